Source: an optimization exercise on an open RTL-to-GDS flow (aim: a short achievable clock period and few clock cycles). Production flows keep margins and buffers that such runs may drop.
RTL that was checked went through simulation tests only; none was proved equivalent to the original.
Order is by start time. A run may have started before the one above it ended, and the first run may already hold edits.
Not every run is shown, and edits may drop behaviour that the tests do not exercise.
Function not checked in runs 2 to 4: the RTL went through the layout flow alone.
Power figures rest on the tool's default switching activity, not on a simulated workload.

`config.mk`:
```
export PLATFORM = sky130hd
export DESIGN_NAME = minirv_top
export DESIGN_NICKNAME = minirv_top
export VERILOG_FILES = /design/flow/design.v
export SDC_FILE = /design/flow/constraint.sdc
export NUM_CORES = 4
export LEC_CHECK = 0
export CAP_MARGIN = 20
export CORE_MARGIN = 2
export CORE_UTILIZATION = 30
export PLACE_DENSITY = 0.5
export SETUP_SLACK_MARGIN = 0.6
export SLEW_MARGIN = 20
```
`design.v`:
```
module pc
(
    input  wire [31:0]  D,
    input  wire         enable,
    input  wire         clk,
    input  wire         rst,
    output wire [31:0]  pc_out
);
    reg [31:0] reg_pc_out;
    always @(posedge clk or posedge rst)
    begin
        if (rst) 
        begin
            reg_pc_out <= 32'h80000000;
        end else if (enable) 
        begin
            reg_pc_out <= D;
        end
    end
    assign pc_out = reg_pc_out;
endmodule
module my_decoder 
(
    input   wire [31:0] instruction,
    output  wire [6:0]  opcode,
    output  wire [4:0]  rd,
    output  wire [2:0]  funct3,
    output  wire [4:0]  rs1,
    output  wire [4:0]  rs2,
    output  wire [6:0]  funct7,
    output  wire        ebreak
);
    assign opcode   = instruction[6:0];
    assign rd       = instruction[11:7];
    assign funct3   = instruction[14:12];
    assign rs1      = instruction[19:15];
    assign rs2      = instruction[24:20];
    assign funct7   = instruction[31:25];
    assign ebreak   = (instruction == 32'h0010_0073) ? 1'b1 : 1'b0;
endmodule
module which_type (
    input  wire [6:0]   opcode,
    output wire         r_type,
    output wire         i_type,
    output wire         s_type,
    output wire         u_type
);
    assign r_type = (opcode == 7'b0110011);  
    assign i_type =
        (opcode == 7'b0010011) ||  
        (opcode == 7'b0000011) ||  
        (opcode == 7'b1100111);    
    assign s_type = (opcode == 7'b0100011);  
    assign u_type = (opcode == 7'b0110111);  
endmodule
module which_instruction
(
    input   wire [6:0]  opcode,
    input   wire [2:0]  funct3,
    input   wire [6:0]  funct7,
    input   wire        ebreak,
    output  wire        add,
    output  wire        addi,
    output  wire        lui,
    output  wire        lw,
    output  wire        lbu,
    output  wire        sw,
    output  wire        sb,
    output  wire        jalr,
    output  wire        illegal
);
    localparam [6:0] OPCODE_RTYPE  = 7'b0110011;  
    localparam [6:0] OPCODE_ITYPE  = 7'b0010011;  
    localparam [6:0] OPCODE_LOAD   = 7'b0000011;  
    localparam [6:0] OPCODE_STORE  = 7'b0100011;  
    localparam [6:0] OPCODE_LUI    = 7'b0110111;  
    localparam [6:0] OPCODE_JALR   = 7'b1100111;  
    assign add  = (opcode == OPCODE_RTYPE) && (funct3 == 3'b000) && (funct7 == 7'b0000000) && ~ebreak;
    assign addi = (opcode == OPCODE_ITYPE) && (funct3 == 3'b000) && ~ebreak;
    assign lui  = (opcode == OPCODE_LUI) && ~ebreak;
    assign lw   = (opcode == OPCODE_LOAD)  && (funct3 == 3'b010) && ~ebreak;
    assign lbu  = (opcode == OPCODE_LOAD)  && (funct3 == 3'b100) && ~ebreak;
    assign sw   = (opcode == OPCODE_STORE) && (funct3 == 3'b010) && ~ebreak;
    assign sb   = (opcode == OPCODE_STORE) && (funct3 == 3'b000) && ~ebreak;
    assign jalr = (opcode == OPCODE_JALR)  && (funct3 == 3'b000) && ~ebreak;
    assign illegal = ~(add | addi | lui | lw | lbu | sw | sb | jalr) && ~ebreak;
endmodule
module immediate_generator (
    input   wire [31:0] instruction,
    input   wire        illegal,
    input   wire        r_type,
    input   wire        i_type,
    input   wire        s_type,
    input   wire        u_type,
    output  wire [31:0] imm
);
    reg     [31:0] reg_imm;
    wire    [11:0] imm_i = instruction[31:20];
    wire    [11:0] imm_s = {instruction[31:25], instruction[11:7]};
    wire    [19:0] imm_u = instruction[31:12];
    always @(*) 
    begin
        if (i_type) 
        begin
            reg_imm = {{20{imm_i[11]}}, imm_i};
        end
        else if (s_type) 
        begin
            reg_imm = {{20{imm_s[11]}}, imm_s};
        end
        else if (u_type) 
        begin
            reg_imm = {imm_u, 12'b0};
        end
        else 
        begin
            reg_imm = 32'b0;
        end
    end
    assign imm = reg_imm;
endmodule
module reg_write_enabler
(
    input   wire add,
    input   wire addi,
    input   wire lui,
    input   wire lw,
    input   wire lbu,
    input   wire jalr,
    input   wire illegal,
    input   wire ebreak,
    output  wire reg_write
);
    assign reg_write = ((add || addi || lui || lw || lbu || jalr) && ~illegal && ~ebreak);
endmodule
module register_32bits 
(
    input   wire [31:0]     D,
    input   wire            enable,
    input   wire            clk,
    input   wire            rst,
    output  wire [31:0]     reg_out
);
    reg [31:0] reg_reg_out;
    always @(posedge clk or posedge rst)
    begin
        if (rst) 
        begin
            reg_reg_out <= 32'b0;
        end
        else 
        begin
            if (enable) 
            begin
                reg_reg_out <= D;
            end
        end
    end
    assign reg_out = reg_reg_out;
endmodule
module mux_32to1_32bits 
(   
    input   wire    [31:0]  in0,
    input   wire    [31:0]  in1,
    input   wire    [31:0]  in2,
    input   wire    [31:0]  in3,
    input   wire    [31:0]  in4,
    input   wire    [31:0]  in5,
    input   wire    [31:0]  in6,
    input   wire    [31:0]  in7,
    input   wire    [31:0]  in8,
    input   wire    [31:0]  in9,
    input   wire    [31:0]  in10,
    input   wire    [31:0]  in11,
    input   wire    [31:0]  in12,
    input   wire    [31:0]  in13,
    input   wire    [31:0]  in14,
    input   wire    [31:0]  in15,
    input   wire    [31:0]  in16,
    input   wire    [31:0]  in17,
    input   wire    [31:0]  in18,
    input   wire    [31:0]  in19,
    input   wire    [31:0]  in20,
    input   wire    [31:0]  in21,
    input   wire    [31:0]  in22,
    input   wire    [31:0]  in23,
    input   wire    [31:0]  in24,
    input   wire    [31:0]  in25,
    input   wire    [31:0]  in26,
    input   wire    [31:0]  in27,
    input   wire    [31:0]  in28,
    input   wire    [31:0]  in29,
    input   wire    [31:0]  in30,
    input   wire    [31:0]  in31,
    input   wire    [4:0]   sel, 
    output  wire    [31:0]  mux_out
);
    reg [31:0] reg_mux_out;
    always @(*) 
    begin
        case (sel)
            5'b00000: reg_mux_out = in0;
            5'b00001: reg_mux_out = in1;
            5'b00010: reg_mux_out = in2;
            5'b00011: reg_mux_out = in3;
            5'b00100: reg_mux_out = in4;
            5'b00101: reg_mux_out = in5;
            5'b00110: reg_mux_out = in6;
            5'b00111: reg_mux_out = in7;
            5'b01000: reg_mux_out = in8;
            5'b01001: reg_mux_out = in9;
            5'b01010: reg_mux_out = in10;
            5'b01011: reg_mux_out = in11;
            5'b01100: reg_mux_out = in12;
            5'b01101: reg_mux_out = in13;
            5'b01110: reg_mux_out = in14;
            5'b01111: reg_mux_out = in15;
            5'b10000: reg_mux_out = in16;
            5'b10001: reg_mux_out = in17;
            5'b10010: reg_mux_out = in18;
            5'b10011: reg_mux_out = in19;
            5'b10100: reg_mux_out = in20;
            5'b10101: reg_mux_out = in21;
            5'b10110: reg_mux_out = in22;
            5'b10111: reg_mux_out = in23;
            5'b11000: reg_mux_out = in24;
            5'b11001: reg_mux_out = in25;
            5'b11010: reg_mux_out = in26;
            5'b11011: reg_mux_out = in27;
            5'b11100: reg_mux_out = in28;
            5'b11101: reg_mux_out = in29;
            5'b11110: reg_mux_out = in30;
            5'b11111: reg_mux_out = in31;
            default: reg_mux_out = 32'd0;
        endcase
    end
    assign mux_out = reg_mux_out;
endmodule
module register_file
(
    input   wire [4:0]  rs1_addr,
    input   wire [4:0]  rs2_addr,
    input   wire [4:0]  rd_addr,
    input   wire        reg_write,
    input   wire [31:0] rd_data,
    input   wire        clk,
    input   wire        rst,
    output  wire [31:0] rs1_val,
    output  wire [31:0] rs2_val,
    output wire [31:0] register_32bits_0_value,
    output wire [31:0] register_32bits_1_value,
    output wire [31:0] register_32bits_2_value,
    output wire [31:0] register_32bits_3_value,
    output wire [31:0] register_32bits_4_value,
    output wire [31:0] register_32bits_5_value,
    output wire [31:0] register_32bits_6_value,
    output wire [31:0] register_32bits_7_value,
    output wire [31:0] register_32bits_8_value,
    output wire [31:0] register_32bits_9_value,
    output wire [31:0] register_32bits_10_value,
    output wire [31:0] register_32bits_11_value,
    output wire [31:0] register_32bits_12_value,
    output wire [31:0] register_32bits_13_value,
    output wire [31:0] register_32bits_14_value,
    output wire [31:0] register_32bits_15_value,
    output wire [31:0] register_32bits_16_value,
    output wire [31:0] register_32bits_17_value,
    output wire [31:0] register_32bits_18_value,
    output wire [31:0] register_32bits_19_value,
    output wire [31:0] register_32bits_20_value,
    output wire [31:0] register_32bits_21_value,
    output wire [31:0] register_32bits_22_value,
    output wire [31:0] register_32bits_23_value,
    output wire [31:0] register_32bits_24_value,
    output wire [31:0] register_32bits_25_value,
    output wire [31:0] register_32bits_26_value,
    output wire [31:0] register_32bits_27_value,
    output wire [31:0] register_32bits_28_value,
    output wire [31:0] register_32bits_29_value,
    output wire [31:0] register_32bits_30_value,
    output wire [31:0] register_32bits_31_value
);
    wire [31:0] wire_register_32bits_0_reg_out;
    wire [31:0] wire_register_32bits_1_reg_out;
    wire [31:0] wire_register_32bits_2_reg_out;
    wire [31:0] wire_register_32bits_3_reg_out;
    wire [31:0] wire_register_32bits_4_reg_out;
    wire [31:0] wire_register_32bits_5_reg_out;
    wire [31:0] wire_register_32bits_6_reg_out;
    wire [31:0] wire_register_32bits_7_reg_out;
    wire [31:0] wire_register_32bits_8_reg_out;
    wire [31:0] wire_register_32bits_9_reg_out;
    wire [31:0] wire_register_32bits_10_reg_out;
    wire [31:0] wire_register_32bits_11_reg_out;
    wire [31:0] wire_register_32bits_12_reg_out;
    wire [31:0] wire_register_32bits_13_reg_out;
    wire [31:0] wire_register_32bits_14_reg_out;
    wire [31:0] wire_register_32bits_15_reg_out;
    wire [31:0] wire_register_32bits_16_reg_out;
    wire [31:0] wire_register_32bits_17_reg_out;
    wire [31:0] wire_register_32bits_18_reg_out;
    wire [31:0] wire_register_32bits_19_reg_out;
    wire [31:0] wire_register_32bits_20_reg_out;
    wire [31:0] wire_register_32bits_21_reg_out;
    wire [31:0] wire_register_32bits_22_reg_out;
    wire [31:0] wire_register_32bits_23_reg_out;
    wire [31:0] wire_register_32bits_24_reg_out;
    wire [31:0] wire_register_32bits_25_reg_out;
    wire [31:0] wire_register_32bits_26_reg_out;
    wire [31:0] wire_register_32bits_27_reg_out;
    wire [31:0] wire_register_32bits_28_reg_out;
    wire [31:0] wire_register_32bits_29_reg_out;
    wire [31:0] wire_register_32bits_30_reg_out;
    wire [31:0] wire_register_32bits_31_reg_out;
    assign register_32bits_0_value  = wire_register_32bits_0_reg_out;
    assign register_32bits_1_value  = wire_register_32bits_1_reg_out;
    assign register_32bits_2_value  = wire_register_32bits_2_reg_out;
    assign register_32bits_3_value  = wire_register_32bits_3_reg_out;
    assign register_32bits_4_value  = wire_register_32bits_4_reg_out;
    assign register_32bits_5_value  = wire_register_32bits_5_reg_out;
    assign register_32bits_6_value  = wire_register_32bits_6_reg_out;
    assign register_32bits_7_value  = wire_register_32bits_7_reg_out;
    assign register_32bits_8_value  = wire_register_32bits_8_reg_out;
    assign register_32bits_9_value  = wire_register_32bits_9_reg_out;
    assign register_32bits_10_value = wire_register_32bits_10_reg_out;
    assign register_32bits_11_value = wire_register_32bits_11_reg_out;
    assign register_32bits_12_value = wire_register_32bits_12_reg_out;
    assign register_32bits_13_value = wire_register_32bits_13_reg_out;
    assign register_32bits_14_value = wire_register_32bits_14_reg_out;
    assign register_32bits_15_value = wire_register_32bits_15_reg_out;
    assign register_32bits_16_value = wire_register_32bits_16_reg_out;
    assign register_32bits_17_value = wire_register_32bits_17_reg_out;
    assign register_32bits_18_value = wire_register_32bits_18_reg_out;
    assign register_32bits_19_value = wire_register_32bits_19_reg_out;
    assign register_32bits_20_value = wire_register_32bits_20_reg_out;
    assign register_32bits_21_value = wire_register_32bits_21_reg_out;
    assign register_32bits_22_value = wire_register_32bits_22_reg_out;
    assign register_32bits_23_value = wire_register_32bits_23_reg_out;
    assign register_32bits_24_value = wire_register_32bits_24_reg_out;
    assign register_32bits_25_value = wire_register_32bits_25_reg_out;
    assign register_32bits_26_value = wire_register_32bits_26_reg_out;
    assign register_32bits_27_value = wire_register_32bits_27_reg_out;
    assign register_32bits_28_value = wire_register_32bits_28_reg_out;
    assign register_32bits_29_value = wire_register_32bits_29_reg_out;
    assign register_32bits_30_value = wire_register_32bits_30_reg_out;
    assign register_32bits_31_value = wire_register_32bits_31_reg_out;
    register_32bits register_32bits_0 
    (
        .D(32'd0),
        .enable(1'b0),
        .clk(clk),
        .rst(rst),
        .reg_out(wire_register_32bits_0_reg_out)
    );
    register_32bits register_32bits_1 
    (
        .D(rd_data),
        .enable((rd_addr == 5'd1) && reg_write),
        .clk(clk),
        .rst(rst),
        .reg_out(wire_register_32bits_1_reg_out)
    );
    register_32bits register_32bits_2
    (
        .D(rd_data),
        .enable((rd_addr == 5'd2) && reg_write),
        .clk(clk),
        .rst(rst),
        .reg_out(wire_register_32bits_2_reg_out)
    );
    register_32bits register_32bits_3
    (
        .D(rd_data),
        .enable((rd_addr == 5'd3) && reg_write),
        .clk(clk),
        .rst(rst),
        .reg_out(wire_register_32bits_3_reg_out)
    );
    register_32bits register_32bits_4 
    (
        .D(rd_data),
        .enable((rd_addr == 5'd4) && reg_write),
        .clk(clk),
        .rst(rst),
        .reg_out(wire_register_32bits_4_reg_out)
    );
    register_32bits register_32bits_5
    (
        .D(rd_data),
        .enable((rd_addr == 5'd5) && reg_write),
        .clk(clk),
        .rst(rst),
        .reg_out(wire_register_32bits_5_reg_out)
    );
    register_32bits register_32bits_6 
    (
        .D(rd_data),
        .enable((rd_addr == 5'd6) && reg_write),
        .clk(clk),
        .rst(rst),
        .reg_out(wire_register_32bits_6_reg_out)
    );
    register_32bits register_32bits_7 
    (
        .D(rd_data),
        .enable((rd_addr == 5'd7) && reg_write),
        .clk(clk),
        .rst(rst),
        .reg_out(wire_register_32bits_7_reg_out)
    );
    register_32bits register_32bits_8 
    (
        .D(rd_data),
        .enable((rd_addr == 5'd8) && reg_write),
        .clk(clk),
        .rst(rst),
        .reg_out(wire_register_32bits_8_reg_out)
    );
    register_32bits register_32bits_9 
    (
        .D(rd_data),
        .enable((rd_addr == 5'd9) && reg_write),
        .clk(clk),
        .rst(rst),
        .reg_out(wire_register_32bits_9_reg_out)
    );
    register_32bits register_32bits_10 
    (
        .D(rd_data),
        .enable((rd_addr == 5'd10) && reg_write),
        .clk(clk),
        .rst(rst),
        .reg_out(wire_register_32bits_10_reg_out)
    );
    register_32bits register_32bits_11 
    (
        .D(rd_data),
        .enable((rd_addr == 5'd11) && reg_write),
        .clk(clk),
        .rst(rst),
        .reg_out(wire_register_32bits_11_reg_out)
    );
    register_32bits register_32bits_12 
    (
        .D(rd_data),
        .enable((rd_addr == 5'd12) && reg_write),
        .clk(clk),
        .rst(rst),
        .reg_out(wire_register_32bits_12_reg_out)
    );
    register_32bits register_32bits_13 
    (
        .D(rd_data),
        .enable((rd_addr == 5'd13) && reg_write),
        .clk(clk),
        .rst(rst),
        .reg_out(wire_register_32bits_13_reg_out)
    );
    register_32bits register_32bits_14 
    (
        .D(rd_data),
        .enable((rd_addr == 5'd14) && reg_write),
        .clk(clk),
        .rst(rst),
        .reg_out(wire_register_32bits_14_reg_out)
    );
    register_32bits register_32bits_15 
    (
        .D(rd_data),
        .enable((rd_addr == 5'd15) && reg_write),
        .clk(clk),
        .rst(rst),
        .reg_out(wire_register_32bits_15_reg_out)
    );
    register_32bits register_32bits_16
    (
        .D(rd_data),
        .enable((rd_addr == 5'd16) && reg_write),
        .clk(clk),
        .rst(rst),
        .reg_out(wire_register_32bits_16_reg_out)
    );
    register_32bits register_32bits_17
    (
        .D(rd_data),
        .enable((rd_addr == 5'd17) && reg_write),
        .clk(clk),
        .rst(rst),
        .reg_out(wire_register_32bits_17_reg_out)
    );
    register_32bits register_32bits_18
    (
        .D(rd_data),
        .enable((rd_addr == 5'd18) && reg_write),
        .clk(clk),
        .rst(rst),
        .reg_out(wire_register_32bits_18_reg_out)
    );
    register_32bits register_32bits_19
    (
        .D(rd_data),
        .enable((rd_addr == 5'd19) && reg_write),
        .clk(clk),
        .rst(rst),
        .reg_out(wire_register_32bits_19_reg_out)
    );
    register_32bits register_32bits_20
    (
        .D(rd_data),
        .enable((rd_addr == 5'd20) && reg_write),
        .clk(clk),
        .rst(rst),
        .reg_out(wire_register_32bits_20_reg_out)
    );
    register_32bits register_32bits_21
    (
        .D(rd_data),
        .enable((rd_addr == 5'd21) && reg_write),
        .clk(clk),
        .rst(rst),
        .reg_out(wire_register_32bits_21_reg_out)
    );
    register_32bits register_32bits_22
    (
        .D(rd_data),
        .enable((rd_addr == 5'd22) && reg_write),
        .clk(clk),
        .rst(rst),
        .reg_out(wire_register_32bits_22_reg_out)
    );
    register_32bits register_32bits_23
    (
        .D(rd_data),
        .enable((rd_addr == 5'd23) && reg_write),
        .clk(clk),
        .rst(rst),
        .reg_out(wire_register_32bits_23_reg_out)
    );
    register_32bits register_32bits_24
    (
        .D(rd_data),
        .enable((rd_addr == 5'd24) && reg_write),
        .clk(clk),
        .rst(rst),
        .reg_out(wire_register_32bits_24_reg_out)
    );
    register_32bits register_32bits_25
    (
        .D(rd_data),
        .enable((rd_addr == 5'd25) && reg_write),
        .clk(clk),
        .rst(rst),
        .reg_out(wire_register_32bits_25_reg_out)
    );
    register_32bits register_32bits_26
    (
        .D(rd_data),
        .enable((rd_addr == 5'd26) && reg_write),
        .clk(clk),
        .rst(rst),
        .reg_out(wire_register_32bits_26_reg_out)
    );
    register_32bits register_32bits_27
    (
        .D(rd_data),
        .enable((rd_addr == 5'd27) && reg_write),
        .clk(clk),
        .rst(rst),
        .reg_out(wire_register_32bits_27_reg_out)
    );
    register_32bits register_32bits_28
    (
        .D(rd_data),
        .enable((rd_addr == 5'd28) && reg_write),
        .clk(clk),
        .rst(rst),
        .reg_out(wire_register_32bits_28_reg_out)
    );
    register_32bits register_32bits_29
    (
        .D(rd_data),
        .enable((rd_addr == 5'd29) && reg_write),
        .clk(clk),
        .rst(rst),
        .reg_out(wire_register_32bits_29_reg_out)
    );
    register_32bits register_32bits_30
    (
        .D(rd_data),
        .enable((rd_addr == 5'd30) && reg_write),
        .clk(clk),
        .rst(rst),
        .reg_out(wire_register_32bits_30_reg_out)
    );
    register_32bits register_32bits_31
    (
        .D(rd_data),
        .enable((rd_addr == 5'd31) && reg_write),
        .clk(clk),
        .rst(rst),
        .reg_out(wire_register_32bits_31_reg_out)
    );
    mux_32to1_32bits mux_32to1_32bits_0 
    (
        .in0(wire_register_32bits_0_reg_out),
        .in1(wire_register_32bits_1_reg_out),
        .in2(wire_register_32bits_2_reg_out),
        .in3(wire_register_32bits_3_reg_out),
        .in4(wire_register_32bits_4_reg_out),
        .in5(wire_register_32bits_5_reg_out),
        .in6(wire_register_32bits_6_reg_out),
        .in7(wire_register_32bits_7_reg_out),
        .in8(wire_register_32bits_8_reg_out),
        .in9(wire_register_32bits_9_reg_out),
        .in10(wire_register_32bits_10_reg_out),
        .in11(wire_register_32bits_11_reg_out),
        .in12(wire_register_32bits_12_reg_out),
        .in13(wire_register_32bits_13_reg_out),
        .in14(wire_register_32bits_14_reg_out),
        .in15(wire_register_32bits_15_reg_out),
        .in16(wire_register_32bits_16_reg_out),
        .in17(wire_register_32bits_17_reg_out),
        .in18(wire_register_32bits_18_reg_out),
        .in19(wire_register_32bits_19_reg_out),
        .in20(wire_register_32bits_20_reg_out),
        .in21(wire_register_32bits_21_reg_out),
        .in22(wire_register_32bits_22_reg_out),
        .in23(wire_register_32bits_23_reg_out),
        .in24(wire_register_32bits_24_reg_out),
        .in25(wire_register_32bits_25_reg_out),
        .in26(wire_register_32bits_26_reg_out),
        .in27(wire_register_32bits_27_reg_out),
        .in28(wire_register_32bits_28_reg_out),
        .in29(wire_register_32bits_29_reg_out),
        .in30(wire_register_32bits_30_reg_out),
        .in31(wire_register_32bits_31_reg_out),
        .sel(rs1_addr),
        .mux_out(rs1_val)
    );
    mux_32to1_32bits mux_32to1_32bits_1
    (
        .in0(wire_register_32bits_0_reg_out),
        .in1(wire_register_32bits_1_reg_out),
        .in2(wire_register_32bits_2_reg_out),
        .in3(wire_register_32bits_3_reg_out),
        .in4(wire_register_32bits_4_reg_out),
        .in5(wire_register_32bits_5_reg_out),
        .in6(wire_register_32bits_6_reg_out),
        .in7(wire_register_32bits_7_reg_out),
        .in8(wire_register_32bits_8_reg_out),
        .in9(wire_register_32bits_9_reg_out),
        .in10(wire_register_32bits_10_reg_out),
        .in11(wire_register_32bits_11_reg_out),
        .in12(wire_register_32bits_12_reg_out),
        .in13(wire_register_32bits_13_reg_out),
        .in14(wire_register_32bits_14_reg_out),
        .in15(wire_register_32bits_15_reg_out),
        .in16(wire_register_32bits_16_reg_out),
        .in17(wire_register_32bits_17_reg_out),
        .in18(wire_register_32bits_18_reg_out),
        .in19(wire_register_32bits_19_reg_out),
        .in20(wire_register_32bits_20_reg_out),
        .in21(wire_register_32bits_21_reg_out),
        .in22(wire_register_32bits_22_reg_out),
        .in23(wire_register_32bits_23_reg_out),
        .in24(wire_register_32bits_24_reg_out),
        .in25(wire_register_32bits_25_reg_out),
        .in26(wire_register_32bits_26_reg_out),
        .in27(wire_register_32bits_27_reg_out),
        .in28(wire_register_32bits_28_reg_out),
        .in29(wire_register_32bits_29_reg_out),
        .in30(wire_register_32bits_30_reg_out),
        .in31(wire_register_32bits_31_reg_out),
        .sel(rs2_addr),
        .mux_out(rs2_val)
    );
endmodule
module b_mux 
(
    input   wire [31:0] rs2_val,
    input   wire [31:0] imm,
    input   wire        addi,
    input   wire        lw,
    input   wire        lbu,
    input   wire        sw,
    input   wire        sb,
    input   wire        jalr,
    output  wire [31:0] b
);
    assign b = (addi || lw || lbu || sw || sb || jalr) ? imm : rs2_val;
endmodule
module alu
(
    input   wire [31:0] a,
    input   wire [31:0] b,
    output  wire [31:0] y
);
    assign y = a + b;
endmodule
module pc_plus_4
(
    input   wire [31:0] pc,
    output  wire [31:0] pc_plus_4_out
);
    assign pc_plus_4_out = pc + 4;
endmodule
module writeback_mux
(
    input   wire [31:0] y,
    input   wire [31:0] imm,
    input   wire [31:0] read_data,
    input   wire [31:0] pc_plus_4,
    input   wire        lw,
    input   wire        lbu,
    input   wire        lui,
    input   wire        jalr,
    output  wire [31:0] rd_data
);
    assign rd_data =
        (lw  || lbu) ? read_data :
        (lui)        ? imm       :
        (jalr)       ? pc_plus_4  :
                       y;
endmodule
module next_pc 
(
    input   wire [31:0] pc_plus_4,
    input   wire [31:0] y,
    input   wire        jalr,
    output  wire [31:0] pc_next
);
    assign pc_next = jalr ? {y[31:1], 1'b0} : pc_plus_4;
endmodule
module memory_control
(
    input  wire [31:0] y,          
    input  wire [31:0] rs2_val,     
    input  wire        lw,
    input  wire        lbu,
    input  wire        sw,
    input  wire        sb,
    input  wire        ebreak,      
    input  wire [31:0] d_rdata_word,   
    output wire [31:0] d_addr,         
    output wire [31:0] d_wdata,        
    output wire [3:0]  d_wstrb,        
    output wire        d_we,           
    output wire [31:0] load_data       
);
    wire [31:0] addr_aligned = {y[31:2], 2'b00};
    assign d_addr = addr_aligned;
    assign d_we = (sw | sb) & ~ebreak;
    assign d_wstrb =
        sw ? 4'b1111 :
        sb ? (4'b0001 << y[1:0]) :
             4'b0000;
    assign d_wdata =
        sw ? rs2_val :
        sb ? {4{rs2_val[7:0]}} :
             32'b0;
    wire [7:0] sel_byte =
        (y[1:0] == 2'b00) ? d_rdata_word[7:0]   :
        (y[1:0] == 2'b01) ? d_rdata_word[15:8]  :
        (y[1:0] == 2'b10) ? d_rdata_word[23:16] :
                            d_rdata_word[31:24];
    assign load_data =
        lw  ? d_rdata_word :
        lbu ? {24'b0, sel_byte} :
              32'b0;
endmodule
module minirv_top
(
    input   wire        clk,
    input   wire        rst,
    output  wire [31:0] i_addr,
    input   wire [31:0] i_rdata,
    output  wire [31:0] d_addr,
    output  wire [31:0] d_wdata,
    output  wire [3:0]  d_wstrb,
    output  wire        d_we,
    input   wire [31:0] d_rdata,
    output  wire        halt,
    output  wire [31:0] reg0_val,
    output  wire [31:0] reg1_val,
    output  wire [31:0] reg2_val,
    output  wire [31:0] reg3_val,
    output  wire [31:0] reg4_val,
    output  wire [31:0] reg5_val,
    output  wire [31:0] reg6_val,
    output  wire [31:0] reg7_val,
    output  wire [31:0] reg8_val,
    output  wire [31:0] reg9_val,
    output  wire [31:0] reg10_val,
    output  wire [31:0] reg11_val,
    output  wire [31:0] reg12_val,
    output  wire [31:0] reg13_val,
    output  wire [31:0] reg14_val,
    output  wire [31:0] reg15_val,
    output  wire [31:0] reg16_val,
    output  wire [31:0] reg17_val,
    output  wire [31:0] reg18_val,
    output  wire [31:0] reg19_val,
    output  wire [31:0] reg20_val,
    output  wire [31:0] reg21_val,
    output  wire [31:0] reg22_val,
    output  wire [31:0] reg23_val,
    output  wire [31:0] reg24_val,
    output  wire [31:0] reg25_val,
    output  wire [31:0] reg26_val,
    output  wire [31:0] reg27_val,
    output  wire [31:0] reg28_val,
    output  wire [31:0] reg29_val,
    output  wire [31:0] reg30_val,
    output  wire [31:0] reg31_val
);
    wire [31:0] wire_pc_pc_out;
    wire [6:0] wire_my_decoder_opcode;
    wire [4:0] wire_my_decoder_rd;
    wire [2:0] wire_my_decoder_funct3;
    wire [4:0] wire_my_decoder_rs1;
    wire [4:0] wire_my_decoder_rs2;
    wire [6:0] wire_my_decoder_funct7;
    wire       wire_my_decoder_ebreak;
    wire wire_which_type_r_type;
    wire wire_which_type_i_type;
    wire wire_which_type_s_type;
    wire wire_which_type_u_type;
    wire [31:0] wire_register_file_rs1_val;
    wire [31:0] wire_register_file_rs2_val;
    wire [31:0] wire_register_file_reg0_val;
    wire [31:0] wire_register_file_reg1_val;
    wire [31:0] wire_register_file_reg2_val;
    wire [31:0] wire_register_file_reg3_val;
    wire [31:0] wire_register_file_reg4_val;
    wire [31:0] wire_register_file_reg5_val;
    wire [31:0] wire_register_file_reg6_val;
    wire [31:0] wire_register_file_reg7_val;
    wire [31:0] wire_register_file_reg8_val;
    wire [31:0] wire_register_file_reg9_val;
    wire [31:0] wire_register_file_reg10_val;
    wire [31:0] wire_register_file_reg11_val;
    wire [31:0] wire_register_file_reg12_val;
    wire [31:0] wire_register_file_reg13_val;
    wire [31:0] wire_register_file_reg14_val;
    wire [31:0] wire_register_file_reg15_val;
    wire [31:0] wire_register_file_reg16_val;
    wire [31:0] wire_register_file_reg17_val;
    wire [31:0] wire_register_file_reg18_val;
    wire [31:0] wire_register_file_reg19_val;
    wire [31:0] wire_register_file_reg20_val;
    wire [31:0] wire_register_file_reg21_val;
    wire [31:0] wire_register_file_reg22_val;
    wire [31:0] wire_register_file_reg23_val;
    wire [31:0] wire_register_file_reg24_val;
    wire [31:0] wire_register_file_reg25_val;
    wire [31:0] wire_register_file_reg26_val;
    wire [31:0] wire_register_file_reg27_val;
    wire [31:0] wire_register_file_reg28_val;
    wire [31:0] wire_register_file_reg29_val;
    wire [31:0] wire_register_file_reg30_val;
    wire [31:0] wire_register_file_reg31_val;
    wire [31:0] wire_immediate_generator_imm;
    wire wire_which_instruction_add;
    wire wire_which_instruction_addi;
    wire wire_which_instruction_lui;
    wire wire_which_instruction_lw;
    wire wire_which_instruction_lbu;
    wire wire_which_instruction_sw;
    wire wire_which_instruction_sb;
    wire wire_which_instruction_jalr;
    wire wire_which_instruction_illegal;
    wire [31:0] wire_b_mux_b;
    wire [31:0] wire_alu_y;
    wire [31:0] wire_writeback_mux_rd_data;
    wire [31:0] wire_pc_plus_4_pc_plus_4_out;
    wire [31:0] wire_next_pc_pc_next;
    wire wire_reg_write_enabler_reg_write;
    wire [31:0] wire_unified_memory_i_rdata;
    wire [31:0] wire_unified_memory_d_rdata;
    wire [31:0] wire_memory_control_d_addr;
    wire [31:0] wire_memory_control_d_wdata;
    wire [3:0]  wire_memory_control_d_wstrb;
    wire        wire_memory_control_d_we;
    wire [31:0] wire_memory_control_load_data;
    pc pc_0 
    (
        .D      (wire_next_pc_pc_next),
        .enable (~wire_my_decoder_ebreak),
        .clk    (clk),
        .rst    (rst),
        .pc_out (wire_pc_pc_out)
    );
    assign wire_unified_memory_i_rdata = i_rdata;
    assign wire_unified_memory_d_rdata = d_rdata;
    assign i_addr  = wire_pc_pc_out;
    assign d_addr  = wire_memory_control_d_addr;
    assign d_wdata = wire_memory_control_d_wdata;
    assign d_wstrb = wire_memory_control_d_wstrb;
    assign d_we    = wire_memory_control_d_we;
    memory_control memory_control_0
    (
        .y                  (wire_alu_y),
        .rs2_val            (wire_register_file_rs2_val),
        .lw                 (wire_which_instruction_lw),
        .lbu                (wire_which_instruction_lbu),
        .sw                 (wire_which_instruction_sw),
        .sb                 (wire_which_instruction_sb),
        .ebreak             (wire_my_decoder_ebreak),
        .d_rdata_word       (wire_unified_memory_d_rdata),
        .d_addr             (wire_memory_control_d_addr),
        .d_wdata            (wire_memory_control_d_wdata),
        .d_wstrb            (wire_memory_control_d_wstrb),
        .d_we               (wire_memory_control_d_we),
        .load_data          (wire_memory_control_load_data)
    );
    my_decoder my_decoder_0 
    (
        .instruction (wire_unified_memory_i_rdata),
        .opcode      (wire_my_decoder_opcode),
        .rd          (wire_my_decoder_rd),
        .funct3      (wire_my_decoder_funct3),
        .rs1         (wire_my_decoder_rs1),
        .rs2         (wire_my_decoder_rs2),
        .funct7      (wire_my_decoder_funct7),
        .ebreak      (wire_my_decoder_ebreak)
    );
    which_type which_type_0
    (
        .opcode (wire_my_decoder_opcode),
        .r_type (wire_which_type_r_type),
        .i_type (wire_which_type_i_type),
        .s_type (wire_which_type_s_type),
        .u_type (wire_which_type_u_type)
    );
    which_instruction which_instruction_0
    (
        .opcode  (wire_my_decoder_opcode),
        .funct3  (wire_my_decoder_funct3),
        .funct7  (wire_my_decoder_funct7),
        .ebreak  (wire_my_decoder_ebreak),
        .add     (wire_which_instruction_add),
        .addi    (wire_which_instruction_addi),
        .lui     (wire_which_instruction_lui),
        .lw      (wire_which_instruction_lw),
        .lbu     (wire_which_instruction_lbu),
        .sw      (wire_which_instruction_sw),
        .sb      (wire_which_instruction_sb),
        .jalr    (wire_which_instruction_jalr),
        .illegal (wire_which_instruction_illegal)
    );
    immediate_generator immediate_generator_0
    (
        .instruction (wire_unified_memory_i_rdata),
        .illegal     (wire_which_instruction_illegal),
        .r_type      (wire_which_type_r_type),
        .i_type      (wire_which_type_i_type),
        .s_type      (wire_which_type_s_type),
        .u_type      (wire_which_type_u_type),
        .imm         (wire_immediate_generator_imm)
    );
    reg_write_enabler reg_write_enabler_0
    (
        .add      (wire_which_instruction_add),
        .addi     (wire_which_instruction_addi),
        .lui      (wire_which_instruction_lui),
        .lw       (wire_which_instruction_lw),
        .lbu      (wire_which_instruction_lbu),
        .jalr     (wire_which_instruction_jalr),
        .illegal  (wire_which_instruction_illegal),
        .ebreak   (wire_my_decoder_ebreak),
        .reg_write(wire_reg_write_enabler_reg_write)
    );
    register_file register_file_0
    (
        .rs1_addr                   (wire_my_decoder_rs1),
        .rs2_addr                   (wire_my_decoder_rs2),
        .rd_addr                    (wire_my_decoder_rd),
        .reg_write                  (wire_reg_write_enabler_reg_write),
        .rd_data                    (wire_writeback_mux_rd_data),
        .clk                        (clk),
        .rst                        (rst),
        .rs1_val                    (wire_register_file_rs1_val),
        .rs2_val                    (wire_register_file_rs2_val),
        .register_32bits_0_value    (wire_register_file_reg0_val),
        .register_32bits_1_value    (wire_register_file_reg1_val),
        .register_32bits_2_value    (wire_register_file_reg2_val),
        .register_32bits_3_value    (wire_register_file_reg3_val),
        .register_32bits_4_value    (wire_register_file_reg4_val),
        .register_32bits_5_value    (wire_register_file_reg5_val),
        .register_32bits_6_value    (wire_register_file_reg6_val),
        .register_32bits_7_value    (wire_register_file_reg7_val),
        .register_32bits_8_value    (wire_register_file_reg8_val),
        .register_32bits_9_value    (wire_register_file_reg9_val),
        .register_32bits_10_value   (wire_register_file_reg10_val),
        .register_32bits_11_value   (wire_register_file_reg11_val),
        .register_32bits_12_value   (wire_register_file_reg12_val),
        .register_32bits_13_value   (wire_register_file_reg13_val),
        .register_32bits_14_value   (wire_register_file_reg14_val),
        .register_32bits_15_value   (wire_register_file_reg15_val),
        .register_32bits_16_value   (wire_register_file_reg16_val),
        .register_32bits_17_value   (wire_register_file_reg17_val),
        .register_32bits_18_value   (wire_register_file_reg18_val),
        .register_32bits_19_value   (wire_register_file_reg19_val),
        .register_32bits_20_value   (wire_register_file_reg20_val),
        .register_32bits_21_value   (wire_register_file_reg21_val),
        .register_32bits_22_value   (wire_register_file_reg22_val),
        .register_32bits_23_value   (wire_register_file_reg23_val),
        .register_32bits_24_value   (wire_register_file_reg24_val),
        .register_32bits_25_value   (wire_register_file_reg25_val),
        .register_32bits_26_value   (wire_register_file_reg26_val),
        .register_32bits_27_value   (wire_register_file_reg27_val),
        .register_32bits_28_value   (wire_register_file_reg28_val),
        .register_32bits_29_value   (wire_register_file_reg29_val),
        .register_32bits_30_value   (wire_register_file_reg30_val),
        .register_32bits_31_value   (wire_register_file_reg31_val)
    );
    b_mux b_mux_0
    (
        .rs2_val (wire_register_file_rs2_val),
        .imm     (wire_immediate_generator_imm),
        .addi    (wire_which_instruction_addi),
        .lw      (wire_which_instruction_lw),
        .lbu     (wire_which_instruction_lbu),
        .sw      (wire_which_instruction_sw),
        .sb      (wire_which_instruction_sb),
        .jalr    (wire_which_instruction_jalr),
        .b       (wire_b_mux_b)
    );
    alu alu_0
    (
        .a (wire_register_file_rs1_val),
        .b (wire_b_mux_b),
        .y (wire_alu_y)
    );
    pc_plus_4 pc_plus_4_0
    (
        .pc          (wire_pc_pc_out),
        .pc_plus_4_out(wire_pc_plus_4_pc_plus_4_out)
    );
    writeback_mux writeback_mux_0
    (
        .y         (wire_alu_y),
        .imm       (wire_immediate_generator_imm),
        .read_data (wire_memory_control_load_data),
        .pc_plus_4 (wire_pc_plus_4_pc_plus_4_out),
        .lw        (wire_which_instruction_lw),
        .lbu       (wire_which_instruction_lbu),
        .lui       (wire_which_instruction_lui),
        .jalr      (wire_which_instruction_jalr),
        .rd_data   (wire_writeback_mux_rd_data)
    );
    next_pc next_pc_0
    (
        .pc_plus_4 (wire_pc_plus_4_pc_plus_4_out),
        .y         (wire_alu_y),
        .jalr      (wire_which_instruction_jalr),
        .pc_next   (wire_next_pc_pc_next)
    );
    assign halt        = wire_my_decoder_ebreak;
    assign reg0_val  = wire_register_file_reg0_val;
    assign reg1_val  = wire_register_file_reg1_val;
    assign reg2_val  = wire_register_file_reg2_val;
    assign reg3_val  = wire_register_file_reg3_val;
    assign reg4_val  = wire_register_file_reg4_val;
    assign reg5_val  = wire_register_file_reg5_val;
    assign reg6_val  = wire_register_file_reg6_val;
    assign reg7_val  = wire_register_file_reg7_val;
    assign reg8_val  = wire_register_file_reg8_val;
    assign reg9_val  = wire_register_file_reg9_val;
    assign reg10_val = wire_register_file_reg10_val;
    assign reg11_val = wire_register_file_reg11_val;
    assign reg12_val = wire_register_file_reg12_val;
    assign reg13_val = wire_register_file_reg13_val;
    assign reg14_val = wire_register_file_reg14_val;
    assign reg15_val = wire_register_file_reg15_val;
    assign reg16_val  = wire_register_file_reg16_val;
    assign reg17_val  = wire_register_file_reg17_val;
    assign reg18_val  = wire_register_file_reg18_val;
    assign reg19_val  = wire_register_file_reg19_val;
    assign reg20_val  = wire_register_file_reg20_val;
    assign reg21_val  = wire_register_file_reg21_val;
    assign reg22_val  = wire_register_file_reg22_val;
    assign reg23_val  = wire_register_file_reg23_val;
    assign reg24_val  = wire_register_file_reg24_val;
    assign reg25_val  = wire_register_file_reg25_val;
    assign reg26_val = wire_register_file_reg26_val;
    assign reg27_val = wire_register_file_reg27_val;
    assign reg28_val = wire_register_file_reg28_val;
    assign reg29_val = wire_register_file_reg29_val;
    assign reg30_val = wire_register_file_reg30_val;
    assign reg31_val = wire_register_file_reg31_val;
endmodule
```
`run.sh`:
```
#!/bin/bash
# synth_recipe.tcl (not shown) runs the flow's synth.tcl, then flattens the netlist and writes it again
# the make line also repeats each setting of config.mk as NAME=value (left out here)
make -C /OpenROAD-flow-scripts/flow DESIGN_CONFIG=/design/flow/config.mk WORK_HOME=/design/flow/orfs CLKGATE_MAP_FILE= SYNTH_SCRIPT=/design/flow/synth_recipe.tcl finish
```
`constraint.sdc`:
```
create_clock -name core_clock -period 9.5 [get_ports {clk}]
set_input_delay 1.9000 -clock core_clock [delete_from_list [all_inputs] [get_ports {clk}]]
set_output_delay 1.9000 -clock core_clock [all_outputs]
set_load 0.01 [all_outputs]
```
==> out/results.ini, run 1 <==
[setup_path]
max_stage_delay_ps = 510
worst_ep_required_time_ps = 7600
cp-end-kind = output pin
critPathKind = primary input to output pin
startpoint_type = primary input
cpMostUsedCell = buf_4
critPathSlowestCell = clkdlybuf4s50_1
cp.arrival_ps = 7080
crit_path_cell_trace = clkdlybuf4s50_1 > buf_12 > nand2b_2 > buf_12 > nor2_4 > buf_4 > buf_4 > a222oi_1 > nand4_1 > or3_1 > ha_1 > nand2_1 > nor2_1 > a221oi_2 > buf_4 > a2111oi_4 > buf_4 > a21oi_4 > a311o_1 > nor2_2 > inv_1 > dlygate4sd2_1
cp_max_fo = 20

[cts]
cts_sinks = 1023
cts_hold_buf = 0
h-tree-depth = 3
cts_root_buffer = clkbuf_16
cts_max_path_buffers = 3
insertion_delay_ps = 840
cts_tree = yes
cts_buffers = 112
clk_pin_slew_ps = 60

[floorplan]
core-area_um2 = 174000
fp.dieH_um = 422
die-area_um2 = 178000
ios = 1192
die_w_um = 422
start_util_pct = 30.2
rows = 153

[final_layout]
area_growth_syn_to_layout_pct = 43.9
nFillCells = 17055
seq_area_um2 = 25600
stdcell_count = 9533
fin_nets = 7202
multi_input_area_um2 = 25900
layout-drive-gt1-share_pct = 15.2

[timing]
rsz0062_at_grt = yes
fmax_ghz = 0.111
post-route-period-util_pct = 94.5
hold_viol = 0
period_minus_slack_ps = 8980
setup_viol = 0
drv_slew = 0
slew_headroom_pct = 20.9
finalClockSkew_ps = 92.0
hold_slack_ps = 549
worst_slack_ps = 521
worstMarginPinSlew_ps = 1180

[logic_synthesis]
syn_area_um2 = 52500
yosysMostFrequentCell = dfrtp_1
synth_edf_count = 0
yosys-top-cells-count = dfrtp_1, nor2_1, a21oi_1, nand2_1, a22oi_1
ys_seq_area_share_pct = 48.8
synth_top_area_cell = dfrtp_1
ys_types = 88
ys_ff_latch = 1023
yosysTopAreaCellShare_pct = 48.7
ys_warn_count = 4
yosys-top-cells-area = dfrtp_1, a22oi_1, a21oi_1
synth-main-ff-cell = dfrtp_1
syn_avg_cell_area_um2 = 9.01
syn_inst = 5825
ys_async_sr_fraction_pct = 100

[place]
gp_congestion = 1.07
hpwl_um = 339000
dpl.cell_count = 9206
port_buffers = 1156
pre_cts_ws_ps = -392

[pwr]
power_w = 0.0103
leakage_nw = 31.9
power_density_nw_per_um2 = 136
ir_drop_mv = 0.142

[drt]
drtAntennaViolNets = 0
drtIter0Drc = 11089
topRoutingLayerUsed = met5
dr.pass1.iters = 10
dr_wl_met2_um = 188000
drcViolationCount = 0
vias = 64538
avgRoutedWirePerCell_um = 48.5
met3WireLength_um = 58200
wirelength_um = 462000
routed_via_density = 6.77
drt-met1-wl_um = 175000

[global_route]
grt_max_degree = 169
antenna_found_initial = 39
grtUsageTotal_pct = 49.8
grt_pass1_vias = 59519
grt_pass1_wl_um = 597000
grt.overflow.total = 0

[flow_run]
drv_cap = 0

[hold_path]
min_path_type = flop to flop

[outcome]
status = complete, no violations

[critical path: cells and delay by family]
| kind | cells | cell delay, ps |
|---|---|---|
| buf+inv | 9 | 2130 |
| compound gates | 5 | 1350 |
| simple gates | 7 | 1250 |
| fa+ha+maj | 1 | 390 |
[per-stage QoR]
step	instance area (µm²)	TNS (ps)	util, %
4_1_cts	74900	0	43.1
2_1_floorplan	52600	-6644570	-
6_report	75500	0	43.4
5_1_grt	75500	0	43.4
3_5_place_dp	70000	-2670	40.3
3_3_place_gp	70000	-3100	40.2
[area by class of cell]
cell class / count / area share, %
antenna: 19 / 0.0630
multi-input combinational: 4198 / 34.4
clock buffer: 155 / 4.22
tap: 2325 / 3.85
inverter: 32 / 0.167
timing repair buffer: 1736 / 22.7
clock inverter: 45 / 0.723
sequential: 1023 / 33.9
[power breakdown]
group | switching (W) | total (W) | internal [W]
registers | 0.000241 | 0.00468 | 0.00444
logic | 0.000659 | 0.00104 | 0.000377
clock network | 0.00201 | 0.00457 | 0.00256
total | 0.00291 | 0.0103 | 0.00738
[final timing paths]
check	to	slack, ps	depth (start not counted)	startpoint
min	pc_0.reg_pc_out[1]	550	2	pc_0.reg_pc_out[1]
max	d_addr[29]	520	22	i_rdata[15]
max reg2reg	flop	3400	20	flop
min reg2reg	pc_0.reg_pc_out[1]	550	2	pc_0.reg_pc_out[1]
max in group asynchronous	asynchronous set/reset pin	5990	4	rst
min in group asynchronous	pc_0.reg_pc_out[7]	1480	2	rst
[routing by layer]
layer / vias to the layer above / global-route usage (%)
met2: 5992 / 70.5
met3: 1822 / 18.8
met1: 32569 / 62.6
met5: - / 0
li1: 24123 / -
met4: 32 / 33.9
[kinds of logic (layout without fill, tap and decap cells)]
logic type	count (synthesis)	count (layout)	share of synthesized area [%]
flops	1023	1023	48.8
simple gates	1813	1813	15.4
xor+xnor	57	57	0.966
other cells	1	54	0.00715
compound gates	2208	2208	27.9
fa+ha+maj	33	33	0.801
mux	52	52	1.09
buf+inv	638	1968	5.05
[layout by cell type (no fill, tap or decap), types with 21 or more instances in the layout]
cell type,instances
clkdlybuf4s50_1,1134
dfrtp_1,1022
nor2_1,679
a21oi_1,607
nand2_1,531
a22oi_1,478
buf_4,471
o21ai_0,351
a22o_1,207
a221oi_1,189
nand3_1,133
nand4_1,117
clkbuf_16,115
o21ai_1,100
buf_12,83
a222oi_1,65
nor2_4,61
a21oi_2,51
mux2_2,40
conb_1,35
and3_1,34
or3_1,33
nor3_1,32
xnor2_1,29
a21o_1,28
ha_1,28
inv_1,27
clkbuf_1,22
a221oi_2,21
xor2_1,21
[repair_timing]
item	4_1_cts	5_1_grt
endpoints found under the hold margin	0	0
cloned	1	2
endpoints found under the setup margin	25	21
pin swaps	43	36
gates resized for setup	121	70
setup buffers	81	21
Testbench counts, summed over its fixed seeds: cycles 30,642.
==> run 2, diff against run 1 <==
--- a/design.v
+++ b/design.v
@@ -815,278 +815,363 @@
 );
-    wire [31:0] wire_pc_pc_out;
-    wire [6:0] wire_my_decoder_opcode;
-    wire [4:0] wire_my_decoder_rd;
-    wire [2:0] wire_my_decoder_funct3;
-    wire [4:0] wire_my_decoder_rs1;
-    wire [4:0] wire_my_decoder_rs2;
-    wire [6:0] wire_my_decoder_funct7;
-    wire       wire_my_decoder_ebreak;
-    wire wire_which_type_r_type;
-    wire wire_which_type_i_type;
-    wire wire_which_type_s_type;
-    wire wire_which_type_u_type;
-    wire [31:0] wire_register_file_rs1_val;
-    wire [31:0] wire_register_file_rs2_val;
-    wire [31:0] wire_register_file_reg0_val;
-    wire [31:0] wire_register_file_reg1_val;
-    wire [31:0] wire_register_file_reg2_val;
-    wire [31:0] wire_register_file_reg3_val;
-    wire [31:0] wire_register_file_reg4_val;
-    wire [31:0] wire_register_file_reg5_val;
-    wire [31:0] wire_register_file_reg6_val;
-    wire [31:0] wire_register_file_reg7_val;
-    wire [31:0] wire_register_file_reg8_val;
-    wire [31:0] wire_register_file_reg9_val;
-    wire [31:0] wire_register_file_reg10_val;
-    wire [31:0] wire_register_file_reg11_val;
-    wire [31:0] wire_register_file_reg12_val;
-    wire [31:0] wire_register_file_reg13_val;
-    wire [31:0] wire_register_file_reg14_val;
-    wire [31:0] wire_register_file_reg15_val;
-    wire [31:0] wire_register_file_reg16_val;
-    wire [31:0] wire_register_file_reg17_val;
-    wire [31:0] wire_register_file_reg18_val;
-    wire [31:0] wire_register_file_reg19_val;
-    wire [31:0] wire_register_file_reg20_val;
-    wire [31:0] wire_register_file_reg21_val;
-    wire [31:0] wire_register_file_reg22_val;
-    wire [31:0] wire_register_file_reg23_val;
-    wire [31:0] wire_register_file_reg24_val;
-    wire [31:0] wire_register_file_reg25_val;
-    wire [31:0] wire_register_file_reg26_val;
-    wire [31:0] wire_register_file_reg27_val;
-    wire [31:0] wire_register_file_reg28_val;
-    wire [31:0] wire_register_file_reg29_val;
-    wire [31:0] wire_register_file_reg30_val;
-    wire [31:0] wire_register_file_reg31_val;
-    wire [31:0] wire_immediate_generator_imm;
-    wire wire_which_instruction_add;
-    wire wire_which_instruction_addi;
-    wire wire_which_instruction_lui;
-    wire wire_which_instruction_lw;
-    wire wire_which_instruction_lbu;
-    wire wire_which_instruction_sw;
-    wire wire_which_instruction_sb;
-    wire wire_which_instruction_jalr;
-    wire wire_which_instruction_illegal;
-    wire [31:0] wire_b_mux_b;
-    wire [31:0] wire_alu_y;
-    wire [31:0] wire_writeback_mux_rd_data;
-    wire [31:0] wire_pc_plus_4_pc_plus_4_out;
-    wire [31:0] wire_next_pc_pc_next;
-    wire wire_reg_write_enabler_reg_write;
-    wire [31:0] wire_unified_memory_i_rdata;
-    wire [31:0] wire_unified_memory_d_rdata;
-    wire [31:0] wire_memory_control_d_addr;
-    wire [31:0] wire_memory_control_d_wdata;
-    wire [3:0]  wire_memory_control_d_wstrb;
-    wire        wire_memory_control_d_we;
-    wire [31:0] wire_memory_control_load_data;
-    pc pc_0 
-    (
-        .D      (wire_next_pc_pc_next),
-        .enable (~wire_my_decoder_ebreak),
-        .clk    (clk),
-        .rst    (rst),
-        .pc_out (wire_pc_pc_out)
-    );
-    assign wire_unified_memory_i_rdata = i_rdata;
-    assign wire_unified_memory_d_rdata = d_rdata;
-    assign i_addr  = wire_pc_pc_out;
-    assign d_addr  = wire_memory_control_d_addr;
-    assign d_wdata = wire_memory_control_d_wdata;
-    assign d_wstrb = wire_memory_control_d_wstrb;
-    assign d_we    = wire_memory_control_d_we;
-    memory_control memory_control_0
-    (
-        .y                  (wire_alu_y),
-        .rs2_val            (wire_register_file_rs2_val),
-        .lw                 (wire_which_instruction_lw),
-        .lbu                (wire_which_instruction_lbu),
-        .sw                 (wire_which_instruction_sw),
-        .sb                 (wire_which_instruction_sb),
-        .ebreak             (wire_my_decoder_ebreak),
-        .d_rdata_word       (wire_unified_memory_d_rdata),
-        .d_addr             (wire_memory_control_d_addr),
-        .d_wdata            (wire_memory_control_d_wdata),
-        .d_wstrb            (wire_memory_control_d_wstrb),
-        .d_we               (wire_memory_control_d_we),
-        .load_data          (wire_memory_control_load_data)
-    );
-    my_decoder my_decoder_0 
-    (
-        .instruction (wire_unified_memory_i_rdata),
-        .opcode      (wire_my_decoder_opcode),
-        .rd          (wire_my_decoder_rd),
-        .funct3      (wire_my_decoder_funct3),
-        .rs1         (wire_my_decoder_rs1),
-        .rs2         (wire_my_decoder_rs2),
-        .funct7      (wire_my_decoder_funct7),
-        .ebreak      (wire_my_decoder_ebreak)
-    );
-    which_type which_type_0
-    (
-        .opcode (wire_my_decoder_opcode),
-        .r_type (wire_which_type_r_type),
-        .i_type (wire_which_type_i_type),
-        .s_type (wire_which_type_s_type),
-        .u_type (wire_which_type_u_type)
-    );
-    which_instruction which_instruction_0
-    (
-        .opcode  (wire_my_decoder_opcode),
-        .funct3  (wire_my_decoder_funct3),
-        .funct7  (wire_my_decoder_funct7),
-        .ebreak  (wire_my_decoder_ebreak),
-        .add     (wire_which_instruction_add),
-        .addi    (wire_which_instruction_addi),
-        .lui     (wire_which_instruction_lui),
-        .lw      (wire_which_instruction_lw),
-        .lbu     (wire_which_instruction_lbu),
-        .sw      (wire_which_instruction_sw),
-        .sb      (wire_which_instruction_sb),
-        .jalr    (wire_which_instruction_jalr),
-        .illegal (wire_which_instruction_illegal)
-    );
-    immediate_generator immediate_generator_0
-    (
-        .instruction (wire_unified_memory_i_rdata),
-        .illegal     (wire_which_instruction_illegal),
-        .r_type      (wire_which_type_r_type),
-        .i_type      (wire_which_type_i_type),
-        .s_type      (wire_which_type_s_type),
-        .u_type      (wire_which_type_u_type),
-        .imm         (wire_immediate_generator_imm)
-    );
-    reg_write_enabler reg_write_enabler_0
-    (
-        .add      (wire_which_instruction_add),
-        .addi     (wire_which_instruction_addi),
-        .lui      (wire_which_instruction_lui),
-        .lw       (wire_which_instruction_lw),
-        .lbu      (wire_which_instruction_lbu),
-        .jalr     (wire_which_instruction_jalr),
-        .illegal  (wire_which_instruction_illegal),
-        .ebreak   (wire_my_decoder_ebreak),
-        .reg_write(wire_reg_write_enabler_reg_write)
-    );
-    register_file register_file_0
-    (
-        .rs1_addr                   (wire_my_decoder_rs1),
-        .rs2_addr                   (wire_my_decoder_rs2),
-        .rd_addr                    (wire_my_decoder_rd),
-        .reg_write                  (wire_reg_write_enabler_reg_write),
-        .rd_data                    (wire_writeback_mux_rd_data),
-        .clk                        (clk),
-        .rst                        (rst),
-        .rs1_val                    (wire_register_file_rs1_val),
-        .rs2_val                    (wire_register_file_rs2_val),
-        .register_32bits_0_value    (wire_register_file_reg0_val),
-        .register_32bits_1_value    (wire_register_file_reg1_val),
-        .register_32bits_2_value    (wire_register_file_reg2_val),
-        .register_32bits_3_value    (wire_register_file_reg3_val),
-        .register_32bits_4_value    (wire_register_file_reg4_val),
-        .register_32bits_5_value    (wire_register_file_reg5_val),
-        .register_32bits_6_value    (wire_register_file_reg6_val),
-        .register_32bits_7_value    (wire_register_file_reg7_val),
-        .register_32bits_8_value    (wire_register_file_reg8_val),
-        .register_32bits_9_value    (wire_register_file_reg9_val),
-        .register_32bits_10_value   (wire_register_file_reg10_val),
-        .register_32bits_11_value   (wire_register_file_reg11_val),
-        .register_32bits_12_value   (wire_register_file_reg12_val),
-        .register_32bits_13_value   (wire_register_file_reg13_val),
-        .register_32bits_14_value   (wire_register_file_reg14_val),
-        .register_32bits_15_value   (wire_register_file_reg15_val),
-        .register_32bits_16_value   (wire_register_file_reg16_val),
-        .register_32bits_17_value   (wire_register_file_reg17_val),
-        .register_32bits_18_value   (wire_register_file_reg18_val),
-        .register_32bits_19_value   (wire_register_file_reg19_val),
-        .register_32bits_20_value   (wire_register_file_reg20_val),
-        .register_32bits_21_value   (wire_register_file_reg21_val),
-        .register_32bits_22_value   (wire_register_file_reg22_val),
-        .register_32bits_23_value   (wire_register_file_reg23_val),
-        .register_32bits_24_value   (wire_register_file_reg24_val),
-        .register_32bits_25_value   (wire_register_file_reg25_val),
-        .register_32bits_26_value   (wire_register_file_reg26_val),
-        .register_32bits_27_value   (wire_register_file_reg27_val),
-        .register_32bits_28_value   (wire_register_file_reg28_val),
-        .register_32bits_29_value   (wire_register_file_reg29_val),
-        .register_32bits_30_value   (wire_register_file_reg30_val),
-        .register_32bits_31_value   (wire_register_file_reg31_val)
-    );
-    b_mux b_mux_0
-    (
-        .rs2_val (wire_register_file_rs2_val),
-        .imm     (wire_immediate_generator_imm),
-        .addi    (wire_which_instruction_addi),
-        .lw      (wire_which_instruction_lw),
-        .lbu     (wire_which_instruction_lbu),
-        .sw      (wire_which_instruction_sw),
-        .sb      (wire_which_instruction_sb),
-        .jalr    (wire_which_instruction_jalr),
-        .b       (wire_b_mux_b)
-    );
-    alu alu_0
-    (
-        .a (wire_register_file_rs1_val),
-        .b (wire_b_mux_b),
-        .y (wire_alu_y)
-    );
-    pc_plus_4 pc_plus_4_0
-    (
-        .pc          (wire_pc_pc_out),
-        .pc_plus_4_out(wire_pc_plus_4_pc_plus_4_out)
-    );
-    writeback_mux writeback_mux_0
-    (
-        .y         (wire_alu_y),
-        .imm       (wire_immediate_generator_imm),
-        .read_data (wire_memory_control_load_data),
-        .pc_plus_4 (wire_pc_plus_4_pc_plus_4_out),
-        .lw        (wire_which_instruction_lw),
-        .lbu       (wire_which_instruction_lbu),
-        .lui       (wire_which_instruction_lui),
-        .jalr      (wire_which_instruction_jalr),
-        .rd_data   (wire_writeback_mux_rd_data)
-    );
-    next_pc next_pc_0
-    (
-        .pc_plus_4 (wire_pc_plus_4_pc_plus_4_out),
-        .y         (wire_alu_y),
-        .jalr      (wire_which_instruction_jalr),
-        .pc_next   (wire_next_pc_pc_next)
-    );
-    assign halt        = wire_my_decoder_ebreak;
-    assign reg0_val  = wire_register_file_reg0_val;
-    assign reg1_val  = wire_register_file_reg1_val;
-    assign reg2_val  = wire_register_file_reg2_val;
-    assign reg3_val  = wire_register_file_reg3_val;
-    assign reg4_val  = wire_register_file_reg4_val;
-    assign reg5_val  = wire_register_file_reg5_val;
-    assign reg6_val  = wire_register_file_reg6_val;
-    assign reg7_val  = wire_register_file_reg7_val;
-    assign reg8_val  = wire_register_file_reg8_val;
-    assign reg9_val  = wire_register_file_reg9_val;
-    assign reg10_val = wire_register_file_reg10_val;
-    assign reg11_val = wire_register_file_reg11_val;
-    assign reg12_val = wire_register_file_reg12_val;
-    assign reg13_val = wire_register_file_reg13_val;
-    assign reg14_val = wire_register_file_reg14_val;
-    assign reg15_val = wire_register_file_reg15_val;
-    assign reg16_val  = wire_register_file_reg16_val;
-    assign reg17_val  = wire_register_file_reg17_val;
-    assign reg18_val  = wire_register_file_reg18_val;
-    assign reg19_val  = wire_register_file_reg19_val;
-    assign reg20_val  = wire_register_file_reg20_val;
-    assign reg21_val  = wire_register_file_reg21_val;
-    assign reg22_val  = wire_register_file_reg22_val;
-    assign reg23_val  = wire_register_file_reg23_val;
-    assign reg24_val  = wire_register_file_reg24_val;
-    assign reg25_val  = wire_register_file_reg25_val;
-    assign reg26_val = wire_register_file_reg26_val;
-    assign reg27_val = wire_register_file_reg27_val;
-    assign reg28_val = wire_register_file_reg28_val;
-    assign reg29_val = wire_register_file_reg29_val;
-    assign reg30_val = wire_register_file_reg30_val;
-    assign reg31_val = wire_register_file_reg31_val;
+    localparam [31:0] RESET_PC = 32'h8000_0000;
+    reg  [4:0]  rd_w0, rd_w1;
+    reg  [31:0] res_w0, res_w1;
+    reg clr;
+    always @(posedge clk or posedge rst) begin
+        if (rst)
+            clr <= 1'b1;
+        else
+            clr <= 1'b0;
+    end
+    reg  [4:0]  rd_x0, rd_x1;
+    reg  [31:0] res_x0, res_x1;
+    wire [31:0] rfv [0:31];
+    wire [31:0] rov [0:31];
+    assign rfv[0] = 32'd0;
+    assign rov[0] = 32'd0;
+    genvar gi;
+    generate
+        for (gi = 1; gi < 32; gi = gi + 1) begin : g_rf
+            reg [31:0] r;
+            reg [31:0] o;
+            always @(posedge clk) begin
+                if (clr)
+                    r <= 32'd0;
+                else if (rd_w1 == gi)
+                    r <= res_w1;
+                else if (rd_w0 == gi)
+                    r <= res_w0;
+            end
+            always @(posedge clk) begin
+                if (clr)
+                    o <= 32'd0;
+                else if (rd_x1 == gi)
+                    o <= res_x1;
+                else if (rd_x0 == gi)
+                    o <= res_x0;
+            end
+            assign rfv[gi] = r;
+            assign rov[gi] = o;
+        end
+    endgenerate
+    reg  [31:0] pc_f;
+    reg         f2ok;        
+    reg  [31:0] q0, q1, q2, q3, pc0;
+    reg  [2:0]  qn;
+    wire        v0 = (qn != 3'd0);
+    wire        v1 = (qn[2] | qn[1]);
+    wire [31:0] ir0 = q0;
+    wire [31:0] ir1 = q1;
+    reg         stopped;
+    reg  [31:0] a0_v, b0_v, s0_v, p1_v, q1_v, r1_v, s1_v;
+    reg  [4:0]  a0_s, b0_s, s0_s, p1_s, q1_s, r1_s, s1_s;    
+    reg         s1_c;                                        
+    reg  [31:0] link_e0, link_e1;
+    reg  [4:0]  rd_e0, rd_e1;
+    reg         ld_e0, ld_e1, lw_e0, lw_e1, st_e0, st_e1, sw_e0, sw_e1, jalr_e0, jalr_e1;
+    reg         h_e;
+    reg  [31:0] sum_m0, sum_m1, link_m0, link_m1;
+    reg  [31:0] daddr_r, wdata_m;
+    reg  [3:0]  wstrb_m;
+    reg         we_m;
+    reg  [4:0]  rd_m0, rd_m1;
+    reg         lw_m0, lw_m1, lbu_m0, lbu_m1, jalr_m0, jalr_m1;
+    reg         h_m, h_w;
+    reg         halt_r;
+    wire [6:0] op0 = ir0[6:0];
+    wire [2:0] f3_0 = ir0[14:12];
+    wire add0  = (op0 == 7'h33) && (f3_0 == 3'd0) && (ir0[31:25] == 7'd0);
+    wire addi0 = (op0 == 7'h13) && (f3_0 == 3'd0);
+    wire lui0  = (op0 == 7'h37);
+    wire lw0   = (op0 == 7'h03) && (f3_0 == 3'd2);
+    wire lbu0  = (op0 == 7'h03) && (f3_0 == 3'd4);
+    wire sw0   = (op0 == 7'h23) && (f3_0 == 3'd2);
+    wire sb0   = (op0 == 7'h23) && (f3_0 == 3'd0);
+    wire jalr0 = (op0 == 7'h67) && (f3_0 == 3'd0);
+    wire ebrk0 = (ir0 == 32'h0010_0073);
+    wire wr0   = (add0 | addi0 | lui0 | lw0 | lbu0 | jalr0) && (ir0[11:7] != 5'd0);
+    wire ld0   = (lw0 | lbu0) && wr0;      
+    wire st0   = sw0 | sb0;
+    wire mem0  = ld0 | st0;
+    wire alu0  = add0 | addi0 | lui0;
+    wire [4:0] rd0  = wr0 ? ir0[11:7] : 5'd0;
+    wire [4:0] fa0  = (add0 | addi0 | ld0 | st0 | jalr0) ? ir0[19:15] : 5'd0;
+    wire [4:0] fb0  = (add0 | st0) ? ir0[24:20] : 5'd0;
+    wire [31:0] imm0 = lui0 ? {ir0[31:12], 12'd0} :
+                        st0  ? {{20{ir0[31]}}, ir0[31:25], ir0[11:7]} :
+                                 {{20{ir0[31]}}, ir0[31:20]};
+    wire [6:0] op1 = ir1[6:0];
+    wire [2:0] f3_1 = ir1[14:12];
+    wire add1  = (op1 == 7'h33) && (f3_1 == 3'd0) && (ir1[31:25] == 7'd0);
+    wire addi1 = (op1 == 7'h13) && (f3_1 == 3'd0);
+    wire lui1  = (op1 == 7'h37);
+    wire lw1   = (op1 == 7'h03) && (f3_1 == 3'd2);
+    wire lbu1  = (op1 == 7'h03) && (f3_1 == 3'd4);
+    wire sw1   = (op1 == 7'h23) && (f3_1 == 3'd2);
+    wire sb1   = (op1 == 7'h23) && (f3_1 == 3'd0);
+    wire jalr1 = (op1 == 7'h67) && (f3_1 == 3'd0);
+    wire ebrk1 = (ir1 == 32'h0010_0073);
+    wire wr1   = (add1 | addi1 | lui1 | lw1 | lbu1 | jalr1) && (ir1[11:7] != 5'd0);
+    wire ld1   = (lw1 | lbu1) && wr1;      
+    wire st1   = sw1 | sb1;
+    wire mem1  = ld1 | st1;
+    wire alu1  = add1 | addi1 | lui1;
+    wire [4:0] rd1  = wr1 ? ir1[11:7] : 5'd0;
+    wire [4:0] fa1  = (add1 | addi1 | ld1 | st1 | jalr1) ? ir1[19:15] : 5'd0;
+    wire [4:0] fb1  = (add1 | st1) ? ir1[24:20] : 5'd0;
+    wire [31:0] imm1 = lui1 ? {ir1[31:12], 12'd0} :
+                        st1  ? {{20{ir1[31]}}, ir1[31:25], ir1[11:7]} :
+                                 {{20{ir1[31]}}, ir1[31:20]};
+    wire [31:0] fa0_rv = (fa0 == rd_w1 && rd_w1 != 5'd0) ? res_w1 :
+                        (fa0 == rd_w0 && rd_w0 != 5'd0) ? res_w0 : rfv[fa0];
+    wire fa0_me1 = (fa0 != 5'd0) && (fa0 == rd_e1);
+    wire fa0_me0 = (fa0 != 5'd0) && (fa0 == rd_e0);
+    wire fa0_mm1 = (fa0 != 5'd0) && (fa0 == rd_m1);
+    wire fa0_mm0 = (fa0 != 5'd0) && (fa0 == rd_m0);
+    wire [4:0] fa0_sel = fa0_me1 ? 5'b00100 : fa0_me0 ? 5'b00010 :
+                        fa0_mm1 ? 5'b10000 : fa0_mm0 ? 5'b01000 : 5'b00001;
+    wire fa0_haz = (fa0_me1 && ld_e1) || (!fa0_me1 && fa0_me0 && ld_e0);
+    wire [31:0] fb0_rv = (fb0 == rd_w1 && rd_w1 != 5'd0) ? res_w1 :
+                        (fb0 == rd_w0 && rd_w0 != 5'd0) ? res_w0 : rfv[fb0];
+    wire fb0_me1 = (fb0 != 5'd0) && (fb0 == rd_e1);
+    wire fb0_me0 = (fb0 != 5'd0) && (fb0 == rd_e0);
+    wire fb0_mm1 = (fb0 != 5'd0) && (fb0 == rd_m1);
+    wire fb0_mm0 = (fb0 != 5'd0) && (fb0 == rd_m0);
+    wire [4:0] fb0_sel = fb0_me1 ? 5'b00100 : fb0_me0 ? 5'b00010 :
+                        fb0_mm1 ? 5'b10000 : fb0_mm0 ? 5'b01000 : 5'b00001;
+    wire fb0_haz = (fb0_me1 && ld_e1) || (!fb0_me1 && fb0_me0 && ld_e0);
+    wire [31:0] fa1_rv = (fa1 == rd_w1 && rd_w1 != 5'd0) ? res_w1 :
+                        (fa1 == rd_w0 && rd_w0 != 5'd0) ? res_w0 : rfv[fa1];
+    wire fa1_me1 = (fa1 != 5'd0) && (fa1 == rd_e1);
+    wire fa1_me0 = (fa1 != 5'd0) && (fa1 == rd_e0);
+    wire fa1_mm1 = (fa1 != 5'd0) && (fa1 == rd_m1);
+    wire fa1_mm0 = (fa1 != 5'd0) && (fa1 == rd_m0);
+    wire [4:0] fa1_sel = fa1_me1 ? 5'b00100 : fa1_me0 ? 5'b00010 :
+                        fa1_mm1 ? 5'b10000 : fa1_mm0 ? 5'b01000 : 5'b00001;
+    wire fa1_haz = (fa1_me1 && ld_e1) || (!fa1_me1 && fa1_me0 && ld_e0);
+    wire [31:0] fb1_rv = (fb1 == rd_w1 && rd_w1 != 5'd0) ? res_w1 :
+                        (fb1 == rd_w0 && rd_w0 != 5'd0) ? res_w0 : rfv[fb1];
+    wire fb1_me1 = (fb1 != 5'd0) && (fb1 == rd_e1);
+    wire fb1_me0 = (fb1 != 5'd0) && (fb1 == rd_e0);
+    wire fb1_mm1 = (fb1 != 5'd0) && (fb1 == rd_m1);
+    wire fb1_mm0 = (fb1 != 5'd0) && (fb1 == rd_m0);
+    wire [4:0] fb1_sel = fb1_me1 ? 5'b00100 : fb1_me0 ? 5'b00010 :
+                        fb1_mm1 ? 5'b10000 : fb1_mm0 ? 5'b01000 : 5'b00001;
+    wire fb1_haz = (fb1_me1 && ld_e1) || (!fb1_me1 && fb1_me0 && ld_e0);
+    wire cascA = (fa1 != 5'd0) && (fa1 == rd0);
+    wire cascB = add1 && (fb1 != 5'd0) && (fb1 == rd0);
+    wire cascS = st1 && (fb1 != 5'd0) && (fb1 == rd0);
+    wire casc  = cascA | cascB | cascS;
+    wire haz0  = fa0_haz | fb0_haz;
+    wire haz1  = (fa1_haz && !cascA) || (fb1_haz && !(cascB || cascS));
+    wire pair_ok = v1 && !jalr0 && !(mem0 && mem1) && !haz1 && !ebrk1 &&
+                   (!casc || alu0) && !(cascA && cascB);
+    wire redirect = jalr_e0 | jalr_e1;
+    wire ebrk_go  = v0 && ebrk0 && !redirect;
+    wire issue0   = v0 && !ebrk0 && !haz0 && !redirect;
+    wire issue1   = issue0 && pair_ok;
+    wire [1:0] k    = issue1 ? 2'd2 : issue0 ? 2'd1 : 2'd0;
+    wire [2:0] rem  = qn - {1'b0, k};
+    wire [1:0] acc  = (rem == 3'd4) ? 2'd0 : (rem == 3'd3 || !f2ok) ? 2'd1 : 2'd2;
+    wire [31:0] sum_e0, sum_e1;
+    wire [31:0] a0_x = ({32{a0_s[0]}} & a0_v) | ({32{a0_s[1]}} & sum_m0) | ({32{a0_s[2]}} & sum_m1) |
+                       ({32{a0_s[3]}} & res_w0) | ({32{a0_s[4]}} & res_w1);
+    wire [31:0] b0_x = ({32{b0_s[0]}} & b0_v) | ({32{b0_s[1]}} & sum_m0) | ({32{b0_s[2]}} & sum_m1) |
+                       ({32{b0_s[3]}} & res_w0) | ({32{b0_s[4]}} & res_w1);
+    wire [31:0] s0_x = ({32{s0_s[0]}} & s0_v) | ({32{s0_s[1]}} & sum_m0) | ({32{s0_s[2]}} & sum_m1) |
+                       ({32{s0_s[3]}} & res_w0) | ({32{s0_s[4]}} & res_w1);
+    wire [31:0] p1_x = ({32{p1_s[0]}} & p1_v) | ({32{p1_s[1]}} & sum_m0) | ({32{p1_s[2]}} & sum_m1) |
+                       ({32{p1_s[3]}} & res_w0) | ({32{p1_s[4]}} & res_w1);
+    wire [31:0] q1_x = ({32{q1_s[0]}} & q1_v) | ({32{q1_s[1]}} & sum_m0) | ({32{q1_s[2]}} & sum_m1) |
+                       ({32{q1_s[3]}} & res_w0) | ({32{q1_s[4]}} & res_w1);
+    wire [31:0] r1_x = ({32{r1_s[0]}} & r1_v) | ({32{r1_s[1]}} & sum_m0) | ({32{r1_s[2]}} & sum_m1) |
+                       ({32{r1_s[3]}} & res_w0) | ({32{r1_s[4]}} & res_w1);
+    wire [31:0] s1_x = ({32{s1_s[0]}} & s1_v) | ({32{s1_s[1]}} & sum_m0) | ({32{s1_s[2]}} & sum_m1) |
+                       ({32{s1_s[3]}} & res_w0) | ({32{s1_s[4]}} & res_w1) | ({32{s1_c}} & sum_e0);
+    assign sum_e0 = a0_x + b0_x;
+    wire [31:0] csa_s = p1_x ^ q1_x ^ r1_x;
+    wire [31:0] csa_c = (p1_x & q1_x) | (p1_x & r1_x) | (q1_x & r1_x);
+    assign sum_e1 = csa_s + {csa_c[30:0], 1'b0};
+    wire [31:0] target = jalr_e0 ? sum_e0 : sum_e1;
+    wire        mem_e0 = ld_e0 | st_e0;
+    wire        mem_e1 = ld_e1 | st_e1;
+    wire [31:0] st_x   = st_e0 ? s0_x : s1_x;
+    wire        st_sw  = st_e0 ? sw_e0 : sw_e1;
+    reg [7:0] lbyte;
+    always @(*) begin
+        case (daddr_r[1:0])
+            2'd0: lbyte = d_rdata[7:0];
+            2'd1: lbyte = d_rdata[15:8];
+            2'd2: lbyte = d_rdata[23:16];
+            default: lbyte = d_rdata[31:24];
+        endcase
+    end
+    wire [31:0] res_m0 = lw_m0 ? d_rdata : lbu_m0 ? {24'd0, lbyte} : jalr_m0 ? link_m0 : sum_m0;
+    wire [31:0] res_m1 = lw_m1 ? d_rdata : lbu_m1 ? {24'd0, lbyte} : jalr_m1 ? link_m1 : sum_m1;
+    wire [31:0] pc_f4  = pc_f + 32'd4;
+    wire [31:0] pc_f8  = pc_f + 32'd8;
+    wire [31:0] pc_f12 = pc_f + 32'd12;
+    wire [31:0] pc0_4  = pc0 + 32'd4;
+    wire [31:0] pc0_8  = pc0 + 32'd8;
+    reg  [31:0] qx0, qx1, qx2, qx3;
+    always @(*) begin
+        case (k)
+            2'd0: begin qx0 = q0; qx1 = q1; qx2 = q2; qx3 = q3; end
+            2'd1: begin qx0 = q1; qx1 = q2; qx2 = q3; qx3 = q3; end
+            default: begin qx0 = q2; qx1 = q3; qx2 = q3; qx3 = q3; end
+        endcase
+        case (rem)
+            3'd0: begin qx0 = i_rdata; qx1 = d_rdata; end
+            3'd1: begin qx1 = i_rdata; qx2 = d_rdata; end
+            3'd2: begin qx2 = i_rdata; qx3 = d_rdata; end
+            3'd3: begin qx3 = i_rdata; end
+            default: ;
+        endcase
+    end
+    always @(posedge clk or posedge rst) begin
+        if (rst) begin
+            pc_f    <= RESET_PC;
+            daddr_r <= RESET_PC + 32'd4;
+            f2ok    <= 1'b1;
+            qn      <= 3'd0;
+            pc0     <= RESET_PC;
+            stopped <= 1'b0;
+            rd_e0 <= 5'd0; rd_e1 <= 5'd0;
+            ld_e0 <= 1'b0; ld_e1 <= 1'b0; st_e0 <= 1'b0; st_e1 <= 1'b0;
+            jalr_e0 <= 1'b0; jalr_e1 <= 1'b0;
+            h_e <= 1'b0; h_m <= 1'b0; h_w <= 1'b0; halt_r <= 1'b0;
+            rd_x0 <= 5'd0; rd_x1 <= 5'd0;
+            we_m <= 1'b0;
+            rd_m0 <= 5'd0; rd_m1 <= 5'd0;
+            lw_m0 <= 1'b0; lw_m1 <= 1'b0; lbu_m0 <= 1'b0; lbu_m1 <= 1'b0;
+            jalr_m0 <= 1'b0; jalr_m1 <= 1'b0;
+            rd_w0 <= 5'd0; rd_w1 <= 5'd0;
+        end else begin
+            if (redirect) begin
+                pc_f <= {target[31:1], 1'b0};
+                qn   <= 3'd0;
+            end else if (stopped || ebrk_go) begin
+                qn   <= 3'd0;
+            end else begin
+                pc_f <= (acc == 2'd2) ? pc_f8 : (acc == 2'd1) ? pc_f4 : pc_f;
+                qn   <= rem + {1'b0, acc};
+            end
+            if (ebrk_go) stopped <= 1'b1;
+            pc0 <= redirect ? {target[31:1], 1'b0} : (k == 2'd2) ? pc0_8 : (k == 2'd1) ? pc0_4 : pc0;
+            if (mem_e0)
+                daddr_r <= sum_e0;
+            else if (mem_e1)
+                daddr_r <= sum_e1;
+            else
+                daddr_r <= (acc == 2'd2) ? pc_f12 : (acc == 2'd1) ? pc_f8 : pc_f4;
+            f2ok <= !mem_e0 && !mem_e1 && !redirect;
+            rd_e0   <= issue0 ? rd0 : 5'd0;
+            ld_e0   <= issue0 && ld0;
+            st_e0   <= issue0 && st0;
+            jalr_e0 <= issue0 && jalr0;
+            rd_e1   <= issue1 ? rd1 : 5'd0;
+            ld_e1   <= issue1 && ld1;
+            st_e1   <= issue1 && st1;
+            jalr_e1 <= issue1 && jalr1;
+            h_e     <= ebrk_go;
+            we_m    <= st_e0 | st_e1;
+            rd_m0   <= rd_e0;
+            rd_m1   <= rd_e1;
+            lw_m0   <= ld_e0 && lw_e0;
+            lbu_m0  <= ld_e0 && !lw_e0;
+            lw_m1   <= ld_e1 && lw_e1;
+            lbu_m1  <= ld_e1 && !lw_e1;
+            jalr_m0 <= jalr_e0;
+            jalr_m1 <= jalr_e1;
+            h_m     <= h_e;
+            h_w     <= h_m;
+            halt_r  <= halt_r | h_w;
+            rd_w0   <= rd_m0;
+            rd_w1   <= rd_m1;
+            rd_x0   <= rd_w0;
+            rd_x1   <= rd_w1;
+        end
+    end
+    always @(posedge clk) begin
+        q0 <= qx0;
+        q1 <= qx1;
+        q2 <= qx2;
+        q3 <= qx3;
+        a0_v <= lui0 ? 32'd0 : fa0_rv;
+        a0_s <= fa0_sel;
+        b0_v <= add0 ? fb0_rv : imm0;
+        b0_s <= add0 ? fb0_sel : 5'b00001;
+        s0_v <= fb0_rv;
+        s0_s <= fb0_sel;
+        link_e0 <= pc0_4;
+        lw_e0 <= lw0;
+        sw_e0 <= sw0;
+        if (cascA) begin
+            p1_v <= lui0 ? 32'd0 : fa0_rv;  p1_s <= fa0_sel;
+            q1_v <= add0 ? fb0_rv : imm0;   q1_s <= add0 ? fb0_sel : 5'b00001;
+            r1_v <= add1 ? fb1_rv : imm1;   r1_s <= add1 ? fb1_sel : 5'b00001;
+        end else if (cascB) begin
+            p1_v <= lui0 ? 32'd0 : fa0_rv;  p1_s <= fa0_sel;
+            q1_v <= add0 ? fb0_rv : imm0;   q1_s <= add0 ? fb0_sel : 5'b00001;
+            r1_v <= fa1_rv;                 r1_s <= fa1_sel;
+        end else begin
+            p1_v <= lui1 ? 32'd0 : fa1_rv;  p1_s <= fa1_sel;
+            q1_v <= add1 ? fb1_rv : imm1;   q1_s <= add1 ? fb1_sel : 5'b00001;
+            r1_v <= 32'd0;                  r1_s <= 5'b00001;
+        end
+        s1_v <= fb1_rv;
+        s1_s <= cascS ? 5'b00000 : fb1_sel;
+        s1_c <= cascS;
+        link_e1 <= pc0_8;
+        lw_e1 <= lw1;
+        sw_e1 <= sw1;
+        sum_m0  <= sum_e0;
+        sum_m1  <= sum_e1;
+        link_m0 <= link_e0;
+        link_m1 <= link_e1;
+        wdata_m <= st_sw ? st_x : {4{st_x[7:0]}};
+        wstrb_m <= st_sw ? 4'b1111 : (4'b0001 << (st_e0 ? sum_e0[1:0] : sum_e1[1:0]));
+        res_w0 <= res_m0;
+        res_w1 <= res_m1;
+        res_x0 <= res_w0;
+        res_x1 <= res_w1;
+    end
+    assign i_addr  = pc_f;
+    assign d_addr  = daddr_r;
+    assign d_wdata = wdata_m;
+    assign d_wstrb = wstrb_m;
+    assign d_we    = we_m;
+    assign halt    = halt_r;
+    assign reg0_val = rov[0];
+    assign reg1_val = rov[1];
+    assign reg2_val = rov[2];
+    assign reg3_val = rov[3];
+    assign reg4_val = rov[4];
+    assign reg5_val = rov[5];
+    assign reg6_val = rov[6];
+    assign reg7_val = rov[7];
+    assign reg8_val = rov[8];
+    assign reg9_val = rov[9];
+    assign reg10_val = rov[10];
+    assign reg11_val = rov[11];
+    assign reg12_val = rov[12];
+    assign reg13_val = rov[13];
+    assign reg14_val = rov[14];
+    assign reg15_val = rov[15];
+    assign reg16_val = rov[16];
+    assign reg17_val = rov[17];
+    assign reg18_val = rov[18];
+    assign reg19_val = rov[19];
+    assign reg20_val = rov[20];
+    assign reg21_val = rov[21];
+    assign reg22_val = rov[22];
+    assign reg23_val = rov[23];
+    assign reg24_val = rov[24];
+    assign reg25_val = rov[25];
+    assign reg26_val = rov[26];
+    assign reg27_val = rov[27];
+    assign reg28_val = rov[28];
+    assign reg29_val = rov[29];
+    assign reg30_val = rov[30];
+    assign reg31_val = rov[31];
 endmodule
==> flow/run.sh (new file) <==
#!/bin/bash
set -euo pipefail
MARGIN=$(cat flow/margin.txt 2>/dev/null || echo 6.5)
bash standard.sh SETUP_SLACK_MARGIN=$MARGIN finish > make_finish.log 2>&1
==> flow/margin.txt (new file) <==
6.5
==> standard.sh (new file) <==
#!/bin/bash
# synth_recipe.tcl (not shown) runs the flow's synth.tcl, then flattens the netlist and writes it again
# the make line also repeats each setting of config.mk as NAME=value (left out here)
make -C /OpenROAD-flow-scripts/flow DESIGN_CONFIG=/design/flow/config.mk WORK_HOME=/design/flow/orfs CLKGATE_MAP_FILE= SYNTH_SCRIPT=/design/flow/synth_recipe.tcl "${@:-finish}"
--- a/config.mk
+++ b/config.mk
@@ -7,7 +7,8 @@
 export LEC_CHECK = 0
+export ABC_CLOCK_PERIOD_IN_PS = 2500
 export CAP_MARGIN = 20
 export CORE_MARGIN = 2
-export CORE_UTILIZATION = 30
-export PLACE_DENSITY = 0.5
-export SETUP_SLACK_MARGIN = 0.6
+export CORE_UTILIZATION = 45
+export PLACE_DENSITY = 0.6
+export SETUP_SLACK_MARGIN = 5
 export SLEW_MARGIN = 20
removed: run.sh
==> run 2 against run 1 <==
Compared with the run above: the flow now stops in global routing; synthesized cell count increased to 3.2 times the previous value; synthesized area increased to 3.1 times the previous value.
==> out/results.ini, run 2 <==
[logic_synthesis]
yosys.area_share.simple_pct = 12.3
yosys-top-cells-count = dfxtp_1, nor2_1, mux2i_1, a211oi_1, clkbuf_1
synth-main-ff-cell = dfxtp_1
syn_inst = 18385
ys_types = 120
muxShareOfSynthArea_pct = 14.8
ys_async_sr_fraction_pct = 5.41
yosys.area_share.adder_pct = 0.971
syn_avg_cell_area_um2 = 8.76
synth_compound_area_share_pct = 27.9
syn_area_um2 = 161000
yosysTopAreaCellShare_pct = 32.3
synth_edf_count = 128
synth_top_family_by_area = compound AO/OA/AOI/OAI gates
ys_ff_latch = 2882
synth-xor-area-share_pct = 1.25
ys_seq_area_share_pct = 37.1
synth_top_area_cell = dfxtp_1
ys_warn_count = 1
yosys-top-cells-area = dfxtp_1, mux2i_1, a211oi_1
yosysMostFrequentCell = dfxtp_1

[floorplan]
die_w_um = 602
ios = 1192
fp.dieH_um = 602
rows = 219
start_util_pct = 45.2

[place]
gp_congestion = 1.22
hpwl_um = 910000
port_buffers = 1158

[cts]
h-tree-depth = 5
cts_buffers = 324
cts_hold_buf = 0
cts_sinks = 2882
cts_max_path_buffers = 4
cts_root_buffer = clkbuf_16

[global_route]
grt_pass1_vias = 215201
grt.overflow.total = 10
grt_pass1_wl_um = 2120000
grt_max_degree = 216
grtUsageTotal_pct = 85.6

[outcome]
error = [ERROR GRT-0116] Global routing finished with congestion. Check the congestion regions in the DRC Viewer.
status = aborted with a tool error
failed_stage = global routing

==> run 2: cell types whose count changed after synthesis, moves of 173 or more <==
cell      previous run  this run
a211oi_1             5      2064
a21oi_1            631       458
a222oi_1            65       326
a22oi_1            479      1241
clkbuf_1           435      1745
dfrtp_1           1022       150
dfxtp_1              0      2598
mux2i_1             11      2225
nand2_1            533      1023
nor2_1             748      2487
==> run 2: timing repair <==
action	in CTS
cloned	98
setup endpoints to repair	2480
pin swaps	688
gates resized for setup	9403
buffers inserted	1345
==> run 2: worst min path at each step <==
stage,endpoint,from,slack (ps)
floorplan,link_m0[10],link_e0[10],310
global placement,link_m1[27],link_e1[27],310
detailed placement,link_m0[27],link_e0[27],310
CTS,link_m1[25],link_e1[25],320
==> run 2: routing by layer <==
metal	GRT usage (%)	GRT overflow
met5	62.0	0
met1	87.9	0
met2	93.3	3
met3	78.1	1
met4	80.4	6
==> run 2: through the flow <==
step | util, % | cells | setup slack, ps | hold WS [ps] | cell area (µm²)
CTS | 62.0 | 25041 | 4070 | 325 | 221000
detailed placement | 51.0 | 23014 | 2460 | 312 | 181000
global placement | 50.9 | 23010 | 2300 | 310 | 181000
floorplan | - | 18418 | 4060 | 310 | 164000
==> run 2: logic make-up after synthesis <==
| group | after synthesis |
|---|---|
| AO/OA/AOI/OAI | 5921 |
| AND/OR/NAND/NOR | 4602 |
| flip-flops | 2882 |
| multiplexers | 2348 |
| buffers and inverters | 2298 |
| XOR/XNOR | 229 |
| adder cells (fa/ha/maj) | 104 |
| other | 1 |
==> run 2: power groups by stage <==
stage,Combinational (W),Sequential [W],Clock [W]
3_3_place_gp,0.0213,0.0169,0
3_5_place_dp,0.0214,0.0169,0
4_1_cts,0.0286,0.0165,0.0136
2_1_floorplan,0.0110,0.0153,0
==> run 3, diff against run 2 <==
--- a/design.v
+++ b/design.v
@@ -858,3 +858,4 @@
     reg         f2ok;        
-    reg  [31:0] q0, q1, q2, q3, pc0;
+    reg  [60:0] q0, q1, q2, q3;
+    reg  [31:0] pc0;
     reg  [2:0]  qn;
@@ -862,7 +863,7 @@
     wire        v1 = (qn[2] | qn[1]);
-    wire [31:0] ir0 = q0;
-    wire [31:0] ir1 = q1;
+    wire [31:0] ir0 = q0[31:0];
+    wire [31:0] ir1 = q1[31:0];
     reg         stopped;
-    reg  [31:0] a0_v, b0_v, s0_v, p1_v, q1_v, r1_v, s1_v;
-    reg  [4:0]  a0_s, b0_s, s0_s, p1_s, q1_s, r1_s, s1_s;    
+    reg  [31:0] a0_v, b0_v, s0_v, p1_v, q1_v, s1_v;
+    reg  [4:0]  a0_s, b0_s, s0_s, p1_s, q1_s, s1_s;    
     reg         s1_c;                                        
@@ -880,21 +881,63 @@
     reg         halt_r;
-    wire [6:0] op0 = ir0[6:0];
-    wire [2:0] f3_0 = ir0[14:12];
-    wire add0  = (op0 == 7'h33) && (f3_0 == 3'd0) && (ir0[31:25] == 7'd0);
-    wire addi0 = (op0 == 7'h13) && (f3_0 == 3'd0);
-    wire lui0  = (op0 == 7'h37);
-    wire lw0   = (op0 == 7'h03) && (f3_0 == 3'd2);
-    wire lbu0  = (op0 == 7'h03) && (f3_0 == 3'd4);
-    wire sw0   = (op0 == 7'h23) && (f3_0 == 3'd2);
-    wire sb0   = (op0 == 7'h23) && (f3_0 == 3'd0);
-    wire jalr0 = (op0 == 7'h67) && (f3_0 == 3'd0);
-    wire ebrk0 = (ir0 == 32'h0010_0073);
-    wire wr0   = (add0 | addi0 | lui0 | lw0 | lbu0 | jalr0) && (ir0[11:7] != 5'd0);
-    wire ld0   = (lw0 | lbu0) && wr0;      
-    wire st0   = sw0 | sb0;
-    wire mem0  = ld0 | st0;
-    wire alu0  = add0 | addi0 | lui0;
-    wire [4:0] rd0  = wr0 ? ir0[11:7] : 5'd0;
-    wire [4:0] fa0  = (add0 | addi0 | ld0 | st0 | jalr0) ? ir0[19:15] : 5'd0;
-    wire [4:0] fb0  = (add0 | st0) ? ir0[24:20] : 5'd0;
+    wire [6:0] pw0_op = i_rdata[6:0];
+    wire [2:0] pw0_f3 = i_rdata[14:12];
+    wire pw0_add  = (pw0_op == 7'h33) && (pw0_f3 == 3'd0) && (i_rdata[31:25] == 7'd0);
+    wire pw0_addi = (pw0_op == 7'h13) && (pw0_f3 == 3'd0);
+    wire pw0_lui  = (pw0_op == 7'h37);
+    wire pw0_lw   = (pw0_op == 7'h03) && (pw0_f3 == 3'd2);
+    wire pw0_lbu  = (pw0_op == 7'h03) && (pw0_f3 == 3'd4);
+    wire pw0_sw   = (pw0_op == 7'h23) && (pw0_f3 == 3'd2);
+    wire pw0_sb   = (pw0_op == 7'h23) && (pw0_f3 == 3'd0);
+    wire pw0_jalr = (pw0_op == 7'h67) && (pw0_f3 == 3'd0);
+    wire pw0_ebrk = (i_rdata == 32'h0010_0073);
+    wire pw0_wr   = (pw0_add | pw0_addi | pw0_lui | pw0_lw | pw0_lbu | pw0_jalr) && (i_rdata[11:7] != 5'd0);
+    wire pw0_ld   = (pw0_lw | pw0_lbu) && pw0_wr;      
+    wire pw0_st   = pw0_sw | pw0_sb;
+    wire pw0_mem  = pw0_ld | pw0_st;
+    wire pw0_alu  = pw0_add | pw0_addi | pw0_lui;
+    wire [4:0] pw0_rd = pw0_wr ? i_rdata[11:7] : 5'd0;
+    wire [4:0] pw0_fa = (pw0_add | pw0_addi | pw0_ld | pw0_st | pw0_jalr) ? i_rdata[19:15] : 5'd0;
+    wire [4:0] pw0_fb = (pw0_add | pw0_st) ? i_rdata[24:20] : 5'd0;
+    wire [60:0] pw0 = {pw0_fb, pw0_fa, pw0_rd, pw0_alu, pw0_mem, pw0_st, pw0_ld, pw0_wr,
+                        pw0_ebrk, pw0_jalr, pw0_sb, pw0_sw, pw0_lbu, pw0_lw, pw0_lui, pw0_addi,
+                        pw0_add, i_rdata};
+    wire [6:0] pw1_op = d_rdata[6:0];
+    wire [2:0] pw1_f3 = d_rdata[14:12];
+    wire pw1_add  = (pw1_op == 7'h33) && (pw1_f3 == 3'd0) && (d_rdata[31:25] == 7'd0);
+    wire pw1_addi = (pw1_op == 7'h13) && (pw1_f3 == 3'd0);
+    wire pw1_lui  = (pw1_op == 7'h37);
+    wire pw1_lw   = (pw1_op == 7'h03) && (pw1_f3 == 3'd2);
+    wire pw1_lbu  = (pw1_op == 7'h03) && (pw1_f3 == 3'd4);
+    wire pw1_sw   = (pw1_op == 7'h23) && (pw1_f3 == 3'd2);
+    wire pw1_sb   = (pw1_op == 7'h23) && (pw1_f3 == 3'd0);
+    wire pw1_jalr = (pw1_op == 7'h67) && (pw1_f3 == 3'd0);
+    wire pw1_ebrk = (d_rdata == 32'h0010_0073);
+    wire pw1_wr   = (pw1_add | pw1_addi | pw1_lui | pw1_lw | pw1_lbu | pw1_jalr) && (d_rdata[11:7] != 5'd0);
+    wire pw1_ld   = (pw1_lw | pw1_lbu) && pw1_wr;      
+    wire pw1_st   = pw1_sw | pw1_sb;
+    wire pw1_mem  = pw1_ld | pw1_st;
+    wire pw1_alu  = pw1_add | pw1_addi | pw1_lui;
+    wire [4:0] pw1_rd = pw1_wr ? d_rdata[11:7] : 5'd0;
+    wire [4:0] pw1_fa = (pw1_add | pw1_addi | pw1_ld | pw1_st | pw1_jalr) ? d_rdata[19:15] : 5'd0;
+    wire [4:0] pw1_fb = (pw1_add | pw1_st) ? d_rdata[24:20] : 5'd0;
+    wire [60:0] pw1 = {pw1_fb, pw1_fa, pw1_rd, pw1_alu, pw1_mem, pw1_st, pw1_ld, pw1_wr,
+                        pw1_ebrk, pw1_jalr, pw1_sb, pw1_sw, pw1_lbu, pw1_lw, pw1_lui, pw1_addi,
+                        pw1_add, d_rdata};
+    wire add0  = q0[32];
+    wire addi0 = q0[33];
+    wire lui0  = q0[34];
+    wire lw0   = q0[35];
+    wire lbu0  = q0[36];
+    wire sw0   = q0[37];
+    wire sb0   = q0[38];
+    wire jalr0 = q0[39];
+    wire ebrk0 = q0[40];
+    wire wr0   = q0[41];
+    wire ld0   = q0[42];
+    wire st0   = q0[43];
+    wire mem0  = q0[44];
+    wire alu0  = q0[45];
+    wire [4:0] rd0 = q0[50:46];
+    wire [4:0] fa0 = q0[55:51];
+    wire [4:0] fb0 = q0[60:56];
     wire [31:0] imm0 = lui0 ? {ir0[31:12], 12'd0} :
@@ -902,21 +945,19 @@
                                  {{20{ir0[31]}}, ir0[31:20]};
-    wire [6:0] op1 = ir1[6:0];
-    wire [2:0] f3_1 = ir1[14:12];
-    wire add1  = (op1 == 7'h33) && (f3_1 == 3'd0) && (ir1[31:25] == 7'd0);
-    wire addi1 = (op1 == 7'h13) && (f3_1 == 3'd0);
-    wire lui1  = (op1 == 7'h37);
-    wire lw1   = (op1 == 7'h03) && (f3_1 == 3'd2);
-    wire lbu1  = (op1 == 7'h03) && (f3_1 == 3'd4);
-    wire sw1   = (op1 == 7'h23) && (f3_1 == 3'd2);
-    wire sb1   = (op1 == 7'h23) && (f3_1 == 3'd0);
-    wire jalr1 = (op1 == 7'h67) && (f3_1 == 3'd0);
-    wire ebrk1 = (ir1 == 32'h0010_0073);
-    wire wr1   = (add1 | addi1 | lui1 | lw1 | lbu1 | jalr1) && (ir1[11:7] != 5'd0);
-    wire ld1   = (lw1 | lbu1) && wr1;      
-    wire st1   = sw1 | sb1;
-    wire mem1  = ld1 | st1;
-    wire alu1  = add1 | addi1 | lui1;
-    wire [4:0] rd1  = wr1 ? ir1[11:7] : 5'd0;
-    wire [4:0] fa1  = (add1 | addi1 | ld1 | st1 | jalr1) ? ir1[19:15] : 5'd0;
-    wire [4:0] fb1  = (add1 | st1) ? ir1[24:20] : 5'd0;
+    wire add1  = q1[32];
+    wire addi1 = q1[33];
+    wire lui1  = q1[34];
+    wire lw1   = q1[35];
+    wire lbu1  = q1[36];
+    wire sw1   = q1[37];
+    wire sb1   = q1[38];
+    wire jalr1 = q1[39];
+    wire ebrk1 = q1[40];
+    wire wr1   = q1[41];
+    wire ld1   = q1[42];
+    wire st1   = q1[43];
+    wire mem1  = q1[44];
+    wire alu1  = q1[45];
+    wire [4:0] rd1 = q1[50:46];
+    wire [4:0] fa1 = q1[55:51];
+    wire [4:0] fb1 = q1[60:56];
     wire [31:0] imm1 = lui1 ? {ir1[31:12], 12'd0} :
@@ -924,4 +965,5 @@
                                  {{20{ir1[31]}}, ir1[31:20]};
-    wire [31:0] fa0_rv = (fa0 == rd_w1 && rd_w1 != 5'd0) ? res_w1 :
-                        (fa0 == rd_w0 && rd_w0 != 5'd0) ? res_w0 : rfv[fa0];
+    wire [4:0]  fa0_r  = ir0[19:15];
+    wire [31:0] fa0_rv = (fa0_r == rd_w1 && rd_w1 != 5'd0) ? res_w1 :
+                        (fa0_r == rd_w0 && rd_w0 != 5'd0) ? res_w0 : rfv[fa0_r];
     wire fa0_me1 = (fa0 != 5'd0) && (fa0 == rd_e1);
@@ -933,4 +975,5 @@
     wire fa0_haz = (fa0_me1 && ld_e1) || (!fa0_me1 && fa0_me0 && ld_e0);
-    wire [31:0] fb0_rv = (fb0 == rd_w1 && rd_w1 != 5'd0) ? res_w1 :
-                        (fb0 == rd_w0 && rd_w0 != 5'd0) ? res_w0 : rfv[fb0];
+    wire [4:0]  fb0_r  = ir0[24:20];
+    wire [31:0] fb0_rv = (fb0_r == rd_w1 && rd_w1 != 5'd0) ? res_w1 :
+                        (fb0_r == rd_w0 && rd_w0 != 5'd0) ? res_w0 : rfv[fb0_r];
     wire fb0_me1 = (fb0 != 5'd0) && (fb0 == rd_e1);
@@ -942,4 +985,5 @@
     wire fb0_haz = (fb0_me1 && ld_e1) || (!fb0_me1 && fb0_me0 && ld_e0);
-    wire [31:0] fa1_rv = (fa1 == rd_w1 && rd_w1 != 5'd0) ? res_w1 :
-                        (fa1 == rd_w0 && rd_w0 != 5'd0) ? res_w0 : rfv[fa1];
+    wire [4:0]  fa1_r  = ir1[19:15];
+    wire [31:0] fa1_rv = (fa1_r == rd_w1 && rd_w1 != 5'd0) ? res_w1 :
+                        (fa1_r == rd_w0 && rd_w0 != 5'd0) ? res_w0 : rfv[fa1_r];
     wire fa1_me1 = (fa1 != 5'd0) && (fa1 == rd_e1);
@@ -951,4 +995,5 @@
     wire fa1_haz = (fa1_me1 && ld_e1) || (!fa1_me1 && fa1_me0 && ld_e0);
-    wire [31:0] fb1_rv = (fb1 == rd_w1 && rd_w1 != 5'd0) ? res_w1 :
-                        (fb1 == rd_w0 && rd_w0 != 5'd0) ? res_w0 : rfv[fb1];
+    wire [4:0]  fb1_r  = ir1[24:20];
+    wire [31:0] fb1_rv = (fb1_r == rd_w1 && rd_w1 != 5'd0) ? res_w1 :
+                        (fb1_r == rd_w0 && rd_w0 != 5'd0) ? res_w0 : rfv[fb1_r];
     wire fb1_me1 = (fb1 != 5'd0) && (fb1 == rd_e1);
@@ -960,2 +1005,3 @@
     wire fb1_haz = (fb1_me1 && ld_e1) || (!fb1_me1 && fb1_me0 && ld_e0);
+    wire [31:0] kc = imm0 + imm1;
     wire cascA = (fa1 != 5'd0) && (fa1 == rd0);
@@ -967,3 +1013,4 @@
     wire pair_ok = v1 && !jalr0 && !(mem0 && mem1) && !haz1 && !ebrk1 &&
-                   (!casc || alu0) && !(cascA && cascB);
+                   (!casc || alu0) && !(cascA && cascB) &&
+                   (!cascA || lui0 || (addi0 && !add1)) && (!cascB || lui0);
     wire redirect = jalr_e0 | jalr_e1;
@@ -973,4 +1020,32 @@
     wire [1:0] k    = issue1 ? 2'd2 : issue0 ? 2'd1 : 2'd0;
-    wire [2:0] rem  = qn - {1'b0, k};
-    wire [1:0] acc  = (rem == 3'd4) ? 2'd0 : (rem == 3'd3 || !f2ok) ? 2'd1 : 2'd2;
+    reg  [2:0] rem_0, rem_1, rem_2;      
+    reg  [2:0] qn_0, qn_1, qn_2;         
+    reg  [1:0] acc_0, acc_1, acc_2;      
+    always @(*) begin
+        case (qn)
+            3'd0: begin rem_0 = 3'd0; rem_1 = 3'd0; rem_2 = 3'd0; end
+            3'd1: begin rem_0 = 3'd1; rem_1 = 3'd0; rem_2 = 3'd0; end
+            3'd2: begin rem_0 = 3'd2; rem_1 = 3'd1; rem_2 = 3'd0; end
+            3'd3: begin rem_0 = 3'd3; rem_1 = 3'd2; rem_2 = 3'd1; end
+            default: begin rem_0 = 3'd4; rem_1 = 3'd3; rem_2 = 3'd2; end
+        endcase
+        case (rem_0)
+            3'd4: begin acc_0 = 2'd0; qn_0 = 3'd4; end
+            3'd3: begin acc_0 = 2'd1; qn_0 = 3'd4; end
+            3'd2: begin acc_0 = f2ok ? 2'd2 : 2'd1; qn_0 = f2ok ? 3'd4 : 3'd3; end
+            3'd1: begin acc_0 = f2ok ? 2'd2 : 2'd1; qn_0 = f2ok ? 3'd3 : 3'd2; end
+            default: begin acc_0 = f2ok ? 2'd2 : 2'd1; qn_0 = f2ok ? 3'd2 : 3'd1; end
+        endcase
+        case (rem_1)
+            3'd3: begin acc_1 = 2'd1; qn_1 = 3'd4; end
+            3'd2: begin acc_1 = f2ok ? 2'd2 : 2'd1; qn_1 = f2ok ? 3'd4 : 3'd3; end
+            3'd1: begin acc_1 = f2ok ? 2'd2 : 2'd1; qn_1 = f2ok ? 3'd3 : 3'd2; end
+            default: begin acc_1 = f2ok ? 2'd2 : 2'd1; qn_1 = f2ok ? 3'd2 : 3'd1; end
+        endcase
+        case (rem_2)
+            3'd2: begin acc_2 = f2ok ? 2'd2 : 2'd1; qn_2 = f2ok ? 3'd4 : 3'd3; end
+            3'd1: begin acc_2 = f2ok ? 2'd2 : 2'd1; qn_2 = f2ok ? 3'd3 : 3'd2; end
+            default: begin acc_2 = f2ok ? 2'd2 : 2'd1; qn_2 = f2ok ? 3'd2 : 3'd1; end
+        endcase
+    end
     wire [31:0] sum_e0, sum_e1;
@@ -986,4 +1061,2 @@
                        ({32{q1_s[3]}} & res_w0) | ({32{q1_s[4]}} & res_w1);
-    wire [31:0] r1_x = ({32{r1_s[0]}} & r1_v) | ({32{r1_s[1]}} & sum_m0) | ({32{r1_s[2]}} & sum_m1) |
-                       ({32{r1_s[3]}} & res_w0) | ({32{r1_s[4]}} & res_w1);
     wire [31:0] s1_x = ({32{s1_s[0]}} & s1_v) | ({32{s1_s[1]}} & sum_m0) | ({32{s1_s[2]}} & sum_m1) |
@@ -991,5 +1064,3 @@
     assign sum_e0 = a0_x + b0_x;
-    wire [31:0] csa_s = p1_x ^ q1_x ^ r1_x;
-    wire [31:0] csa_c = (p1_x & q1_x) | (p1_x & r1_x) | (q1_x & r1_x);
-    assign sum_e1 = csa_s + {csa_c[30:0], 1'b0};
+    assign sum_e1 = p1_x + q1_x;
     wire [31:0] target = jalr_e0 ? sum_e0 : sum_e1;
@@ -1015,17 +1086,32 @@
     wire [31:0] pc0_8  = pc0 + 32'd8;
-    reg  [31:0] qx0, qx1, qx2, qx3;
-    always @(*) begin
-        case (k)
-            2'd0: begin qx0 = q0; qx1 = q1; qx2 = q2; qx3 = q3; end
-            2'd1: begin qx0 = q1; qx1 = q2; qx2 = q3; qx3 = q3; end
-            default: begin qx0 = q2; qx1 = q3; qx2 = q3; qx3 = q3; end
-        endcase
-        case (rem)
-            3'd0: begin qx0 = i_rdata; qx1 = d_rdata; end
-            3'd1: begin qx1 = i_rdata; qx2 = d_rdata; end
-            3'd2: begin qx2 = i_rdata; qx3 = d_rdata; end
-            3'd3: begin qx3 = i_rdata; end
-            default: ;
-        endcase
-    end
+    wire [60:0] qa [0:3];
+    assign qa[0] = q0; assign qa[1] = q1; assign qa[2] = q2; assign qa[3] = q3;
+    wire [60:0] qk0 [0:3];
+    wire [60:0] qk1 [0:3];
+    wire [60:0] qk2 [0:3];
+    generate
+        for (gi = 0; gi < 4; gi = gi + 1) begin : g_qx
+            assign qk0[gi] = (gi < rem_0) ? qa[gi] : (gi == rem_0) ? pw0 : pw1;
+            if (gi < 3) begin : g1
+                assign qk1[gi] = (gi < rem_1) ? qa[gi + 1] : (gi == rem_1) ? pw0 : pw1;
+            end else begin : g1n
+                assign qk1[gi] = (gi == rem_1) ? pw0 : pw1;
+            end
+            if (gi < 2) begin : g2
+                assign qk2[gi] = (gi < rem_2) ? qa[gi + 2] : (gi == rem_2) ? pw0 : pw1;
+            end else begin : g2n
+                assign qk2[gi] = (gi == rem_2) ? pw0 : pw1;
+            end
+        end
+    endgenerate
+    wire [60:0] qx0 = issue1 ? qk2[0] : issue0 ? qk1[0] : qk0[0];
+    wire [60:0] qx1 = issue1 ? qk2[1] : issue0 ? qk1[1] : qk0[1];
+    wire [60:0] qx2 = issue1 ? qk2[2] : issue0 ? qk1[2] : qk0[2];
+    wire [60:0] qx3 = issue1 ? qk2[3] : issue0 ? qk1[3] : qk0[3];
+    wire [31:0] pcn_0 = (acc_0 == 2'd2) ? pc_f8 : (acc_0 == 2'd1) ? pc_f4 : pc_f;
+    wire [31:0] pcn_1 = (acc_1 == 2'd2) ? pc_f8 : pc_f4;
+    wire [31:0] pcn_2 = (acc_2 == 2'd2) ? pc_f8 : pc_f4;
+    wire [31:0] dan_0 = (acc_0 == 2'd2) ? pc_f12 : (acc_0 == 2'd1) ? pc_f8 : pc_f4;
+    wire [31:0] dan_1 = (acc_1 == 2'd2) ? pc_f12 : pc_f8;
+    wire [31:0] dan_2 = (acc_2 == 2'd2) ? pc_f12 : pc_f8;
     always @(posedge clk or posedge rst) begin
@@ -1055,4 +1141,4 @@
             end else begin
-                pc_f <= (acc == 2'd2) ? pc_f8 : (acc == 2'd1) ? pc_f4 : pc_f;
-                qn   <= rem + {1'b0, acc};
+                pc_f <= issue1 ? pcn_2 : issue0 ? pcn_1 : pcn_0;
+                qn   <= issue1 ? qn_2 : issue0 ? qn_1 : qn_0;
             end
@@ -1065,3 +1151,3 @@
             else
-                daddr_r <= (acc == 2'd2) ? pc_f12 : (acc == 2'd1) ? pc_f8 : pc_f4;
+                daddr_r <= issue1 ? dan_2 : issue0 ? dan_1 : dan_0;
             f2ok <= !mem_e0 && !mem_e1 && !redirect;
@@ -1108,10 +1194,14 @@
         sw_e0 <= sw0;
-        if (cascA) begin
-            p1_v <= lui0 ? 32'd0 : fa0_rv;  p1_s <= fa0_sel;
-            q1_v <= add0 ? fb0_rv : imm0;   q1_s <= add0 ? fb0_sel : 5'b00001;
-            r1_v <= add1 ? fb1_rv : imm1;   r1_s <= add1 ? fb1_sel : 5'b00001;
+        if (cascA && lui0 && add1) begin
+            p1_v <= imm0;                   p1_s <= 5'b00001;
+            q1_v <= fb1_rv;                 q1_s <= fb1_sel;
+        end else if (cascA && lui0) begin
+            p1_v <= kc;                     p1_s <= 5'b00001;
+            q1_v <= 32'd0;                  q1_s <= 5'b00001;
+        end else if (cascA) begin
+            p1_v <= fa0_rv;                 p1_s <= fa0_sel;
+            q1_v <= kc;                     q1_s <= 5'b00001;
         end else if (cascB) begin
-            p1_v <= lui0 ? 32'd0 : fa0_rv;  p1_s <= fa0_sel;
-            q1_v <= add0 ? fb0_rv : imm0;   q1_s <= add0 ? fb0_sel : 5'b00001;
-            r1_v <= fa1_rv;                 r1_s <= fa1_sel;
+            p1_v <= fa1_rv;                 p1_s <= fa1_sel;
+            q1_v <= imm0;                   q1_s <= 5'b00001;
         end else begin
@@ -1119,3 +1209,2 @@
             q1_v <= add1 ? fb1_rv : imm1;   q1_s <= add1 ? fb1_sel : 5'b00001;
-            r1_v <= 32'd0;                  r1_s <= 5'b00001;
         end
--- a/config.mk
+++ b/config.mk
@@ -7,3 +7,3 @@
 export LEC_CHECK = 0
-export ABC_CLOCK_PERIOD_IN_PS = 2500
+export ABC_CLOCK_PERIOD_IN_PS = 1500
 export CAP_MARGIN = 20
==> run 3 against run 2 <==
Compared with the run above: the flow again stops in global routing; synthesized cell count rose by 6.8%; synthesized area rose by 2.7%.
==> out/results.ini, run 3 <==
[global_route]
grt.overflow.total = 4
grtUsageTotal_pct = 70.7
grt_max_degree = 187

[logic_synthesis]
ys_ff_latch = 2922
yosys-top-cells-count = nor2_1, dfxtp_1, mux2i_1, a211oi_1, clkbuf_1
yosysTopAreaCellShare_pct = 31.0
syn_inst = 19640
ys_async_sr_fraction_pct = 5.37
yosysMostFrequentCell = nor2_1
ys_types = 115
synth-main-ff-cell = dfxtp_1
ys_seq_area_share_pct = 37.1
syn_avg_cell_area_um2 = 8.42
ys_warn_count = 1
synth_edf_count = 204
synth_top_area_cell = dfxtp_1
yosys-top-cells-area = dfxtp_1, mux2i_1, a211oi_1
syn_area_um2 = 165000

[cts]
cts_max_path_buffers = 4
cts_root_buffer = clkbuf_16
h-tree-depth = 5
cts_buffers = 339
cts_sinks = 2922

[place]
dpl_cell_area_um2 = 182000
port_buffers = 1158
hpwl_um = 752000
pre_cts_ws_ps = 3600
gp_congestion = 1.13

[floorplan]
rows = 222
ios = 1192
fp.dieH_um = 610
start_util_pct = 45.2
die_w_um = 610

[outcome]
error = [ERROR GRT-0232] Routing congestion too high. Check the congestion heatmap in the GUI.
failed_stage = global routing
status = aborted with a tool error

==> run 3: cell types whose count changed after synthesis, moves of 82 or more <==
cell and delta:
a21oi_1 +120, a221oi_1 -209, a222oi_1 -82, a22o_1 -147, a22oi_1 +691, buf_2 -122
clkbuf_1 +205, mux2_2 -88, mux2i_1 -84, nand2_1 +563, nand3_1 +142, nor2_1 +124
o21ai_0 +84
==> run 3: power by group through the flow <==
stage	clock, W	combinational [W]	sequential, W
3_5_place_dp	0	0.0249	0.0176
3_3_place_gp	0	0.0250	0.0177
4_1_cts	0.0137	0.0357	0.0172
2_1_floorplan	0	0.0136	0.0155
==> run 3: per-layer routing <==
metal	track usage, %	overflow
met5	34.5	0
met4	61.1	0
met3	55.4	4
met2	83.7	0
met1	76.2	0
==> run 3: cell families after synthesis <==
| family | share of synthesized area, % |
|---|---|
| fa+ha+maj | 0.800 |
| mux | 13.2 |
| buf+inv | 5.60 |
| simple gates | 14.3 |
| other cells | 0.00227 |
| compound gates | 27.4 |
| flops | 37.1 |
| xor+xnor | 1.60 |
==> run 3: what timing repair did <==
action	4_1_cts
pin swaps	819
gates cloned	174
hold buffers	0
hold endpoints to repair	0
resized for setup	10013
buffers inserted	1304
setup endpoints to repair	2721
==> run 3: worst min path at each step <==
| stage | cells after the start | to | from | slack [ps] |
|---|---|---|---|---|
| 3_5_place_dp | 0 | link_m0[16] | link_e0[16] | 310 |
| 2_1_floorplan | 0 | link_m0[10] | link_e0[10] | 310 |
| 4_1_cts | 0 | link_m0[12] | link_e0[12] | 320 |
| 3_3_place_gp | 0 | link_m0[13] | link_e0[13] | 310 |
==> run 3: stage by stage <==
stage / cells / hold slack, ps / util, % / total power, W
after global placement: 23979 / 311 / 49.8 / 0.0426
after detailed placement: 23981 / 312 / 49.8 / 0.0426
after CTS: 26072 / 321 / 61.3 / 0.0666
after floorplan: 19673 / 310 / - / 0.0291
==> run 4, diff against run 3 <==
--- a/design.v
+++ b/design.v
@@ -816,2 +816,3 @@
     localparam [31:0] RESET_PC = 32'h8000_0000;
+    wire [31:0] res_m0, res_m1;      
     reg  [4:0]  rd_w0, rd_w1;
@@ -867,5 +868,6 @@
     reg  [31:0] a0_v, b0_v, s0_v, p1_v, q1_v, s1_v;
-    reg  [4:0]  a0_s, b0_s, s0_s, p1_s, q1_s, s1_s;    
+    reg  [2:0]  a0_s, b0_s, s0_s, p1_s, q1_s, s1_s;    
     reg         s1_c;                                        
     reg  [31:0] link_e0, link_e1;
+    reg  [31:0] jb0_v, jq1_v;        
     reg  [4:0]  rd_e0, rd_e1;
@@ -972,4 +974,4 @@
     wire fa0_mm0 = (fa0 != 5'd0) && (fa0 == rd_m0);
-    wire [4:0] fa0_sel = fa0_me1 ? 5'b00100 : fa0_me0 ? 5'b00010 :
-                        fa0_mm1 ? 5'b10000 : fa0_mm0 ? 5'b01000 : 5'b00001;
+    wire [2:0] fa0_sel = fa0_me1 ? 3'b100 : fa0_me0 ? 3'b010 : 3'b001;
+    wire [31:0] fa0_vv = fa0_mm1 ? res_m1 : fa0_mm0 ? res_m0 : fa0_rv;
     wire fa0_haz = (fa0_me1 && ld_e1) || (!fa0_me1 && fa0_me0 && ld_e0);
@@ -982,4 +984,4 @@
     wire fb0_mm0 = (fb0 != 5'd0) && (fb0 == rd_m0);
-    wire [4:0] fb0_sel = fb0_me1 ? 5'b00100 : fb0_me0 ? 5'b00010 :
-                        fb0_mm1 ? 5'b10000 : fb0_mm0 ? 5'b01000 : 5'b00001;
+    wire [2:0] fb0_sel = fb0_me1 ? 3'b100 : fb0_me0 ? 3'b010 : 3'b001;
+    wire [31:0] fb0_vv = fb0_mm1 ? res_m1 : fb0_mm0 ? res_m0 : fb0_rv;
     wire fb0_haz = (fb0_me1 && ld_e1) || (!fb0_me1 && fb0_me0 && ld_e0);
@@ -992,4 +994,4 @@
     wire fa1_mm0 = (fa1 != 5'd0) && (fa1 == rd_m0);
-    wire [4:0] fa1_sel = fa1_me1 ? 5'b00100 : fa1_me0 ? 5'b00010 :
-                        fa1_mm1 ? 5'b10000 : fa1_mm0 ? 5'b01000 : 5'b00001;
+    wire [2:0] fa1_sel = fa1_me1 ? 3'b100 : fa1_me0 ? 3'b010 : 3'b001;
+    wire [31:0] fa1_vv = fa1_mm1 ? res_m1 : fa1_mm0 ? res_m0 : fa1_rv;
     wire fa1_haz = (fa1_me1 && ld_e1) || (!fa1_me1 && fa1_me0 && ld_e0);
@@ -1002,6 +1004,15 @@
     wire fb1_mm0 = (fb1 != 5'd0) && (fb1 == rd_m0);
-    wire [4:0] fb1_sel = fb1_me1 ? 5'b00100 : fb1_me0 ? 5'b00010 :
-                        fb1_mm1 ? 5'b10000 : fb1_mm0 ? 5'b01000 : 5'b00001;
+    wire [2:0] fb1_sel = fb1_me1 ? 3'b100 : fb1_me0 ? 3'b010 : 3'b001;
+    wire [31:0] fb1_vv = fb1_mm1 ? res_m1 : fb1_mm0 ? res_m0 : fb1_rv;
     wire fb1_haz = (fb1_me1 && ld_e1) || (!fb1_me1 && fb1_me0 && ld_e0);
-    wire [31:0] kc = imm0 + imm1;
+    wire [12:0] i0_13  = {ir0[31], ir0[31:20]};           
+    wire [12:0] i1_13  = {imm1[11], imm1[11:0]};           
+    wire [12:0] kc13   = i0_13 + i1_13;
+    wire [12:0] i0p4   = i0_13 + 13'd4;
+    wire [12:0] i1p4   = i1_13 + 13'd4;
+    wire [12:0] kcp413 = i0_13 + i1p4;
+    wire [31:0] kc     = {{19{kc13[12]}}, kc13};
+    wire [31:0] imm0p4 = {{19{i0p4[12]}}, i0p4};
+    wire [31:0] imm1p4 = {{19{i1p4[12]}}, i1p4};
+    wire [31:0] kcp4   = {{19{kcp413[12]}}, kcp413};
     wire cascA = (fa1 != 5'd0) && (fa1 == rd0);
@@ -1051,14 +1062,9 @@
     wire [31:0] sum_e0, sum_e1;
-    wire [31:0] a0_x = ({32{a0_s[0]}} & a0_v) | ({32{a0_s[1]}} & sum_m0) | ({32{a0_s[2]}} & sum_m1) |
-                       ({32{a0_s[3]}} & res_w0) | ({32{a0_s[4]}} & res_w1);
-    wire [31:0] b0_x = ({32{b0_s[0]}} & b0_v) | ({32{b0_s[1]}} & sum_m0) | ({32{b0_s[2]}} & sum_m1) |
-                       ({32{b0_s[3]}} & res_w0) | ({32{b0_s[4]}} & res_w1);
-    wire [31:0] s0_x = ({32{s0_s[0]}} & s0_v) | ({32{s0_s[1]}} & sum_m0) | ({32{s0_s[2]}} & sum_m1) |
-                       ({32{s0_s[3]}} & res_w0) | ({32{s0_s[4]}} & res_w1);
-    wire [31:0] p1_x = ({32{p1_s[0]}} & p1_v) | ({32{p1_s[1]}} & sum_m0) | ({32{p1_s[2]}} & sum_m1) |
-                       ({32{p1_s[3]}} & res_w0) | ({32{p1_s[4]}} & res_w1);
-    wire [31:0] q1_x = ({32{q1_s[0]}} & q1_v) | ({32{q1_s[1]}} & sum_m0) | ({32{q1_s[2]}} & sum_m1) |
-                       ({32{q1_s[3]}} & res_w0) | ({32{q1_s[4]}} & res_w1);
+    wire [31:0] a0_x = ({32{a0_s[0]}} & a0_v) | ({32{a0_s[1]}} & sum_m0) | ({32{a0_s[2]}} & sum_m1);
+    wire [31:0] b0_x = ({32{b0_s[0]}} & b0_v) | ({32{b0_s[1]}} & sum_m0) | ({32{b0_s[2]}} & sum_m1);
+    wire [31:0] s0_x = ({32{s0_s[0]}} & s0_v) | ({32{s0_s[1]}} & sum_m0) | ({32{s0_s[2]}} & sum_m1);
+    wire [31:0] p1_x = ({32{p1_s[0]}} & p1_v) | ({32{p1_s[1]}} & sum_m0) | ({32{p1_s[2]}} & sum_m1);
+    wire [31:0] q1_x = ({32{q1_s[0]}} & q1_v) | ({32{q1_s[1]}} & sum_m0) | ({32{q1_s[2]}} & sum_m1);
     wire [31:0] s1_x = ({32{s1_s[0]}} & s1_v) | ({32{s1_s[1]}} & sum_m0) | ({32{s1_s[2]}} & sum_m1) |
-                       ({32{s1_s[3]}} & res_w0) | ({32{s1_s[4]}} & res_w1) | ({32{s1_c}} & sum_e0);
+                       ({32{s1_c}} & sum_e0);
     assign sum_e0 = a0_x + b0_x;
@@ -1066,2 +1072,5 @@
     wire [31:0] target = jalr_e0 ? sum_e0 : sum_e1;
+    wire [31:0] t4_e0 = a0_x + jb0_v;
+    wire [31:0] t4_e1 = p1_x + jq1_v;
+    wire [31:0] tgt4  = jalr_e0 ? t4_e0 : t4_e1;
     wire        mem_e0 = ld_e0 | st_e0;
@@ -1079,4 +1088,4 @@
     end
-    wire [31:0] res_m0 = lw_m0 ? d_rdata : lbu_m0 ? {24'd0, lbyte} : jalr_m0 ? link_m0 : sum_m0;
-    wire [31:0] res_m1 = lw_m1 ? d_rdata : lbu_m1 ? {24'd0, lbyte} : jalr_m1 ? link_m1 : sum_m1;
+    assign res_m0 = lw_m0 ? d_rdata : lbu_m0 ? {24'd0, lbyte} : jalr_m0 ? link_m0 : sum_m0;
+    assign res_m1 = lw_m1 ? d_rdata : lbu_m1 ? {24'd0, lbyte} : jalr_m1 ? link_m1 : sum_m1;
     wire [31:0] pc_f4  = pc_f + 32'd4;
@@ -1150,5 +1159,7 @@
                 daddr_r <= sum_e1;
+            else if (redirect)
+                daddr_r <= {tgt4[31:1], 1'b0};
             else
                 daddr_r <= issue1 ? dan_2 : issue0 ? dan_1 : dan_0;
-            f2ok <= !mem_e0 && !mem_e1 && !redirect;
+            f2ok <= !mem_e0 && !mem_e1;
             rd_e0   <= issue0 ? rd0 : 5'd0;
@@ -1185,9 +1196,10 @@
         q3 <= qx3;
-        a0_v <= lui0 ? 32'd0 : fa0_rv;
+        a0_v <= lui0 ? 32'd0 : fa0_vv;
         a0_s <= fa0_sel;
-        b0_v <= add0 ? fb0_rv : imm0;
-        b0_s <= add0 ? fb0_sel : 5'b00001;
-        s0_v <= fb0_rv;
+        b0_v <= add0 ? fb0_vv : imm0;
+        b0_s <= add0 ? fb0_sel : 3'b001;
+        s0_v <= fb0_vv;
         s0_s <= fb0_sel;
         link_e0 <= pc0_4;
+        jb0_v   <= imm0p4;
         lw_e0 <= lw0;
@@ -1195,21 +1207,22 @@
         if (cascA && lui0 && add1) begin
-            p1_v <= imm0;                   p1_s <= 5'b00001;
-            q1_v <= fb1_rv;                 q1_s <= fb1_sel;
+            p1_v <= imm0;                   p1_s <= 3'b001;
+            q1_v <= fb1_vv;                 q1_s <= fb1_sel;
         end else if (cascA && lui0) begin
-            p1_v <= kc;                     p1_s <= 5'b00001;
-            q1_v <= 32'd0;                  q1_s <= 5'b00001;
+            p1_v <= imm0;                   p1_s <= 3'b001;
+            q1_v <= imm1;                   q1_s <= 3'b001;
         end else if (cascA) begin
-            p1_v <= fa0_rv;                 p1_s <= fa0_sel;
-            q1_v <= kc;                     q1_s <= 5'b00001;
+            p1_v <= fa0_vv;                 p1_s <= fa0_sel;
+            q1_v <= kc;                     q1_s <= 3'b001;
         end else if (cascB) begin
-            p1_v <= fa1_rv;                 p1_s <= fa1_sel;
-            q1_v <= imm0;                   q1_s <= 5'b00001;
+            p1_v <= fa1_vv;                 p1_s <= fa1_sel;
+            q1_v <= imm0;                   q1_s <= 3'b001;
         end else begin
-            p1_v <= lui1 ? 32'd0 : fa1_rv;  p1_s <= fa1_sel;
-            q1_v <= add1 ? fb1_rv : imm1;   q1_s <= add1 ? fb1_sel : 5'b00001;
+            p1_v <= lui1 ? 32'd0 : fa1_vv;  p1_s <= fa1_sel;
+            q1_v <= add1 ? fb1_vv : imm1;   q1_s <= add1 ? fb1_sel : 3'b001;
         end
-        s1_v <= fb1_rv;
-        s1_s <= cascS ? 5'b00000 : fb1_sel;
+        s1_v <= fb1_vv;
+        s1_s <= cascS ? 3'b000 : fb1_sel;
         s1_c <= cascS;
         link_e1 <= pc0_8;
+        jq1_v   <= (cascA && !lui0) ? kcp4 : imm1p4;
         lw_e1 <= lw1;
==> flow/run.sh (replaced) <==
#!/bin/bash
# Standard ORFS layout (standard synthesis unchanged) with more timing repair:
#  - cell resizing after CTS may change footprints;
set -euo pipefail
MARGIN=$(cat flow/margin.txt 2>/dev/null || echo 6.5)
bash standard.sh SETUP_SLACK_MARGIN=$MARGIN MATCH_CELL_FOOTPRINT=0 \
    POST_RESIZE_TCL=$PWD/flow/post_resize.tcl finish > make_finish.log 2>&1
==> flow/post_resize.tcl (new file) <==
# extra timing repair after placement resizing (detailed placement follows)
estimate_parasitics -placement
repair_timing -setup -setup_margin $::env(SETUP_SLACK_MARGIN) -repair_tns 100 -verbose
--- a/config.mk
+++ b/config.mk
@@ -7,7 +7,7 @@
 export LEC_CHECK = 0
-export ABC_CLOCK_PERIOD_IN_PS = 1500
+export ABC_CLOCK_PERIOD_IN_PS = 1000
 export CAP_MARGIN = 20
 export CORE_MARGIN = 2
-export CORE_UTILIZATION = 45
-export PLACE_DENSITY = 0.6
+export CORE_UTILIZATION = 35
+export PLACE_DENSITY = 0.5
 export SETUP_SLACK_MARGIN = 5
==> run 4 against run 3 <==
Compared with the run above: the flow stops in placement repair; synthesized cell count increased by 2.4%; synthesized area increased by 2.8%.
==> out/results.ini, run 4 <==
[outcome]
status = aborted with a tool error
failed_stage = placement repair
error = Error: resize.tcl, 39 can't read "::env(SETUP_SLACK_MARGIN)": no such variable

[logic_synthesis]
synth_top_area_cell = dfxtp_1
ys_types = 97
yosysTopAreaCellShare_pct = 30.3
synth_edf_count = 204
ys_ff_latch = 2936
ys_warn_count = 1
syn_inst = 20107
ys_async_sr_fraction_pct = 5.35
yosys-top-cells-area = dfxtp_1, mux2i_1, a211oi_1
syn_avg_cell_area_um2 = 8.46
synth-main-ff-cell = dfxtp_1
yosysMostFrequentCell = nor2_1
yosys-top-cells-count = nor2_1, dfxtp_1, mux2i_1, a211oi_1, clkbuf_1
syn_area_um2 = 170000
ys_seq_area_share_pct = 36.2

[floorplan]
start_util_pct = 35.2
ios = 1192
fp.dieH_um = 701
die_w_um = 701
rows = 255

[place]
gp_congestion = 1.10
port_buffers = 1158

[run 4: cells by family after synthesis]
logic type,synth area share (%)
AO/OA/AOI/OAI,27.4
AND/OR/NAND/NOR,14.0
flip-flops,36.2
buffers and inverters,5.88
multiplexers,13.4
XOR/XNOR,1.91
adder cells (fa/ha/maj),1.21
other,0.00221
[run 4: power groups by stage]
stage	clock (W)	combinational [W]	sequential, W
2_1_floorplan	0	0.0152	0.0157
3_3_place_gp	0	0.0303	0.0178
[run 4: worst max-delay path by stage]
stage | endpoint | start | slack [ps] | cells past startpoint
after floorplan | q2[55] | i_rdata[12] | 5430 | 11
after global placement | p1_v[14] | q0[17] | 3350 | 13
[run 4: stage by stage]
step              cells  hold slack (ps)
floorplan         20140              310
global placement  26103              312
==> run 5, diff against run 4 <==
--- a/design.v
+++ b/design.v
@@ -816,18 +816,6 @@
     localparam [31:0] RESET_PC = 32'h8000_0000;
-    wire [31:0] res_m0, res_m1;      
-    reg  [4:0]  rd_w0, rd_w1;
-    reg  [31:0] res_w0, res_w1;
-    reg clr;
-    always @(posedge clk or posedge rst) begin
-        if (rst)
-            clr <= 1'b1;
-        else
-            clr <= 1'b0;
-    end
-    reg  [4:0]  rd_x0, rd_x1;
-    reg  [31:0] res_x0, res_x1;
     wire [31:0] rfv [0:31];
-    wire [31:0] rov [0:31];
     assign rfv[0] = 32'd0;
-    assign rov[0] = 32'd0;
+    reg  [4:0]  rd_w;
+    reg  [31:0] res_w;
     genvar gi;
@@ -836,21 +824,9 @@
             reg [31:0] r;
-            reg [31:0] o;
-            always @(posedge clk) begin
-                if (clr)
+            always @(posedge clk or posedge rst) begin
+                if (rst)
                     r <= 32'd0;
-                else if (rd_w1 == gi)
-                    r <= res_w1;
-                else if (rd_w0 == gi)
-                    r <= res_w0;
-            end
-            always @(posedge clk) begin
-                if (clr)
-                    o <= 32'd0;
-                else if (rd_x1 == gi)
-                    o <= res_x1;
-                else if (rd_x0 == gi)
-                    o <= res_x0;
+                else if (rd_w == gi)
+                    r <= res_w;
             end
             assign rfv[gi] = r;
-            assign rov[gi] = o;
         end
@@ -858,226 +834,62 @@
     reg  [31:0] pc_f;
-    reg         f2ok;        
-    reg  [60:0] q0, q1, q2, q3;
-    reg  [31:0] pc0;
-    reg  [2:0]  qn;
-    wire        v0 = (qn != 3'd0);
-    wire        v1 = (qn[2] | qn[1]);
-    wire [31:0] ir0 = q0[31:0];
-    wire [31:0] ir1 = q1[31:0];
+    reg  [31:0] ir_d, pc_d;
+    reg         v_d;
     reg         stopped;
-    reg  [31:0] a0_v, b0_v, s0_v, p1_v, q1_v, s1_v;
-    reg  [2:0]  a0_s, b0_s, s0_s, p1_s, q1_s, s1_s;    
-    reg         s1_c;                                        
-    reg  [31:0] link_e0, link_e1;
-    reg  [31:0] jb0_v, jq1_v;        
-    reg  [4:0]  rd_e0, rd_e1;
-    reg         ld_e0, ld_e1, lw_e0, lw_e1, st_e0, st_e1, sw_e0, sw_e1, jalr_e0, jalr_e1;
+    reg  [31:0] a_e, b_e, sd_e, link_e;
+    reg         fa_m, fa_l, fa_w, fa_0;
+    reg         fb_m, fb_l, fb_w, fb_0;
+    reg         fs_m, fs_l, fs_w, fs_0;
+    reg  [4:0]  rd_e;
+    reg         ld_e, lw_e, st_e, sw_e, jalr_e;
     reg         h_e;
-    reg  [31:0] sum_m0, sum_m1, link_m0, link_m1;
-    reg  [31:0] daddr_r, wdata_m;
+    reg  [31:0] sum_m, link_m, wdata_m;
     reg  [3:0]  wstrb_m;
     reg         we_m;
-    reg  [4:0]  rd_m0, rd_m1;
-    reg         lw_m0, lw_m1, lbu_m0, lbu_m1, jalr_m0, jalr_m1;
-    reg         h_m, h_w;
+    reg  [4:0]  rd_m;
+    reg         lw_m, lbu_m, jalr_m;
+    reg         h_m;
     reg         halt_r;
-    wire [6:0] pw0_op = i_rdata[6:0];
-    wire [2:0] pw0_f3 = i_rdata[14:12];
-    wire pw0_add  = (pw0_op == 7'h33) && (pw0_f3 == 3'd0) && (i_rdata[31:25] == 7'd0);
-    wire pw0_addi = (pw0_op == 7'h13) && (pw0_f3 == 3'd0);
-    wire pw0_lui  = (pw0_op == 7'h37);
-    wire pw0_lw   = (pw0_op == 7'h03) && (pw0_f3 == 3'd2);
-    wire pw0_lbu  = (pw0_op == 7'h03) && (pw0_f3 == 3'd4);
-    wire pw0_sw   = (pw0_op == 7'h23) && (pw0_f3 == 3'd2);
-    wire pw0_sb   = (pw0_op == 7'h23) && (pw0_f3 == 3'd0);
-    wire pw0_jalr = (pw0_op == 7'h67) && (pw0_f3 == 3'd0);
-    wire pw0_ebrk = (i_rdata == 32'h0010_0073);
-    wire pw0_wr   = (pw0_add | pw0_addi | pw0_lui | pw0_lw | pw0_lbu | pw0_jalr) && (i_rdata[11:7] != 5'd0);
-    wire pw0_ld   = (pw0_lw | pw0_lbu) && pw0_wr;      
-    wire pw0_st   = pw0_sw | pw0_sb;
-    wire pw0_mem  = pw0_ld | pw0_st;
-    wire pw0_alu  = pw0_add | pw0_addi | pw0_lui;
-    wire [4:0] pw0_rd = pw0_wr ? i_rdata[11:7] : 5'd0;
-    wire [4:0] pw0_fa = (pw0_add | pw0_addi | pw0_ld | pw0_st | pw0_jalr) ? i_rdata[19:15] : 5'd0;
-    wire [4:0] pw0_fb = (pw0_add | pw0_st) ? i_rdata[24:20] : 5'd0;
-    wire [60:0] pw0 = {pw0_fb, pw0_fa, pw0_rd, pw0_alu, pw0_mem, pw0_st, pw0_ld, pw0_wr,
-                        pw0_ebrk, pw0_jalr, pw0_sb, pw0_sw, pw0_lbu, pw0_lw, pw0_lui, pw0_addi,
-                        pw0_add, i_rdata};
-    wire [6:0] pw1_op = d_rdata[6:0];
-    wire [2:0] pw1_f3 = d_rdata[14:12];
-    wire pw1_add  = (pw1_op == 7'h33) && (pw1_f3 == 3'd0) && (d_rdata[31:25] == 7'd0);
-    wire pw1_addi = (pw1_op == 7'h13) && (pw1_f3 == 3'd0);
-    wire pw1_lui  = (pw1_op == 7'h37);
-    wire pw1_lw   = (pw1_op == 7'h03) && (pw1_f3 == 3'd2);
-    wire pw1_lbu  = (pw1_op == 7'h03) && (pw1_f3 == 3'd4);
-    wire pw1_sw   = (pw1_op == 7'h23) && (pw1_f3 == 3'd2);
-    wire pw1_sb   = (pw1_op == 7'h23) && (pw1_f3 == 3'd0);
-    wire pw1_jalr = (pw1_op == 7'h67) && (pw1_f3 == 3'd0);
-    wire pw1_ebrk = (d_rdata == 32'h0010_0073);
-    wire pw1_wr   = (pw1_add | pw1_addi | pw1_lui | pw1_lw | pw1_lbu | pw1_jalr) && (d_rdata[11:7] != 5'd0);
-    wire pw1_ld   = (pw1_lw | pw1_lbu) && pw1_wr;      
-    wire pw1_st   = pw1_sw | pw1_sb;
-    wire pw1_mem  = pw1_ld | pw1_st;
-    wire pw1_alu  = pw1_add | pw1_addi | pw1_lui;
-    wire [4:0] pw1_rd = pw1_wr ? d_rdata[11:7] : 5'd0;
-    wire [4:0] pw1_fa = (pw1_add | pw1_addi | pw1_ld | pw1_st | pw1_jalr) ? d_rdata[19:15] : 5'd0;
-    wire [4:0] pw1_fb = (pw1_add | pw1_st) ? d_rdata[24:20] : 5'd0;
-    wire [60:0] pw1 = {pw1_fb, pw1_fa, pw1_rd, pw1_alu, pw1_mem, pw1_st, pw1_ld, pw1_wr,
-                        pw1_ebrk, pw1_jalr, pw1_sb, pw1_sw, pw1_lbu, pw1_lw, pw1_lui, pw1_addi,
-                        pw1_add, d_rdata};
-    wire add0  = q0[32];
-    wire addi0 = q0[33];
-    wire lui0  = q0[34];
-    wire lw0   = q0[35];
-    wire lbu0  = q0[36];
-    wire sw0   = q0[37];
-    wire sb0   = q0[38];
-    wire jalr0 = q0[39];
-    wire ebrk0 = q0[40];
-    wire wr0   = q0[41];
-    wire ld0   = q0[42];
-    wire st0   = q0[43];
-    wire mem0  = q0[44];
-    wire alu0  = q0[45];
-    wire [4:0] rd0 = q0[50:46];
-    wire [4:0] fa0 = q0[55:51];
-    wire [4:0] fb0 = q0[60:56];
-    wire [31:0] imm0 = lui0 ? {ir0[31:12], 12'd0} :
-                        st0  ? {{20{ir0[31]}}, ir0[31:25], ir0[11:7]} :
-                                 {{20{ir0[31]}}, ir0[31:20]};
-    wire add1  = q1[32];
-    wire addi1 = q1[33];
-    wire lui1  = q1[34];
-    wire lw1   = q1[35];
-    wire lbu1  = q1[36];
-    wire sw1   = q1[37];
-    wire sb1   = q1[38];
-    wire jalr1 = q1[39];
-    wire ebrk1 = q1[40];
-    wire wr1   = q1[41];
-    wire ld1   = q1[42];
-    wire st1   = q1[43];
-    wire mem1  = q1[44];
-    wire alu1  = q1[45];
-    wire [4:0] rd1 = q1[50:46];
-    wire [4:0] fa1 = q1[55:51];
-    wire [4:0] fb1 = q1[60:56];
-    wire [31:0] imm1 = lui1 ? {ir1[31:12], 12'd0} :
-                        st1  ? {{20{ir1[31]}}, ir1[31:25], ir1[11:7]} :
-                                 {{20{ir1[31]}}, ir1[31:20]};
-    wire [4:0]  fa0_r  = ir0[19:15];
-    wire [31:0] fa0_rv = (fa0_r == rd_w1 && rd_w1 != 5'd0) ? res_w1 :
-                        (fa0_r == rd_w0 && rd_w0 != 5'd0) ? res_w0 : rfv[fa0_r];
-    wire fa0_me1 = (fa0 != 5'd0) && (fa0 == rd_e1);
-    wire fa0_me0 = (fa0 != 5'd0) && (fa0 == rd_e0);
-    wire fa0_mm1 = (fa0 != 5'd0) && (fa0 == rd_m1);
-    wire fa0_mm0 = (fa0 != 5'd0) && (fa0 == rd_m0);
-    wire [2:0] fa0_sel = fa0_me1 ? 3'b100 : fa0_me0 ? 3'b010 : 3'b001;
-    wire [31:0] fa0_vv = fa0_mm1 ? res_m1 : fa0_mm0 ? res_m0 : fa0_rv;
-    wire fa0_haz = (fa0_me1 && ld_e1) || (!fa0_me1 && fa0_me0 && ld_e0);
-    wire [4:0]  fb0_r  = ir0[24:20];
-    wire [31:0] fb0_rv = (fb0_r == rd_w1 && rd_w1 != 5'd0) ? res_w1 :
-                        (fb0_r == rd_w0 && rd_w0 != 5'd0) ? res_w0 : rfv[fb0_r];
-    wire fb0_me1 = (fb0 != 5'd0) && (fb0 == rd_e1);
-    wire fb0_me0 = (fb0 != 5'd0) && (fb0 == rd_e0);
-    wire fb0_mm1 = (fb0 != 5'd0) && (fb0 == rd_m1);
-    wire fb0_mm0 = (fb0 != 5'd0) && (fb0 == rd_m0);
-    wire [2:0] fb0_sel = fb0_me1 ? 3'b100 : fb0_me0 ? 3'b010 : 3'b001;
-    wire [31:0] fb0_vv = fb0_mm1 ? res_m1 : fb0_mm0 ? res_m0 : fb0_rv;
-    wire fb0_haz = (fb0_me1 && ld_e1) || (!fb0_me1 && fb0_me0 && ld_e0);
-    wire [4:0]  fa1_r  = ir1[19:15];
-    wire [31:0] fa1_rv = (fa1_r == rd_w1 && rd_w1 != 5'd0) ? res_w1 :
-                        (fa1_r == rd_w0 && rd_w0 != 5'd0) ? res_w0 : rfv[fa1_r];
-    wire fa1_me1 = (fa1 != 5'd0) && (fa1 == rd_e1);
-    wire fa1_me0 = (fa1 != 5'd0) && (fa1 == rd_e0);
-    wire fa1_mm1 = (fa1 != 5'd0) && (fa1 == rd_m1);
-    wire fa1_mm0 = (fa1 != 5'd0) && (fa1 == rd_m0);
-    wire [2:0] fa1_sel = fa1_me1 ? 3'b100 : fa1_me0 ? 3'b010 : 3'b001;
-    wire [31:0] fa1_vv = fa1_mm1 ? res_m1 : fa1_mm0 ? res_m0 : fa1_rv;
-    wire fa1_haz = (fa1_me1 && ld_e1) || (!fa1_me1 && fa1_me0 && ld_e0);
-    wire [4:0]  fb1_r  = ir1[24:20];
-    wire [31:0] fb1_rv = (fb1_r == rd_w1 && rd_w1 != 5'd0) ? res_w1 :
-                        (fb1_r == rd_w0 && rd_w0 != 5'd0) ? res_w0 : rfv[fb1_r];
-    wire fb1_me1 = (fb1 != 5'd0) && (fb1 == rd_e1);
-    wire fb1_me0 = (fb1 != 5'd0) && (fb1 == rd_e0);
-    wire fb1_mm1 = (fb1 != 5'd0) && (fb1 == rd_m1);
-    wire fb1_mm0 = (fb1 != 5'd0) && (fb1 == rd_m0);
-    wire [2:0] fb1_sel = fb1_me1 ? 3'b100 : fb1_me0 ? 3'b010 : 3'b001;
-    wire [31:0] fb1_vv = fb1_mm1 ? res_m1 : fb1_mm0 ? res_m0 : fb1_rv;
-    wire fb1_haz = (fb1_me1 && ld_e1) || (!fb1_me1 && fb1_me0 && ld_e0);
-    wire [12:0] i0_13  = {ir0[31], ir0[31:20]};           
-    wire [12:0] i1_13  = {imm1[11], imm1[11:0]};           
-    wire [12:0] kc13   = i0_13 + i1_13;
-    wire [12:0] i0p4   = i0_13 + 13'd4;
-    wire [12:0] i1p4   = i1_13 + 13'd4;
-    wire [12:0] kcp413 = i0_13 + i1p4;
-    wire [31:0] kc     = {{19{kc13[12]}}, kc13};
-    wire [31:0] imm0p4 = {{19{i0p4[12]}}, i0p4};
-    wire [31:0] imm1p4 = {{19{i1p4[12]}}, i1p4};
-    wire [31:0] kcp4   = {{19{kcp413[12]}}, kcp413};
-    wire cascA = (fa1 != 5'd0) && (fa1 == rd0);
-    wire cascB = add1 && (fb1 != 5'd0) && (fb1 == rd0);
-    wire cascS = st1 && (fb1 != 5'd0) && (fb1 == rd0);
-    wire casc  = cascA | cascB | cascS;
-    wire haz0  = fa0_haz | fb0_haz;
-    wire haz1  = (fa1_haz && !cascA) || (fb1_haz && !(cascB || cascS));
-    wire pair_ok = v1 && !jalr0 && !(mem0 && mem1) && !haz1 && !ebrk1 &&
-                   (!casc || alu0) && !(cascA && cascB) &&
-                   (!cascA || lui0 || (addi0 && !add1)) && (!cascB || lui0);
-    wire redirect = jalr_e0 | jalr_e1;
-    wire ebrk_go  = v0 && ebrk0 && !redirect;
-    wire issue0   = v0 && !ebrk0 && !haz0 && !redirect;
-    wire issue1   = issue0 && pair_ok;
-    wire [1:0] k    = issue1 ? 2'd2 : issue0 ? 2'd1 : 2'd0;
-    reg  [2:0] rem_0, rem_1, rem_2;      
-    reg  [2:0] qn_0, qn_1, qn_2;         
-    reg  [1:0] acc_0, acc_1, acc_2;      
-    always @(*) begin
-        case (qn)
-            3'd0: begin rem_0 = 3'd0; rem_1 = 3'd0; rem_2 = 3'd0; end
-            3'd1: begin rem_0 = 3'd1; rem_1 = 3'd0; rem_2 = 3'd0; end
-            3'd2: begin rem_0 = 3'd2; rem_1 = 3'd1; rem_2 = 3'd0; end
-            3'd3: begin rem_0 = 3'd3; rem_1 = 3'd2; rem_2 = 3'd1; end
-            default: begin rem_0 = 3'd4; rem_1 = 3'd3; rem_2 = 3'd2; end
-        endcase
-        case (rem_0)
-            3'd4: begin acc_0 = 2'd0; qn_0 = 3'd4; end
-            3'd3: begin acc_0 = 2'd1; qn_0 = 3'd4; end
-            3'd2: begin acc_0 = f2ok ? 2'd2 : 2'd1; qn_0 = f2ok ? 3'd4 : 3'd3; end
-            3'd1: begin acc_0 = f2ok ? 2'd2 : 2'd1; qn_0 = f2ok ? 3'd3 : 3'd2; end
-            default: begin acc_0 = f2ok ? 2'd2 : 2'd1; qn_0 = f2ok ? 3'd2 : 3'd1; end
-        endcase
-        case (rem_1)
-            3'd3: begin acc_1 = 2'd1; qn_1 = 3'd4; end
-            3'd2: begin acc_1 = f2ok ? 2'd2 : 2'd1; qn_1 = f2ok ? 3'd4 : 3'd3; end
-            3'd1: begin acc_1 = f2ok ? 2'd2 : 2'd1; qn_1 = f2ok ? 3'd3 : 3'd2; end
-            default: begin acc_1 = f2ok ? 2'd2 : 2'd1; qn_1 = f2ok ? 3'd2 : 3'd1; end
-        endcase
-        case (rem_2)
-            3'd2: begin acc_2 = f2ok ? 2'd2 : 2'd1; qn_2 = f2ok ? 3'd4 : 3'd3; end
-            3'd1: begin acc_2 = f2ok ? 2'd2 : 2'd1; qn_2 = f2ok ? 3'd3 : 3'd2; end
-            default: begin acc_2 = f2ok ? 2'd2 : 2'd1; qn_2 = f2ok ? 3'd2 : 3'd1; end
-        endcase
-    end
-    wire [31:0] sum_e0, sum_e1;
-    wire [31:0] a0_x = ({32{a0_s[0]}} & a0_v) | ({32{a0_s[1]}} & sum_m0) | ({32{a0_s[2]}} & sum_m1);
-    wire [31:0] b0_x = ({32{b0_s[0]}} & b0_v) | ({32{b0_s[1]}} & sum_m0) | ({32{b0_s[2]}} & sum_m1);
-    wire [31:0] s0_x = ({32{s0_s[0]}} & s0_v) | ({32{s0_s[1]}} & sum_m0) | ({32{s0_s[2]}} & sum_m1);
-    wire [31:0] p1_x = ({32{p1_s[0]}} & p1_v) | ({32{p1_s[1]}} & sum_m0) | ({32{p1_s[2]}} & sum_m1);
-    wire [31:0] q1_x = ({32{q1_s[0]}} & q1_v) | ({32{q1_s[1]}} & sum_m0) | ({32{q1_s[2]}} & sum_m1);
-    wire [31:0] s1_x = ({32{s1_s[0]}} & s1_v) | ({32{s1_s[1]}} & sum_m0) | ({32{s1_s[2]}} & sum_m1) |
-                       ({32{s1_c}} & sum_e0);
-    assign sum_e0 = a0_x + b0_x;
-    assign sum_e1 = p1_x + q1_x;
-    wire [31:0] target = jalr_e0 ? sum_e0 : sum_e1;
-    wire [31:0] t4_e0 = a0_x + jb0_v;
-    wire [31:0] t4_e1 = p1_x + jq1_v;
-    wire [31:0] tgt4  = jalr_e0 ? t4_e0 : t4_e1;
-    wire        mem_e0 = ld_e0 | st_e0;
-    wire        mem_e1 = ld_e1 | st_e1;
-    wire [31:0] st_x   = st_e0 ? s0_x : s1_x;
-    wire        st_sw  = st_e0 ? sw_e0 : sw_e1;
+    wire [6:0] op  = ir_d[6:0];
+    wire [2:0] f3  = ir_d[14:12];
+    wire [6:0] f7  = ir_d[31:25];
+    wire [4:0] rd  = ir_d[11:7];
+    wire [4:0] rs1 = ir_d[19:15];
+    wire [4:0] rs2 = ir_d[24:20];
+    wire d_add   = (op == 7'h33) && (f3 == 3'd0) && (f7 == 7'd0);
+    wire d_addi  = (op == 7'h13) && (f3 == 3'd0);
+    wire d_lui   = (op == 7'h37);
+    wire d_lw    = (op == 7'h03) && (f3 == 3'd2);
+    wire d_lbu   = (op == 7'h03) && (f3 == 3'd4);
+    wire d_sw    = (op == 7'h23) && (f3 == 3'd2);
+    wire d_sb    = (op == 7'h23) && (f3 == 3'd0);
+    wire d_jalr  = (op == 7'h67) && (f3 == 3'd0);
+    wire d_ebrk  = (ir_d == 32'h0010_0073);
+    wire d_wr    = (d_add | d_addi | d_lui | d_lw | d_lbu | d_jalr) && (rd != 5'd0);
+    wire d_use1  = d_add | d_addi | d_lw | d_lbu | d_sw | d_sb | d_jalr;
+    wire d_use2  = d_add | d_sw | d_sb;
+    wire d_st    = d_sw | d_sb;
+    wire d_live  = d_wr | d_st | d_jalr;
+    wire [31:0] imm_i = {{20{ir_d[31]}}, ir_d[31:20]};
+    wire [31:0] imm_s = {{20{ir_d[31]}}, ir_d[31:25], ir_d[11:7]};
+    wire [31:0] imm_u = {ir_d[31:12], 12'd0};
+    wire [31:0] r1 = (rd_w == rs1 && rs1 != 5'd0) ? res_w : rfv[rs1];
+    wire [31:0] r2 = (rd_w == rs2 && rs2 != 5'd0) ? res_w : rfv[rs2];
+    wire m1e = (rs1 != 5'd0) && (rs1 == rd_e);
+    wire m1m = (rs1 != 5'd0) && (rs1 == rd_m);
+    wire m2e = (rs2 != 5'd0) && (rs2 == rd_e);
+    wire m2m = (rs2 != 5'd0) && (rs2 == rd_m);
+    wire        redirect = jalr_e;
+    wire        stall    = v_d && ld_e && ((d_use1 && m1e) || (d_use2 && m2e));
+    wire        ebrk_go  = v_d && d_ebrk && !redirect;
+    wire        issue    = v_d && d_live && !redirect && !stall;
+    wire [31:0] a_x = ({32{fa_m}} & sum_m) | ({32{fa_l}} & link_m) |
+                      ({32{fa_w}} & res_w) | ({32{fa_0}} & a_e);
+    wire [31:0] b_x = ({32{fb_m}} & sum_m) | ({32{fb_l}} & link_m) |
+                      ({32{fb_w}} & res_w) | ({32{fb_0}} & b_e);
+    wire [31:0] s_x = ({32{fs_m}} & sum_m) | ({32{fs_l}} & link_m) |
+                      ({32{fs_w}} & res_w) | ({32{fs_0}} & sd_e);
+    wire [31:0] sum = a_x + b_x;
     reg [7:0] lbyte;
     always @(*) begin
-        case (daddr_r[1:0])
+        case (sum_m[1:0])
             2'd0: lbyte = d_rdata[7:0];
@@ -1088,39 +900,5 @@
     end
-    assign res_m0 = lw_m0 ? d_rdata : lbu_m0 ? {24'd0, lbyte} : jalr_m0 ? link_m0 : sum_m0;
-    assign res_m1 = lw_m1 ? d_rdata : lbu_m1 ? {24'd0, lbyte} : jalr_m1 ? link_m1 : sum_m1;
-    wire [31:0] pc_f4  = pc_f + 32'd4;
-    wire [31:0] pc_f8  = pc_f + 32'd8;
-    wire [31:0] pc_f12 = pc_f + 32'd12;
-    wire [31:0] pc0_4  = pc0 + 32'd4;
-    wire [31:0] pc0_8  = pc0 + 32'd8;
-    wire [60:0] qa [0:3];
-    assign qa[0] = q0; assign qa[1] = q1; assign qa[2] = q2; assign qa[3] = q3;
-    wire [60:0] qk0 [0:3];
-    wire [60:0] qk1 [0:3];
-    wire [60:0] qk2 [0:3];
-    generate
-        for (gi = 0; gi < 4; gi = gi + 1) begin : g_qx
-            assign qk0[gi] = (gi < rem_0) ? qa[gi] : (gi == rem_0) ? pw0 : pw1;
-            if (gi < 3) begin : g1
-                assign qk1[gi] = (gi < rem_1) ? qa[gi + 1] : (gi == rem_1) ? pw0 : pw1;
-            end else begin : g1n
-                assign qk1[gi] = (gi == rem_1) ? pw0 : pw1;
-            end
-            if (gi < 2) begin : g2
-                assign qk2[gi] = (gi < rem_2) ? qa[gi + 2] : (gi == rem_2) ? pw0 : pw1;
-            end else begin : g2n
-                assign qk2[gi] = (gi == rem_2) ? pw0 : pw1;
-            end
-        end
-    endgenerate
-    wire [60:0] qx0 = issue1 ? qk2[0] : issue0 ? qk1[0] : qk0[0];
-    wire [60:0] qx1 = issue1 ? qk2[1] : issue0 ? qk1[1] : qk0[1];
-    wire [60:0] qx2 = issue1 ? qk2[2] : issue0 ? qk1[2] : qk0[2];
-    wire [60:0] qx3 = issue1 ? qk2[3] : issue0 ? qk1[3] : qk0[3];
-    wire [31:0] pcn_0 = (acc_0 == 2'd2) ? pc_f8 : (acc_0 == 2'd1) ? pc_f4 : pc_f;
-    wire [31:0] pcn_1 = (acc_1 == 2'd2) ? pc_f8 : pc_f4;
-    wire [31:0] pcn_2 = (acc_2 == 2'd2) ? pc_f8 : pc_f4;
-    wire [31:0] dan_0 = (acc_0 == 2'd2) ? pc_f12 : (acc_0 == 2'd1) ? pc_f8 : pc_f4;
-    wire [31:0] dan_1 = (acc_1 == 2'd2) ? pc_f12 : pc_f8;
-    wire [31:0] dan_2 = (acc_2 == 2'd2) ? pc_f12 : pc_f8;
+    wire [31:0] res_mx = lw_m   ? d_rdata :
+                         lbu_m  ? {24'd0, lbyte} :
+                         jalr_m ? link_m : sum_m;
     always @(posedge clk or posedge rst) begin
@@ -1128,63 +906,46 @@
             pc_f    <= RESET_PC;
-            daddr_r <= RESET_PC + 32'd4;
-            f2ok    <= 1'b1;
-            qn      <= 3'd0;
-            pc0     <= RESET_PC;
+            v_d     <= 1'b0;
             stopped <= 1'b0;
-            rd_e0 <= 5'd0; rd_e1 <= 5'd0;
-            ld_e0 <= 1'b0; ld_e1 <= 1'b0; st_e0 <= 1'b0; st_e1 <= 1'b0;
-            jalr_e0 <= 1'b0; jalr_e1 <= 1'b0;
-            h_e <= 1'b0; h_m <= 1'b0; h_w <= 1'b0; halt_r <= 1'b0;
-            rd_x0 <= 5'd0; rd_x1 <= 5'd0;
-            we_m <= 1'b0;
-            rd_m0 <= 5'd0; rd_m1 <= 5'd0;
-            lw_m0 <= 1'b0; lw_m1 <= 1'b0; lbu_m0 <= 1'b0; lbu_m1 <= 1'b0;
-            jalr_m0 <= 1'b0; jalr_m1 <= 1'b0;
-            rd_w0 <= 5'd0; rd_w1 <= 5'd0;
+            rd_e    <= 5'd0;
+            ld_e    <= 1'b0;
+            lw_e    <= 1'b0;
+            st_e    <= 1'b0;
+            sw_e    <= 1'b0;
+            jalr_e  <= 1'b0;
+            h_e     <= 1'b0;
+            we_m    <= 1'b0;
+            rd_m    <= 5'd0;
+            lw_m    <= 1'b0;
+            lbu_m   <= 1'b0;
+            jalr_m  <= 1'b0;
+            h_m     <= 1'b0;
+            halt_r  <= 1'b0;
+            rd_w    <= 5'd0;
         end else begin
             if (redirect) begin
-                pc_f <= {target[31:1], 1'b0};
-                qn   <= 3'd0;
+                pc_f <= {sum[31:1], 1'b0};
+                v_d  <= 1'b0;
+            end else if (stall) begin
             end else if (stopped || ebrk_go) begin
-                qn   <= 3'd0;
+                v_d  <= 1'b0;
             end else begin
-                pc_f <= issue1 ? pcn_2 : issue0 ? pcn_1 : pcn_0;
-                qn   <= issue1 ? qn_2 : issue0 ? qn_1 : qn_0;
+                pc_f <= pc_f + 32'd4;
+                v_d  <= 1'b1;
             end
             if (ebrk_go) stopped <= 1'b1;
-            pc0 <= redirect ? {target[31:1], 1'b0} : (k == 2'd2) ? pc0_8 : (k == 2'd1) ? pc0_4 : pc0;
-            if (mem_e0)
-                daddr_r <= sum_e0;
-            else if (mem_e1)
-                daddr_r <= sum_e1;
-            else if (redirect)
-                daddr_r <= {tgt4[31:1], 1'b0};
-            else
-                daddr_r <= issue1 ? dan_2 : issue0 ? dan_1 : dan_0;
-            f2ok <= !mem_e0 && !mem_e1;
-            rd_e0   <= issue0 ? rd0 : 5'd0;
-            ld_e0   <= issue0 && ld0;
-            st_e0   <= issue0 && st0;
-            jalr_e0 <= issue0 && jalr0;
-            rd_e1   <= issue1 ? rd1 : 5'd0;
-            ld_e1   <= issue1 && ld1;
-            st_e1   <= issue1 && st1;
-            jalr_e1 <= issue1 && jalr1;
-            h_e     <= ebrk_go;
-            we_m    <= st_e0 | st_e1;
-            rd_m0   <= rd_e0;
-            rd_m1   <= rd_e1;
-            lw_m0   <= ld_e0 && lw_e0;
-            lbu_m0  <= ld_e0 && !lw_e0;
-            lw_m1   <= ld_e1 && lw_e1;
-            lbu_m1  <= ld_e1 && !lw_e1;
-            jalr_m0 <= jalr_e0;
-            jalr_m1 <= jalr_e1;
-            h_m     <= h_e;
-            h_w     <= h_m;
-            halt_r  <= halt_r | h_w;
-            rd_w0   <= rd_m0;
-            rd_w1   <= rd_m1;
-            rd_x0   <= rd_w0;
-            rd_x1   <= rd_w1;
+            rd_e   <= (issue && d_wr) ? rd : 5'd0;
+            ld_e   <= issue && (d_lw | d_lbu) && d_wr;
+            lw_e   <= d_lw;
+            st_e   <= issue && d_st;
+            sw_e   <= d_sw;
+            jalr_e <= issue && d_jalr;
+            h_e    <= ebrk_go;
+            we_m   <= st_e;
+            rd_m   <= rd_e;
+            lw_m   <= ld_e && lw_e;
+            lbu_m  <= ld_e && !lw_e;
+            jalr_m <= jalr_e;
+            h_m    <= h_e;
+            halt_r <= halt_r | h_m;
+            rd_w   <= rd_m;
         end
@@ -1192,52 +953,30 @@
     always @(posedge clk) begin
-        q0 <= qx0;
-        q1 <= qx1;
-        q2 <= qx2;
-        q3 <= qx3;
-        a0_v <= lui0 ? 32'd0 : fa0_vv;
-        a0_s <= fa0_sel;
-        b0_v <= add0 ? fb0_vv : imm0;
-        b0_s <= add0 ? fb0_sel : 3'b001;
-        s0_v <= fb0_vv;
-        s0_s <= fb0_sel;
-        link_e0 <= pc0_4;
-        jb0_v   <= imm0p4;
-        lw_e0 <= lw0;
-        sw_e0 <= sw0;
-        if (cascA && lui0 && add1) begin
-            p1_v <= imm0;                   p1_s <= 3'b001;
-            q1_v <= fb1_vv;                 q1_s <= fb1_sel;
-        end else if (cascA && lui0) begin
-            p1_v <= imm0;                   p1_s <= 3'b001;
-            q1_v <= imm1;                   q1_s <= 3'b001;
-        end else if (cascA) begin
-            p1_v <= fa0_vv;                 p1_s <= fa0_sel;
-            q1_v <= kc;                     q1_s <= 3'b001;
-        end else if (cascB) begin
-            p1_v <= fa1_vv;                 p1_s <= fa1_sel;
-            q1_v <= imm0;                   q1_s <= 3'b001;
-        end else begin
-            p1_v <= lui1 ? 32'd0 : fa1_vv;  p1_s <= fa1_sel;
-            q1_v <= add1 ? fb1_vv : imm1;   q1_s <= add1 ? fb1_sel : 3'b001;
+        if (!stall && !redirect) begin
+            ir_d <= i_rdata;
+            pc_d <= pc_f;
         end
-        s1_v <= fb1_vv;
-        s1_s <= cascS ? 3'b000 : fb1_sel;
-        s1_c <= cascS;
-        link_e1 <= pc0_8;
-        jq1_v   <= (cascA && !lui0) ? kcp4 : imm1p4;
-        lw_e1 <= lw1;
-        sw_e1 <= sw1;
-        sum_m0  <= sum_e0;
-        sum_m1  <= sum_e1;
-        link_m0 <= link_e0;
-        link_m1 <= link_e1;
-        wdata_m <= st_sw ? st_x : {4{st_x[7:0]}};
-        wstrb_m <= st_sw ? 4'b1111 : (4'b0001 << (st_e0 ? sum_e0[1:0] : sum_e1[1:0]));
-        res_w0 <= res_m0;
-        res_w1 <= res_m1;
-        res_x0 <= res_w0;
-        res_x1 <= res_w1;
+        a_e    <= d_lui ? 32'd0 : r1;
+        b_e    <= d_add ? r2 : (d_lui ? imm_u : (d_st ? imm_s : imm_i));
+        sd_e   <= r2;
+        link_e <= pc_d + 32'd4;
+        fa_m   <= d_use1 && m1e && !jalr_e;
+        fa_l   <= d_use1 && m1e && jalr_e;
+        fa_w   <= d_use1 && !m1e && m1m;
+        fa_0   <= !(d_use1 && (m1e || m1m));
+        fb_m   <= d_add && m2e && !jalr_e;
+        fb_l   <= d_add && m2e && jalr_e;
+        fb_w   <= d_add && !m2e && m2m;
+        fb_0   <= !(d_add && (m2e || m2m));
+        fs_m   <= m2e && !jalr_e;
+        fs_l   <= m2e && jalr_e;
+        fs_w   <= !m2e && m2m;
+        fs_0   <= !(m2e || m2m);
+        sum_m   <= sum;
+        link_m  <= link_e;
+        wdata_m <= sw_e ? s_x : {4{s_x[7:0]}};
+        wstrb_m <= sw_e ? 4'b1111 : (4'b0001 << sum[1:0]);
+        res_w  <= res_mx;
     end
     assign i_addr  = pc_f;
-    assign d_addr  = daddr_r;
+    assign d_addr  = sum_m;
     assign d_wdata = wdata_m;
@@ -1246,34 +985,34 @@
     assign halt    = halt_r;
-    assign reg0_val = rov[0];
-    assign reg1_val = rov[1];
-    assign reg2_val = rov[2];
-    assign reg3_val = rov[3];
-    assign reg4_val = rov[4];
-    assign reg5_val = rov[5];
-    assign reg6_val = rov[6];
-    assign reg7_val = rov[7];
-    assign reg8_val = rov[8];
-    assign reg9_val = rov[9];
-    assign reg10_val = rov[10];
-    assign reg11_val = rov[11];
-    assign reg12_val = rov[12];
-    assign reg13_val = rov[13];
-    assign reg14_val = rov[14];
-    assign reg15_val = rov[15];
-    assign reg16_val = rov[16];
-    assign reg17_val = rov[17];
-    assign reg18_val = rov[18];
-    assign reg19_val = rov[19];
-    assign reg20_val = rov[20];
-    assign reg21_val = rov[21];
-    assign reg22_val = rov[22];
-    assign reg23_val = rov[23];
-    assign reg24_val = rov[24];
-    assign reg25_val = rov[25];
-    assign reg26_val = rov[26];
-    assign reg27_val = rov[27];
-    assign reg28_val = rov[28];
-    assign reg29_val = rov[29];
-    assign reg30_val = rov[30];
-    assign reg31_val = rov[31];
+    assign reg0_val = rfv[0];
+    assign reg1_val = rfv[1];
+    assign reg2_val = rfv[2];
+    assign reg3_val = rfv[3];
+    assign reg4_val = rfv[4];
+    assign reg5_val = rfv[5];
+    assign reg6_val = rfv[6];
+    assign reg7_val = rfv[7];
+    assign reg8_val = rfv[8];
+    assign reg9_val = rfv[9];
+    assign reg10_val = rfv[10];
+    assign reg11_val = rfv[11];
+    assign reg12_val = rfv[12];
+    assign reg13_val = rfv[13];
+    assign reg14_val = rfv[14];
+    assign reg15_val = rfv[15];
+    assign reg16_val = rfv[16];
+    assign reg17_val = rfv[17];
+    assign reg18_val = rfv[18];
+    assign reg19_val = rfv[19];
+    assign reg20_val = rfv[20];
+    assign reg21_val = rfv[21];
+    assign reg22_val = rfv[22];
+    assign reg23_val = rfv[23];
+    assign reg24_val = rfv[24];
+    assign reg25_val = rfv[25];
+    assign reg26_val = rfv[26];
+    assign reg27_val = rfv[27];
+    assign reg28_val = rfv[28];
+    assign reg29_val = rfv[29];
+    assign reg30_val = rfv[30];
+    assign reg31_val = rfv[31];
 endmodule
==> flow/post_resize.tcl (replaced) <==
# extra timing repair after placement resizing (detailed placement follows);
# aims past the loose clock, like the setup margin given to the later steps
estimate_parasitics -placement
repair_timing -setup -setup_margin 6.5 -repair_tns 100 -verbose
--- a/config.mk
+++ b/config.mk
@@ -10,3 +10,3 @@
 export CORE_MARGIN = 2
-export CORE_UTILIZATION = 35
+export CORE_UTILIZATION = 30
 export PLACE_DENSITY = 0.5
removed: flow/margin.txt
==> run 5 against run 4 <==
Compared with the run above: now clean on timing, DRC and antenna; synthesized area decreased by 62%; synthesized cell count shrank 71%.
==> out/results.ini, run 5 <==
[setup_path]
cp_top_family = flip-flops
worst_ep_required_time_ps = 7600
cp-startpoint = g_rf[13].r[30]
startpoint_type = flop
crit_path_cell_trace = buf_6
cp_max_fo = 2
cp.arrival_ps = 1650
path_buf_inv = 1
timing.rr.start = fa_w
critPathKind = flop to output pin
max_stage_delay_ps = 620
critPathSlowestCell = dfrtp_4
cp-end-kind = output pin

[drt]
drtAntennaViolNets = 0
routed_via_density = 6.46
wirelength_um = 511000
vias = 71276
avgRoutedWirePerCell_um = 46.3
drcViolationCount = 0
dr.pass1.iters = 17
drtIter0Drc = 13279

[global_route]
grt_max_degree = 65
antenna_found_initial = 27
grt_pass1_wl_um = 662000
grt_pass1_vias = 68647
grtUsageTotal_pct = 44.5
grt.overflow.total = 0

[place]
hpwl_um = 357000
gp_congestion = 1.02
pre_cts_ws_ps = 6100
port_buffers = 1158

[pwr]
power_density_nw_per_um2 = 148
leakage_nw = 46.9
ir_drop_mv = 0.202

[logic_synthesis]
yosys.area_share.adder_pct = 0.665
syn_avg_cell_area_um2 = 11.3
muxShareOfSynthArea_pct = 18.1
ys_warn_count = 1
syn_inst = 5757
synth-main-ff-cell = dfrtp_1
yosysTopAreaCellShare_pct = 40.4
synth-xor-area-share_pct = 1.53
synth_top_area_cell = dfrtp_1
ys_types = 71
ys_seq_area_share_pct = 51.7
yosys-top-cells-area = dfrtp_1, mux2_2, a22oi_1
yosysMostFrequentCell = dfrtp_1
synth_compound_area_share_pct = 16.1
ys_async_sr_fraction_pct = 76.0
synth_top_family_by_area = multiplexers
ys_ff_latch = 1385
syn_area_um2 = 65100
yosys.area_share.simple_pct = 8.22
yosys-top-cells-count = dfrtp_1, a22oi_1, mux2_2, clkbuf_1, nand2_1
synth_edf_count = 63

[floorplan]
die_w_um = 470
die-area_um2 = 221000
fp.dieH_um = 470
core-area_um2 = 215000
ios = 1192
rows = 170
start_util_pct = 30.3

[timing]
worst_slack_ps = 5950
hold_viol = 0
setup_viol = 0
hold_slack_ps = 316
slew_headroom_pct = 15.8
worstMarginPinSlew_ps = 1260
post-route-period-util_pct = 37.4
finalClockSkew_ps = 39.4
rsz0062_at_grt = yes
period_minus_slack_ps = 3550
fmax_ghz = 0.281
drv_slew = 0

[cts]
cts_root_buffer = clkbuf_16
cts_hold_buf = 0
cts_buffers = 160
cts_sinks = 1385
cts_max_path_buffers = 3
insertion_delay_ps = 860
h-tree-depth = 4
clk_pin_slew_ps = 70
cts_tree = yes

[final_layout]
final_common_cell = buf_4
layout-drive-gt1-share_pct = 62.1
area_growth_syn_to_layout_pct = 54.8
largest_reg_flops = 992
final_cell_mix = buf_4, buf_6, a22oi_1, mux2_2, dfrtp_2
fin_nets = 8150
regMostFlops = g_rf.r
nFillCells = 19920

[flow_run]
drv_cap = 0

[outcome]
status = complete, no violations

[hold_path]
min_path_type = flop to flop
hold_start = link_e[15]

## run 5: changes by cell type after synthesis, moves of 657 or more
cell and change:
dfxtp_1 -2305, nor2_1 -2403, dfrtp_1 +900, mux2_2 +923, a211oi_1 -2100, clkbuf_1 -1552, nand2_1 -657, a21oi_1 -676
mux2i_1 -2136
## run 5: worst paths after layout
kind	to	slack (ps)	cells after the start
setup / recovery	reg13_val[30]	5950	1
min in group asynchronous	g_rf[2].r[16]	1670	4
setup reg to reg	pc_f[31]	6240	13
hold reg to reg	link_m[15]	320	0
hold / removal	link_m[15]	320	0
max in group asynchronous	g_rf[26].r[2]	7200	6
## run 5: area by class of cell
cell class | instances | area (µm²) | area share, %
clock inverters | 56 | 688 | 0.683
well taps | 2838 | 3550 | 3.52
flip-flops and latches | 1385 | 34900 | 34.7
clock buffers | 243 | 4780 | 4.75
repair buffers | 2663 | 25500 | 25.3
diodes | 10 | 25.0 | 0.0248
multi-input cells | 3814 | 31200 | 30.9
inverters | 26 | 104 | 0.103
## run 5: logic make-up after synthesis
logic type,count (synthesis)
compound gates,1423
xor+xnor,114
fa+ha+maj,34
buf+inv,594
flops,1385
mux,1045
other cells,1
simple gates,1161
## run 5: report_power, final
group          switching (W)  internal [W]
clock network        0.00276       0.00380
logic                0.00116      0.000739
registers           0.000269       0.00617
total                0.00419        0.0107
## run 5: layer usage
layer  up-vias  routed length [µm]  global-route usage [%]
li1      26304                   -                       -
met1     36335              185000                    52.2
met2      6417              206000                    62.9
met3      2202               64300                    18.4
met4        18               54900                    37.3
met5         -                 294                   0.887
## run 5: through the flow
stage / instance area [µm²] / utilization (%) / power, W / std cells / setup TNS, ps
2_1_floorplan: 65200 / - / 0.00701 / 5789 / -7259650
3_3_place_gp: 80000 / 37.2 / 0.00795 / 9366 / 0
3_5_place_dp: 84500 / 39.3 / 0.00809 / 9562 / 0
4_1_cts: 98500 / 45.8 / 0.0147 / 10911 / 0
5_1_grt: 101000 / 46.8 / 0.0152 / 11027 / 0
6_report: 101000 / 46.9 / 0.0149 / 11035 / 0
## run 5: timing repair
action | in CTS | in global routing
gates resized for setup | 4956 | 333
pin swaps | 33 | 34
endpoints found under the setup margin | 1414 | 1402
setup buffers | 1047 | 109
gates cloned | 3 | 4
Testbench counts for the RTL of run 5, summed over its fixed seeds: cycles 33,659.

-- what the ideal ports hide --
The flow's constraints put no driver on any port. The routed layouts listed below were extracted and timed again, unchanged, in two steps.
Step 1 sets driving cells, clkbuf_16 on the clock port and buf_2 on the other inputs (assumed; they add their load-dependent delay and slew).
Step 2 moves the port delays by t, midway between the first and last clock arrival at a register: inputs arrive t later, outputs are due t later. That takes back most of the time a late clock gives input paths.
Three values: ideal ports, drivers, drivers and shift; two values: the first two.
run	t, ns	setup WS [ns]	worst hold slack (ns)	worst setup path after step 2	slew at the worst register clock pin (ns)
run 1	0.896	0.521 / 0.486 / 0.486	0.549 / 0.549 / 0.549	input to output	0.07 / 0.07
run 5	0.935	5.946 / 5.851 / 6.048	0.316 / 0.316 / 0.316	input to register	0.07 / 0.07
After both steps setup and hold are still met in every run listed. For run 1, which loses most, drivers alone change the setup slack by -0.035 ns; drivers and shift together by -0.035 ns.
